Background: an optimization exercise with open tools, aiming at small area, a short achievable clock period and few clock cycles. Do not read the settings as production practice.
RTL that was checked went through simulation tests only; none was proved equivalent to the original.
Order is by start time. A run may have started before the one above it ended, and the first run may already hold edits.
The series may have gaps, and a smaller design here may also do less where the tests do not look.
The RTL of run 9 was laid out without a check of its function.
No activity file was given, so power comes from the tool's default toggle rates.

<file path="design/flow/run.sh">
#!/bin/bash
# synth_recipe.tcl (not shown) runs the flow's synth.tcl, then flattens the netlist and writes it again
# the make line also repeats each setting of config.mk as NAME=value (left out here)
make -C /OpenROAD-flow-scripts/flow DESIGN_CONFIG=/design/flow/config.mk WORK_HOME=/design/flow/orfs CLKGATE_MAP_FILE= SYNTH_SCRIPT=/design/flow/synth_recipe.tcl finish
</file>
<file path="design/flow/config.mk">
export PLATFORM = sky130hd
export DESIGN_NAME = cpu
export DESIGN_NICKNAME = cpu
export VERILOG_FILES = /design/flow/design.v
export SDC_FILE = /design/flow/constraint.sdc
export NUM_CORES = 4
export LEC_CHECK = 0
export CAP_MARGIN = 40
export CORE_MARGIN = 2
export CORE_UTILIZATION = 30
export SLEW_MARGIN = 40
</file>
<file path="design/flow/constraint.sdc">
create_clock -name core_clock -period 110.0 [get_ports {clk}]
set_input_delay 22.0000 -clock core_clock [delete_from_list [all_inputs] [get_ports {clk}]]
set_output_delay 22.0000 -clock core_clock [all_outputs]
set_load 0.01 [all_outputs]
</file>
<file path="design/flow/design.v">
module mux2 #(
    parameter N = 32
)(
    input [N-1:0] x,  
    input [N-1:0] y,  
    input sel,  
    output [N-1:0] z  
);
    assign z = (sel == 0) ? x : y;
endmodule
module mux4 #(
    parameter N = 32
)(
    input [N-1:0] v,  
    input [N-1:0] w,  
    input [N-1:0] x,  
    input [N-1:0] y,  
    input [1:0] sel,  
    output reg [N-1:0] z  
);
    always @(v or w or x or y or sel) begin
        case (sel)
            2'b00: z = v;
            2'b01: z = w;
            2'b10: z = x;
            2'b11: z = y;
        endcase
    end
endmodule
module alu #(
    parameter N = 32  
)(
    input clk,
    input rst,  
    input en,   
    input [N-1:0] x,
    input [N-1:0] y,
    input [3:0] mode,
    output reg [N-1:0] z
);
    reg [N-1:0] hi;  
    always @(posedge clk or negedge rst) begin
        if (rst == 1'b0) begin
            z <= 0;
            hi <= 0;
        end
        else if (en) begin
            case (mode)
                4'b0001: begin z <= x + y; end
                4'b0010: begin z <= x - y; end
                4'b0011: begin {hi, z} <= x * y; end
                4'b0100: begin
                    if (y == 0) begin
                        z <= {N{1'b1}}; hi <= x;
                    end
                    else begin
                        z <= x / y; hi <= x % y;
                    end
                end
                4'b0101: begin z <= x & y; end
                4'b0110: begin z <= x | y; end
                4'b0111: begin z <= x ^ y; end
                4'b1000: begin z <= ~(x | y); end    
                4'b1001: begin z <= x << y; end
                4'b1010: begin z <= x >> y; end
                4'b1011: begin z <= x < y; end
                4'b1101: begin z <= hi; end       
                4'b1110: begin z <= x == y; end
                4'b1111: begin z <= x != y; end
            endcase
        end
    end
endmodule
module registers #(
    parameter N = 32,  
    parameter M = 2   
)(
    input clk,  
    input rst,  
    input [M-1:0] r1,   
    input [M-1:0] r2,   
    input [M-1:0] w1,   
    input [N-1:0] mask,  
    input wf,   
    input [N-1:0] w,   
    output [N-1:0] v1,  
    output [N-1:0] v2  
);
    reg [N-1:0] regs[2**M-1:0];  
    integer i;
    assign v1 = (r1 == 0) ? 0 : regs[r1];
    assign v2 = (r2 == 0) ? 0 : regs[r2];
    always @(posedge clk or negedge rst) begin
        if (rst == 1'b0) begin
            for (i = 0; i < 2**M; i = i + 1) begin
                regs[i] <= 0;
            end
        end
        else if (wf == 1'b1) begin
            regs[w1] <= (regs[w1]&(~mask))|(w&mask);
        end
    end
endmodule
module controller (
    input clk,
    input rst,  
    input en,   
    input [N-1:0] instr,
    output reg [3:0] r1,  
    output reg [3:0] r2,
    output reg [3:0] w1,  
    output reg [N-1:0] imm,
    output reg [3:0] alu_mode,
    output reg imm_flag,   
    output reg [N-1:0] mask,  
    output reg reg_write,  
    output reg mem_write,  
    output reg mem_read,  
    output reg pc_read,  
    output reg is_jump,  
    output reg is_branch,  
    output reg is_halted  
);
    localparam N = 32;  
    localparam M = 16;  
    reg halted_flag;
    reg [3:0] n_alu_mode;
    reg [3:0] n_r1;
    reg [3:0] n_r2;
    reg [3:0] n_w1;
    reg n_imm_flag;
    reg [N-1:0] n_imm;
    reg [N-1:0] n_mask;
    reg n_reg_write;
    reg n_mem_write;
    reg n_mem_read;
    reg n_pc_read;
    reg n_is_jump;
    reg n_is_branch;
    reg n_is_halted;
    reg n_halted_flag;
    always @(*) begin
        n_alu_mode = alu_mode;
        n_r1 = r1;
        n_r2 = r2;
        n_w1 = w1;
        n_imm_flag = imm_flag;
        n_imm = imm;
        n_mask = mask;
        n_reg_write = reg_write;
        n_mem_write = mem_write;
        n_mem_read = mem_read;
        n_pc_read = pc_read;
        n_is_jump = is_jump;
        n_is_branch = is_branch;
        n_is_halted = is_halted;
        n_halted_flag = halted_flag;
        if (n_halted_flag == 0) begin
            casex (instr[31:29])
                3'b010, 3'b00x: begin
                    n_alu_mode = instr[30:27];
                    if (instr[26] == 0) begin
                        n_w1 = instr[25:22];   
                        n_r1 = instr[21:18];   
                        n_r2 = instr[17:14];   
                        n_imm = 0;
                        n_imm_flag = 0;
                    end
                    else begin
                        n_w1 = instr[25:22];   
                        n_r1 = instr[21:18];   
                        n_r2 = 4'b0;
                        n_imm = instr[17:0];   
                        n_imm_flag = 1;
                    end
                    n_mask = 32'hffffffff;
                    n_reg_write = 1;
                    n_mem_write = 0;
                    n_mem_read = 0;
                    n_pc_read = 0;
                    n_is_jump = 0;
                    n_is_branch = 0;
                    n_halted_flag = 0;
                end
                3'b011: begin
                    n_alu_mode = 4'b0001;  
                    n_w1 = instr[25:22];   
                    n_r1 = instr[21:18];   
                    n_r2 = instr[25:22];   
                    n_imm = instr[17:0];   
                    n_imm_flag = 1;
                    n_mask = {{16{instr[28]&instr[27]}}, {8{instr[28]}}, 8'b11111111};
                    n_pc_read = 0;
                    n_is_jump = 0;
                    n_is_branch = 0;
                    n_halted_flag = 0;
                    if (instr[26] == 0) begin
                        n_reg_write = 1;
                        n_mem_write = 0;
                        n_mem_read = 1;
                    end
                    else begin
                        n_reg_write = 0;
                        n_mem_write = 1;
                        n_mem_read = 0;
                    end
                end
                3'b100: begin
                    case (instr[31:26])
                        6'b100000: begin
                            n_alu_mode = 4'b1110;  
                            n_r1 = instr[25:22];  
                            n_r2 = instr[21:18];  
                            n_w1 = 0;
                            n_imm = instr[17:0];   
                            n_imm_flag = 0;
                            n_mask = 0;
                            n_reg_write = 0;
                            n_mem_write = 0;
                            n_mem_read = 0;
                            n_pc_read = 0;
                            n_is_jump = 0;
                            n_is_branch = 1;
                            end
                        6'b100001: begin
                            n_alu_mode = 4'b1111;  
                            n_r1 = instr[25:22];  
                            n_r2 = instr[21:18];  
                            n_w1 = 0;
                            n_imm = instr[17:0];   
                            n_imm_flag = 0;
                            n_mask = 0;
                            n_reg_write = 0;
                            n_mem_write = 0;
                            n_mem_read = 0;
                            n_pc_read = 0;
                            n_is_jump = 0;
                            n_is_branch = 1;
                        end
                        6'b100010: begin
                            n_alu_mode = 4'b0001;  
                            n_r1 = 0;  
                            n_r2 = 0;
                            n_w1 = 0;
                            n_imm = instr[25:14];
                            n_imm_flag = 1;
                            n_mask = 0;
                            n_reg_write = 0;
                            n_mem_write = 0;
                            n_mem_read = 0;
                            n_pc_read = 0;
                            n_is_jump = 1;
                            n_is_branch = 0;
                        end
                        6'b100011: begin
                            n_alu_mode = 4'b0001;  
                            n_r1 = 0;  
                            n_r2 = instr[25:22];   
                            n_w1 = 0;
                            n_imm = instr[25:14];
                            n_imm_flag = 1;
                            n_mask = 0;
                            n_reg_write = 0;
                            n_mem_write = 0;
                            n_mem_read = 0;
                            n_pc_read = 0;
                            n_is_jump = 1;
                            n_is_branch = 0;
                        end
                        6'b100100: begin
                            n_alu_mode = 4'b0001;  
                            n_r1 = 0;  
                            n_r2 = 0;
                            n_w1 = 4'b1111;  
                            n_imm = instr[25:14];
                            n_imm_flag = 1;
                            n_mask = 32'hffffffff;
                            n_reg_write = 1;
                            n_mem_write = 0;
                            n_mem_read = 0;
                            n_pc_read = 1;
                            n_is_jump = 1;
                            n_is_branch = 0;
                        end
                        6'b100101: begin
                            n_alu_mode = 4'b1101;  
                            n_w1 = instr[25:22];   
                            n_r1 = 0;
                            n_r2 = 0;
                            n_imm = 0;
                            n_imm_flag = 0;
                            n_mask = 32'hffffffff;
                            n_reg_write = 1;
                            n_mem_write = 0;
                            n_mem_read = 0;
                            n_pc_read = 0;
                            n_is_jump = 0;
                            n_is_branch = 0;
                        end
                        default: begin
                            n_halted_flag = 1;
                        end
                    endcase
                end
                default: begin
                    n_halted_flag = 1;
                end
            endcase
        end
        if (n_halted_flag) begin
            n_alu_mode = 1'b0;
            n_r1 = 0;
            n_r2 = 0;
            n_w1 = 2'b00;
            n_imm = 0;
            n_imm_flag = 0;
            n_mask = 0;
            n_reg_write = 0;
            n_mem_write = 0;
            n_mem_read = 0;
            n_pc_read = 0;
            n_is_jump = 0;
            n_is_branch = 0;
            n_is_halted = 1;
        end
    end
    always @(posedge clk or negedge rst) begin
        if (rst == 1'b0) begin
            alu_mode <= 0;
            r1 <= 0;
            r2 <= 0;
            w1 <= 0;
            imm_flag <= 0;
            imm <= 0;
            mask <= 0;
            reg_write <= 0;
            mem_write <= 0;
            mem_read <= 0;
            pc_read <= 0;
            is_jump <= 0;
            is_branch <= 0;
            is_halted <= 0;
            halted_flag <= 0;
        end
        else if (en) begin
            alu_mode <= n_alu_mode;
            r1 <= n_r1;
            r2 <= n_r2;
            w1 <= n_w1;
            imm_flag <= n_imm_flag;
            imm <= n_imm;
            mask <= n_mask;
            reg_write <= n_reg_write;
            mem_write <= n_mem_write;
            mem_read <= n_mem_read;
            pc_read <= n_pc_read;
            is_jump <= n_is_jump;
            is_branch <= n_is_branch;
            is_halted <= n_is_halted;
            halted_flag <= n_halted_flag;
        end
    end
endmodule
module cpu(
    input clk,
    input rst,  
    output [9:0] imem_addr,    
    input [31:0] imem_rdata,   
    output [11:0] dmem_addr,   
    output [31:0] dmem_wdata,  
    output [3:0] dmem_wmask,   
    output dmem_we,            
    input [31:0] dmem_rdata,   
    output reg is_halted
);
    localparam N = 32;
    localparam M = 10;
    reg [M-1:0] pc;  
    reg [3:0] state;
    wire [3:0] r1;
    wire [3:0] r2;
    wire [3:0] w1;
    wire [N-1:0] imm;
    wire imm_flag;
    wire [N-1:0] mask;
    wire reg_write;
    wire mem_write;
    wire mem_read;
    wire [3:0] alu_mode;
    wire pc_read;
    wire is_branch;
    wire is_jump;
    wire halted_flag;
    wire [N-1:0] v1;
    wire [N-1:0] v2;
    wire [N-1:0] m1;   
    wire [N-1:0] memv;   
    wire [N-1:0] z;
    wire [N-1:0] w;
    wire running = (halted_flag == 0);
    controller controller(
        .clk(clk),
        .rst(rst),
        .en(running && state == 4'b0000),
        .instr(imem_rdata),
        .alu_mode(alu_mode),
        .r1(r1),
        .r2(r2),
        .w1(w1),
        .imm(imm),
        .imm_flag(imm_flag),
        .mask(mask),
        .reg_write(reg_write),
        .mem_write(mem_write),
        .mem_read(mem_read),
        .pc_read(pc_read),
        .is_branch(is_branch),
        .is_jump(is_jump),
        .is_halted(halted_flag));
    registers #(.M(4)) registers(
        .clk(clk),
        .rst(rst),
        .r1(r1),
        .r2(r2),
        .w1(w1),
        .mask(mask),
        .wf(running && state == 4'b0100 && reg_write),
        .w(w),
        .v1(v1),
        .v2(v2));
    mux2 aluinputmux(
        .x(v2),
        .y(imm),
        .sel(imm_flag),
        .z(m1));
    alu alu(
        .clk(clk),
        .rst(rst),
        .en(running && state == 4'b0010),
        .x(v1),
        .y(m1),
        .mode(alu_mode),
        .z(z));
    mux4 regwritemux(
        .v(z),
        .w({22'b0, pc + 10'd4}),
        .x(memv),
        .y(32'h0),
        .sel({mem_read, pc_read}),
        .z(w));
    assign imem_addr = pc;
    assign dmem_addr = z[M+2-1:0];
    assign dmem_wdata = v2;
    assign dmem_wmask = {mask[24], mask[16], mask[8], mask[0]};
    assign dmem_we = running && state == 4'b0011 && mem_write;
    assign memv = dmem_rdata;
    always @(posedge clk or negedge rst) begin
        if (rst == 1'b0) begin
            pc <= 0;
            state <= 4'b0000;
            is_halted <= 0;
        end
        else if (halted_flag == 0) begin
            case (state)
                4'b0000: begin
                    state <= 4'b0001;
                end
                4'b0001: begin
                    state <= 4'b0010;
                end
                4'b0010: begin
                    state <= 4'b0011;
                end
                4'b0011: begin
                    state <= 4'b0100;
                end
                4'b0100: begin
                    state <= 4'b0101;
                end
                4'b0101: begin
                    if (is_jump) begin
                        pc <= z[M-1:0];
                    end
                    else if (is_branch & z[0] == 1) begin
                        pc <= imm;
                    end
                    else begin
                        pc <= pc + 4;
                    end
                    state <= 4'b0000;
                end
            endcase
        end
        else begin
            is_halted <= 1;
        end
    end
endmodule
</file>
==> impl_metrics.toml, run 1 <==
[status]
run_status = "finished clean"

[synth]
syn_area_um2 = 106000
syn_area_per_cell_um2 = 7.71
synth-seq-cells = 636
synthMuxAreaShare_pct = 2.50
yosys.area_share.xor_xnor_pct = 3.40
synth_fa_ha_area_share_pct = 27.6
synth_compound_area_share_pct = 24.6
ys_seq_area_share_pct = 15.1
synth_top_family_by_area = "adder cells"
ys_warn_count = 6
synth-edff-count = 0
synthCells = 13700
async_flop_share_pct = 100
ys_types = 105
synth_nets = 15500
synthSimpleGateAreaFrac_pct = 18.9
synth_ff_type = "dfrtp_1"

[drt]
met1_length_um = 223000
avgRoutedWirePerCell_um = 31.8
top_layer = "met5"
vias_per_cell = 6.20
met3WireLength_um = 72400
via_count = 112000
dr_wl_met2_um = 234000
drt_iter0_drc = 16000
ant_nets = 0
drc = 0
dr.pass1.iters = 9
routed_wl_um = 577000

[setup_path]
crit_type = "register to register"
r2r-start = "controller.r2[3]$_DFFE_PN0P_"
r2r_cells = 348
r2r-end = "alu.hi[28]$_DFFE_PN0P_"
r2r_slack_ns = 12.42
required_ns = 110.61
cp_data_arrival_time_ns = 98.19
crit_end = "alu.hi[28]$_DFFE_PN0P_"
cp-end-kind = "register"
critPathSlowestCell = "dfrtp_4"
startpoint_type = "register"
startpoint = "controller.r2[3]$_DFFE_PN0P_"
max_stage_delay_ns = 0.85
critPathMaxFanout = 65
crit_top_cell = "ha_1"

[clocking]
postCtsHoldBufs = 0
clock_latency_ns = 0.74
cts_sinks = 636
clk_pin_slew_ns = 0.06
cts-resized-gates = 0
cts_tree = "built"
postCtsSetupBuffers = 0
numCtsBuffers = 80
htreeDepth = 3
cts.path.max_buffers = 3
clock_tree.root_cell = "clkbuf_16"

[sta]
finalCritPeriodShare_pct = 88.7
rsz0062_at_grt = "false"
drv_slew = 0
setup_viol = 0
relSlewSlack_pct = 29.6
worst_pin_slew_ns = 1.03
post-route-min-period_ns = 97.58
setup-tns-final_ns = 0
max_freq_mhz = 10.2
final-hold-violation-count = 0
skew_ns = 0.0494

[global_routing]
antenna_found_initial = 62
grt_pass1_vias = 106000
grt_overflow = 0
grt.total_usage_pct = 31.4
grt_max_degree = 139
grt_pass1_wl_um = 809000

[floorplan]
core_area_um2 = 350000
dieWidth_um = 597
rows = 217
start_util_pct = 30.2
die_h_um = 597
ioPinCount = 126
die_area_um2 = 357000

[cells_and_area]
layout-drive-gt1-share_pct = 7.57
layout.nets = 15300
area_delta_synth_final_pct = 10.4

[min_path]
worstHoldPathType = "register to register"

[place]
port_buffers = 125
place_congestion = 1.07
dpl.hpwl_um = 425000

[flow_run]
maxCapViolCount = 0
[state kept, by name (all words and copies together) (netlist names)]
register	count
alu.hi	32
controller.pc_read	1
controller.reg_write	1
controller.is_jump	1
is_halted	1
controller.is_branch	1
state	3
controller.imm_flag	1
controller.r2	4
pc	10
controller.imm	18
controller.mask	3
controller.mem_write	1
controller.r1	4
controller.mem_read	1
controller.w1	4
controller.alu_mode	4
alu.z	32
controller.halted_flag	1
controller.is_halted	1
registers.regs	512
[placed cells by master (no fill, tap or decap), types with 40 or more instances in the layout]
master,count
a211oi_1,101
a21o_1,215
a21oi_1,1330
a221o_1,40
a221oi_1,105
a22o_1,95
a22oi_1,331
a31oi_1,123
and2_1,69
and3_1,85
buf_4,382
clkbuf_16,80
clkdlybuf4s50_1,122
dfrtp_1,626
fa_1,899
ha_1,891
inv_1,1240
mux2_2,102
mux2i_1,130
nand2_1,1525
nand2b_1,99
nand3_1,267
nand3b_1,42
nand4_1,102
nor2_1,1566
nor2b_1,95
nor3_1,245
o211ai_1,80
o21a_1,175
o21ai_0,556
o21bai_1,50
o221ai_1,44
o22a_1,43
o22ai_1,93
o31ai_1,51
or2_2,58
or3_1,88
xnor2_1,255
xor2_1,154
[through the flow]
step	instance area, um^2	std cells	hold slack [ns]	util (%)	setup slack, ns
after global placement	113000	17900	0.483	32.3	14.24
after detailed placement	114000	18000	0.490	32.5	15.00
final	117000	18100	0.503	33.3	12.42
after CTS	116000	18100	0.505	33.3	14.56
after global routing	116000	18100	0.522	33.3	5.94
after floorplan	106000	13700	0.442	-	27.88
[worst min-delay path by stage]
stage                                      from                                to  slack, ns  cells past startpoint
2_1_floorplan    controller.imm[11]$_DFFE_PN0P_    controller.imm[11]$_DFFE_PN0P_       0.44                      2
3_3_place_gp     controller.imm[17]$_DFFE_PN0P_    controller.imm[17]$_DFFE_PN0P_       0.48                      1
3_5_place_dp     controller.imm[17]$_DFFE_PN0P_    controller.imm[17]$_DFFE_PN0P_       0.49                      1
4_1_cts        controller.is_branch$_DFFE_PN0P_  controller.is_branch$_DFFE_PN0P_       0.51                      2
5_1_grt        controller.is_branch$_DFFE_PN0P_  controller.is_branch$_DFFE_PN0P_       0.52                      2
6_report       controller.is_branch$_DFFE_PN0P_  controller.is_branch$_DFFE_PN0P_       0.50                      2
[metal layers]
metal | vias to the layer above | global-route usage, %
met4 | 50 | 20.9
met5 | - | 0.541
met1 | 55500 | 40.0
li1 | 47300 | -
met3 | 1851 | 9.92
met2 | 7632 | 45.4
[logic make-up (layout without fill, tap and decap cells)]
| kind of cell | after synthesis | in the layout |
|---|---|---|
| AOI/OAI and AO/OA | 3968 | 3968 |
| xor gates and xnor gates | 410 | 410 |
| adders and majority gates | 1790 | 1790 |
| buffers and inverters | 2144 | 1963 |
| DFF | 636 | 636 |
| muxes | 243 | 243 |
| other | 0 | 28 |
| and+or+nand+nor | 4494 | 4494 |
[critical path: cells and delay by family, from the launching register on]
| family | cells | cell delay, ns |
|---|---|---|
| compound gates | 203 | 56.55 |
| buf+inv | 26 | 6.86 |
| simple gates | 86 | 22.52 |
| mux | 2 | 0.61 |
| fa+ha+maj | 31 | 9.64 |
| flops | 1 | 0.85 |
[Yosys cell counts, drive strengths merged, types with 136 or more instances]
master  instances  share of area (%)
ha            891                 11
buf           243                1.1
xor2          154                1.3
a21o          218                1.6
inv          1253                4.5
nand2        1534                5.5
nor3          275                1.3
o21ai         587                2.8
dfrtp         636                 15
a31oi         136               0.82
o21a          177                1.3
nor2         1591                5.7
a21oi        1351                6.4
clkbuf        627                2.2
a22oi         331                2.4
nand3         268                1.3
fa            899                 17
xnor2         256                2.1
[cell type report]
class                           instances  area (um^2)
Antenna cell                           28         70.1
Clock buffer                          112         2290
Clock inverter                         35          485
Fill cell                           37100       233000
Inverter                             1274         4780
Multi-Input combinational cell      10900        82600
Sequential cell                       636        15900
Tap cell                             4599         5750
Timing Repair Buffer                  542         4610
Testbench counts, summed over its fixed seeds: cycles 264,018.
Power of run 1 is not shown: default switching activity piles up to over one toggle a cycle in this logic, so the estimate is an artifact.
==> run 2: changes to the inputs <==
==> design/flow/design.v (replaced) <==
module mux2 #(
    parameter N = 32
)(
    input [N-1:0] x,  
    input [N-1:0] y,  
    input sel,  
    output [N-1:0] z  
);
    assign z = (sel == 0) ? x : y;
endmodule
module mux4 #(
    parameter N = 32
)(
    input [N-1:0] v,  
    input [N-1:0] w,  
    input [N-1:0] x,  
    input [N-1:0] y,  
    input [1:0] sel,  
    output reg [N-1:0] z  
);
    always @(v or w or x or y or sel) begin
        case (sel)
            2'b00: z = v;
            2'b01: z = w;
            2'b10: z = x;
            2'b11: z = y;
        endcase
    end
endmodule
module registers (
    input clk,
    input rst,  
    input [3:0] ra,
    input [3:0] rb,
    input we,
    input [3:0] wa,
    input be_mid,  
    input be_hi,   
    input [31:0] wd,
    output [31:0] va,
    output [31:0] vb
);
    reg [31:0] regs [1:15];
    reg [15:1] valid;
    wire [15:0] vld = {valid, 1'b0};
    assign va = vld[ra] ? regs[ra] : 32'b0;
    assign vb = vld[rb] ? regs[rb] : 32'b0;
    always @(posedge clk or negedge rst) begin
        if (rst == 1'b0)
            valid <= 0;
        else if (we && wa != 0)
            valid[wa] <= 1'b1;
    end
    integer i;
    always @(posedge clk) begin
        for (i = 1; i < 16; i = i + 1) begin
            if (we && wa == i) begin
                regs[i][7:0] <= wd[7:0];
                if (be_mid || !valid[i]) regs[i][15:8] <= wd[15:8];
                if (be_hi || !valid[i]) regs[i][31:16] <= wd[31:16];
            end
        end
    end
endmodule
module cpu(
    input clk,
    input rst,  
    output [9:0] imem_addr,    
    input [31:0] imem_rdata,   
    output [11:0] dmem_addr,   
    output [31:0] dmem_wdata,  
    output [3:0] dmem_wmask,   
    output dmem_we,            
    input [31:0] dmem_rdata,   
    output reg is_halted
);
    reg [9:0] pc;      
    reg [31:0] ir;     
    reg ir_v;          
    reg [31:0] z;      
    reg [31:0] hi;
    reg busy;          
    reg [4:0] cnt;     
    reg w_we;          
    reg w_ld;          
    reg w_jal;         
    reg w_st;          
    reg w_half;        
    reg w_word;        
    reg [3:0] w_d;
    reg [31:0] sd;     
    wire [5:0] op = ir[31:26];
    wire [3:0] mode = op[4:1];
    wire is_mov = (op[5:1] == 5'b00000);
    wire is_mem = (op[5:3] == 3'b011);
    wire is_alu = !op[5] && !is_mov && !is_mem;
    wire is_ld = is_mem && !op[0];
    wire is_st = is_mem && op[0];
    wire is_beq = (op == 6'h20);
    wire is_bne = (op == 6'h21);
    wire is_br = is_beq || is_bne;
    wire is_j = (op == 6'h22) || (op == 6'h23);
    wire is_jal = (op == 6'h24);
    wire is_mfhi = (op == 6'h25);
    wire is_halt = op[5] && (op[4] || op[3] || (op[2] && op[1]));
    wire is_mul = is_alu && (mode == 4'd3);
    wire is_div = is_alu && (mode == 4'd4);
    wire use_imm = (is_alu && op[0]) || is_mem;
    wire r_fmt = is_alu && !op[0];
    wire [3:0] ra = ir[21:18];
    wire [3:0] rb = r_fmt ? ir[17:14] : ir[25:22];
    wire [3:0] rd = ir[25:22];
    wire use_a = is_alu || is_mem || is_br;
    wire use_b = r_fmt || is_st || is_br;
    wire wr_d = is_alu || is_mov || is_ld || is_mfhi;
    wire [31:0] ldm = dmem_rdata & {{16{w_word}}, {8{w_half}}, 8'hff};
    wire [31:0] wd = w_ld ? ldm : (w_jal ? sd : z);
    wire [31:0] rfa, rfb;
    registers registers(
        .clk(clk), .rst(rst),
        .ra(ra), .rb(rb),
        .we(w_we), .wa(w_d),
        .be_mid(!w_ld || w_half), .be_hi(!w_ld || w_word),
        .wd(wd),
        .va(rfa), .vb(rfb));
    wire fwd_ok = w_we && !w_ld && !w_jal;
    wire [31:0] a = (fwd_ok && w_d == ra) ? z : rfa;
    wire [31:0] b = (fwd_ok && w_d == rb) ? z : rfb;
    wire lu = w_we && (w_ld || w_jal) &&
              ((use_a && w_d == ra) || (use_b && w_d == rb));
    wire [31:0] y = use_imm ? {14'b0, ir[17:0]} : b;
    wire sub = !(is_mem || mode == 4'd1);
    wire [32:0] as = {1'b0, a} + {1'b0, sub ? ~y : y} + {32'b0, sub};
    wire lt = !as[32];                  
    wire y_big = (y[31:5] != 0);
    wire y_zero = (y == 0);
    reg [5:0] by;
    integer k;
    always @(*) begin
        by = 0;
        for (k = 0; k < 32; k = k + 1)
            if (y[k]) by = k + 1;
    end
    wire [4:0] shl_n = is_div ? (by[4:0] - 5'd1) : y[4:0];
    wire [5:0] shr_n = is_div ? (6'd33 - by) : {y_big, y[4:0]};
    wire [31:0] shl = (y_big && !is_div) ? 32'b0 : (a << shl_n);
    wire [31:0] shr = shr_n[5] ? 32'b0 : (a >> shr_n[4:0]);
    wire eq = (a == b);
    wire taken = is_beq ? eq : !eq;
    reg [31:0] res;
    always @(*) begin
        case (mode)
            4'd5: res = a & y;
            4'd6: res = a | y;
            4'd7: res = a ^ y;
            4'd8: res = ~(a | y);
            4'd9: res = shl;
            4'd10: res = shr;
            4'd11: res = {31'b0, lt};
            default: res = as[31:0];
        endcase
    end
    wire [31:0] mz = busy ? z : y;
    wire [31:0] mh = busy ? hi : 32'b0;
    wire [35:0] mt = {4'b0, mh}
                   + (mz[0] ? {4'b0, a} : 36'b0)
                   + (mz[1] ? {3'b0, a, 1'b0} : 36'b0)
                   + (mz[2] ? {2'b0, a, 2'b0} : 36'b0)
                   + (mz[3] ? {1'b0, a, 3'b0} : 36'b0);
    wire [32:0] dt = {hi, z[31]} - {1'b0, y};
    wire qb = !dt[32];
    wire md = is_mul || is_div;
    wire md_triv = is_mul ? (a == 0 || y_zero) : (y_zero || lt);
    wire md_fin = busy ? (cnt == 0) : md_triv;
    wire e_v = ir_v && !is_halted;
    wire e_go = e_v && !lu;               
    wire e_done = e_go && (!md || md_fin);
    wire redirect = e_done && (is_j || is_jal || (is_br && taken));
    wire [9:0] target = is_br ? ir[9:0] : ir[23:14];
    wire fetch = !is_halted && (e_done || !ir_v);
    assign imem_addr = pc;
    assign dmem_addr = z[11:0];
    assign dmem_wdata = sd;
    assign dmem_wmask = {w_word, w_word, w_half, 1'b1};
    assign dmem_we = w_st;
    always @(posedge clk or negedge rst) begin
        if (rst == 1'b0) begin
            pc <= 0;
            ir_v <= 0;
            is_halted <= 0;
        end
        else begin
            if (e_v && is_halt)
                is_halted <= 1;
            if (redirect) begin
                pc <= target;
                ir_v <= 0;
            end
            else if (fetch) begin
                pc <= pc + 10'd4;
                ir_v <= 1;
            end
        end
    end
    always @(posedge clk) begin
        if (fetch && !redirect)
            ir <= imem_rdata;
        sd <= is_jal ? {22'b0, pc} : b;
        w_d <= is_jal ? 4'd15 : rd;
        w_half <= op[2];
        w_word <= op[2] && op[1];
    end
    always @(posedge clk or negedge rst) begin
        if (rst == 1'b0) begin
            w_we <= 0;
            w_ld <= 0;
            w_jal <= 0;
            w_st <= 0;
        end
        else begin
            w_we <= e_done && ((wr_d && rd != 0) || is_jal);
            w_ld <= e_done && is_ld;
            w_jal <= e_done && is_jal;
            w_st <= e_done && is_st;
        end
    end
    always @(posedge clk or negedge rst) begin
        if (rst == 1'b0) begin
            z <= 0;
            hi <= 0;
            busy <= 0;
            cnt <= 0;
        end
        else if (e_go) begin
            if (is_mul) begin
                if (!busy && md_triv) begin
                    z <= 0;
                    hi <= 0;
                end
                else begin
                    z <= {mt[3:0], mz[31:4]};
                    hi <= mt[35:4];
                    busy <= !md_fin;
                    cnt <= busy ? cnt - 5'd1 : 5'd6;
                end
            end
            else if (is_div) begin
                if (!busy) begin
                    if (y_zero) begin
                        z <= 32'hffffffff;
                        hi <= a;
                    end
                    else if (lt) begin
                        z <= 0;
                        hi <= a;
                    end
                    else begin
                        z <= shl;
                        hi <= shr;
                        busy <= 1;
                        cnt <= 5'd31 - by[4:0] + 5'd1;
                    end
                end
                else begin
                    z <= {z[30:0], qb};
                    hi <= qb ? dt[31:0] : {hi[30:0], z[31]};
                    busy <= !md_fin;
                    cnt <= cnt - 5'd1;
                end
            end
            else if (is_alu || is_mem)
                z <= res;
            else if (is_br)
                z <= {31'b0, taken};
            else if (is_j || is_jal)
                z <= {20'b0, ir[25:14]};
            else if (is_mfhi)
                z <= hi;
        end
    end
endmodule
==> impl_metrics.toml, run 2 <==
[sta]
rsz0062_at_grt = "false"
relSlewSlack_pct = 28.2
worst_pin_slew_ns = 1.07
drv_slew = 0
post-route-min-period_ns = 24.12
finalCritPeriodShare_pct = 21.9
max_freq_mhz = 41.5
skew_ns = 0.0511
final-hold-violation-count = 0
setup-tns-final_ns = 0
setup_viol = 0
worst_slack_ns = 85.88

[place]
dp_worst_setup_slack_ns = 86.35
placed_cell_area_um2 = 53800
post-place-cells = 7372
place_congestion = 1.08
port_buffers = 124
dpl.hpwl_um = 186000

[floorplan]
die_h_um = 408
rows = 148
ioPinCount = 126
core_area_um2 = 163000
die_area_um2 = 167000
dieWidth_um = 408
start_util_pct = 30.1

[cells_and_area]
layout.nets = 5621
final_common_cell = "edfxtp_1"
layout-drive-gt1-share_pct = 11.7
area_delta_synth_final_pct = 15.6
stdcell_area_um2 = 56600
layout.cells.non_filler = 7522
fillers = 16600
multi_input_area_um2 = 28600
seqCellArea_um2 = 18700
regMostFlops = "registers.regs"
largest_reg_flops = 480
final_cell_mix = "edfxtp_1, nand2_1, a21oi_1"

[clocking]
numCtsBuffers = 77
clock_latency_ns = 0.72
cts-resized-gates = 0
htreeDepth = 3
clock_tree.root_cell = "clkbuf_16"
postCtsSetupBuffers = 0
cts.path.max_buffers = 3
postCtsHoldBufs = 0
cts_sinks = 651
clk_pin_slew_ns = 0.06
cts_tree = "built"

[setup_path]
cp-end-kind = "output pin"
r2r_cells = 36
critical_path.top_delay_family = "buffers and inverters"
crit_type = "register to output pin"
r2r-start = "ir[29]$_DFFE_PP_"
crit_chain = "clkdlybuf4s50_1"
critPathMaxFanout = 8
r2r_slack_ns = 98.33
max_stage_delay_ns = 0.85
startpoint_type = "register"
cp_num_buf_inv = 1
cp_data_arrival_time_ns = 2.12
required_ns = 88.00
critPathSlowestCell = "clkdlybuf4s50_1"
r2r-end = "hi[30]$_DFFE_PN0P_"

[synth]
synth_top_area_share_pct = 31.4
synth.most_common_cell = "edfxtp_1"
ys_seq_area_share_pct = 38.1
ys_warn_count = 35
yosys.area.top_type = "edfxtp_1"
ys_types = 121
syn_area_per_cell_um2 = 9.36
synth_ff_type = "edfxtp_1"
syn_area_um2 = 49000
async_flop_share_pct = 15.5
synth-seq-cells = 651
synth_common_cells = "edfxtp_1, nand2_1, a21oi_1"
synthCells = 5237
synth_nets = 5580
synth.top_cells.by_area = "edfxtp_1, dfrtp_1, ha_1"
synth-edff-count = 512

[power_and_ir_drop]
leakage_uw = 0.0213
ir_drop_mv = 0.0110
power_uw = 641
power_density_nw_per_um2 = 11.3

[drt]
avgRoutedWirePerCell_um = 34.6
drc = 0
dr.pass1.iters = 11
vias_per_cell = 6.54
routed_wl_um = 260000
via_count = 49200
ant_nets = 0
drt_iter0_drc = 9620

[min_path]
hold_depth = 2
min_to = "pc[0]$_DFFE_PN0P_"
worstHoldPathType = "register to register"
hold_start = "pc[0]$_DFFE_PN0P_"

[global_routing]
grt_overflow = 0
grt.total_usage_pct = 29.9
antenna_found_initial = 24
grt_max_degree = 58
grt_pass1_vias = 46700
grt_pass1_wl_um = 359000

[flow_run]
maxCapViolCount = 0

[status]
run_status = "finished clean"
==> run 2: cell count changes after synthesis, moves of 142 or more <==
cell | previous run | this run
fa_1 | 899 | 94
a21oi_1 | 1350 | 384
ha_1 | 891 | 183
dfrtp_1 | 636 | 101
inv_1 | 1249 | 186
o21a_1 | 177 | 32
a21o_1 | 218 | 61
xnor2_1 | 256 | 114
nand2_1 | 1534 | 503
clkbuf_1 | 627 | 280
nor2_1 | 1591 | 345
edfxtp_1 | 0 | 512
nor3_1 | 274 | 100
o21ai_0 | 567 | 302
==> run 2: final cells by class <==
class | instances | area share, %
well taps | 2175 | 4.80
clock inverters | 49 | 1.09
flip-flops and latches | 651 | 33.0
inverters | 197 | 1.31
multi-input cells | 3990 | 50.5
diodes | 8 | 0.0353
repair buffers | 361 | 5.69
clock buffers | 91 | 3.60
==> run 2: power breakdown <==
group | switching (uW) | total, uW | internal, uW
clock | 119 | 273 | 154
combinational | 47.9 | 71.5 | 23.6
sequential | 15.8 | 297 | 281
total | 182 | 641 | 459
==> run 2: kinds of logic (layout without fill, tap and decap cells) <==
group / count (synthesis) / count (layout) / share of synthesized area (%)
AO/OA/AOI/OAI: 1808 / 1808 / 25.5
XOR/XNOR: 152 / 152 / 2.72
adder cells (fa/ha/maj): 277 / 277 / 8.51
buffers and inverters: 596 / 698 / 5.18
flip-flops: 651 / 651 / 38.1
multiplexers: 244 / 244 / 5.31
other: 1 / 9 / 0.00765
AND/OR/NAND/NOR: 1508 / 1508 / 14.7
==> run 2: layer usage <==
| metal | GRT usage (%) | vias up | share of wire (%) | wire (um) |
|---|---|---|---|---|
| met2 | 43.3 | 4182 | 41 | 106000 |
| met1 | 37.6 | 23800 | 37 | 95900 |
| li1 | - | 20100 | - | - |
| met5 | 0 | - | 0.080 | 207 |
| met4 | 18.3 | 30 | 7.5 | 19500 |
| met3 | 11.2 | 1096 | 15 | 38100 |
==> run 2: stage by stage <==
step,util (%),hold WS (ns)
2_1_floorplan,-,0.491
3_3_place_gp,32.8,0.499
3_5_place_dp,33.1,0.513
4_1_cts,34.7,0.537
5_1_grt,34.8,0.593
6_report,34.8,0.539
==> run 2: worst max path at each step <==
stage | start | endpoint | slack [ns] | cells after the start
finish | z[9]$_DFFE_PN0P_ | dmem_addr[9] | 85.88 | 1
global route | z[0]$_DFFE_PN0P_ | dmem_addr[0] | 85.85 | 1
CTS | z[0]$_DFFE_PN0P_ | dmem_addr[0] | 85.91 | 1
detailed placement | dmem_rdata[21] | registers.regs[13][21]$_DFFE_PP_ | 86.35 | 3
global placement | rst | w_jal$_DFF_PN0_ | 86.39 | 2
floorplan | dmem_rdata[0] | registers.regs[10][0]$_DFFE_PP_ | 87.30 | 2
Testbench counts for the RTL of run 2, summed over its fixed seeds: cycles 68,477.
==> run 3: changes to the inputs <==
--- a/design/flow/design.v
+++ b/design/flow/design.v
@@ -27,6 +27,38 @@
         endcase
     end
 endmodule
+module rca #(
+    parameter W = 32
+)(
+    input [W-1:0] x,
+    input [W-1:0] y,
+    input ci,
+    output [W-1:0] s,
+    output co
+);
+    wire [W:0] c;
+    assign c[0] = ci;
+    genvar i;
+    generate
+        for (i = 0; i < W; i = i + 1) begin : bit_
+            assign s[i] = x[i] ^ y[i] ^ c[i];
+            assign c[i+1] = (x[i] & y[i]) | (x[i] & c[i]) | (y[i] & c[i]);
+        end
+    endgenerate
+    assign co = c[W];
+endmodule
+module csa #(
+    parameter W = 32
+)(
+    input [W-1:0] x,
+    input [W-1:0] y,
+    input [W-1:0] z,
+    output [W-1:0] s,
+    output [W-1:0] c
+);
+    assign s = x ^ y ^ z;
+    assign c = {(x[W-2:0] & y[W-2:0]) | (x[W-2:0] & z[W-2:0]) | (y[W-2:0] & z[W-2:0]), 1'b0};
+endmodule
 module registers (
     input clk,
     input rst,  
@@ -105,6 +137,7 @@
     wire is_halt = op[5] && (op[4] || op[3] || (op[2] && op[1]));
     wire is_mul = is_alu && (mode == 4'd3);
     wire is_div = is_alu && (mode == 4'd4);
+    wire is_sll = is_alu && (mode == 4'd9);
     wire use_imm = (is_alu && op[0]) || is_mem;
     wire r_fmt = is_alu && !op[0];
     wire [3:0] ra = ir[21:18];
@@ -129,49 +162,80 @@
     wire lu = w_we && (w_ld || w_jal) &&
               ((use_a && w_d == ra) || (use_b && w_d == rb));
     wire [31:0] y = use_imm ? {14'b0, ir[17:0]} : b;
-    wire sub = !(is_mem || mode == 4'd1);
-    wire [32:0] as = {1'b0, a} + {1'b0, sub ? ~y : y} + {32'b0, sub};
-    wire lt = !as[32];                  
     wire y_big = (y[31:5] != 0);
     wire y_zero = (y == 0);
-    reg [5:0] by;
+    wire busy_div = busy && is_div;
+    wire sub = !(is_mem || mode == 4'd1);
+    wire [32:0] opa = busy_div ? {hi, a[cnt]} : {1'b0, a};
+    wire [32:0] opb = {1'b0, y} ^ {33{sub}};
+    wire [32:0] as;
+    wire as_co;
+    rca #(33) addsub(.x(opa), .y(opb), .ci(sub), .s(as), .co(as_co));
+    wire lt = !as_co;                   
+    reg [5:0] by, bx;
+    reg [2:0] ny;
     integer k;
     always @(*) begin
         by = 0;
-        for (k = 0; k < 32; k = k + 1)
+        bx = 0;
+        ny = 0;
+        for (k = 0; k < 32; k = k + 1) begin
             if (y[k]) by = k + 1;
+            if (a[k]) bx = k + 1;
+        end
+        for (k = 0; k < 8; k = k + 1)
+            if (y[4*k +: 4] != 0) ny = k;
     end
-    wire [4:0] shl_n = is_div ? (by[4:0] - 5'd1) : y[4:0];
-    wire [5:0] shr_n = is_div ? (6'd33 - by) : {y_big, y[4:0]};
-    wire [31:0] shl = (y_big && !is_div) ? 32'b0 : (a << shl_n);
-    wire [31:0] shr = shr_n[5] ? 32'b0 : (a >> shr_n[4:0]);
-    wire eq = (a == b);
+    wire [5:0] dn = bx - by + 6'd1;    
+    reg [31:0] ar;
+    integer m;
+    always @(*)
+        for (m = 0; m < 32; m = m + 1)
+            ar[m] = a[31-m];
+    wire [31:0] sh_in = is_sll ? ar : a;
+    wire [5:0] sh_n = is_div ? dn : {y_big, y[4:0]};
+    wire [31:0] sh = sh_n[5] ? 32'b0 : (sh_in >> sh_n[4:0]);
+    reg [31:0] shr;
+    always @(*)
+        for (m = 0; m < 32; m = m + 1)
+            shr[m] = sh[31-m];
+    wire [31:0] xr = a ^ y;
+    wire eq = (xr == 0);
     wire taken = is_beq ? eq : !eq;
     reg [31:0] res;
     always @(*) begin
         case (mode)
             4'd5: res = a & y;
             4'd6: res = a | y;
-            4'd7: res = a ^ y;
+            4'd7: res = xr;
             4'd8: res = ~(a | y);
-            4'd9: res = shl;
-            4'd10: res = shr;
+            4'd9: res = shr;
+            4'd10: res = sh;
             4'd11: res = {31'b0, lt};
             default: res = as[31:0];
         endcase
     end
-    wire [31:0] mz = busy ? z : y;
-    wire [31:0] mh = busy ? hi : 32'b0;
-    wire [35:0] mt = {4'b0, mh}
-                   + (mz[0] ? {4'b0, a} : 36'b0)
-                   + (mz[1] ? {3'b0, a, 1'b0} : 36'b0)
-                   + (mz[2] ? {2'b0, a, 2'b0} : 36'b0)
-                   + (mz[3] ? {1'b0, a, 3'b0} : 36'b0);
-    wire [32:0] dt = {hi, z[31]} - {1'b0, y};
-    wire qb = !dt[32];
+    wire [2:0] di = busy ? cnt[2:0] : ny;
+    wire [3:0] dg = y[{di, 2'b00} +: 4];
+    wire [36:0] pp0 = {5'b0, a & {32{dg[0]}}};
+    wire [36:0] pp1 = {4'b0, a & {32{dg[1]}}, 1'b0};
+    wire [36:0] pp2 = {3'b0, a & {32{dg[2]}}, 2'b0};
+    wire [36:0] pp3 = {2'b0, a & {32{dg[3]}}, 3'b0};
+    wire [36:0] ppz = {1'b0, busy ? z : 32'b0, 4'b0};
+    wire [36:0] s1, c1, s2, c2, s3, c3, ml;
+    csa #(37) csa1(.x(pp0), .y(pp1), .z(pp2), .s(s1), .c(c1));
+    csa #(37) csa2(.x(s1), .y(c1), .z(pp3), .s(s2), .c(c2));
+    csa #(37) csa3(.x(s2), .y(c2), .z(ppz), .s(s3), .c(c3));
+    rca #(37) mcpa(.x(s3), .y(c3), .ci(1'b0), .s(ml), .co());
+    wire [27:0] mh = busy ? hi[27:0] : 28'b0;
+    wire [27:0] mhi;
+    rca #(28) minc(.x(mh), .y(28'b0), .ci(1'b1), .s(mhi), .co());
+    wire [31:0] mhn = {ml[36] ? mhi : mh, ml[35:32]};
+    wire qb = as_co;
+    wire [31:0] dr = qb ? as[31:0] : {hi[30:0], a[cnt]};
     wire md = is_mul || is_div;
     wire md_triv = is_mul ? (a == 0 || y_zero) : (y_zero || lt);
-    wire md_fin = busy ? (cnt == 0) : md_triv;
+    wire md_fin = busy ? (cnt == 0) : (md_triv || (is_mul && ny == 0));
     wire e_v = ir_v && !is_halted;
     wire e_go = e_v && !lu;               
     wire e_done = e_go && (!md || md_fin);
@@ -238,10 +302,10 @@
                     hi <= 0;
                 end
                 else begin
-                    z <= {mt[3:0], mz[31:4]};
-                    hi <= mt[35:4];
+                    z <= ml[31:0];
+                    hi <= mhn;
                     busy <= !md_fin;
-                    cnt <= busy ? cnt - 5'd1 : 5'd6;
+                    cnt <= {2'b0, di} - 5'd1;
                 end
             end
             else if (is_div) begin
@@ -255,15 +319,15 @@
                         hi <= a;
                     end
                     else begin
-                        z <= shl;
-                        hi <= shr;
+                        z <= 0;
+                        hi <= sh;
                         busy <= 1;
-                        cnt <= 5'd31 - by[4:0] + 5'd1;
+                        cnt <= dn[4:0] - 5'd1;
                     end
                 end
                 else begin
                     z <= {z[30:0], qb};
-                    hi <= qb ? dt[31:0] : {hi[30:0], z[31]};
+                    hi <= dr;
                     busy <= !md_fin;
                     cnt <= cnt - 5'd1;
                 end
==> design/flow/config.mk (replaced) <==
export PLATFORM = sky130hd
export DESIGN_NAME = cpu
export DESIGN_NICKNAME = cpu
export VERILOG_FILES = /design/flow/design.v
export SDC_FILE = /design/flow/constraint.sdc
export NUM_CORES = 4
export LEC_CHECK = 0
export ABC_AREA = 1
export CAP_MARGIN = 20
export CORE_MARGIN = 2
export CORE_UTILIZATION = 45
export CTS_BUF_LIST = sky130_fd_sc_hd__clkbuf_4 sky130_fd_sc_hd__clkbuf_8
export SLEW_MARGIN = 20
==> impl_metrics.toml, run 3 <==
[status]
run_status = "finished clean"

[sta]
setup-tns-final_ns = 0
max_freq_mhz = 41.3
setup_viol = 0
drv_slew = 0
post-route-min-period_ns = 24.24
holdWs_ns = 0.508
worst_pin_slew_ns = 1.28
worst_slack_ns = 85.76
final-hold-violation-count = 0
finalCritPeriodShare_pct = 22.0
skew_ns = 0.0580
rsz0062_at_grt = "false"
relSlewSlack_pct = 13.8

[global_routing]
busiest_layer = "met1"
grt_util_met1_pct = 56.4
antenna_found_initial = 8
grt_use_met2_pct = 55.0
grt_overflow = 0
grt_pass1_wl_um = 296000
grt_pass1_vias = 41500
grt.total_usage_pct = 40.0
grt_max_degree = 70
met3_usage_pct = 12.6

[drt]
dr.pass1.iters = 7
ant_nets = 0
drt_iter0_drc = 7392
avgRoutedWirePerCell_um = 29.9
via_count = 44500
drc = 0
routed_wl_um = 210000
vias_per_cell = 6.33

[place]
post-place-cells = 6815
dpl.hpwl_um = 146000
place_congestion = 1.05
port_buffers = 124
dp_worst_setup_slack_ns = 86.28

[flow_run]
maxCapViolCount = 0

[cells_and_area]
regMostFlops = "registers.regs"
final_cell_mix = "nand2_1, inv_1, edfxtp_1"
area_delta_synth_final_pct = 11.4
final_common_cell = "nand2_1"
layout-drive-gt1-share_pct = 9.19
layout.cells.non_filler = 7026
layout.nets = 5971
fillers = 9655
largest_reg_flops = 480
post-route-util_pct = 50.5

[setup_path]
r2r_cells = 72
critPathMaxFanout = 10
required_ns = 88.00
critPathSlowestCell = "dfxtp_1"
cp_data_arrival_time_ns = 2.24
r2r-start = "ir[19]$_DFFE_PP_"
startpoint = "w_half$_DFF_P_"
r2r-end = "ir[19]$_DFFE_PP_"
r2r_slack_ns = 86.64
crit_end = "dmem_wmask[1]"
critical_path.top_delay_family = "flip-flops"
crit_cells = 1
crit_type = "register to output pin"
cp_num_buf_inv = 1
max_stage_delay_ns = 0.76
crit_chain = "clkdlybuf4s50_1"
cp-end-kind = "output pin"
startpoint_type = "register"

[synth]
yosys.area.top_type = "edfxtp_1"
synthCells = 5531
synth.most_common_cell = "nand2_1"
ys_seq_area_share_pct = 41.1
synth-edff-count = 512
synth-seq-cells = 651
synth_common_cells = "nand2_1, inv_1, edfxtp_1"
synth_top_area_share_pct = 33.9
synth.top_cells.by_area = "edfxtp_1, nand2_1, fa_1"
async_flop_share_pct = 15.5
syn_area_um2 = 45400
synth_ff_type = "edfxtp_1"
ys_warn_count = 35
ys_types = 71
syn_area_per_cell_um2 = 8.20
synth_nets = 5871

[clocking]
cts_sinks = 651
numCtsBuffers = 112
cts.path.max_buffers = 3
clock_latency_ns = 0.84
clk_pin_slew_ns = 0.06
postCtsSetupBuffers = 0
postCtsHoldBufs = 0
cts_tree = "built"
clock_tree.root_cell = "clkbuf_8"
htreeDepth = 3
cts-resized-gates = 0

[power_and_ir_drop]
leakage_uw = 0.0207
ir_drop_mv = 0.00939
power_density_nw_per_um2 = 12.5

[min_path]
worstHoldPathType = "register to register"

[floorplan]
ioPinCount = 126
die_area_um2 = 103000
start_util_pct = 45.4
die_h_um = 322
core_area_um2 = 100000
dieWidth_um = 322
rows = 116
==> run 3: final cells by class <==
class | count | area, um^2 | area share (%)
Inverter | 735 | 2760 | 5.46
Multi-Input combinational cell | 3851 | 22700 | 45.0
Sequential cell | 651 | 18700 | 36.9
Timing Repair Buffer | 280 | 2410 | 4.77
Clock inverter | 57 | 474 | 0.938
Clock buffer | 151 | 1850 | 3.67
Antenna cell | 3 | 7.51 | 0.0149
Tap cell | 1298 | 1620 | 3.21
==> run 3: stage by stage <==
stage | power, uW | area (um^2)
finish | 631 | 50500
global route | 651 | 50500
CTS | 629 | 50500
detailed placement | 398 | 48200
global placement | 397 | 48200
floorplan | 357 | 45400
==> run 3: where the power goes <==
| part | internal (uW) | total [uW] | switching, uW |
|---|---|---|---|
| sequential | 292 | 301 | 9.26 |
| clock | 123 | 234 | 111 |
| combinational | 27.2 | 96.1 | 68.9 |
==> run 3: worst min-delay path by stage <==
stage | slack [ns] | from | to | cells after the start
after floorplan | 0.43 | ir[28]$_DFFE_PP_ | w_half$_DFF_P_ | 0
after global placement | 0.48 | ir[28]$_DFFE_PP_ | w_half$_DFF_P_ | 0
after detailed placement | 0.49 | ir[28]$_DFFE_PP_ | w_half$_DFF_P_ | 0
after CTS | 0.50 | ir[28]$_DFFE_PP_ | w_half$_DFF_P_ | 0
after global routing | 0.52 | ir[28]$_DFFE_PP_ | w_half$_DFF_P_ | 0
final | 0.51 | ir[28]$_DFFE_PP_ | w_half$_DFF_P_ | 0
==> run 3: cells by family (layout without fill, tap and decap cells) <==
kind of cell / Yosys count / in the layout / share of synthesized area (%)
AO/OA/AOI/OAI: 1325 / 1325 / 18.0
XOR/XNOR: 50 / 50 / 0.965
adder cells (fa/ha/maj): 274 / 274 / 10.1
buffers and inverters: 1029 / 1223 / 9.20
flip-flops: 651 / 651 / 41.1
multiplexers: 6 / 6 / 0.132
other: 1 / 4 / 0.00827
AND/OR/NAND/NOR: 2195 / 2195 / 20.4
==> run 3: per-layer routing <==
| metal | wire length, um | vias up |
|---|---|---|
| li1 | - | 19000 |
| met1 | 83200 | 21300 |
| met2 | 83600 | 3496 |
| met3 | 31000 | 642 |
| met4 | 12200 | 8 |
| met5 | 137 | - |
Testbench counts for the RTL of run 3, summed over its fixed seeds: cycles 59,218.
==> run 4: changes to the inputs <==
--- a/design/flow/config.mk
+++ b/design/flow/config.mk
@@ -9,5 +9,4 @@
 export CAP_MARGIN = 20
 export CORE_MARGIN = 2
 export CORE_UTILIZATION = 45
-export CTS_BUF_LIST = sky130_fd_sc_hd__clkbuf_4 sky130_fd_sc_hd__clkbuf_8
 export SLEW_MARGIN = 20
==> impl_metrics.toml, run 4 <==
[status]
run_status = "finished clean"

[place]
port_buffers = 124
post-place-cells = 6815
dp_worst_setup_slack_ns = 86.28
dpl.hpwl_um = 146000
place_congestion = 1.05

[cells_and_area]
fillers = 9545
largest_reg_flops = 480
post-route-util_pct = 50.9
layout.nets = 5936
final_cell_mix = "nand2_1, inv_1, edfxtp_1"
final_common_cell = "nand2_1"
regMostFlops = "registers.regs"
seqCellArea_um2 = 18700
multi_input_area_um2 = 22700
area_delta_synth_final_pct = 12.1
layout-drive-gt1-share_pct = 8.03
layout.cells.non_filler = 6957

[synth]
synth-seq-cells = 651
synth_common_cells = "nand2_1, inv_1, edfxtp_1"
synth_top_area_share_pct = 33.9
yosys.area.top_type = "edfxtp_1"
syn_area_um2 = 45400
ys_types = 71
synth_nets = 5871
synth.most_common_cell = "nand2_1"
synthCells = 5531
synth_ff_type = "edfxtp_1"
synth-edff-count = 512
ys_warn_count = 35
ys_seq_area_share_pct = 41.1
async_flop_share_pct = 15.5
syn_area_per_cell_um2 = 8.20
synth.top_cells.by_area = "edfxtp_1, nand2_1, fa_1"

[sta]
rsz0062_at_grt = "false"
relSlewSlack_pct = 19.3
setup-tns-final_ns = 0
finalCritPeriodShare_pct = 21.9
worst_slack_ns = 85.90
worst_pin_slew_ns = 1.21
setup_viol = 0
drv_slew = 0
post-route-min-period_ns = 24.10
skew_ns = 0.0548
max_freq_mhz = 41.5
final-hold-violation-count = 0

[power_and_ir_drop]
power_density_nw_per_um2 = 13.2
leakage_uw = 0.0208
p_int_uw = 478
ir_drop_mv = 0.0165
p_switching_uw = 191
power_uw = 669
combPwrFrac_pct = 14.3
p_clk_share_pct = 40.7
p_sw_share_pct = 28.5
p_seq_share_pct = 45.0

[drt]
drt_iter0_drc = 7723
ant_nets = 0
drc = 0
dr.pass1.iters = 7
via_count = 44300
routed_wl_um = 210000
avgRoutedWirePerCell_um = 30.2
vias_per_cell = 6.37

[global_routing]
grt_util_met1_pct = 56.5
grt_pass1_vias = 41200
busiest_layer = "met1"
grt_overflow = 0
grt.total_usage_pct = 40.0
met3_usage_pct = 11.8
grt_pass1_wl_um = 296000
grt_use_met2_pct = 54.6
antenna_found_initial = 5
grt_max_degree = 70

[clocking]
clock_tree.root_cell = "clkbuf_16"
numCtsBuffers = 76
postCtsSetupBuffers = 0
cts_sinks = 651
cts_tree = "built"
cts-resized-gates = 0
cts.path.max_buffers = 3
htreeDepth = 3
clk_pin_slew_ns = 0.06
postCtsHoldBufs = 0
clock_latency_ns = 0.69

[setup_path]
crit_chain = "clkdlybuf4s50_1"
critical_path.top_delay_family = "flip-flops"
cp_data_arrival_time_ns = 2.10
required_ns = 88.00
max_stage_delay_ns = 0.76
cp-end-kind = "output pin"
startpoint_type = "register"
critPathMaxFanout = 10
crit_type = "register to output pin"
critPathSlowestCell = "dfxtp_1"
cp_num_buf_inv = 1

[floorplan]
ioPinCount = 126
core_area_um2 = 100000
die_area_um2 = 103000
die_h_um = 322
dieWidth_um = 322
rows = 116
start_util_pct = 45.4

[flow_run]
maxCapViolCount = 0

[min_path]
worstHoldPathType = "register to register"
run 4: area by class of cell:
type | instances | share of cell area [%]
inverters | 735 | 5.43
clock buffers | 97 | 3.95
clock inverters | 41 | 1.23
well taps | 1298 | 3.19
flip-flops and latches | 651 | 36.7
multi-input cells | 3851 | 44.7
diodes | 3 | 0.0148
repair buffers | 281 | 4.77
run 4: final timing paths:
kind	from	to	slack (ns)	cells past startpoint
max	w_half$_DFF_P_	dmem_wmask[1]	85.90	1
min	ir[28]$_DFFE_PP_	w_half$_DFF_P_	0.50	0
max reg2reg	ir[19]$_DFFE_PP_	ir[19]$_DFFE_PP_	86.50	73
min reg2reg	ir[28]$_DFFE_PP_	w_half$_DFF_P_	0.50	0
max in group asynchronous	rst	busy$_DFFE_PN0P_	87.20	2
min in group asynchronous	rst	hi[22]$_DFFE_PN0P_	21.41	1
run 4: power by group through the flow:
| stage | clock network, uW | registers, uW | logic (uW) |
|---|---|---|---|
| finish | 272 | 301 | 96.0 |
| global route | 282 | 302 | 104 |
| CTS | 273 | 301 | 93.2 |
| detailed placement | 0 | 305 | 92.4 |
| global placement | 0 | 306 | 91.3 |
| floorplan | 0 | 301 | 55.8 |
run 4: cell families after synthesis:
| logic type | synth area share, % |
|---|---|
| AO/OA/AOI/OAI | 18.0 |
| flip-flops | 41.1 |
| AND/OR/NAND/NOR | 20.4 |
| XOR/XNOR | 0.965 |
| multiplexers | 0.132 |
| adder cells (fa/ha/maj) | 10.1 |
| buffers and inverters | 9.20 |
| other | 0.00827 |
run 4: stage by stage:
step | hold slack, ns | cell area (um^2)
after global routing | 0.521 | 50900
after CTS | 0.502 | 50800
after floorplan | 0.435 | 45400
after global placement | 0.478 | 48200
after detailed placement | 0.490 | 48200
final | 0.502 | 50900
run 4: layer usage:
metal  share of wire, %  up-vias
met1                 40    21200
li1                   -    18900
met2                 39     3520
met4                6.2        6
met5              0.058        -
met3                 15      641
==> run 5: changes to the inputs <==
--- a/design/flow/design.v
+++ b/design/flow/design.v
@@ -107,6 +107,7 @@
     output reg is_halted
 );
     reg [9:0] pc;      
+    reg [9:0] pcn;     
     reg [31:0] ir;     
     reg ir_v;          
     reg [31:0] z;      
@@ -239,9 +240,13 @@
     wire e_v = ir_v && !is_halted;
     wire e_go = e_v && !lu;               
     wire e_done = e_go && (!md || md_fin);
-    wire redirect = e_done && (is_j || is_jal || (is_br && taken));
-    wire [9:0] target = is_br ? ir[9:0] : ir[23:14];
+    wire redirect = e_done && ((is_beq && taken) || (is_bne && !taken));
+    wire [9:0] target = is_beq ? ir[9:0] : pcn;
     wire fetch = !is_halted && (e_done || !ir_v);
+    wire [5:0] fop = imem_rdata[31:26];
+    wire f_jmp = (fop == 6'h22) || (fop == 6'h23) || (fop == 6'h24);
+    wire f_bne = (fop == 6'h21);
+    wire [9:0] pc4 = pc + 10'd4;
     assign imem_addr = pc;
     assign dmem_addr = z[11:0];
     assign dmem_wdata = sd;
@@ -261,15 +266,17 @@
                 ir_v <= 0;
             end
             else if (fetch) begin
-                pc <= pc + 10'd4;
+                pc <= f_bne ? imem_rdata[9:0] : (f_jmp ? imem_rdata[23:14] : pc4);
                 ir_v <= 1;
             end
         end
     end
     always @(posedge clk) begin
-        if (fetch && !redirect)
+        if (fetch && !redirect) begin
             ir <= imem_rdata;
-        sd <= is_jal ? {22'b0, pc} : b;
+            pcn <= pc4;
+        end
+        sd <= is_jal ? {22'b0, pcn} : b;
         w_d <= is_jal ? 4'd15 : rd;
         w_half <= op[2];
         w_word <= op[2] && op[1];
==> impl_metrics.toml, run 5 <==
[setup_path]
cp-end-kind = "output pin"
r2r_slack_ns = 86.16
crit_end = "dmem_wmask[1]"
critPathSlowestCell = "dfxtp_1"
cp_num_buf_inv = 1
max_stage_delay_ns = 0.74
crit_chain = "clkdlybuf4s50_1"
critPathMaxFanout = 10
r2r-end = "hi[16]$_DFFE_PN0P_"
startpoint = "w_half$_DFF_P_"
r2r_cells = 77
crit_cells = 1
critical_path.top_delay_family = "flip-flops"
required_ns = 88.00
crit_type = "register to output pin"
cp_data_arrival_time_ns = 2.07
startpoint_type = "register"
r2r-start = "ir[27]$_DFFE_PP_"

[clocking]
postCtsHoldBufs = 0
cts_tree = "built"
clock_latency_ns = 0.68
cts-resized-gates = 0
clk_pin_slew_ns = 0.06
cts_sinks = 661
clock_tree.root_cell = "clkbuf_16"
numCtsBuffers = 79
cts.path.max_buffers = 3
htreeDepth = 3
postCtsSetupBuffers = 0

[sta]
final-hold-violation-count = 0
skew_ns = 0.0381
rsz0062_at_grt = "false"
relSlewSlack_pct = 20.3
worst_pin_slew_ns = 1.19
max_freq_mhz = 41.6
post-route-min-period_ns = 24.07
finalCritPeriodShare_pct = 21.9
drv_slew = 0
setup-tns-final_ns = 0
setup_viol = 0

[global_routing]
grt_overflow = 0
grt.total_usage_pct = 40.5
antenna_found_initial = 4
grt_pass1_vias = 41700
grt_max_degree = 64
grt_pass1_wl_um = 301000

[synth]
synth-edff-count = 522
ys_seq_area_share_pct = 41.4
synth_ff_type = "edfxtp_1"
synth_nets = 5941
synth-seq-cells = 661
syn_area_per_cell_um2 = 8.18
synthCells = 5602
yosys.area.top_type = "edfxtp_1"
synth.most_common_cell = "nand2_1"
syn_area_um2 = 45800
async_flop_share_pct = 15.3
ys_warn_count = 35
synth_common_cells = "nand2_1, inv_1, edfxtp_1"
synth_top_area_share_pct = 34.2
synth.top_cells.by_area = "edfxtp_1, nand2_1, fa_1"
ys_types = 71

[floorplan]
dieWidth_um = 323
rows = 117
ioPinCount = 126
die_h_um = 323
core_area_um2 = 101000
die_area_um2 = 104000
start_util_pct = 45.2

[drt]
ant_nets = 0
routed_wl_um = 214000
vias_per_cell = 6.28
dr.pass1.iters = 8
avgRoutedWirePerCell_um = 30.1
drt_iter0_drc = 7193
drc = 0
via_count = 44600

[place]
port_buffers = 124
post-place-cells = 6955
place_congestion = 1.04
dpl.hpwl_um = 149000

[cells_and_area]
final_cell_mix = "nand2_1, inv_1, edfxtp_1"
layout-drive-gt1-share_pct = 8.48
regMostFlops = "registers.regs"
largest_reg_flops = 480
area_delta_synth_final_pct = 12.3
fillers = 9733
final_common_cell = "nand2_1"
layout.cells.non_filler = 7099
layout.nets = 6009

[power_and_ir_drop]
power_density_nw_per_um2 = 14.0
leakage_uw = 0.0212
ir_drop_mv = 0.0146

[flow_run]
maxCapViolCount = 0

[status]
run_status = "finished clean"

[min_path]
worstHoldPathType = "register to register"
==> run 5: changes by cell type in the layout (fill, tap and decap cells not counted), sizes merged, moves of 12 or more <==
cell,previous run,this run
nor2,414,458
a21oi,247,234
or2,22,8
o21ai,563,595
xnor2,25,5
o211ai,87,61
xor2,25,46
a211oi,46,34
nand2,1401,1461
==> run 5: routing by layer <==
layer  global-route usage (%)  share of wire (%)
met1                     56.0                 39
met2                     56.9                 40
met3                     12.0                 14
met4                     21.5                6.4
met5                        0                  0
==> run 5: report_power, final <==
group          switching [uW]  internal [uW]  total, uW
Sequential               12.1            308        320
Combinational            90.3           36.9        127
Clock                     114            157        271
Total                     216            502        718
==> run 5: cells by family after synthesis <==
logic type / count (synthesis) / synth area share, %
other: 1 / 0.00818
DFF: 661 / 41.4
and+or+nand+nor: 2260 / 20.8
xor gates and xnor gates: 51 / 0.974
muxes: 10 / 0.218
buffers and inverters: 1039 / 9.23
AOI/OAI and AO/OA: 1307 / 17.4
adders and majority gates: 273 / 9.99
==> run 5: stage by stage <==
step,hold slack (ns),worst slack [ns],area [um^2],utilization [%],total power (uW)
2_1_floorplan,0.446,86.34,45800,-,393
3_3_place_gp,0.480,85.71,48700,48.0,446
3_5_place_dp,0.471,85.78,48800,48.1,447
4_1_cts,0.489,85.93,51400,50.7,715
5_1_grt,0.515,85.34,51500,50.7,740
6_report,0.493,85.93,51500,50.7,718
==> run 5: how the worst min path moves through the flow <==
stage,startpoint,end,slack (ns),cells past startpoint
final,pc[0]$_DFFE_PN0P_,pcn[0]$_DFFE_PP_,0.49,0
after global routing,pc[0]$_DFFE_PN0P_,pcn[0]$_DFFE_PP_,0.52,0
after CTS,pc[1]$_DFFE_PN0P_,pcn[1]$_DFFE_PP_,0.49,0
after detailed placement,pc[1]$_DFFE_PN0P_,pcn[1]$_DFFE_PP_,0.47,0
after global placement,pc[0]$_DFFE_PN0P_,pcn[0]$_DFFE_PP_,0.48,0
after floorplan,pcn[8]$_DFFE_PP_,sd[8]$_DFF_P_,0.45,2
==> run 5: final cells by class <==
type                            instances  area, um^2  share of cell area (%)
Sequential cell                       661       19000                    36.8
Tap cell                             1368        1710                    3.32
Antenna cell                            1        2.50                 0.00486
Multi-Input combinational cell       3902       22900                    44.5
Inverter                              741        2780                    5.40
Clock inverter                         40         472                   0.916
Timing Repair Buffer                  285        2490                    4.85
Clock buffer                          101        2140                    4.16
Testbench counts for the RTL of run 5, summed over its fixed seeds: cycles 56,898.
==> run 6: changes to the inputs <==
--- a/design/flow/design.v
+++ b/design/flow/design.v
@@ -122,6 +122,7 @@
     reg w_word;        
     reg [3:0] w_d;
     reg [31:0] sd;     
+    reg half_on, word_on;  
     wire [5:0] op = ir[31:26];
     wire [3:0] mode = op[4:1];
     wire is_mov = (op[5:1] == 5'b00000);
@@ -227,7 +228,12 @@
     csa #(37) csa1(.x(pp0), .y(pp1), .z(pp2), .s(s1), .c(c1));
     csa #(37) csa2(.x(s1), .y(c1), .z(pp3), .s(s2), .c(c2));
     csa #(37) csa3(.x(s2), .y(c2), .z(ppz), .s(s3), .c(c3));
-    rca #(37) mcpa(.x(s3), .y(c3), .ci(1'b0), .s(ml), .co());
+    wire mco;
+    wire [17:0] mh0, mh1;
+    rca #(19) mcpl(.x(s3[18:0]), .y(c3[18:0]), .ci(1'b0), .s(ml[18:0]), .co(mco));
+    rca #(18) mcph0(.x(s3[36:19]), .y(c3[36:19]), .ci(1'b0), .s(mh0), .co());
+    rca #(18) mcph1(.x(s3[36:19]), .y(c3[36:19]), .ci(1'b1), .s(mh1), .co());
+    assign ml[36:19] = mco ? mh1 : mh0;
     wire [27:0] mh = busy ? hi[27:0] : 28'b0;
     wire [27:0] mhi;
     rca #(28) minc(.x(mh), .y(28'b0), .ci(1'b1), .s(mhi), .co());
@@ -235,7 +241,7 @@
     wire qb = as_co;
     wire [31:0] dr = qb ? as[31:0] : {hi[30:0], a[cnt]};
     wire md = is_mul || is_div;
-    wire md_triv = is_mul ? (a == 0 || y_zero) : (y_zero || lt);
+    wire md_triv = is_mul ? (a == 0 || y_zero) : (y_zero || bx < by);
     wire md_fin = busy ? (cnt == 0) : (md_triv || (is_mul && ny == 0));
     wire e_v = ir_v && !is_halted;
     wire e_go = e_v && !lu;               
@@ -250,7 +256,7 @@
     assign imem_addr = pc;
     assign dmem_addr = z[11:0];
     assign dmem_wdata = sd;
-    assign dmem_wmask = {w_word, w_word, w_half, 1'b1};
+    assign dmem_wmask = {~word_on, ~word_on, ~half_on, 1'b1};
     assign dmem_we = w_st;
     always @(posedge clk or negedge rst) begin
         if (rst == 1'b0) begin
@@ -280,6 +286,8 @@
         w_d <= is_jal ? 4'd15 : rd;
         w_half <= op[2];
         w_word <= op[2] && op[1];
+        half_on <= !op[2];
+        word_on <= !(op[2] && op[1]);
     end
     always @(posedge clk or negedge rst) begin
         if (rst == 1'b0) begin
@@ -321,7 +329,7 @@
                         z <= 32'hffffffff;
                         hi <= a;
                     end
-                    else if (lt) begin
+                    else if (bx < by) begin
                         z <= 0;
                         hi <= a;
                     end
==> design/flow/flow/run.sh (new file) <==
#!/bin/bash
# The standard layout with two changes:
#  - synthesis maps the logic with an area-oriented ABC script (flow/abc.script)
#    in place of ORFS's; everything else in synthesis is the standard flow's own script
#    (synth_recipe.tcl), so the registers are the standard synthesis's;
#  - the input and output ports get buf_4 buffers.
set -euo pipefail
W=$PWD
F=$W/flow
# synth_recipe.tcl, with yosys's abc command wrapped to use flow/abc.script
# and no delay target
{
  cat <<TCL
proc abc {args} {
  set i [lsearch -exact \$args -script]
  if {\$i >= 0} { set args [lreplace \$args \$i [expr {\$i + 1}] -script $F/abc.script] }
  set i [lsearch -exact \$args -D]
  if {\$i >= 0} { set args [lreplace \$args \$i [expr {\$i + 1}]] }
  yosys abc {*}\$args
}
TCL
  cat "$W/synth_recipe.tcl"
} > "$W/flow_synth.tcl"
export BUFFER_PORTS_ARGS="-buffer_cell sky130_fd_sc_hd__buf_4"
bash "$W/standard.sh" SYNTH_SCRIPT="$W/flow_synth.tcl" finish > "$W/standard.log" 2>&1
==> design/flow/flow/abc.script (new file) <==
strash
&get -n
&dch
&nf -p -R 1000
&put
topo
stime -c
buffer -c
upsize -c
dnsize -c
==> design/flow/standard.sh (new file) <==
#!/bin/bash
# synth_recipe.tcl (not shown) runs the flow's synth.tcl, then flattens the netlist and writes it again
# the make line also repeats each setting of config.mk as NAME=value (left out here)
make -C /OpenROAD-flow-scripts/flow DESIGN_CONFIG=/design/flow/config.mk WORK_HOME=/design/flow/orfs CLKGATE_MAP_FILE= SYNTH_SCRIPT=/design/flow/synth_recipe.tcl "${@:-finish}"
removed: design/flow/run.sh
==> impl_metrics.toml, run 6 <==
[drt]
ant_nets = 0
met3WireLength_um = 32100
drc = 0
via_count = 41200
top_layer = "met5"
met1_length_um = 80100
avgRoutedWirePerCell_um = 34.7
drt_iter0_drc = 8155
dr.pass1.iters = 8
dr_wl_met2_um = 82100
routed_wl_um = 207000
vias_per_cell = 6.91

[clocking]
clock_latency_ns = 0.70
clk_pin_slew_ns = 0.06
numCtsBuffers = 76
postCtsSetupBuffers = 0
postCtsHoldBufs = 0
cts.path.max_buffers = 3
cts_sinks = 663
cts_tree = "built"
cts-resized-gates = 0
htreeDepth = 3
clock_tree.root_cell = "clkbuf_16"

[synth]
synth_ff_type = "edfxtp_1"
synth-seq-cells = 663
ys_types = 89
synth_nets = 4943
ys_warn_count = 35
yosys.area_share.xor_xnor_pct = 1.50
synthCells = 4597
synthMuxAreaShare_pct = 2.07
synth_fa_ha_area_share_pct = 10.5
syn_area_per_cell_um2 = 9.41
ys_seq_area_share_pct = 43.9
synth_top_family_by_area = "compound AO/OA/AOI/OAI gates"
synth.top_cells.by_area = "edfxtp_1, fa_1, dfrtp_1"
async_flop_share_pct = 15.2
synth.most_common_cell = "nor2_1"
synthSimpleGateAreaFrac_pct = 13.9
syn_area_um2 = 43200
synth_top_area_share_pct = 36.2
synth_compound_area_share_pct = 22.1
synth_common_cells = "nor2_1, edfxtp_1, nand2_1"
yosys.area.top_type = "edfxtp_1"
synth-edff-count = 522

[cells_and_area]
area_delta_synth_final_pct = 12.7
layout.cells.non_filler = 5970
multi_input_area_um2 = 22100
final_cell_mix = "nor2_1, edfxtp_1, nand2_1"
seqCellArea_um2 = 19000
fillers = 8797
layout-drive-gt1-share_pct = 12.5
layout.nets = 4987
regMostFlops = "registers.regs"
largest_reg_flops = 480

[sta]
setup_viol = 0
skew_ns = 0.0526
setup-tns-final_ns = 0
drv_slew = 0
post-route-min-period_ns = 23.60
relSlewSlack_pct = 19.0
max_freq_mhz = 42.4
rsz0062_at_grt = "false"
finalCritPeriodShare_pct = 21.5
final-hold-violation-count = 0
worst_pin_slew_ns = 1.22

[global_routing]
grt_pass1_vias = 38600
grt_overflow = 0
grt_max_degree = 80
grt_pass1_wl_um = 290000
antenna_found_initial = 13
grt.total_usage_pct = 41.3

[setup_path]
r2r_slack_ns = 88.50
cp_data_arrival_time_ns = 1.60
max_stage_delay_ns = 0.69
cp_num_buf_inv = 1
critical_path.top_delay_family = "flip-flops"
startpoint_type = "register"
r2r-start = "ir[28]$_DFFE_PP_"
critPathMaxFanout = 2
r2r-end = "z[0]$_DFFE_PN0P_"
r2r_cells = 58
required_ns = 88.00
crit_type = "register to output pin"
crit_chain = "buf_4"
critPathSlowestCell = "dfxtp_1"
cp-end-kind = "output pin"

[status]
run_status = "finished clean"

[floorplan]
dieWidth_um = 314
start_util_pct = 45.5
die_h_um = 314
core_area_um2 = 95200
die_area_um2 = 98600
ioPinCount = 126
rows = 113

[min_path]
hold_start = "pc[0]$_DFFE_PN0P_"
min_to = "pcn[0]$_DFFE_PP_"
hold_depth = 0
worstHoldPathType = "register to register"

[power_and_ir_drop]
leakage_uw = 0.0186
ir_drop_mv = 0.0135
power_density_nw_per_um2 = 15.4

[flow_run]
maxCapViolCount = 0

[place]
port_buffers = 124
post-place-cells = 5827
dpl.hpwl_um = 141000
place_congestion = 1.06
-- run 6: changes by cell type after synthesis, moves of 46 or more --
cell,before,now
nand2_1,1428,451
nor2_1,405,555
a21oi_1,232,383
clkbuf_1,173,219
mux2i_1,10,74
inv_1,682,260
o211ai_1,61,6
xnor2_1,5,55
a222oi_1,0,86
a22oi_1,19,323
nand3_1,174,112
o21ai_0,476,307
-- run 6: logic make-up after synthesis --
group | count (synthesis)
AOI/OAI and AO/OA | 1494
and+or+nand+nor | 1376
DFF | 663
buffers and inverters | 622
adders and majority gates | 280
muxes | 87
xor gates and xnor gates | 74
other | 1
-- run 6: how the worst max path moves through the flow --
stage / startpoint / end / slack [ns] / cells past startpoint
2_1_floorplan: imem_rdata[29] / pc[1]$_DFFE_PN0P_ / 86.69 / 4
3_3_place_gp: imem_rdata[29] / pc[1]$_DFFE_PN0P_ / 86.03 / 5
3_5_place_dp: imem_rdata[29] / pc[1]$_DFFE_PN0P_ / 86.00 / 5
4_1_cts: sd[3]$_DFF_P_ / dmem_wdata[3] / 86.46 / 1
5_1_grt: sd[3]$_DFF_P_ / dmem_wdata[3] / 86.44 / 1
6_report: sd[3]$_DFF_P_ / dmem_wdata[3] / 86.40 / 1
-- run 6: power breakdown --
group | total (uW) | leakage [uW] | internal, uW | switching (uW)
clock | 271 | 0.00127 | 157 | 115
sequential | 334 | 0.00632 | 309 | 24.1
combinational | 144 | 0.0110 | 49.1 | 94.5
total | 749 | 0.0186 | 515 | 233
-- run 6: area by class of cell --
type / count / share of cell area, %
timing repair buffer: 315 / 4.89
clock inverter: 47 / 1.35
tap: 1265 / 3.25
inverter: 273 / 2.10
clock buffer: 93 / 4.07
sequential: 663 / 39.0
antenna: 2 / 0.0103
multi-input combinational: 3312 / 45.3
-- run 6: metrics by stage --
stage,total power [uW],hold WS [ns],area [um^2],utilization (%),setup WS (ns)
after floorplan,412,0.349,43200,-,86.69
after global placement,474,0.469,46100,48.4,86.03
after detailed placement,476,0.466,46100,48.4,86.00
after CTS,744,0.474,48700,51.2,86.46
after global routing,772,0.499,48700,51.2,86.44
final,749,0.474,48700,51.2,86.40
-- run 6: metal layers --
layer | up-vias | global-route usage, %
met4 | 10 | 21.2
met3 | 663 | 13.6
li1 | 16900 | -
met1 | 20000 | 58.2
met2 | 3581 | 56.4
met5 | - | 0
Testbench counts for the RTL of run 6, summed over its fixed seeds: cycles 56,928.
==> run 7: changes to the inputs <==
==> design/flow/flow/abc.script (replaced) <==
strash
&get -n
&dch
&nf -p -R 1000
&put
topo
stime -c
upsize -c
dnsize -c
==> impl_metrics.toml, run 7 <==
[clocking]
cts.path.max_buffers = 3
postCtsSetupBuffers = 0
numCtsBuffers = 74
clk_pin_slew_ns = 0.06
clock_tree.root_cell = "clkbuf_16"
clock_latency_ns = 0.68
postCtsHoldBufs = 0
cts_tree = "built"
cts_sinks = 663
htreeDepth = 3
cts-resized-gates = 0

[drt]
drt_iter0_drc = 7466
via_count = 40300
avgRoutedWirePerCell_um = 31.5
ant_nets = 0
dr.pass1.iters = 9
drc = 0
vias_per_cell = 6.79
routed_wl_um = 187000

[synth]
syn_area_um2 = 41800
async_flop_share_pct = 15.2
syn_area_per_cell_um2 = 9.81
yosys.area.top_type = "edfxtp_1"
ys_seq_area_share_pct = 45.4
synth_nets = 4610
synth-edff-count = 522
synth.most_common_cell = "nor2_1"
synth-seq-cells = 663
synth_common_cells = "nor2_1, edfxtp_1, nand2_1"
ys_warn_count = 35
synthCells = 4264
synth_top_area_share_pct = 37.5
ys_types = 93
synth.top_cells.by_area = "edfxtp_1, fa_1, dfrtp_1"
synth_ff_type = "edfxtp_1"

[min_path]
min_to = "pcn[0]$_DFFE_PP_"
hold_depth = 0
hold_start = "pc[0]$_DFFE_PN0P_"
worstHoldPathType = "register to register"

[setup_path]
startpoint_type = "input pin"
cp_data_arrival_time_ns = 24.09
crit_chain = "buf_4 -> nor3b_1 -> nand3_1 -> a31oi_1 -> mux2_1"
critPathMaxFanout = 19
r2r_slack_ns = 88.43
critPathSlowestCell = "nand3_1"
cp_num_buf_inv = 1
r2r_cells = 56
r2r-end = "z[0]$_DFFE_PN0P_"
critical_path.top_delay_family = "simple AND/OR/NAND/NOR gates"
cp-end-kind = "register"
r2r-start = "ir[27]$_DFFE_PP_"
crit_type = "input pin to register"
max_stage_delay_ns = 0.68
required_ns = 110.52

[status]
run_status = "finished clean"

[sta]
holdWs_ns = 0.470
skew_ns = 0.0507
setup-tns-final_ns = 0
post-route-min-period_ns = 23.57
drv_slew = 0
relSlewSlack_pct = 11.9
rsz0062_at_grt = "false"
worst_pin_slew_ns = 1.31
final-hold-violation-count = 0
setup_viol = 0
finalCritPeriodShare_pct = 21.4
max_freq_mhz = 42.4

[place]
port_buffers = 124
post-place-cells = 5791
place_congestion = 1.10
dpl.hpwl_um = 124000
placed_cell_area_um2 = 45900

[cells_and_area]
stdcell_area_um2 = 48400
regMostFlops = "registers.regs"
layout-drive-gt1-share_pct = 11.3
final_common_cell = "nor2_1"
fillers = 8526
post-route-util_pct = 52.6
largest_reg_flops = 480
area_delta_synth_final_pct = 15.7
final_cell_mix = "nor2_1, edfxtp_1, nand2_1"
layout.nets = 4971
layout.cells.non_filler = 5930

[global_routing]
grt_pass1_vias = 38500
grt_max_degree = 66
antenna_found_initial = 9
grt.total_usage_pct = 38.7
grt_pass1_wl_um = 267000
grt_overflow = 0

[power_and_ir_drop]
ir_drop_mv = 0.0172
leakage_uw = 0.0173
power_density_nw_per_um2 = 15.1

[floorplan]
dieWidth_um = 309
die_h_um = 309
ioPinCount = 126
rows = 111
start_util_pct = 45.5
die_area_um2 = 95400
core_area_um2 = 91900

[flow_run]
maxCapViolCount = 0
## run 7: cell types whose count changed in the layout (fill, tap and decap cells not counted), sizes merged
cell	delta
inv	-257
clkinv	+257
diode	+2
bufinv	-6
or2b	+3
clkinvlp	-5
nand2b	-3
buf	-15
clkbuf	+6
## run 7: worst register-to-register path: cells and delay by family (launching register included)
kind / cells / cell delay [ns]
adder cells (fa/ha/maj): 31 / 14.20
AND/OR/NAND/NOR: 9 / 3.19
AO/OA/AOI/OAI: 10 / 2.18
flip-flops: 1 / 0.74
buffers and inverters: 4 / 0.56
multiplexers: 1 / 0.53
XOR/XNOR: 1 / 0.11
## run 7: through the flow
stage / total power [uW] / worst slack [ns]
2_1_floorplan: 411 / 86.53
3_5_place_dp: 474 / 85.77
5_1_grt: 755 / 86.27
4_1_cts: 727 / 86.40
3_3_place_gp: 472 / 85.75
6_report: 731 / 86.43
## run 7: kinds of logic (layout without fill, tap and decap cells)
kind of cell / count (synthesis) / count (layout) / synth area share [%]
compound gates: 1494 / 1494 / 22.7
simple gates: 1376 / 1376 / 14.5
mux: 87 / 87 / 2.16
xor+xnor: 74 / 74 / 1.55
flops: 663 / 663 / 45.4
other cells: 1 / 5 / 0.00897
fa+ha+maj: 280 / 280 / 10.9
buf+inv: 289 / 708 / 2.74
## run 7: final cells by class
type / instances / area [um^2] / area share (%)
diodes: 4 / 10.0 / 0.0207
clock buffers: 98 / 2060 / 4.25
clock inverters: 36 / 428 / 0.885
inverters: 273 / 1020 / 2.12
multi-input cells: 3312 / 22000 / 45.5
flip-flops and latches: 663 / 19000 / 39.3
well taps: 1243 / 1560 / 3.22
repair buffers: 301 / 2250 / 4.66
## run 7: report_power, final
group / leakage [uW] / total, uW / internal [uW] / switching (uW)
registers: 0.00632 / 335 / 309 / 25.4
clock network: 0.00122 / 257 / 146 / 111
logic: 0.00976 / 139 / 48.2 / 91.1
total: 0.0173 / 731 / 503 / 228
## run 7: worst max path at each step
stage                   start                 to  slack (ns)  cells after the start
3_3_place_gp   imem_rdata[29]  pc[0]$_DFFE_PN0P_       85.75                      5
6_report       imem_rdata[29]  pc[0]$_DFFE_PN0P_       86.43                      5
2_1_floorplan  imem_rdata[29]  pc[0]$_DFFE_PN0P_       86.53                      4
3_5_place_dp   imem_rdata[29]  pc[0]$_DFFE_PN0P_       85.77                      5
4_1_cts        imem_rdata[29]  pc[0]$_DFFE_PN0P_       86.40                      5
5_1_grt        imem_rdata[29]  pc[0]$_DFFE_PN0P_       86.27                      5
## run 7: per-layer routing
metal / part of all wire [%] / wire length [um] / track usage, %
met1: 38 / 70100 / 52.0
met4: 6.5 / 12100 / 20.6
met5: 0.021 / 39 / 0
met2: 41 / 76400 / 55.4
met3: 15 / 28100 / 12.6
==> run 8: changes to the inputs <==
--- a/design/flow/design.v
+++ b/design/flow/design.v
@@ -75,8 +75,18 @@
     reg [31:0] regs [1:15];
     reg [15:1] valid;
     wire [15:0] vld = {valid, 1'b0};
-    assign va = vld[ra] ? regs[ra] : 32'b0;
-    assign vb = vld[rb] ? regs[rb] : 32'b0;
+    reg [31:0] va_r, vb_r;
+    integer j;
+    always @(*) begin
+        va_r = 0;
+        vb_r = 0;
+        for (j = 1; j < 16; j = j + 1) begin
+            va_r = va_r | (regs[j] & {32{vld[j] && ra == j}});
+            vb_r = vb_r | (regs[j] & {32{vld[j] && rb == j}});
+        end
+    end
+    assign va = va_r;
+    assign vb = vb_r;
     always @(posedge clk or negedge rst) begin
         if (rst == 1'b0)
             valid <= 0;
==> design/flow/flow/abc.script (replaced) <==
strash
&get -n
&dch
&nf -p -R 1000
&put
topo
stime -c
buffer -c
upsize -c
dnsize -c
==> impl_metrics.toml, run 8 <==
[status]
run_status = "finished clean"

[sta]
skew_ns = 0.0504
final-hold-violation-count = 0
finalCritPeriodShare_pct = 21.3
post-route-min-period_ns = 23.40
relSlewSlack_pct = 19.3
setup_viol = 0
setup-tns-final_ns = 0
max_freq_mhz = 42.7
rsz0062_at_grt = "false"
drv_slew = 0
worst_pin_slew_ns = 1.20

[floorplan]
ioPinCount = 126
core_area_um2 = 94600
start_util_pct = 45.3
die_h_um = 312
dieWidth_um = 312
rows = 113
die_area_um2 = 97600

[global_routing]
grt_pass1_wl_um = 258000
grt_pass1_vias = 36200
antenna_found_initial = 5
grt.total_usage_pct = 36.6
grt_max_degree = 66
grt_overflow = 0

[drt]
drt_iter0_drc = 7867
drc = 0
routed_wl_um = 184000
dr.pass1.iters = 13
via_count = 38700
vias_per_cell = 6.82
ant_nets = 0
avgRoutedWirePerCell_um = 32.4

[setup_path]
r2r-start = "ir[27]$_DFFE_PP_"
cp_num_buf_inv = 1
r2r-end = "hi[3]$_DFFE_PN0P_"
critPathMaxFanout = 6
critPathSlowestCell = "dfrtp_1"
cp-end-kind = "output pin"
startpoint_type = "register"
cp_data_arrival_time_ns = 1.40
crit_type = "register to output pin"
r2r_cells = 54
max_stage_delay_ns = 0.55
r2r_slack_ns = 88.07
required_ns = 88.00
crit_chain = "buf_4"
critical_path.top_delay_family = "flip-flops"

[cells_and_area]
layout.cells.non_filler = 5671
layout-drive-gt1-share_pct = 12.3
seqCellArea_um2 = 19000
layout.nets = 4686
area_delta_synth_final_pct = 11.7
regMostFlops = "registers.regs"
final_cell_mix = "edfxtp_1, nor2_1, nand2_1"
multi_input_area_um2 = 21300
fillers = 8715
final_common_cell = "edfxtp_1"
largest_reg_flops = 480

[clocking]
cts-resized-gates = 0
numCtsBuffers = 76
htreeDepth = 3
clock_tree.root_cell = "clkbuf_16"
postCtsHoldBufs = 0
cts_tree = "built"
clk_pin_slew_ns = 0.06
cts_sinks = 663
clock_latency_ns = 0.69
postCtsSetupBuffers = 0
cts.path.max_buffers = 3

[synth]
synth_ff_type = "edfxtp_1"
async_flop_share_pct = 15.2
synth_top_area_share_pct = 36.6
syn_area_um2 = 42800
ys_warn_count = 3
synth.most_common_cell = "edfxtp_1"
synth.top_cells.by_area = "edfxtp_1, fa_1, dfrtp_1"
synth-seq-cells = 663
synth-edff-count = 522
synthCells = 4321
yosys.area.top_type = "edfxtp_1"
ys_types = 89
synth_common_cells = "edfxtp_1, nor2_1, nand2_1"
ys_seq_area_share_pct = 44.4
syn_area_per_cell_um2 = 9.91
synth_nets = 4666

[place]
port_buffers = 124
place_congestion = 1.04
dpl.hpwl_um = 125000
post-place-cells = 5528

[power_and_ir_drop]
power_density_nw_per_um2 = 15.9
leakage_uw = 0.0190
ir_drop_mv = 0.0159

[min_path]
hold_depth = 0
hold_start = "pc[0]$_DFFE_PN0P_"
worstHoldPathType = "register to register"
min_to = "pcn[0]$_DFFE_PP_"

[flow_run]
maxCapViolCount = 0
run 8: cell count changes in the layout (fill, tap and decap cells not counted), sizes merged, moves of 31 or more:
cell,delta
o21ai,-107
and3,+49
a21oi,-60
inv,+246
a22oi,-202
clkinv,-249
a222oi,+132
nor2,-104
o22ai,-38
mux2i,+31
nand3,-34
run 8: power by group:
group	internal [uW]	switching (uW)
logic	50.7	106
registers	308	23.6
clock network	160	111
run 8: kinds of logic (layout without fill, tap and decap cells):
| kind of cell | after synthesis | count (layout) | share of synthesized area, % |
|---|---|---|---|
| AO/OA/AOI/OAI | 1292 | 1292 | 20.9 |
| other | 1 | 4 | 0.00876 |
| multiplexers | 123 | 123 | 3.00 |
| AND/OR/NAND/NOR | 1268 | 1268 | 13.2 |
| flip-flops | 663 | 663 | 44.4 |
| XOR/XNOR | 72 | 72 | 1.47 |
| adder cells (fa/ha/maj) | 279 | 279 | 10.6 |
| buffers and inverters | 623 | 705 | 6.46 |
run 8: metal layers:
layer  share of wire (%)  vias up  GRT usage, %
met2                  41     3141          51.8
met5               0.022        -             0
li1                    -    16200             -
met4                 5.6        6          18.0
met1                  39    18800          51.3
met3                  15      537          10.5
run 8: per-stage QoR:
step	total power (uW)	setup slack, ns	utilization (%)	cell area, um^2	hold slack, ns
detailed placement	487	86.05	47.7	45200	0.478
global route	782	86.57	50.6	47800	0.503
global placement	487	86.05	47.7	45200	0.485
floorplan	415	86.67	-	42800	0.343
finish	760	86.60	50.6	47800	0.490
CTS	756	86.58	50.6	47800	0.495
run 8: area by class of cell:
type / count / share of cell area, %
repair buffers: 299 / 4.69
multi-input cells: 3035 / 44.6
clock inverters: 47 / 1.24
clock buffers: 93 / 4.30
inverters: 266 / 2.09
flip-flops and latches: 663 / 39.7
diodes: 3 / 0.0157
well taps: 1265 / 3.31
run 8: how the worst max path moves through the flow:
stage                           start  slack (ns)  cells after the start                 to
global placement       imem_rdata[29]       86.05                      5  pc[1]$_DFFE_PN0P_
floorplan              imem_rdata[29]       86.67                      5  pc[0]$_DFFE_PN0P_
finish              z[10]$_DFFE_PN0P_       86.60                      1      dmem_addr[10]
detailed placement     imem_rdata[29]       86.05                      5  pc[0]$_DFFE_PN0P_
global route        z[10]$_DFFE_PN0P_       86.57                      1      dmem_addr[10]
CTS                 z[10]$_DFFE_PN0P_       86.58                      1      dmem_addr[10]
run 8: worst reg2reg max path, delay by kind of cell, from the launching register on:
family	cells	cell delay (ns)
xor+xnor	1	0.20
simple gates	9	2.23
compound gates	7	1.99
fa+ha+maj	31	14.49
flops	1	0.61
mux	1	0.71
buf+inv	5	1.55
Testbench counts for the RTL of run 8, summed over its fixed seeds: cycles 56,928.
==> run 9: changes to the inputs <==
--- a/design/flow/design.v
+++ b/design/flow/design.v
@@ -69,6 +69,9 @@
     input be_mid,  
     input be_hi,   
     input [31:0] wd,
+    input [31:0] fz,  
+    input fa,         
+    input fb,         
     output [31:0] va,
     output [31:0] vb
 );
@@ -78,11 +81,11 @@
     reg [31:0] va_r, vb_r;
     integer j;
     always @(*) begin
-        va_r = 0;
-        vb_r = 0;
+        va_r = fz & {32{fa}};
+        vb_r = fz & {32{fb}};
         for (j = 1; j < 16; j = j + 1) begin
-            va_r = va_r | (regs[j] & {32{vld[j] && ra == j}});
-            vb_r = vb_r | (regs[j] & {32{vld[j] && rb == j}});
+            va_r = va_r | (regs[j] & {32{vld[j] && ra == j && !fa}});
+            vb_r = vb_r | (regs[j] & {32{vld[j] && rb == j && !fb}});
         end
     end
     assign va = va_r;
@@ -161,16 +164,19 @@
     wire [31:0] ldm = dmem_rdata & {{16{w_word}}, {8{w_half}}, 8'hff};
     wire [31:0] wd = w_ld ? ldm : (w_jal ? sd : z);
     wire [31:0] rfa, rfb;
+    wire fwd_ok = w_we && !w_ld && !w_jal;
+    wire fwd_a = fwd_ok && w_d == ra;
+    wire fwd_b = fwd_ok && w_d == rb;
     registers registers(
         .clk(clk), .rst(rst),
         .ra(ra), .rb(rb),
         .we(w_we), .wa(w_d),
         .be_mid(!w_ld || w_half), .be_hi(!w_ld || w_word),
         .wd(wd),
+        .fz(z), .fa(fwd_a), .fb(fwd_b),
         .va(rfa), .vb(rfb));
-    wire fwd_ok = w_we && !w_ld && !w_jal;
-    wire [31:0] a = (fwd_ok && w_d == ra) ? z : rfa;
-    wire [31:0] b = (fwd_ok && w_d == rb) ? z : rfb;
+    wire [31:0] a = rfa;
+    wire [31:0] b = rfb;
     wire lu = w_we && (w_ld || w_jal) &&
               ((use_a && w_d == ra) || (use_b && w_d == rb));
     wire [31:0] y = use_imm ? {14'b0, ir[17:0]} : b;
==> design/flow/flow/abc.script (replaced) <==
strash
&get -n
&dch
&nf -p -R 1000
&put
topo
stime -c
upsize -c
dnsize -c
--- a/design/flow/config.mk
+++ b/design/flow/config.mk
@@ -9,4 +9,6 @@
 export CAP_MARGIN = 20
 export CORE_MARGIN = 2
 export CORE_UTILIZATION = 45
+export CTS_CLUSTER_DIAMETER = 180
+export CTS_CLUSTER_SIZE = 20
 export SLEW_MARGIN = 20
==> impl_metrics.toml, run 9 <==
[drt]
avgRoutedWirePerCell_um = 32.6
met1_length_um = 66900
dr.pass1.iters = 10
ant_nets = 0
vias_per_cell = 6.89
drc = 0
met3WireLength_um = 23400
via_count = 38000
dr_wl_met2_um = 77600
top_layer = "met4"
drt_iter0_drc = 6891
routed_wl_um = 180000

[setup_path]
required_ns = 88.00
critPathMaxFanout = 6
cp-end-kind = "output pin"
critical_path.top_delay_family = "flip-flops"
cp_num_buf_inv = 1
crit_cells = 1
cp_data_arrival_time_ns = 1.45
max_stage_delay_ns = 0.62
crit_chain = "buf_4"
critPathSlowestCell = "dfrtp_1"
crit_type = "register to output pin"
startpoint_type = "register"
r2r_cells = 59

[synth]
synth-seq-cells = 663
syn_area_per_cell_um2 = 10.3
synth.most_common_cell = "edfxtp_1"
synth_nets = 4336
synth-edff-count = 522
synth_ff_type = "edfxtp_1"
syn_area_um2 = 41300
synth_common_cells = "edfxtp_1, nand2_1, nor2_1"
ys_seq_area_share_pct = 46.0
synth_top_area_share_pct = 38.0
yosys.area.top_type = "edfxtp_1"
synthCells = 3991
async_flop_share_pct = 15.2
synth.top_cells.by_area = "edfxtp_1, fa_1, dfrtp_1"
ys_types = 81
ys_warn_count = 3

[place]
place_congestion = 1.04
dp_worst_setup_slack_ns = 86.01
port_buffers = 124
placed_cell_area_um2 = 45100
dpl.hpwl_um = 121000

[global_routing]
antenna_found_initial = 5
grt_max_degree = 65
grt.total_usage_pct = 37.4
grt_pass1_vias = 36400
grt_overflow = 0
grt_pass1_wl_um = 256000

[floorplan]
dieWidth_um = 307
rows = 111
die_h_um = 307
core_area_um2 = 91200
start_util_pct = 45.3
ioPinCount = 126
die_area_um2 = 94200

[min_path]
hold_depth = 1
worstHoldPathType = "register to register"

[sta]
rsz0062_at_grt = "false"
drv_slew = 0
post-route-min-period_ns = 23.45
relSlewSlack_pct = 17.6
setup_viol = 0
max_freq_mhz = 42.7
worst_slack_ns = 86.55
finalCritPeriodShare_pct = 21.3
worst_pin_slew_ns = 1.24
skew_ns = 0.0509
setup-tns-final_ns = 0
final-hold-violation-count = 0

[flow_run]
maxCapViolCount = 0

[power_and_ir_drop]
leakage_uw = 0.0168
power_density_nw_per_um2 = 13.8
power_uw = 637
ir_drop_mv = 0.0172

[clocking]
postCtsHoldBufs = 0
clock_latency_ns = 0.63
numCtsBuffers = 39
htreeDepth = 2
clk_pin_slew_ns = 0.10
cts_tree = "built"
cts_sinks = 663
cts.path.max_buffers = 3
cts-resized-gates = 0
postCtsSetupBuffers = 0
clock_tree.root_cell = "clkbuf_16"

[cells_and_area]
largest_reg_flops = 480
post-route-util_pct = 50.7
regMostFlops = "registers.regs"
fillers = 8358
stdcell_area_um2 = 46300
area_delta_synth_final_pct = 12.1
layout-drive-gt1-share_pct = 9.61
layout.nets = 4644
final_cell_mix = "edfxtp_1, nand2_1, nor2_1"
final_common_cell = "edfxtp_1"

[status]
run_status = "finished clean"
[run 9: cell types whose count changed after synthesis, moves of 48 or more]
cell | before | now
clkinv_1 | 11 | 264
inv_1 | 250 | 0
and2_0 | 0 | 51
a21oi_1 | 322 | 263
clkbuf_1 | 218 | 0
buf_2 | 48 | 0
[run 9: per-stage QoR]
stage / cells / hold WS (ns)
finish: 5517 / 0.502
global route: 5515 / 0.522
CTS: 5515 / 0.494
detailed placement: 5444 / 0.477
global placement: 5444 / 0.469
floorplan: 3991 / 0.444
[run 9: final cells by class]
cell class / instances / area [um^2] / area share [%]
multi-input combinational: 3045 / 21500 / 46.5
sequential: 663 / 19000 / 41.1
timing repair buffer: 283 / 2120 / 4.59
tap: 1186 / 1480 / 3.21
clock buffer: 67 / 1100 / 2.38
inverter: 267 / 1000 / 2.16
clock inverter: 4 / 48.8 / 0.105
antenna: 2 / 5.00 / 0.0108
[run 9: routing by layer]
metal	up-vias	track usage, %
met3	622	9.68
met4	0	21.4
met2	2871	56.2
met1	18500	48.9
li1	16000	-
met5	-	0
[run 9: cell families after synthesis]
logic type	Yosys count	share of synthesized area [%]
buf+inv	283	2.72
flops	663	46.0
compound gates	1239	21.0
simple gates	1320	14.4
xor+xnor	75	1.59
mux	131	3.32
fa+ha+maj	279	11.0
other cells	1	0.00908
[run 9: worst paths after layout]
kind | start | to | slack (ns)
min in group asynchronous | rst | hi[10]$_DFFE_PN0P_ | 21.45
max in group asynchronous | rst | busy$_DFFE_PN0P_ | 87.18
min | pcn[4]$_DFFE_PP_ | sd[4]$_DFF_P_ | 0.50
max | z[9]$_DFFE_PN0P_ | dmem_addr[9] | 86.55
min reg2reg | pcn[4]$_DFFE_PP_ | sd[4]$_DFF_P_ | 0.50
max reg2reg | ir[27]$_DFFE_PP_ | z[0]$_DFFE_PN0P_ | 86.80
[run 9: power breakdown]
group	switching [uW]	total, uW	internal [uW]
registers	25.7	332	306
logic	99.1	148	48.6
clock network	87.7	157	69.4
total	213	637	424
==> run 10: changes to the inputs <==
--- a/design/flow/design.v
+++ b/design/flow/design.v
@@ -220,19 +220,18 @@
     wire [31:0] xr = a ^ y;
     wire eq = (xr == 0);
     wire taken = is_beq ? eq : !eq;
-    reg [31:0] res;
-    always @(*) begin
-        case (mode)
-            4'd5: res = a & y;
-            4'd6: res = a | y;
-            4'd7: res = xr;
-            4'd8: res = ~(a | y);
-            4'd9: res = shr;
-            4'd10: res = sh;
-            4'd11: res = {31'b0, lt};
-            default: res = as[31:0];
-        endcase
-    end
+    wire s_and = (mode == 4'd5);
+    wire s_or = (mode == 4'd6);
+    wire s_xor = (mode == 4'd7);
+    wire s_nor = (mode == 4'd8);
+    wire s_sll = (mode == 4'd9);
+    wire s_slr = (mode == 4'd10);
+    wire s_slt = (mode == 4'd11);
+    wire s_as = !(s_and || s_or || s_xor || s_nor || s_sll || s_slr || s_slt);
+    wire [31:0] res = ({32{s_and}} & (a & y)) | ({32{s_or}} & (a | y)) |
+                      ({32{s_xor}} & xr) | ({32{s_nor}} & ~(a | y)) |
+                      ({32{s_sll}} & shr) | ({32{s_slr}} & sh) |
+                      {31'b0, s_slt & lt} | ({32{s_as}} & as[31:0]);
     wire [2:0] di = busy ? cnt[2:0] : ny;
     wire [3:0] dg = y[{di, 2'b00} +: 4];
     wire [36:0] pp0 = {5'b0, a & {32{dg[0]}}};
@@ -319,58 +318,57 @@
             w_st <= e_done && is_st;
         end
     end
+    wire d_triv = y_zero || bx < by;
+    wire m_step = is_mul && !(!busy && md_triv);
+    wire z_en = e_go && !is_mov && !is_halt;
+    wire [31:0] z_n = ({32{is_alu && !md || is_mem}} & res)
+                    | ({32{m_step}} & ml[31:0])
+                    | {32{is_div && !busy && y_zero}}
+                    | ({32{is_div && busy}} & {z[30:0], qb})
+                    | {31'b0, is_br && taken}
+                    | ({32{is_j || is_jal}} & {20'b0, ir[25:14]})
+                    | ({32{is_mfhi}} & hi);
+    wire hi_en = e_go && md;
+    wire [31:0] hi_n = ({32{m_step}} & mhn)
+                     | ({32{is_div && !busy && d_triv}} & a)
+                     | ({32{is_div && !busy && !d_triv}} & sh)
+                     | ({32{is_div && busy}} & dr);
     always @(posedge clk or negedge rst) begin
         if (rst == 1'b0) begin
             z <= 0;
             hi <= 0;
+        end
+        else begin
+            if (z_en)
+                z <= z_n;
+            if (hi_en)
+                hi <= hi_n;
+        end
+    end
+    always @(posedge clk or negedge rst) begin
+        if (rst == 1'b0) begin
             busy <= 0;
             cnt <= 0;
         end
-        else if (e_go) begin
+        else if (e_go && md) begin
             if (is_mul) begin
-                if (!busy && md_triv) begin
-                    z <= 0;
-                    hi <= 0;
-                end
-                else begin
-                    z <= ml[31:0];
-                    hi <= mhn;
+                if (!(!busy && md_triv)) begin
                     busy <= !md_fin;
                     cnt <= {2'b0, di} - 5'd1;
                 end
             end
-            else if (is_div) begin
+            else begin
                 if (!busy) begin
-                    if (y_zero) begin
-                        z <= 32'hffffffff;
-                        hi <= a;
-                    end
-                    else if (bx < by) begin
-                        z <= 0;
-                        hi <= a;
-                    end
-                    else begin
-                        z <= 0;
-                        hi <= sh;
+                    if (!d_triv) begin
                         busy <= 1;
                         cnt <= dn[4:0] - 5'd1;
                     end
                 end
                 else begin
-                    z <= {z[30:0], qb};
-                    hi <= dr;
                     busy <= !md_fin;
                     cnt <= cnt - 5'd1;
                 end
             end
-            else if (is_alu || is_mem)
-                z <= res;
-            else if (is_br)
-                z <= {31'b0, taken};
-            else if (is_j || is_jal)
-                z <= {20'b0, ir[25:14]};
-            else if (is_mfhi)
-                z <= hi;
         end
     end
 endmodule
==> impl_metrics.toml, run 10 <==
[setup_path]
cp_num_buf_inv = 1
critPathMaxFanout = 7
cp_data_arrival_time_ns = 1.57
max_stage_delay_ns = 0.74
crit_type = "register to output pin"
crit_chain = "buf_4"
required_ns = 88.00
critPathSlowestCell = "dfrtp_1"
startpoint = "z[3]$_DFFE_PN0P_"
cp-end-kind = "output pin"
critical_path.top_delay_family = "flip-flops"
r2r-start = "ir[27]$_DFFE_PP_"
startpoint_type = "register"

[clocking]
clock_tree.root_cell = "clkbuf_16"
cts.path.max_buffers = 3
cts_tree = "built"
postCtsSetupBuffers = 0
cts_sinks = 663
postCtsHoldBufs = 0
cts-resized-gates = 0
numCtsBuffers = 39
htreeDepth = 2
clk_pin_slew_ns = 0.10
clock_latency_ns = 0.64

[min_path]
worstHoldPathType = "register to register"
hold_start = "pc[1]$_DFFE_PN0P_"

[flow_run]
maxCapViolCount = 0

[synth]
synth_nets = 4264
synth.top_cells.by_area = "edfxtp_1, fa_1, dfrtp_1"
ys_warn_count = 3
syn_area_um2 = 40700
synth-edff-count = 522
synth_ff_type = "edfxtp_1"
yosys.area.top_type = "edfxtp_1"
synthCells = 3918
ys_types = 86
async_flop_share_pct = 15.2
synth_common_cells = "edfxtp_1, nor2_1, nand2_1"
synth_top_area_share_pct = 38.5
syn_area_per_cell_um2 = 10.4
synth-seq-cells = 663
ys_seq_area_share_pct = 46.7
synth.most_common_cell = "edfxtp_1"

[floorplan]
ioPinCount = 126
dieWidth_um = 305
die_area_um2 = 92900
rows = 110
die_h_um = 305
start_util_pct = 45.3
core_area_um2 = 89900

[cells_and_area]
regMostFlops = "registers.regs"
layout-drive-gt1-share_pct = 10.4
layout.cells.non_filler = 5446
largest_reg_flops = 480
fillers = 8208
area_delta_synth_final_pct = 12.6
multi_input_area_um2 = 21100
layout.nets = 4582
seqCellArea_um2 = 19000
final_cell_mix = "edfxtp_1, nor2_1, nand2_1"
final_common_cell = "edfxtp_1"

[power_and_ir_drop]
ir_drop_mv = 0.0131
combPwrFrac_pct = 22.1
p_clk_share_pct = 25.1
leakage_uw = 0.0165
p_seq_share_pct = 52.9
power_density_nw_per_um2 = 13.7
p_int_uw = 421
p_sw_share_pct = 33.2
p_switching_uw = 209

[global_routing]
grt_pass1_wl_um = 255000
grt_pass1_vias = 36100
met3_usage_pct = 10.3
grt_overflow = 0
grt_use_met2_pct = 56.1
grt.total_usage_pct = 37.5
grt_max_degree = 78
busiest_layer = "met2"
antenna_found_initial = 8
grt_util_met1_pct = 48.2

[sta]
max_freq_mhz = 42.4
setup-tns-final_ns = 0
skew_ns = 0.0497
setup_viol = 0
worst_pin_slew_ns = 1.27
drv_slew = 0
post-route-min-period_ns = 23.57
rsz0062_at_grt = "false"
finalCritPeriodShare_pct = 21.4
relSlewSlack_pct = 14.6
final-hold-violation-count = 0

[drt]
avgRoutedWirePerCell_um = 32.8
ant_nets = 0
via_count = 37600
dr.pass1.iters = 10
vias_per_cell = 6.90
drt_iter0_drc = 6692
drc = 0
routed_wl_um = 179000

[place]
port_buffers = 124
dpl.hpwl_um = 121000
place_congestion = 1.02
post-place-cells = 5371

[status]
run_status = "finished clean"
==> run 10: cell count changes after synthesis, moves of 16 or more <==
cell      delta
nor2_1      +64
clkinv_1    -29
a21oi_1     -25
a31oi_1     -25
nand3_1     -23
mux2i_1     -19
o311ai_0    -19
a221o_1     +16
mux2_1      -16
nand2b_1    -16
o21ai_1     +16
o22ai_1     -16
==> run 10: path summary, 6_finish.rpt <==
path                                    endpoint  slack [ns]  cells after the start
max in group asynchronous       z[0]$_DFFE_PN0P_       87.15                      2
min reg2reg                     pcn[1]$_DFFE_PP_        0.50                      0
max reg2reg                   hi[21]$_DFFE_PN0P_       87.26                     88
max                                 dmem_addr[3]       86.43                      1
min in group asynchronous  is_halted$_DFFE_PN0P_       21.42                      1
min                             pcn[1]$_DFFE_PP_        0.50                      0
==> run 10: power by group through the flow <==
stage | clock [uW] | sequential (uW) | combinational [uW]
after CTS | 157 | 331 | 135
after global routing | 166 | 333 | 151
after detailed placement | 0 | 336 | 135
after floorplan | 0 | 324 | 76.5
after global placement | 0 | 337 | 134
final | 158 | 333 | 139
==> run 10: final cells by class <==
type | instances | area share (%)
well taps | 1176 | 3.21
flip-flops and latches | 663 | 41.5
clock inverters | 4 | 0.175
diodes | 5 | 0.0273
repair buffers | 293 | 4.80
clock buffers | 66 | 2.35
multi-input cells | 2995 | 46.0
inverters | 244 | 2.00
==> run 10: through the flow <==
step	hold WS [ns]	cell area, um^2	worst slack [ns]	power, uW	utilization, %
after global routing	0.522	45800	86.03	650	51.0
after floorplan	0.441	40700	86.58	401	-
after detailed placement	0.479	44700	86.08	471	49.7
after global placement	0.481	44700	86.07	470	49.7
after CTS	0.506	45800	86.47	624	51.0
final	0.502	45900	86.43	630	51.0
==> run 10: cell families (layout without fill, tap and decap cells) <==
family	count (synthesis)	in the layout	share of synthesized area, %
adder cells (fa/ha/maj)	280	280	11.2
AO/OA/AOI/OAI	1209	1209	21.0
XOR/XNOR	73	73	1.57
buffers and inverters	260	607	2.54
multiplexers	96	96	2.45
AND/OR/NAND/NOR	1336	1336	14.5
flip-flops	663	663	46.7
other	1	6	0.00921
==> run 10: routing by layer <==
| layer | vias to the layer above | wire length (um) |
|---|---|---|
| met5 | - | 314 |
| met4 | 20 | 12600 |
| met3 | 695 | 23500 |
| met2 | 2838 | 77000 |
| met1 | 18300 | 65100 |
| li1 | 15800 | - |
Testbench counts for the RTL of run 10, summed over its fixed seeds: cycles 56,928.
==> run 11: changes to the inputs <==
--- a/design/flow/config.mk
+++ b/design/flow/config.mk
@@ -8,7 +8,7 @@
 export ABC_AREA = 1
 export CAP_MARGIN = 20
 export CORE_MARGIN = 2
-export CORE_UTILIZATION = 45
+export CORE_UTILIZATION = 60
 export CTS_CLUSTER_DIAMETER = 180
 export CTS_CLUSTER_SIZE = 20
 export SLEW_MARGIN = 20
==> impl_metrics.toml, run 11 <==
[synth]
synth_ff_type = "edfxtp_1"
yosys.area.top_type = "edfxtp_1"
syn_area_per_cell_um2 = 10.4
syn_area_um2 = 40700
ys_warn_count = 3
synth_nets = 4264
synth_common_cells = "edfxtp_1, nor2_1, nand2_1"
synth_top_area_share_pct = 38.5
async_flop_share_pct = 15.2
ys_seq_area_share_pct = 46.7
synth.top_cells.by_area = "edfxtp_1, fa_1, dfrtp_1"
synth-edff-count = 522
synthCells = 3918
synth-seq-cells = 663
ys_types = 86
synth.most_common_cell = "edfxtp_1"

[power_and_ir_drop]
p_clk_share_pct = 25.8
p_int_uw = 425
combPwrFrac_pct = 21.4
power_density_nw_per_um2 = 13.9
p_sw_share_pct = 33.0
p_switching_uw = 210
ir_drop_mv = 0.0189
leakage_uw = 0.0166
p_seq_share_pct = 52.8

[sta]
finalCritPeriodShare_pct = 21.4
final-hold-violation-count = 0
drv_slew = 0
max_freq_mhz = 42.4
rsz0062_at_grt = "false"
relSlewSlack_pct = 22.1
setup-tns-final_ns = 0
holdWs_ns = 0.491
worst_slack_ns = 86.44
worst_pin_slew_ns = 1.16
skew_ns = 0.0626
post-route-min-period_ns = 23.56
setup_viol = 0

[flow_run]
maxCapViolCount = 0

[clocking]
htreeDepth = 2
cts-resized-gates = 0
numCtsBuffers = 40
cts_sinks = 663
cts_tree = "built"
postCtsHoldBufs = 0
clk_pin_slew_ns = 0.08
postCtsSetupBuffers = 0
clock_latency_ns = 0.65
cts.path.max_buffers = 3
clock_tree.root_cell = "clkbuf_16"

[floorplan]
die_h_um = 265
rows = 95
ioPinCount = 126
core_area_um2 = 67200
dieWidth_um = 265
die_area_um2 = 70000
start_util_pct = 60.6

[cells_and_area]
layout.nets = 4594
largest_reg_flops = 480
layout-drive-gt1-share_pct = 10.5
area_delta_synth_final_pct = 11.9
diodes = 0
regMostFlops = "registers.regs"
final_common_cell = "edfxtp_1"
final_cell_mix = "edfxtp_1, nor2_1, nand2_1"

[place]
dpl.hpwl_um = 115000
port_buffers = 124
place_congestion = 1.05
dp_worst_setup_slack_ns = 86.08

[global_routing]
grt_overflow = 0
grt_pass1_wl_um = 246000
grt.total_usage_pct = 48.4
grt_pass1_vias = 36400
antenna_found_initial = 4
grt_max_degree = 79

[min_path]
worstHoldPathType = "register to register"

[drt]
dr.pass1.iters = 10
drt_iter0_drc = 7887
via_count = 38400
drc = 0
vias_per_cell = 7.46
avgRoutedWirePerCell_um = 33.5
ant_nets = 0
routed_wl_um = 172000

[setup_path]
cp_data_arrival_time_ns = 1.56
crit_chain = "buf_4"
cp_num_buf_inv = 1
max_stage_delay_ns = 0.70
startpoint_type = "register"
required_ns = 88.00
r2r_slack_ns = 87.38
r2r-start = "ir[27]$_DFFE_PP_"
r2r_cells = 89
crit_type = "register to output pin"
critPathSlowestCell = "dfrtp_1"
cp-end-kind = "output pin"
crit_cells = 1
r2r-end = "hi[21]$_DFFE_PN0P_"
critPathMaxFanout = 7
crit_end = "dmem_addr[1]"
critical_path.top_delay_family = "flip-flops"
startpoint = "z[1]$_DFFE_PN0P_"

[status]
run_status = "finished clean"
-- run 11: changes by cell type in the layout (fill, tap and decap cells not counted), moves of 2 or more --
cell and change:
diode_2 -5, a21oi_1 +6, o21ai_1 -2, inv_16 +2, nor2_2 +3, o21ai_0 +2, nor2_4 -3, a21oi_4 -6
buf_4 +10
-- run 11: layout make-up --
| type | instances | area, um^2 |
|---|---|---|
| flip-flops and latches | 663 | 19000 |
| inverters | 244 | 916 |
| fillers | 5332 | 21600 |
| multi-input cells | 2995 | 21000 |
| repair buffers | 304 | 2280 |
| clock buffers | 68 | 1110 |
| well taps | 873 | 1090 |
| clock inverters | 6 | 146 |
-- run 11: metrics by stage --
stage / cell area [um^2] / utilization [%] / std cells / power [uW]
finish: 45500 / 67.8 / 5153 / 635
detailed placement: 44300 / 65.9 / 5077 / 467
CTS: 45500 / 67.8 / 5151 / 625
global route: 45500 / 67.8 / 5153 / 651
floorplan: 40700 / - / 3918 / 401
global placement: 44300 / 65.9 / 5077 / 465
-- run 11: power by group through the flow --
stage	clock network [uW]	logic [uW]	registers, uW
4_1_cts	162	131	331
3_3_place_gp	0	128	337
2_1_floorplan	0	76.5	324
3_5_place_dp	0	130	337
6_report	164	136	335
5_1_grt	171	146	334
-- run 11: worst min-delay path by stage --
stage / from / endpoint / slack (ns) / cells past startpoint
after floorplan: pc[0]$_DFFE_PN0P_ / pcn[0]$_DFFE_PP_ / 0.44 / 0
after global placement: pc[1]$_DFFE_PN0P_ / pcn[1]$_DFFE_PP_ / 0.48 / 0
after detailed placement: pc[1]$_DFFE_PN0P_ / pcn[1]$_DFFE_PP_ / 0.47 / 0
after CTS: pc[1]$_DFFE_PN0P_ / pcn[1]$_DFFE_PP_ / 0.49 / 0
after global routing: pc[1]$_DFFE_PN0P_ / pcn[1]$_DFFE_PP_ / 0.51 / 0
final: pc[1]$_DFFE_PN0P_ / pcn[1]$_DFFE_PP_ / 0.49 / 0
-- run 11: cell families (layout without fill, tap and decap cells) --
group                      after synthesis  after routing  share of synthesized area, %
adders and majority gates              280            280                          11.2
DFF                                    663            663                          46.7
buffers and inverters                  260            622                          2.54
other                                    1              1                       0.00921
muxes                                   96             96                          2.45
and+or+nand+nor                       1336           1336                          14.5
AOI/OAI and AO/OA                     1209           1209                          21.0
xor gates and xnor gates                73             73                          1.57
-- run 11: routing by layer --
metal	part of all wire, %	global-route usage, %
met5	0.015	0
met2	42	70.6
met4	8.3	32.7
met1	34	60.8
met3	16	17.0
==> run 12: changes to the inputs <==
--- a/design/flow/design.v
+++ b/design/flow/design.v
@@ -123,6 +123,7 @@
     reg [9:0] pcn;     
     reg [31:0] ir;     
     reg ir_v;          
+    reg ir_pt;         
     reg [31:0] z;      
     reg [31:0] hi;
     reg busy;          
@@ -261,12 +262,17 @@
     wire e_v = ir_v && !is_halted;
     wire e_go = e_v && !lu;               
     wire e_done = e_go && (!md || md_fin);
-    wire redirect = e_done && ((is_beq && taken) || (is_bne && !taken));
-    wire [9:0] target = is_beq ? ir[9:0] : pcn;
+    wire redirect = e_done && is_br && (taken != ir_pt);
+    wire [9:0] target = taken ? ir[9:0] : pcn;
     wire fetch = !is_halted && (e_done || !ir_v);
     wire [5:0] fop = imem_rdata[31:26];
     wire f_jmp = (fop == 6'h22) || (fop == 6'h23) || (fop == 6'h24);
     wire f_bne = (fop == 6'h21);
+    wire f_beq = (fop == 6'h20);
+    wire f_known = e_done && is_alu && mode == 4'd2 && rd != 0 &&
+                   imem_rdata[25:22] == rd && imem_rdata[21:18] == 4'd0;
+    wire res_zero = eq;                
+    wire f_pt = f_bne ? !(f_known && res_zero) : (f_beq && f_known && res_zero);
     wire [9:0] pc4 = pc + 10'd4;
     assign imem_addr = pc;
     assign dmem_addr = z[11:0];
@@ -287,7 +293,7 @@
                 ir_v <= 0;
             end
             else if (fetch) begin
-                pc <= f_bne ? imem_rdata[9:0] : (f_jmp ? imem_rdata[23:14] : pc4);
+                pc <= f_pt ? imem_rdata[9:0] : (f_jmp ? imem_rdata[23:14] : pc4);
                 ir_v <= 1;
             end
         end
@@ -295,6 +301,7 @@
     always @(posedge clk) begin
         if (fetch && !redirect) begin
             ir <= imem_rdata;
+            ir_pt <= f_pt;
             pcn <= pc4;
         end
         sd <= is_jal ? {22'b0, pcn} : b;
--- a/design/flow/config.mk
+++ b/design/flow/config.mk
@@ -8,7 +8,7 @@
 export ABC_AREA = 1
 export CAP_MARGIN = 20
 export CORE_MARGIN = 2
-export CORE_UTILIZATION = 60
+export CORE_UTILIZATION = 45
 export CTS_CLUSTER_DIAMETER = 180
 export CTS_CLUSTER_SIZE = 20
 export SLEW_MARGIN = 20
==> impl_metrics.toml, run 12 <==
[clocking]
cts_tree = "built"
clock_latency_ns = 0.63
cts_sinks = 664
htreeDepth = 2
postCtsHoldBufs = 0
cts-resized-gates = 0
clock_tree.root_cell = "clkbuf_16"
numCtsBuffers = 39
cts.path.max_buffers = 3
postCtsSetupBuffers = 0
clk_pin_slew_ns = 0.09

[floorplan]
dieWidth_um = 305
ioPinCount = 126
rows = 110
die_h_um = 305
start_util_pct = 45.4
die_area_um2 = 93300
core_area_um2 = 90000

[synth]
synthCells = 3926
synth_nets = 4273
ys_warn_count = 3
ys_seq_area_share_pct = 46.5
synth-edff-count = 523
synth_ff_type = "edfxtp_1"
synth_top_area_share_pct = 38.4
syn_area_per_cell_um2 = 10.4
synth_common_cells = "edfxtp_1, nor2_1, nand2_1"
ys_types = 82
syn_area_um2 = 40900
yosys.area.top_type = "edfxtp_1"
synth.most_common_cell = "edfxtp_1"
synth-seq-cells = 664
async_flop_share_pct = 15.2
synth.top_cells.by_area = "edfxtp_1, fa_1, dfrtp_1"

[sta]
worst_pin_slew_ns = 1.25
skew_ns = 0.0480
finalCritPeriodShare_pct = 21.8
setup_viol = 0
rsz0062_at_grt = "false"
relSlewSlack_pct = 16.8
final-hold-violation-count = 0
post-route-min-period_ns = 23.94
drv_slew = 0
setup-tns-final_ns = 0
max_freq_mhz = 41.8

[global_routing]
grt.total_usage_pct = 38.8
grt_overflow = 0
grt_max_degree = 63
antenna_found_initial = 11
grt_pass1_wl_um = 261000
grt_pass1_vias = 35800

[place]
dpl.hpwl_um = 126000
port_buffers = 124
placed_cell_area_um2 = 44800
place_congestion = 1.04

[setup_path]
crit_type = "input pin to register"
cp-end-kind = "register"
critPathSlowestCell = "a2111o_1"
required_ns = 110.49
max_stage_delay_ns = 0.39
cp_data_arrival_time_ns = 24.43
crit_chain = "buf_4 -> clkinv_1 -> o22ai_1 -> a2111o_1 -> nor4b_1 -> nand4_1 -> and4bb_1 -> nor2_1 -> nand4b_4 -> a31oi_1 -> o211ai_1 -> o21a_1"
startpoint_type = "input pin"
critPathMaxFanout = 20

[power_and_ir_drop]
leakage_uw = 0.0165
power_density_nw_per_um2 = 13.9
ir_drop_mv = 0.0119

[cells_and_area]
final_cell_mix = "edfxtp_1, nor2_1, nand2_1"
layout-drive-gt1-share_pct = 10.9
largest_reg_flops = 480
layout.nets = 4610
regMostFlops = "registers.regs"
stdcell_area_um2 = 46000
final_common_cell = "edfxtp_1"
area_delta_synth_final_pct = 12.5

[min_path]
worstHoldPathType = "register to register"

[flow_run]
maxCapViolCount = 0

[drt]
vias_per_cell = 6.96
routed_wl_um = 186000
drc = 0
via_count = 38100
drt_iter0_drc = 7160
dr.pass1.iters = 10
avgRoutedWirePerCell_um = 33.9
ant_nets = 0

[status]
run_status = "finished clean"
==> run 12: cell count changes after synthesis, sizes merged, moves of 7 or more <==
cell and change:
a211oi -8, a21oi +15, a221oi +10, a222oi -10, clkinv +9, mux4 +7, nand2 -18, nand2b +7
nor2 +8, nor3 -11, o22ai -7, or2 -11
==> run 12: path summary, 6_finish.rpt <==
kind	cells after the start	start	to	slack, ns
setup / recovery	12	imem_rdata[25]	pc[0]$_DFFE_PN0P_	86.06
hold / removal	0	pc[1]$_DFFE_PN0P_	pcn[1]$_DFFE_PP_	0.50
setup reg to reg	84	ir[28]$_DFFE_PP_	hi[4]$_DFFE_PN0P_	86.95
hold reg to reg	0	pc[1]$_DFFE_PN0P_	pcn[1]$_DFFE_PP_	0.50
max in group asynchronous	2	rst	w_jal$_DFF_PN0_	87.13
min in group asynchronous	1	rst	hi[19]$_DFFE_PN0P_	21.41
==> run 12: kinds of logic after synthesis <==
kind of cell	after synthesis	synth area share, %
AOI/OAI and AO/OA	1211	20.8
xor gates and xnor gates	75	1.61
adders and majority gates	281	11.2
buffers and inverters	264	2.57
DFF	664	46.5
muxes	105	2.88
other	1	0.00917
and+or+nand+nor	1325	14.4
==> run 12: worst max-delay path: cells and delay by family <==
kind / cells / cell delay, ns
simple gates: 5 / 1.14
compound gates: 5 / 1.13
buf+inv: 2 / 0.16
==> run 12: report_power, final <==
part	internal, uW	total (uW)	switching (uW)
Combinational	49.4	152	102
Sequential	308	331	23.3
Clock	69.4	156	86.2
==> run 12: cell type report <==
type	count	area, um^2
multi-input cells	2998	21100
diodes	1	2.50
fillers	8227	44000
well taps	1176	1470
clock buffers	67	1100
clock inverters	4	45.0
repair buffers	312	2340
flip-flops and latches	664	19000
inverters	248	931
==> run 12: per-layer routing <==
| layer | vias to the layer above | global-route usage, % | routed length (um) |
|---|---|---|---|
| li1 | 15800 | - | - |
| met1 | 18500 | 51.5 | 68300 |
| met3 | 637 | 10.3 | 26100 |
| met4 | 6 | 20.2 | 11500 |
| met2 | 3081 | 58.2 | 79600 |
| met5 | - | 0 | 39 |
==> run 12: through the flow <==
stage	util [%]	instances	worst slack (ns)	hold slack, ns	total power (uW)
after floorplan	-	3926	85.95	0.434	405
after global placement	49.8	5397	85.56	0.481	481
after detailed placement	49.8	5397	85.49	0.480	481
after CTS	51.1	5468	86.11	0.505	633
after global routing	51.1	5469	85.78	0.510	658
final	51.1	5470	86.06	0.504	639
Testbench counts for the RTL of run 12, summed over its fixed seeds: cycles 55,872.
==> run 13: changes to the inputs <==
--- a/design/flow/config.mk
+++ b/design/flow/config.mk
@@ -6,9 +6,9 @@
 export NUM_CORES = 4
 export LEC_CHECK = 0
 export ABC_AREA = 1
-export CAP_MARGIN = 20
+export CAP_MARGIN = 10
 export CORE_MARGIN = 2
 export CORE_UTILIZATION = 45
 export CTS_CLUSTER_DIAMETER = 180
 export CTS_CLUSTER_SIZE = 20
-export SLEW_MARGIN = 20
+export SLEW_MARGIN = 10
==> impl_metrics.toml, run 13 <==
[status]
run_status = "finished clean"

[clocking]
clk_pin_slew_ns = 0.09
postCtsSetupBuffers = 0
postCtsHoldBufs = 0
cts.path.max_buffers = 3
cts_sinks = 664
clock_tree.root_cell = "clkbuf_16"
cts_tree = "built"
cts-resized-gates = 0
htreeDepth = 2
numCtsBuffers = 39
clock_latency_ns = 0.63

[min_path]
min_to = "sd[6]$_DFF_P_"
hold_start = "pcn[6]$_DFFE_PP_"
hold_depth = 2
worstHoldPathType = "register to register"

[synth]
synth_common_cells = "edfxtp_1, nor2_1, nand2_1"
synthCells = 3926
ys_types = 82
synth_top_area_share_pct = 38.4
synth-edff-count = 523
synth_nets = 4273
synth_ff_type = "edfxtp_1"
synth.top_cells.by_area = "edfxtp_1, fa_1, dfrtp_1"
syn_area_um2 = 40900
synth.most_common_cell = "edfxtp_1"
async_flop_share_pct = 15.2
ys_seq_area_share_pct = 46.5
synth-seq-cells = 664
syn_area_per_cell_um2 = 10.4
ys_warn_count = 3
yosys.area.top_type = "edfxtp_1"

[setup_path]
max_stage_delay_ns = 0.39
required_ns = 110.51
critical_path.top_delay_family = "compound AO/OA/AOI/OAI gates"
cp_data_arrival_time_ns = 24.39
r2r-start = "ir[27]$_DFFE_PP_"
startpoint_type = "input pin"
crit_cells = 12
critPathSlowestCell = "a2111o_1"
cp-end-kind = "register"
r2r_cells = 86
r2r_slack_ns = 86.88
critPathMaxFanout = 20
crit_chain = "buf_4 -> clkinv_1 -> o22ai_1 -> a2111o_1 -> nor4b_1 -> nand4_1 -> and4bb_1 -> nor2_1 -> nand4b_4 -> a31oi_1 -> o211ai_1 -> o21a_1"
r2r-end = "hi[4]$_DFFE_PN0P_"
cp_num_buf_inv = 2
crit_type = "input pin to register"

[floorplan]
die_h_um = 305
ioPinCount = 126
rows = 110
dieWidth_um = 305
die_area_um2 = 93300
core_area_um2 = 90000
start_util_pct = 45.4

[sta]
max_freq_mhz = 41.9
rsz0062_at_grt = "false"
drv_slew = 0
finalCritPeriodShare_pct = 21.7
relSlewSlack_pct = 2.45
post-route-min-period_ns = 23.88
worst_pin_slew_ns = 1.46
skew_ns = 0.0387
final-hold-violation-count = 0
setup_viol = 0
setup-tns-final_ns = 0
worst_slack_ns = 86.12

[drt]
vias_per_cell = 6.97
drc = 0
drt_iter0_drc = 7015
via_count = 38100
routed_wl_um = 186000
dr.pass1.iters = 11
avgRoutedWirePerCell_um = 34.0
ant_nets = 0

[global_routing]
grt.total_usage_pct = 38.8
grt_pass1_wl_um = 261000
grt_overflow = 0
antenna_found_initial = 7
grt_max_degree = 63
grt_pass1_vias = 35800

[power_and_ir_drop]
power_uw = 640
power_density_nw_per_um2 = 13.9
leakage_uw = 0.0165
ir_drop_mv = 0.0139

[place]
port_buffers = 124
place_congestion = 1.04
dpl.hpwl_um = 127000
dp_worst_setup_slack_ns = 85.53

[flow_run]
maxCapViolCount = 0

[cells_and_area]
layout-drive-gt1-share_pct = 10.8
regMostFlops = "registers.regs"
layout.nets = 4609
largest_reg_flops = 480
multi_input_area_um2 = 21100
final_common_cell = "edfxtp_1"
final_cell_mix = "edfxtp_1, nor2_1, nand2_1"
fillers = 8274
seqCellArea_um2 = 19000
area_delta_synth_final_pct = 12.5
==> run 13: cell counts after synthesis <==
No cell type changed its count.
==> run 13: area by class of cell <==
type | count | share of cell area [%]
Sequential cell | 664 | 41.4
Clock buffer | 68 | 2.41
Inverter | 248 | 2.02
Timing Repair Buffer | 311 | 5.08
Multi-Input combinational cell | 2998 | 45.8
Clock inverter | 4 | 0.0952
Tap cell | 1176 | 3.20
Antenna cell | 3 | 0.0163
==> run 13: worst min-delay path, stage by stage (launching register included) <==
cell      delay (ns)
edfxtp_1        0.36
nand2_1         0.05
o21ai_0         0.06
==> run 13: layer usage <==
metal	vias to the layer above	global-route usage, %	wire [um]
met5	-	0	27
met4	4	21.8	12200
met3	667	9.98	25600
met2	3053	57.8	79500
met1	18600	51.7	68600
li1	15800	-	-
==> run 13: worst max path at each step <==
stage                           from                end  slack [ns]
finish                imem_rdata[25]  pc[0]$_DFFE_PN0P_       86.12
global route        ir[27]$_DFFE_PP_  hi[4]$_DFFE_PN0P_       85.79
CTS                   imem_rdata[25]  pc[0]$_DFFE_PN0P_       86.14
detailed placement    imem_rdata[25]  pc[0]$_DFFE_PN0P_       85.53
global placement      imem_rdata[25]  pc[0]$_DFFE_PN0P_       85.56
floorplan             imem_rdata[25]  pc[0]$_DFFE_PN0P_       85.95
==> run 13: power breakdown <==
part,switching (uW),total (uW),internal [uW]
clock,87.4,157,69.5
combinational,103,152,49.1
sequential,23.0,331,308
==> run 13: through the flow <==
step           cell area (um^2)  cells  hold slack [ns]  util (%)
2_1_floorplan             40900   3926            0.434         -
6_report                  46000   5472            0.503      51.1
3_5_place_dp              44800   5397            0.480      49.8
4_1_cts                   46000   5469            0.504      51.1
3_3_place_gp              44800   5397            0.481      49.8
5_1_grt                   46000   5470            0.510      51.1
==> run 13: cells by family after synthesis <==
group	share of synthesized area [%]
DFF	46.5
buffers and inverters	2.57
adders and majority gates	11.2
muxes	2.88
and+or+nand+nor	14.4
other	0.00917
AOI/OAI and AO/OA	20.8
xor gates and xnor gates	1.61
==> run 14: changes to the inputs <==
--- a/design/flow/design.v
+++ b/design/flow/design.v
@@ -269,10 +269,8 @@
     wire f_jmp = (fop == 6'h22) || (fop == 6'h23) || (fop == 6'h24);
     wire f_bne = (fop == 6'h21);
     wire f_beq = (fop == 6'h20);
-    wire f_known = e_done && is_alu && mode == 4'd2 && rd != 0 &&
-                   imem_rdata[25:22] == rd && imem_rdata[21:18] == 4'd0;
-    wire res_zero = eq;                
-    wire f_pt = f_bne ? !(f_known && res_zero) : (f_beq && f_known && res_zero);
+    wire sub_zero = e_done && is_alu && mode == 4'd2 && eq;
+    wire f_pt = f_bne ? !sub_zero : (f_beq && sub_zero);
     wire [9:0] pc4 = pc + 10'd4;
     assign imem_addr = pc;
     assign dmem_addr = z[11:0];
--- a/design/flow/config.mk
+++ b/design/flow/config.mk
@@ -6,9 +6,9 @@
 export NUM_CORES = 4
 export LEC_CHECK = 0
 export ABC_AREA = 1
-export CAP_MARGIN = 10
+export CAP_MARGIN = 20
 export CORE_MARGIN = 2
 export CORE_UTILIZATION = 45
 export CTS_CLUSTER_DIAMETER = 180
 export CTS_CLUSTER_SIZE = 20
-export SLEW_MARGIN = 10
+export SLEW_MARGIN = 20
==> impl_metrics.toml, run 14 <==
[floorplan]
core_area_um2 = 90000
die_h_um = 306
start_util_pct = 45.5
dieWidth_um = 306
ioPinCount = 126
rows = 110
die_area_um2 = 93300

[cells_and_area]
multi_input_area_um2 = 21200
largest_reg_flops = 480
seqCellArea_um2 = 19000
final_common_cell = "edfxtp_1"
final_cell_mix = "edfxtp_1, nor2_1, nand2_1"
layout-drive-gt1-share_pct = 10.8
layout.nets = 4557
regMostFlops = "registers.regs"
layout.cells.non_filler = 5421
fillers = 8287
post-route-util_pct = 51.1
area_delta_synth_final_pct = 12.5

[clocking]
clk_pin_slew_ns = 0.10
postCtsHoldBufs = 0
clock_latency_ns = 0.65
cts.path.max_buffers = 3
postCtsSetupBuffers = 0
clock_tree.root_cell = "clkbuf_16"
cts-resized-gates = 0
numCtsBuffers = 39
htreeDepth = 2
cts_tree = "built"
cts_sinks = 664

[setup_path]
cp_data_arrival_time_ns = 1.52
cp-end-kind = "output pin"
critPathMaxFanout = 7
critical_path.top_delay_family = "flip-flops"
max_stage_delay_ns = 0.68
startpoint_type = "register"
r2r-end = "hi[11]$_DFFE_PN0P_"
crit_type = "register to output pin"
r2r_cells = 85
crit_cells = 1
critPathSlowestCell = "dfrtp_1"
r2r_slack_ns = 87.36
required_ns = 88.00
crit_end = "dmem_addr[6]"
r2r-start = "ir[27]$_DFFE_PP_"
crit_chain = "buf_4"
startpoint = "z[6]$_DFFE_PN0P_"
cp_num_buf_inv = 1

[place]
place_congestion = 1.08
post-place-cells = 5344
port_buffers = 124
dpl.hpwl_um = 128000

[drt]
drc = 0
ant_nets = 0
routed_wl_um = 187000
drt_iter0_drc = 7540
via_count = 38300
vias_per_cell = 7.07
avgRoutedWirePerCell_um = 34.6
dr.pass1.iters = 13

[synth]
synth_common_cells = "edfxtp_1, nor2_1, nand2_1"
ys_types = 89
async_flop_share_pct = 15.2
ys_warn_count = 3
synth.most_common_cell = "edfxtp_1"
synth-seq-cells = 664
ys_seq_area_share_pct = 46.5
synth-edff-count = 523
yosys.area.top_type = "edfxtp_1"
syn_area_um2 = 40900
synthCells = 3889
synth_ff_type = "edfxtp_1"
synth_top_area_share_pct = 38.4
synth.top_cells.by_area = "edfxtp_1, fa_1, dfrtp_1"
synth_nets = 4236
syn_area_per_cell_um2 = 10.5

[sta]
post-route-min-period_ns = 23.52
drv_slew = 0
final-hold-violation-count = 0
setup-tns-final_ns = 0
relSlewSlack_pct = 19.5
setup_viol = 0
skew_ns = 0.0585
finalCritPeriodShare_pct = 21.4
worst_pin_slew_ns = 1.21
max_freq_mhz = 42.5
rsz0062_at_grt = "false"

[power_and_ir_drop]
leakage_uw = 0.0163
power_density_nw_per_um2 = 13.9
ir_drop_mv = 0.0165

[global_routing]
grt.total_usage_pct = 39.2
grt_pass1_wl_um = 263000
antenna_found_initial = 9
grt_pass1_vias = 36100
grt_overflow = 0
grt_max_degree = 70

[status]
run_status = "finished clean"

[flow_run]
maxCapViolCount = 0

[min_path]
worstHoldPathType = "register to register"
run 14: metal layers:
metal / vias to the layer above / wire (um) / track usage (%)
met5: - / 78 / 0.207
met4: 12 / 13500 / 23.5
met3: 776 / 26100 / 10.7
met2: 3177 / 80900 / 59.0
met1: 18600 / 66800 / 50.7
li1: 15700 / - / -
run 14: metrics by stage:
step / power, uW / hold WS [ns] / setup slack, ns / instance area, um^2
2_1_floorplan: 409 / 0.434 / 86.56 / 40900
3_3_place_gp: 480 / 0.483 / 86.34 / 44800
3_5_place_dp: 481 / 0.469 / 86.25 / 44800
4_1_cts: 634 / 0.487 / 86.53 / 46000
5_1_grt: 660 / 0.525 / 86.34 / 46000
6_report: 641 / 0.495 / 86.48 / 46000
run 14: where the power goes:
part	switching [uW]	internal, uW
logic	95.4	47.9
registers	30.4	309
clock network	89.1	69.6
total	215	426
run 14: worst min-delay path by stage:
stage / from / to / slack (ns) / depth (start not counted)
finish: pc[1]$_DFFE_PN0P_ / pcn[1]$_DFFE_PP_ / 0.49 / 0
global route: pc[1]$_DFFE_PN0P_ / pcn[1]$_DFFE_PP_ / 0.53 / 0
global placement: pc[0]$_DFFE_PN0P_ / pcn[0]$_DFFE_PP_ / 0.48 / 0
floorplan: pcn[0]$_DFFE_PP_ / sd[0]$_DFF_P_ / 0.43 / 2
CTS: pc[1]$_DFFE_PN0P_ / pcn[1]$_DFFE_PP_ / 0.49 / 0
detailed placement: pc[1]$_DFFE_PN0P_ / pcn[1]$_DFFE_PP_ / 0.47 / 0
run 14: final cells by class:
class                           count  area share, %
Antenna cell                        4         0.0217
Clock buffer                       68           2.40
Clock inverter                      4         0.0979
Inverter                          246           2.01
Multi-Input combinational cell   2963           46.1
Sequential cell                   664           41.4
Tap cell                         1176           3.20
Timing Repair Buffer              296           4.84
run 14: cell families (layout without fill, tap and decap cells):
group | count (synthesis) | in the layout | synth area share, %
multiplexers | 99 | 99 | 2.65
AO/OA/AOI/OAI | 1249 | 1249 | 21.7
AND/OR/NAND/NOR | 1259 | 1259 | 13.9
flip-flops | 664 | 664 | 46.5
other | 1 | 5 | 0.00917
adder cells (fa/ha/maj) | 281 | 281 | 11.2
XOR/XNOR | 74 | 74 | 1.58
buffers and inverters | 262 | 614 | 2.55
Testbench counts for the RTL of run 14, summed over its fixed seeds: cycles 55,871.
==> run 15: changes to the inputs <==
--- a/design/flow/design.v
+++ b/design/flow/design.v
@@ -136,6 +136,7 @@
     reg w_word;        
     reg [3:0] w_d;
     reg [31:0] sd;     
+    reg [11:0] ma;     
     reg half_on, word_on;  
     wire [5:0] op = ir[31:26];
     wire [3:0] mode = op[4:1];
@@ -273,7 +274,7 @@
     wire f_pt = f_bne ? !sub_zero : (f_beq && sub_zero);
     wire [9:0] pc4 = pc + 10'd4;
     assign imem_addr = pc;
-    assign dmem_addr = z[11:0];
+    assign dmem_addr = ma;
     assign dmem_wdata = sd;
     assign dmem_wmask = {~word_on, ~word_on, ~half_on, 1'b1};
     assign dmem_we = w_st;
@@ -303,6 +304,7 @@
             pcn <= pc4;
         end
         sd <= is_jal ? {22'b0, pcn} : b;
+        ma <= as[11:0];
         w_d <= is_jal ? 4'd15 : rd;
         w_half <= op[2];
         w_word <= op[2] && op[1];
==> impl_metrics.toml, run 15 <==
[cells_and_area]
final_common_cell = "edfxtp_1"
layout-drive-gt1-share_pct = 10.4
largest_reg_flops = 480
area_delta_synth_final_pct = 12.7
final_cell_mix = "edfxtp_1, nor2_1, nand2_1"
fillers = 8246
stdcell_area_um2 = 46300
layout.cells.non_filler = 5428
layout.nets = 4565
regMostFlops = "registers.regs"

[synth]
synth_nets = 4241
yosys.area.top_type = "edfxtp_1"
async_flop_share_pct = 14.9
synth_top_area_share_pct = 38.2
synth-edff-count = 523
ys_types = 85
syn_area_um2 = 41100
ys_warn_count = 3
synthCells = 3894
ys_seq_area_share_pct = 46.9
synth.top_cells.by_area = "edfxtp_1, fa_1, dfrtp_1"
syn_area_per_cell_um2 = 10.5
synth-seq-cells = 676
synth_ff_type = "edfxtp_1"
synth_common_cells = "edfxtp_1, nor2_1, nand2_1"
synth.most_common_cell = "edfxtp_1"

[setup_path]
crit_type = "register to output pin"
r2r-start = "ir[27]$_DFFE_PP_"
r2r_slack_ns = 87.49
critPathSlowestCell = "dfrtp_1"
critical_path.top_delay_family = "flip-flops"
cp-end-kind = "output pin"
max_stage_delay_ns = 0.49
startpoint_type = "register"
cp_num_buf_inv = 1
r2r_cells = 86
critPathMaxFanout = 6
required_ns = 88.00
r2r-end = "hi[14]$_DFFE_PN0P_"
cp_data_arrival_time_ns = 1.29
crit_chain = "buf_4"

[drt]
avgRoutedWirePerCell_um = 33.5
ant_nets = 0
drc = 0
drt_iter0_drc = 7214
routed_wl_um = 182000
dr.pass1.iters = 14
via_count = 37800
vias_per_cell = 6.96

[place]
place_congestion = 1.00
post-place-cells = 5352
dpl.hpwl_um = 123000
placed_cell_area_um2 = 45000
port_buffers = 124

[global_routing]
grt_overflow = 0
grt.total_usage_pct = 37.9
grt_max_degree = 98
antenna_found_initial = 2
grt_pass1_wl_um = 257000
grt_pass1_vias = 36100

[sta]
holdWs_ns = 0.498
setup-tns-final_ns = 0
relSlewSlack_pct = 28.4
finalCritPeriodShare_pct = 21.2
setup_viol = 0
max_freq_mhz = 42.9
post-route-min-period_ns = 23.29
drv_slew = 0
worst_pin_slew_ns = 1.07
rsz0062_at_grt = "false"
final-hold-violation-count = 0
skew_ns = 0.0301

[clocking]
htreeDepth = 2
cts-resized-gates = 0
postCtsSetupBuffers = 0
clock_tree.root_cell = "clkbuf_16"
postCtsHoldBufs = 0
clock_latency_ns = 0.65
cts_sinks = 676
numCtsBuffers = 40
cts.path.max_buffers = 3
clk_pin_slew_ns = 0.09
cts_tree = "built"

[status]
run_status = "finished clean"

[power_and_ir_drop]
ir_drop_mv = 0.0133
leakage_uw = 0.0165
power_density_nw_per_um2 = 14.0

[min_path]
hold_depth = 0
hold_start = "pc[1]$_DFFE_PN0P_"
min_to = "pcn[1]$_DFFE_PP_"
worstHoldPathType = "register to register"

[floorplan]
die_area_um2 = 93700
die_h_um = 306
core_area_um2 = 90300
dieWidth_um = 306
rows = 110
start_util_pct = 45.5
ioPinCount = 126

[flow_run]
maxCapViolCount = 0
run 15: cell count changes after synthesis, moves of 20 or more:
cell	previous run	this run
o211ai_1	44	21
a221oi_1	58	78
nor2_1	497	458
o22ai_1	13	38
o21ai_0	274	305
nand2_1	403	449
a22oi_1	152	129
run 15: cell type report:
type	instances	area [um^2]	area share (%)
tap	1176	1470	3.18
inverter	259	972	2.10
clock inverter	5	109	0.235
antenna	2	5.00	0.0108
clock buffer	69	1110	2.40
sequential	676	19300	41.7
multi-input combinational	2955	21200	45.8
timing repair buffer	286	2150	4.64
run 15: logic make-up after synthesis:
logic type / count (synthesis) / share of synthesized area [%]
AO/OA/AOI/OAI: 1229 / 21.1
adder cells (fa/ha/maj): 281 / 11.1
flip-flops: 676 / 46.9
XOR/XNOR: 75 / 1.60
AND/OR/NAND/NOR: 1267 / 13.9
other: 1 / 0.00913
buffers and inverters: 263 / 2.44
multiplexers: 102 / 2.85
run 15: how the worst max path moves through the flow:
stage | depth (start not counted) | start | endpoint | slack (ns)
after floorplan | 5 | imem_rdata[27] | pc[8]$_DFFE_PN0P_ | 86.62
after global placement | 7 | imem_rdata[29] | pc[1]$_DFFE_PN0P_ | 86.35
after detailed placement | 7 | imem_rdata[29] | pc[1]$_DFFE_PN0P_ | 86.33
after CTS | 1 | pc[2]$_DFFE_PN0P_ | imem_addr[2] | 86.71
after global routing | 90 | ir[27]$_DFFE_PP_ | hi[15]$_DFFE_PN0P_ | 86.20
final | 1 | pc[2]$_DFFE_PN0P_ | imem_addr[2] | 86.71
run 15: routing by layer:
metal / track usage [%] / wire length, um / vias to the layer above / share of wire, %
met5: 0 / 0 / - / 0
met4: 19.5 / 11200 / 0 / 6.2
met3: 10.9 / 25900 / 654 / 14
met2: 57.4 / 78600 / 3003 / 43
met1: 49.6 / 66200 / 18400 / 36
li1: - / - / 15700 / -
run 15: through the flow:
stage	worst slack (ns)	total power, uW	utilization, %
global placement	86.35	480	49.9
detailed placement	86.33	481	49.9
CTS	86.71	640	51.2
floorplan	86.62	403	-
global route	86.20	665	51.2
finish	86.71	646	51.2
run 15: report_power, final:
group          internal, uW  switching, uW
registers               312           24.3
logic                  45.8           99.8
clock network          71.1           93.2
total                   429            217
Testbench counts for the RTL of run 15, summed over its fixed seeds: cycles 55,871.
==> run 16: changes to the inputs <==
--- a/design/flow/design.v
+++ b/design/flow/design.v
@@ -258,7 +258,8 @@
     wire qb = as_co;
     wire [31:0] dr = qb ? as[31:0] : {hi[30:0], a[cnt]};
     wire md = is_mul || is_div;
-    wire md_triv = is_mul ? (a == 0 || y_zero) : (y_zero || bx < by);
+    wire d_one = (by == 6'd1);         
+    wire md_triv = is_mul ? (a == 0 || y_zero) : (y_zero || d_one || bx < by);
     wire md_fin = busy ? (cnt == 0) : (md_triv || (is_mul && ny == 0));
     wire e_v = ir_v && !is_halted;
     wire e_go = e_v && !lu;               
@@ -325,19 +326,20 @@
             w_st <= e_done && is_st;
         end
     end
-    wire d_triv = y_zero || bx < by;
+    wire d_triv = y_zero || d_one || bx < by;
     wire m_step = is_mul && !(!busy && md_triv);
     wire z_en = e_go && !is_mov && !is_halt;
     wire [31:0] z_n = ({32{is_alu && !md || is_mem}} & res)
                     | ({32{m_step}} & ml[31:0])
                     | {32{is_div && !busy && y_zero}}
+                    | ({32{is_div && !busy && d_one}} & a)
                     | ({32{is_div && busy}} & {z[30:0], qb})
                     | {31'b0, is_br && taken}
                     | ({32{is_j || is_jal}} & {20'b0, ir[25:14]})
                     | ({32{is_mfhi}} & hi);
     wire hi_en = e_go && md;
     wire [31:0] hi_n = ({32{m_step}} & mhn)
-                     | ({32{is_div && !busy && d_triv}} & a)
+                     | ({32{is_div && !busy && d_triv && !d_one}} & a)
                      | ({32{is_div && !busy && !d_triv}} & sh)
                      | ({32{is_div && busy}} & dr);
     always @(posedge clk or negedge rst) begin
==> impl_metrics.toml, run 16 <==
[synth]
synth_ff_type = "edfxtp_1"
synth-seq-cells = 676
synth-edff-count = 523
synthCells = 3956
syn_area_per_cell_um2 = 10.5
syn_area_um2 = 41400
synth_top_area_share_pct = 37.9
synth_top_family_by_area = "compound AO/OA/AOI/OAI gates"
synth.most_common_cell = "edfxtp_1"
async_flop_share_pct = 14.9
synthSimpleGateAreaFrac_pct = 14.4
synthMuxAreaShare_pct = 2.84
synth.top_cells.by_area = "edfxtp_1, fa_1, dfrtp_1"
ys_seq_area_share_pct = 46.6
synth_common_cells = "edfxtp_1, nor2_1, nand2_1"
synth_fa_ha_area_share_pct = 11.0
synth_compound_area_share_pct = 21.2
synth_nets = 4303
yosys.area_share.xor_xnor_pct = 1.61
ys_warn_count = 3
yosys.area.top_type = "edfxtp_1"
ys_types = 88

[clocking]
postCtsSetupBuffers = 0
cts-resized-gates = 0
clk_pin_slew_ns = 0.11
numCtsBuffers = 40
cts_tree = "built"
cts.path.max_buffers = 3
clock_latency_ns = 0.64
postCtsHoldBufs = 0
htreeDepth = 2
clock_tree.root_cell = "clkbuf_16"
cts_sinks = 676

[sta]
skew_ns = 0.0321
setup_viol = 0
worst_pin_slew_ns = 1.31
final-hold-violation-count = 0
drv_slew = 0
holdWs_ns = 0.495
worst_slack_ns = 86.62
post-route-min-period_ns = 23.38
finalCritPeriodShare_pct = 21.3
max_freq_mhz = 42.8
relSlewSlack_pct = 12.7
setup-tns-final_ns = 0
rsz0062_at_grt = "false"

[cells_and_area]
layout.nets = 4656
area_delta_synth_final_pct = 13.2
final_cell_mix = "edfxtp_1, nor2_1, nand2_1"
layout-drive-gt1-share_pct = 10.9
final_common_cell = "edfxtp_1"
regMostFlops = "registers.regs"
post-route-util_pct = 51.3
largest_reg_flops = 480

[power_and_ir_drop]
power_uw = 648
power_density_nw_per_um2 = 13.8
ir_drop_mv = 0.0116
leakage_uw = 0.0166

[global_routing]
grt.total_usage_pct = 39.4
grt_max_degree = 65
antenna_found_initial = 6
grt_pass1_vias = 36300
grt_overflow = 0
grt_pass1_wl_um = 267000

[setup_path]
r2r_slack_ns = 87.18
cp_data_arrival_time_ns = 1.38
cp_num_buf_inv = 1
cp-end-kind = "output pin"
critPathMaxFanout = 2
crit_end = "dmem_wdata[10]"
r2r_cells = 88
crit_cells = 1
r2r-end = "hi[11]$_DFFE_PN0P_"
startpoint = "sd[10]$_SDFF_PP0_"
r2r-start = "ir[28]$_DFFE_PP_"
required_ns = 88.00
crit_chain = "buf_4"
max_stage_delay_ns = 0.55
critical_path.top_delay_family = "flip-flops"
startpoint_type = "register"
critPathSlowestCell = "dfxtp_1"
crit_type = "register to output pin"

[drt]
dr.pass1.iters = 8
avgRoutedWirePerCell_um = 34.4
drt_iter0_drc = 7262
routed_wl_um = 190000
vias_per_cell = 6.93
via_count = 38300
drc = 0
ant_nets = 0

[floorplan]
rows = 111
dieWidth_um = 307
die_h_um = 307
core_area_um2 = 91400
start_util_pct = 45.3
die_area_um2 = 94400
ioPinCount = 126

[place]
dpl.hpwl_um = 130000
place_congestion = 1.05
dp_worst_setup_slack_ns = 86.06
port_buffers = 124

[status]
run_status = "finished clean"

[min_path]
worstHoldPathType = "register to register"

[flow_run]
maxCapViolCount = 0
-- run 16: cell types whose count changed after synthesis, sizes merged, moves of 12 or more --
cell,delta
nand3,+17
a21oi,+29
o21ai,-63
o21a,+26
a211oi,-12
nor2,+29
a221oi,-13
a221o,-15
a31oi,+29
-- run 16: where the power goes --
group | internal (uW) | total [uW] | switching [uW]
sequential | 313 | 335 | 22.4
combinational | 49.3 | 150 | 100
clock | 71.6 | 163 | 91.4
total | 434 | 648 | 214
-- run 16: cell families after synthesis --
family | Yosys count
buf+inv | 258
xor+xnor | 76
simple gates | 1320
fa+ha+maj | 281
compound gates | 1237
other cells | 1
mux | 107
flops | 676
-- run 16: area by class of cell --
cell class                      count  area (um^2)
Fill cell                        8414        44500
Multi-Input combinational cell   3022        21600
Sequential cell                   676        19300
Timing Repair Buffer              315         2360
Tap cell                         1186         1480
Clock buffer                       68         1130
Inverter                          254          953
Clock inverter                      6         77.6
Antenna cell                        3         7.51
-- run 16: worst min-delay path by stage --
stage                                 start  slack, ns               end  cells past startpoint
after floorplan            pcn[0]$_DFFE_PP_       0.44     sd[0]$_DFF_P_                      2
after global placement     pcn[8]$_DFFE_PP_       0.48     sd[8]$_DFF_P_                      1
after detailed placement  pc[0]$_DFFE_PN0P_       0.48  pcn[0]$_DFFE_PP_                      0
after CTS                 pc[0]$_DFFE_PN0P_       0.50  pcn[0]$_DFFE_PP_                      0
after global routing      pc[0]$_DFFE_PN0P_       0.51  pcn[0]$_DFFE_PP_                      0
final                     pc[0]$_DFFE_PN0P_       0.50  pcn[0]$_DFFE_PP_                      0
-- run 16: per-stage QoR --
step	cells	instance area, um^2
after floorplan	3956	41400
after global placement	5451	45600
after detailed placement	5452	45600
after CTS	5526	46800
after global routing	5527	46900
final	5530	46900
-- run 16: routing by layer --
| layer | wire [um] | up-vias | global-route usage, % |
|---|---|---|---|
| met3 | 26900 | 692 | 12.2 |
| met1 | 68900 | 18600 | 50.7 |
| met4 | 12800 | 8 | 22.2 |
| met2 | 81500 | 3003 | 58.8 |
| met5 | 90 | - | 0.362 |
| li1 | - | 16000 | - |
Testbench counts for the RTL of run 16, summed over its fixed seeds: cycles 55,345.

## what the ideal ports hide
No port has a modelled driver above. Below, the same layouts with a new extraction and two added sets of constraints. Step 1 sets driving cells, clkbuf_16 on the clock port and buf_2 on the other inputs (assumed; they add their load-dependent delay and slew). Step 2 times the ports against the registers' clock, not the clock port: input delays grow and output delays shrink by t, the midpoint of the rising clock arrivals with the driver on. Three values: no drivers, after step 1, after step 2; two values: the first two.
run	t (ns)	setup slack, ns	hold slack, ns
run 1	0.811	12.418 / 12.418 / 12.418	0.503 / 0.503 / 0.503
run 2	0.766	85.880 / 85.809 / 86.574	0.539 / 0.539 / 0.539
run 3	0.881	85.761 / 85.687 / 86.147	0.508 / 0.508 / 0.508
run 4	0.744	85.900 / 85.820 / 86.153	0.502 / 0.502 / 0.502
run 5	0.743	85.934 / 85.854 / 85.726	0.493 / 0.493 / 0.493
run 6	0.746	86.397 / 86.321 / 86.002	0.474 / 0.474 / 0.474
run 7	0.724	86.432 / 86.482 / 85.758	0.470 / 0.470 / 0.470
run 8	0.736	86.600 / 86.525 / 86.062	0.490 / 0.490 / 0.490
run 9	0.678	86.554 / 86.482 / 86.032	0.502 / 0.502 / 0.502
run 10	0.685	86.427 / 86.359 / 86.012	0.502 / 0.502 / 0.502
run 11	0.683	86.438 / 86.371 / 86.048	0.491 / 0.491 / 0.491
run 12	0.683	86.059 / 86.115 / 85.432	0.504 / 0.504 / 0.504
run 13	0.689	86.122 / 86.180 / 85.491	0.503 / 0.503 / 0.503
run 14	0.699	86.485 / 86.408 / 86.210	0.495 / 0.495 / 0.495
run 15	0.711	86.715 / 86.639 / 86.299	0.498 / 0.498 / 0.498
run 16	0.689	86.624 / 86.557 / 86.047	0.495 / 0.495 / 0.495
After both steps setup and hold are still met in every run listed. The setup slack of run 7, which loses most, moves by +0.050 ns with the drivers and by -0.674 ns with both steps.
